This is an optimization exercise on Yosys and OpenROAD, whose aim is small area, not a production implementation.
At most, simulation tests tie the RTL to the original design; equivalence was not proved.
Order is by start time. A run may have started before the one above it ended, and the first run may already hold edits.
The series may have gaps, and a smaller design here may also do less where the tests do not look.
Function not checked in runs 2, 3 and 5: the RTL went through the layout flow alone.
Power and IR drop assume default switching activity.

==> flow/design.v <==
module ari_unit #(parameter width =16,parameter MSB=32)  
(      input      [width-1:0] A,
       input      [width-1:0] B,
       input                  clk,
       input                  rest,
       input      [1:0]       alu_fun,
       input                  ari_EN,
       output reg [width-1:0] ari_out,  
       output reg             carry_out,
       output reg             ari_flag
       );
       reg  [width-1:0] ari_out_reg;  
 always @(posedge clk or negedge rest)  
       begin 
         if(!rest)
        ari_out <='b0;
      else
          ari_out <=ari_out_reg;
       end  
 always @(*)
      begin 
        carry_out=1'b0;
        ari_flag=1'b0;
        ari_out_reg='b0;
        if(ari_EN)
          begin
          case(alu_fun)    
          2'b00: begin
                 { carry_out,ari_out_reg}=A+B;
                  ari_flag=1'b1;
                  end 
          2'b01:begin
                {carry_out,ari_out_reg}=A-B;                  
                 ari_flag=1'b1;
                end                               
          2'b10:begin
                ari_out_reg=A*B;
                ari_flag=1'b1;
                end                                 
          2'b11:begin
                if(B=='b0)
                  ari_out_reg={width{1'b1}};  
                else
                  ari_out_reg=A/B;
                ari_flag=1'b1;
               end                   
          default: ari_out_reg='b0; 
          endcase
        end  
        else
            begin
            ari_out_reg='b0;
            end   
      end
  endmodule   
module cmp_unit #(parameter width =16)  
(      input      [width-1:0] A,
       input      [width-1:0] B,
       input                  clk,
       input                  rest,
       input      [1:0]       alu_fun,
       input                  cmp_EN,
       output reg [width-1:0] cmp_out,
       output reg             cmp_flag
       );
       reg [width-1:0]  cmp_out_reg; 
 always @(posedge clk or negedge rest)   
       begin 
         if(!rest)
        cmp_out <='b0;
      else
          cmp_out <=cmp_out_reg;
       end  
 always @(*)
      begin 
        cmp_flag=1'b0;
        cmp_out_reg=1'b0;
        if(cmp_EN)
          begin
              case(alu_fun)    
              2'b00: begin
                        cmp_out_reg='b0;
                        cmp_flag=1'b1;
                     end                                       
              2'b01:begin
                     if(A==B)
                       begin
                        cmp_out_reg='b1;
                        cmp_flag=1'b1;
                       end 
                      else
                        begin
                        cmp_out_reg='b0;
                        end
                    end
              2'b10:begin
                     if(A>B)
                       begin
                        cmp_out_reg='b10;
                        cmp_flag=1'b1;
                       end 
                      else
                        begin
                        cmp_out_reg='b0;
                        end
                    end
              2'b11:begin
                     if(A<B)
                       begin
                        cmp_out_reg='b11;
                        cmp_flag=1'b1;
                       end 
                      else
                        begin
                        cmp_out_reg='b0;
                        end
                    end
              default: cmp_out_reg='b0; 
              endcase
       end        
       else
          begin
          cmp_out_reg='b0;
          end 
      end
  endmodule   
module log_unit #(parameter width =16)  
(      input      [width-1:0] A,
       input      [width-1:0] B,
       input                  clk,
       input                  rest,
       input      [1:0]       alu_fun,
       input                  log_EN,
       output reg [width-1:0] log_out,
       output reg             log_flag
       );
       reg  [width-1:0] log_out_reg; 
 always @(posedge clk or negedge rest)   
       begin 
         if(!rest)
        log_out <=1'b0;
      else
          log_out <=log_out_reg;
       end  
 always @(*)
      begin 
        log_flag=1'b0;
        log_out_reg='b0;
        if(log_EN)
        begin  
             case(alu_fun)    
             2'b00: begin                    
                        log_out_reg=A&B;
                        log_flag=1'b1;
                    end                                     
            2'b01:begin     
                        log_out_reg=A|B;
                        log_flag=1'b1;
                   end     
            2'b10:begin                  
                        log_out_reg=~(A&B);
                        log_flag=1'b1;
                  end                    
           2'b11:begin           
                        log_out_reg=~(A|B);
                        log_flag=1'b1;
                 end                  
           default: log_out_reg='b0; 
          endcase  
        end
        else
            begin
            log_out_reg='b0;
            end
      end      
  endmodule   
module shift_unit #(parameter width =16)  
(      input      [width-1:0] A,
       input      [width-1:0] B,
       input                  clk,
       input                  rest,
       input      [1:0]       alu_fun,
       input                  shift_EN,
       output reg [(width*2)-1:0] shift_out,
       output reg             shift_flag
       );
       reg  [(width*2)-1:0]  shift_out_reg; 
 always @(posedge clk or negedge rest)   
       begin 
         if(!rest)
        shift_out <='b0;
      else
          shift_out <=shift_out_reg;
       end  
 always @(*)
      begin 
        shift_flag=1'b0;
        shift_out_reg='b0;
        if(shift_EN)
          begin
          case(alu_fun)    
              2'b00:begin              
                        shift_out_reg=A>>1;
                        shift_flag=1'b1;
                    end                                   
              2'b01:begin
                        shift_out_reg=A<<1;
                        shift_flag=1'b1;
                    end                 
              2'b10:begin
                        shift_out_reg=B>>1;
                        shift_flag=1'b1;
                    end 
              2'b11:begin   
                        shift_out_reg=B<<1;
                        shift_flag=1'b1;
                    end 
             default: shift_out_reg='b0; 
             endcase  
          end
          else
             begin
             shift_out_reg='b0;
             end
      end       
  endmodule   
module dec_unit   
(     
       input           [1:0]     alu_fun,
       output    reg             ari_EN,
       output    reg             log_EN,
       output    reg             cmp_EN,
       output    reg             shift_EN
       );
 always @(*)  
       begin 
       ari_EN=1'b0;
       log_EN=1'b0;
       cmp_EN=1'b0;
       shift_EN=1'b0;
       casex(alu_fun)
         2'b00:ari_EN=1'b1;
         2'b11:shift_EN=1'b1;
         2'b10:cmp_EN=1'b1;
         2'b01:log_EN=1'b1;
         default: begin
                   ari_EN=1'b0;
                   log_EN=1'b0;
                   cmp_EN=1'b0;
                   shift_EN=1'b0;
                  end
       endcase           
       end         
endmodule 
module ALU_TOP #(parameter wid =16,parameter MB=32)   
  (
   input  wire [wid-1:0] A,
   input  wire [wid-1:0] B,
   input  wire [3:0]     alu_fun,
   input  wire           clk,
   input  wire           rest,
   output wire  [wid-1:0]  ari_out,   
   output wire            carry_out,
   output wire            ari_flag,
   output wire  [wid-1:0] log_out,
   output wire            log_flag,
   output wire  [wid-1:0] cmp_out,
   output wire            cmp_flag,
   output wire  [wid-1:0] shift_out,
   output wire            shift_flag
   ); 
  wire  AR_EN,LO_EN,CM_EN,SH_EN; 
  wire [1:0]  ms,ls;
  assign ms=alu_fun[1:0];
  assign ls=alu_fun[3:2];
  ari_unit U_arithmatic (
  .A(A),
  .B(B),
  .clk(clk),
  .rest(rest),
  .alu_fun(ms),
  .ari_EN(AR_EN),
  .ari_out(ari_out),
  .carry_out(carry_out),
  .ari_flag(ari_flag)
  );
  cmp_unit U_compare (
  .A(A),
  .B(B),
  .clk(clk),
  .rest(rest),
  .alu_fun(ms),
  .cmp_EN(CM_EN),
  .cmp_out(cmp_out),
  .cmp_flag(cmp_flag)
  );
  log_unit U_logic (
  .A(A),
  .B(B),
  .clk(clk),
  .rest(rest),
  .alu_fun(ms),
  .log_EN(LO_EN),
  .log_out(log_out),
  .log_flag(log_flag)
  );
  shift_unit U_shift (
  .A(A),
  .B(B),
  .clk(clk),
  .rest(rest),
  .alu_fun(ms),
  .shift_EN(SH_EN),
  .shift_out(shift_out),
  .shift_flag(shift_flag)
  );
  dec_unit U_decoder (
  .alu_fun(ls),
  .cmp_EN(CM_EN),
  .ari_EN(AR_EN),
  .shift_EN(SH_EN),
  .log_EN(LO_EN)
  );
endmodule 
==> flow/run.sh <==
#!/bin/bash
# synth_recipe.tcl (not shown) runs the flow's synth.tcl, then flattens the netlist and writes it again
# the make line also repeats each setting of config.mk as NAME=value (left out here)
make -C /OpenROAD-flow-scripts/flow DESIGN_CONFIG=/design/flow/config.mk WORK_HOME=/design/flow/orfs CLKGATE_MAP_FILE= SYNTH_SCRIPT=/design/flow/synth_recipe.tcl finish
==> flow/config.mk <==
export PLATFORM = sky130hd
export DESIGN_NAME = ALU_TOP
export DESIGN_NICKNAME = ALU_TOP
export VERILOG_FILES = /design/flow/design.v
export SDC_FILE = /design/flow/constraint.sdc
export NUM_CORES = 4
export LEC_CHECK = 0
export CAP_MARGIN = 20
export CORE_MARGIN = 2
export CORE_UTILIZATION = 40
export SLEW_MARGIN = 20
==> flow/constraint.sdc <==
create_clock -name core_clock -period 35.0 [get_ports {clk}]
set_input_delay 7.0000 -clock core_clock [delete_from_list [all_inputs] [get_ports {clk}]]
set_output_delay 7.0000 -clock core_clock [all_outputs]
set_load 0.01 [all_outputs]
==> metrics.cfg, run 1 <==
[drt]
antenna_left=0
vias=15200
drc=0
totalWireLength_um=58100
drt_iter0_markers=1455
viasPerCell=6.12
wl_per_cell_um=23.4
first_pass_iters=5

[synthesis]
yosys_most_used_dff=dfrtp_1
yosys-top-cells-area=ha_1, fa_1, dfrtp_1, xnor2_1, nor2_1
synth_edf_count=0
syn_inst=1936
avgSynthCellArea_um2=7.74
synth_area_um2=15000
synth_largest_area_cell=ha_1
ys_warn_count=6
seq_area_frac_synth=0.0835
synth_cell_types=89
synthArstFlopShare=1.00
synth_top_area_frac=0.197
ys_seq_elements=50

[timing]
worst_pin_slew_ps=1000
tns_ps=0
min_period_ps=33610
maxSlewViolCount=0
post-route-period-util=0.960
setup_viol=0
holdWs_ps=6800
max_slew_margin=0.331
finalHoldViolCount=0
layout_setup_ws_ps=1390
timing.fmax_mhz=29.8

[cells_and_area]
fin_nets=2372
syn2layout_area_growth_pct=13.6
layout-drive-gt1-share=0.0952
instances_no_fill=2486
post-route-util=0.463

[worst_setup_path]
crit_path_end_kind=flip-flop
slowest_stage=or4_4
critPathTopFamily=compound AO/OA/AOI/OAI gates
max_stage_delay_ps=630
cp.arrival_ps=33810
crit_path_max_fanout=16
required_ps=35200
crit_path_frequent_cell=ha_1
path_buf_inv=6
path_depth=115
criticalPathCategory=input port to flip-flop
critPathLaunchType=input port

[clocking]
cts_hold_buf=0
clock_sinks=50
cts_root_buf=clkbuf_16
htreeDepth=2
clockBufferDepth=2
clk_pin_slew_ps=80
cts_tree=built
cts_buffers=5

[pwr]
pwr-share-comb=0.825
p_clk_frac=0.084
pwr-share-seq=0.091
p_per_area_nw_per_um2=40.9
swShare=0.513
p_int_w=0.000339
max-vdd-ir-drop_mv=0.0422
p_switching_w=0.000357
p_leak_nw=7.87

[global_routing]
grt.total_usage=0.295
top_usage_layer=met2
grt_use_met1=0.390
antenna_found_initial=0
grt_pass1_wl_um=87400
grt_max_degree=63
grt_pass1_vias=14700
met2_usage=0.496
grtUsageMet3=0.0355
grt-ovfl-total=0

[floorplanning]
rows=70
die_h_um=198
ios=107
start_util=0.407
die_area_um2=39000
core_area_um2=36800
die_x_um=198

[status]
status=finished clean

[place]
port_buffers=92
post-dp-hpwl_um=44100
dp.cells=2470
place.gp.congestion=1.00
post-place-ws_ps=-319

[run]
cap_violations=0

[hold_path]
hp-class=input port to asynchronous set/reset pin

cells in the final DEF, fill, tap and decap left out, drive strengths merged, types with 10 or more instances in the layout:
cell and count:
a211oi 23, a21o 42, a21oi 140, a31oi 21, and2 12, and3 11
buf 69, clkdlybuf4s50 89, conb 14, dfrtp 50, fa 82, ha 236
inv 169, mux2 19, mux2i 21, mux4 14, nand2 185, nand2b 21
nand3 34, nand4 10, nor2 199, nor2b 26, nor3 54, o211ai 23
o21a 34, o21ai 89, o21bai 10, o22ai 13, o31ai 17, or2 12
or3 20, xnor2 86, xor2 46
cell families after synthesis:
| logic type | share of synthesized area |
|---|---|
| xor+xnor | 0.0772 |
| compound gates | 0.220 |
| fa+ha+maj | 0.307 |
| simple gates | 0.190 |
| buf+inv | 0.0724 |
| mux | 0.0496 |
| flops | 0.0835 |
| other cells | 0.000250 |
per-layer routing:
layer  wire length (um)  up-vias
met5                  0        -
met4               2290        0
met3               4670      141
met2              26700      722
met1              24400     7410
li1                   -     6943
layout make-up:
type	instances	area (um^2)
antenna	1	2.50
timing repair buffer	158	1410
inverter	175	657
multi-input combinational	1626	12900
clock inverter	2	37.5
sequential	50	1250
tap	468	586
fill	3636	19800
clock buffer	6	129
final timing paths:
kind	from	end
max in group asynchronous	rest	U_logic.log_out[0]
max	B[9]	U_arithmatic.ari_out[0]
min	rest	U_shift.shift_out[2]
min in group core_clock	alu_fun[0]	U_compare.cmp_out[0]
cell usage after synthesis, types with 42 or more instances:
| cell type | n |
|---|---|
| fa_1 | 82 |
| nor3_1 | 51 |
| nor2_1 | 197 |
| nand2_1 | 185 |
| o21ai_0 | 82 |
| ha_1 | 236 |
| xnor2_1 | 86 |
| dfrtp_1 | 50 |
| a21o_1 | 42 |
| a21oi_1 | 139 |
| clkbuf_1 | 68 |
| inv_1 | 168 |
| xor2_1 | 46 |
timing repair:
| action | in CTS | in global routing |
|---|---|---|
| pin swaps | 0 | 8 |
| endpoints found under the setup margin | 1 | 2 |
| resized for setup | 3 | 53 |
| buffers inserted | 0 | 7 |
through the flow:
step	total power, W	cell area, um^2
finish	0.000697	17000
global route	0.000756	17000
CTS	0.000685	16700
detailed placement	0.000621	16500
global placement	0.000616	16500
floorplan	0.000472	15000
power by group through the flow:
stage	Combinational [W]	Sequential, W	Clock [W]
4_1_cts	0.000561	0.0000638	0.0000599
5_1_grt	0.000631	0.0000642	0.0000612
3_3_place_gp	0.000552	0.0000648	0
6_report	0.000574	0.0000637	0.0000584
2_1_floorplan	0.000404	0.0000675	0
3_5_place_dp	0.000556	0.0000649	0
==> run 2, diff against run 1 <==
==> flow/design.v (replaced) <==
module ALU_TOP (
  input  wire [15:0] A,
  input  wire [15:0] B,
  input  wire [3:0]  alu_fun,
  input  wire        clk,
  input  wire        rest,
  output wire [15:0] ari_out,
  output wire        carry_out,
  output wire        ari_flag,
  output wire [15:0] log_out,
  output wire        log_flag,
  output wire [15:0] cmp_out,
  output wire        cmp_flag,
  output wire [15:0] shift_out,
  output wire        shift_flag
);
  localparam P = 5;           
  localparam WP = 16 - P;     
  wire [1:0] u  = alu_fun[3:2];
  wire [1:0] op = alu_fun[1:0];
  assign ari_flag   = (u == 2'b00);
  assign log_flag   = (u == 2'b01);
  assign shift_flag = (u == 2'b11);
  wire cmp_en = (u == 2'b10);
  wire inv = op[0] | u[1];
  wire [16:0] csum = {1'b0, A} + {1'b0, B ^ {16{inv}}} + {16'b0, op[0]};
  wire cy = csum[16];
  wire eq = (A == B);
  assign carry_out = ari_flag & ~op[1] & (cy ^ op[0]);
  wire cmp_hit = (op == 2'b00) | ((op == 2'b01) & eq) |
                 ((op == 2'b10) & cy) | ((op == 2'b11) & ~cy);
  assign cmp_flag = cmp_en & cmp_hit;
  wire i_mul = (alu_fun == 4'b0010);
  wire i_div = (alu_fun == 4'b0011);
  wire [15:0] i_cy = i_mul ? 16'b0 : ~B;        
  wire [15:0] i_hz;           
  assign i_hz[0] = 1'b1;
  genvar j, k;
  generate
    for (j = 1; j < 16; j = j + 1) begin : g_ihz
      assign i_hz[j] = i_hz[j-1] & ~B[16-j];
    end
  endgenerate
  wire [15:0] i_q;
  wire [16*16-1:0] i_rem;     
  generate
    for (j = 15; j >= P; j = j - 1) begin : g_irow
      localparam W = 16 - j;
      wire [W-1:0] x, y, s;
      wire [W:0] cc;
      if (j == 15) begin : g_x
        assign x = A[15] & ~i_mul;
      end else begin : g_x
        assign x = {i_rem[(j+1)*16 +: W-1], A[j] & ~i_mul};
      end
      assign y = i_cy[W-1:0] | (B[W-1:0] & {W{A[j] & i_mul}});
      assign cc[0] = ~i_mul;
      for (k = 0; k < W; k = k + 1) begin : g_fa
        assign s[k] = x[k] ^ y[k] ^ cc[k];
        assign cc[k+1] = (x[k] & y[k]) | (cc[k] & (x[k] ^ y[k]));
      end
      assign i_q[j] = cc[W] & i_hz[j];
      wire sel = i_mul | (i_div & i_q[j]);
      assign i_rem[j*16 +: W] = sel ? s : x;
      if (j > 0) begin : g_pad
        assign i_rem[j*16+W +: j] = {j{1'b0}};
      end
    end
  endgenerate
  reg [WP-1:0] rr;            
  reg [WP-1:0] qr;            
  reg [P-1:0]  ar;            
  reg [15:0]   br;
  reg [3:0]    f;
  reg [1:0]    c;
  always @(posedge clk) begin
    rr <= i_rem[P*16 +: WP];
    qr <= i_q[15:P];
    ar <= A[P-1:0];
    br <= B;
  end
  always @(posedge clk or negedge rest) begin
    if (!rest) begin
      f <= 4'b1000;
      c <= 2'b00;
    end else begin
      f <= alu_fun;
      c <= {cmp_flag & op[1], cmp_flag & op[0]};
    end
  end
  assign cmp_out = {14'b0, c};
  wire [1:0] fu = f[3:2];
  wire [1:0] fo = f[1:0];
  wire ari_en = (fu == 2'b00);
  wire log_en = (fu == 2'b01);
  wire sh_en  = (fu == 2'b11);
  wire [15:0] a = {rr, ar};   
  reg [15:0] lg;
  always @(*) begin
    case (fo)
      2'b00: lg = a & br;
      2'b01: lg = a | br;
      2'b10: lg = ~(a & br);
      default: lg = ~(a | br);
    endcase
  end
  assign log_out = log_en ? lg : 16'b0;
  reg [15:0] sh;
  always @(*) begin
    case (fo)
      2'b00: sh = {1'b0, a[15:1]};
      2'b01: sh = {a[14:0], 1'b0};
      2'b10: sh = {1'b0, br[15:1]};
      default: sh = {br[14:0], 1'b0};
    endcase
  end
  assign shift_out = sh_en ? sh : 16'b0;
  wire mul  = (fo == 2'b10);
  wire div  = (fo == 2'b11);
  wire [15:0] cy_in = mul ? 16'b0 : (br ^ {16{fo != 2'b00}});
  wire [15:0] hz;
  assign hz[0] = 1'b1;
  generate
    for (j = 1; j < P; j = j + 1) begin : g_hz
      assign hz[j] = hz[j-1] & ~br[16-j];
    end
  endgenerate
  wire [15:0] q;
  wire [15:0] r0;
  wire [16*16-1:0] rem;
  assign rem[P*16 +: 16] = {{P{1'b0}}, rr};
  generate
    for (j = P - 1; j >= 0; j = j - 1) begin : g_row
      localparam W = 16 - j;
      wire [W-1:0] x, y, s;
      wire [W:0] cc;
      assign x = {rem[(j+1)*16 +: W-1], ar[j] & ~mul};
      assign y = cy_in[W-1:0] | (br[W-1:0] & {W{ar[j] & mul}});
      assign cc[0] = fo[0];
      for (k = 0; k < W; k = k + 1) begin : g_fa
        assign s[k] = x[k] ^ y[k] ^ cc[k];
        assign cc[k+1] = (x[k] & y[k]) | (cc[k] & (x[k] ^ y[k]));
      end
      assign q[j] = cc[W] & hz[j];
      if (j > 0) begin : g_r
        wire sel = mul | (div & q[j]);
        assign rem[j*16 +: 16] = {{j{1'b0}}, sel ? s : x};
      end else begin : g_r
        assign r0 = s;
        assign rem[15:0] = 16'b0;
      end
    end
  endgenerate
  assign q[15:P] = qr;
  assign ari_out = ari_en ? (div ? q : r0) : 16'b0;
endmodule
--- a/flow/config.mk
+++ b/flow/config.mk
@@ -5,6 +5,7 @@
 export SDC_FILE = /design/flow/constraint.sdc
 export NUM_CORES = 4
 export LEC_CHECK = 0
+export ABC_AREA = 1
 export CAP_MARGIN = 20
 export CORE_MARGIN = 2
 export CORE_UTILIZATION = 40
==> run 2 against run 1 <==
Against the previous run:
- power fell by 45%
- critical path type is now flip-flop to output pin
- critical endpoint is now ari_out[0]
- synthesized area decreased by 39%
- global-route usage down 1.0 points
- largest cell class unchanged
- still clean on timing, DRC and antenna
- combinational power fell by 53%
- clock-buffer cell count rose by 1
==> metrics.cfg, run 2 <==
[status]
status=finished clean

[worst_setup_path]
crit_path_max_fanout=4
crit_path_end_kind=output pin
slowest_stage=fa_2
max_stage_delay_ps=460
required_ps=28000
critPathLaunchType=flip-flop
cp.arrival_ps=27060
criticalPathCategory=flip-flop to output pin
crit_path_frequent_cell=fa_2

[synthesis]
synth_largest_area_cell=fa_1
synth_top_area_frac=0.296
ys_top_cells_by_count=nand2_1, inv_1, fa_1
synth_area_um2=9060
ys_seq_elements=49
yosys-top-cells-area=fa_1, dfxtp_1, nand2_1, inv_1, a21oi_1
synth_edf_count=0
synth.most_common_cell=nand2_1
syn_inst=1251
seq_area_frac_synth=0.112
ys_warn_count=1
yosys_most_used_dff=dfxtp_1
synthArstFlopShare=0.122
synth_cell_types=53
avgSynthCellArea_um2=7.25

[cells_and_area]
layout_common_cells=nand2_1, inv_1, buf_4
regArea_um2=1010
layout-drive-gt1-share=0.237
largest-register=br
final_common_cell=nand2_1
largest_register_ffs=16
multi_input_area_um2=7440
antenna_cells=0
instances_no_fill=1745
reg_top3=br x16, qr x11, rr x11
n_fill_cell=2282
syn2layout_area_growth_pct=30.8
post-route-util=0.529
fin_nets=1649

[place]
place.gp.congestion=0.950
post-dp-hpwl_um=27700
dp.cells=1730
port_buffers=92

[clocking]
cts_buffers=5
clock_sinks=49
htreeDepth=2
clk_pin_slew_ps=70
cts_hold_buf=0
clockBufferDepth=2
cts_tree=built
cts_root_buf=clkbuf_16

[hold_path]
hp-class=input port to asynchronous set/reset pin

[timing]
finalHoldViolCount=0
max_slew_margin=0.437
setup_viol=0
tns_ps=0
min_period_ps=34060
worst_pin_slew_ps=842
timing.fmax_mhz=29.4
post-route-period-util=0.973
maxSlewViolCount=0

[floorplanning]
die_area_um2=23900
die_h_um=155
start_util=0.404
rows=55
die_x_um=155
core_area_um2=22400
ios=107

[drt]
first_pass_iters=5
viasPerCell=5.36
antenna_left=0
wl_per_cell_um=19.3
drt_iter0_markers=757
vias=9354
drc=0
totalWireLength_um=33600

[global_routing]
grt_max_degree=43
grt-ovfl-total=0
antenna_found_initial=0
grt.total_usage=0.285
grt_pass1_wl_um=52500
grt_pass1_vias=9472

[run]
cap_violations=0

[pwr]
p_per_area_nw_per_um2=32.4
max-vdd-ir-drop_mv=0.0186
p_leak_nw=5.53
power_w=0.000385

run 2: cell count changes after synthesis, sizes merged, moves of 45 or more:
cell   change
dfrtp     -45
ha       -218
fa        +52
nor2      -76
xnor2     -71
run 2: worst paths after layout:
path                       start    endpoint  depth (start not counted)
worst max-delay path        f[1]  ari_out[0]                         99
worst min-delay path        rest        c[1]                          1
max in group asynchronous   rest        f[3]                          1
min in group core_clock     A[1]       ar[1]                          1
run 2: layer usage:
layer | routed length (um) | up-vias | global-route usage
li1 | - | 4410 | -
met1 | 13700 | 4468 | 0.365
met2 | 16600 | 397 | 0.503
met3 | 2100 | 79 | 0.0235
met4 | 1190 | 0 | 0.105
met5 | 0 | - | 0
run 2: logic make-up (layout without fill, tap and decap cells):
group	after synthesis	after routing	share of synthesized area
other cells	1	14	0.000414
mux	18	18	0.0199
buf+inv	268	464	0.118
xor+xnor	33	33	0.0319
fa+ha+maj	153	153	0.322
flops	49	49	0.112
compound gates	306	306	0.190
simple gates	423	423	0.206
run 2: layout make-up:
| cell class | count | area share |
|---|---|---|
| Sequential cell | 49 | 0.0854 |
| Clock buffer | 7 | 0.0120 |
| Timing Repair inverter | 1 | 0.000527 |
| Multi-Input combinational cell | 947 | 0.627 |
| Inverter | 205 | 0.0654 |
| Timing Repair Buffer | 250 | 0.179 |
| Tap cell | 285 | 0.0301 |
| Clock inverter | 1 | 0.000633 |
run 2: repair_timing:
action                     CTS  global route
setup endpoints to repair   17            17
pin swaps                    7            33
buffers inserted             1             4
gates resized for setup     36            96
cloned                       1             1
run 2: power breakdown:
group | switching [W] | internal [W]
logic | 0.000152 | 0.000119
registers | 0.00000564 | 0.0000599
clock network | 0.0000196 | 0.0000285
total | 0.000177 | 0.000207
run 2: stage by stage:
step | hold WS [ps] | setup WS, ps | instance area, um^2
after floorplan | 6700 | -5.89 | 9230
after global placement | 7260 | -690 | 11300
after detailed placement | 7260 | -1060 | 11300
after CTS | 6950 | 26.7 | 11600
after global routing | 6960 | -22.9 | 11900
final | 6940 | 936 | 11900
run 2: critical path, delay by kind of cell (launching register included):
family	cells	cell delay, ps
AO/OA/AOI/OAI	7	880
adder cells (fa/ha/maj)	66	22990
buffers and inverters	14	1220
flip-flops	1	400
AND/OR/NAND/NOR	12	1290
==> run 3, diff against run 2 <==
==> flow/flow/run.sh (new file) <==
#!/bin/bash
# Standard ORFS layout (standard.sh, unchanged synthesis), except that the
# port buffers use the smallest buffer cell instead of the one buffer_ports
# picks by default.
set -euo pipefail
bash standard.sh "BUFFER_PORTS_ARGS=-buffer_cell sky130_fd_sc_hd__buf_1" finish > standard_flow.log 2>&1
==> flow/standard.sh (new file) <==
#!/bin/bash
# synth_recipe.tcl (not shown) runs the flow's synth.tcl, then flattens the netlist and writes it again
# the make line also repeats each setting of config.mk as NAME=value (left out here)
make -C /OpenROAD-flow-scripts/flow DESIGN_CONFIG=/design/flow/config.mk WORK_HOME=/design/flow/orfs CLKGATE_MAP_FILE= SYNTH_SCRIPT=/design/flow/synth_recipe.tcl "${@:-finish}"
removed: flow/run.sh
==> run 3 against run 2 <==
Against the previous run:
- sequential power grew 0.6%
- synthesized area stayed put
- routed wire length fell by 4.7%
- non-clock buffer count fell by 22
- clock power increased by 14%
- global-route usage is 1.7 points lower
- core utilization fell by 3.5 points
- design area is 6.6% lower
- first-iteration DRC count grew 5.0%
==> metrics.cfg, run 3 <==
[floorplanning]
rows=55
start_util=0.404
die_x_um=155
ios=107
core_area_um2=22400
die_h_um=155
die_area_um2=23900

[cells_and_area]
antenna_cells=0
layout-drive-gt1-share=0.215
largest-register=br
syn2layout_area_growth_pct=22.3
fin_nets=1627
reg_top3=br x16, qr x11, rr x11
n_fill_cell=2291
final_common_cell=nand2_1
largest_register_ffs=16
layout_common_cells=nand2_1, inv_1, buf_4
finalInstanceArea_um2=11100

[synthesis]
yosys_most_used_dff=dfxtp_1
synth_largest_area_cell=fa_1
synth.most_common_cell=nand2_1
synth_edf_count=0
seq_area_frac_synth=0.112
syn_inst=1251
ys_seq_elements=49
synth_area_um2=9060
synth_top_area_frac=0.296
ys_top_cells_by_count=nand2_1, inv_1, fa_1
synthArstFlopShare=0.122
synth_cell_types=53
yosys-top-cells-area=fa_1, dfxtp_1, nand2_1, inv_1, a21oi_1
avgSynthCellArea_um2=7.25
ys_warn_count=1

[drt]
viasPerCell=5.31
drt_iter0_markers=795
wl_per_cell_um=18.6
vias=9156
drc=0
totalWireLength_um=32000
antenna_left=0
first_pass_iters=6

[pwr]
p_leak_nw=5.18
p_per_area_nw_per_um2=33.6
max-vdd-ir-drop_mv=0.0173

[clocking]
cts_buffers=5
cts_tree=built
clock_sinks=49
clk_pin_slew_ps=60
cts_hold_buf=0
clockBufferDepth=2
cts_root_buf=clkbuf_16
htreeDepth=2

[worst_setup_path]
slowest_stage=fa_1
critPathLaunchType=flip-flop
crit_path_max_fanout=5
criticalPathCategory=flip-flop to output pin
crit_path_end_kind=output pin
required_ps=28000
cp.arrival_ps=27130
crit_path_frequent_cell=fa_2
max_stage_delay_ps=480

[timing]
layout_setup_ws_ps=873
max_slew_margin=0.293
min_period_ps=34130
maxSlewViolCount=0
finalHoldViolCount=0
post-route-period-util=0.975
worst_pin_slew_ps=1060
holdWs_ps=6560
setup_viol=0
tns_ps=0
timing.fmax_mhz=29.3

[hold_path]
hp-class=input port to asynchronous set/reset pin

[run]
cap_violations=0

[status]
status=finished clean

[place]
placed_cell_area_um2=10600
post-place-ws_ps=-665
port_buffers=92
place.gp.congestion=0.977
post-dp-hpwl_um=26700

[global_routing]
grt_pass1_vias=9027
grt_max_degree=43
grt_pass1_wl_um=49500
antenna_found_initial=0
grt.total_usage=0.268
grt-ovfl-total=0

## run 3: changes by cell type in the layout (fill, tap and decap cells not counted), sizes merged
cell,change
bufinv,+1
dlymetal6s2s,-1
dlygate4sd2,-1
clkinv,-1
clkdlybuf4s50,-89
buf,+69
## run 3: final cells by class
class	instances	area, um^2	area share
Inverter	205	773	0.0698
Tap cell	285	357	0.0322
Timing Repair inverter	1	7.51	0.000677
Timing Repair Buffer	228	1390	0.125
Clock buffer	7	143	0.0129
Sequential cell	49	1010	0.0913
Multi-Input combinational cell	947	7370	0.665
Clock inverter	1	30.0	0.00271
## run 3: layer usage
| metal | part of all wire | global-route usage | up-vias |
|---|---|---|---|
| li1 | - | - | 4350 |
| met1 | 0.43 | 0.363 | 4368 |
| met2 | 0.48 | 0.456 | 368 |
| met3 | 0.058 | 0.0157 | 70 |
| met4 | 0.034 | 0.0935 | 0 |
| met5 | 0 | 0 | - |
## run 3: cell families (layout without fill, tap and decap cells)
family,count (synthesis),count (layout),share of synthesized area
compound gates,306,306,0.190
xor+xnor,33,33,0.0319
fa+ha+maj,153,153,0.322
buf+inv,268,442,0.118
flops,49,49,0.112
mux,18,18,0.0199
other cells,1,14,0.000414
simple gates,423,423,0.206
## run 3: worst paths after layout
check	start	end	slack (ps)	depth (start not counted)
max	f[0]	ari_out[15]	870	98
min	rest	c[1]	6560	1
max in group asynchronous	rest	f[3]	28160	1
min in group core_clock	A[2]	ar[2]	6910	1
## run 3: power by group
part           internal, W  total [W]  switching [W]
combinational     0.000105   0.000251       0.000147
clock            0.0000356  0.0000545      0.0000189
sequential       0.0000599  0.0000660     0.00000611
## run 3: worst max-delay path: cells and delay by family, from the launching register on
kind / cells / cell delay, ps
AO/OA/AOI/OAI: 6 / 940
adder cells (fa/ha/maj): 65 / 22970
buffers and inverters: 15 / 1310
flip-flops: 1 / 430
AND/OR/NAND/NOR: 12 / 1120
## run 3: timing repair
item,in CTS,in global routing
cloned,0,1
buffers inserted,4,4
gates resized for setup,23,76
setup endpoints to repair,15,16
pin swaps,4,21
hold endpoints to repair,0,0
## run 3: stage by stage
| step | std cells | utilization | total power [W] |
|---|---|---|---|
| 6_report | 1723 | 0.494 | 0.000372 |
| 3_3_place_gp | 1706 | 0.471 | 0.000302 |
| 4_1_cts | 1718 | 0.483 | 0.000365 |
| 3_5_place_dp | 1706 | 0.471 | 0.000306 |
| 2_1_floorplan | 1264 | - | 0.000230 |
| 5_1_grt | 1723 | 0.494 | 0.000412 |
==> run 4, diff against run 3 <==
==> flow/design.v (replaced) <==
module ALU_TOP (
  input  wire [15:0] A,
  input  wire [15:0] B,
  input  wire [3:0]  alu_fun,
  input  wire        clk,
  input  wire        rest,
  output wire [15:0] ari_out,
  output wire        carry_out,
  output wire        ari_flag,
  output wire [15:0] log_out,
  output wire        log_flag,
  output wire [15:0] cmp_out,
  output wire        cmp_flag,
  output wire [15:0] shift_out,
  output wire        shift_flag
);
  wire inv, i_mul, i_dv, i_v1, i_v0, i_nv1, i_nv0;
  wire [16:0] cc;
  wire [15:0] e;
  wire eq;
  dec_pre u_dec (.f(alu_fun), .inv(inv), .cin(cc[0]), .mul(i_mul), .dv(i_dv),
                 .v1(i_v1), .v0(i_v0), .nv1(i_nv1), .nv0(i_nv0),
                 .ari_flag(ari_flag), .log_flag(log_flag), .shift_flag(shift_flag));
  genvar k;
  generate
    for (k = 0; k < 16; k = k + 1) begin : g_cmp
      cmp_bit u_c (.a(A[k]), .b(B[k]), .inv(inv), .ci(cc[k]), .co(cc[k+1]), .e(e[k]));
    end
  endgenerate
  eq_tree u_eq (.e(e), .eq(eq));
  wire c_next1, c_next0;
  flag_out u_fl (.f(alu_fun), .cy(cc[16]), .eq(eq), .carry_out(carry_out), .cmp_flag(cmp_flag),
                 .c1(c_next1), .c0(c_next0));
  wire [15:0] i_nb;
  generate
    for (k = 0; k < 16; k = k + 1) begin : g_nb
      inv_c u_nb (.a(B[k]), .y(i_nb[k]));
    end
  endgenerate
  wire [15:0] i_hz;
  assign i_hz[0] = i_dv;
  nand_c u_i_hz1 (.a(i_hz[0]), .b(i_nb[15]), .y(i_hz[1]));
  nor_c u_i_hz2 (.a(i_hz[1]), .b(B[14]), .y(i_hz[2]));
  nand_c u_i_hz3 (.a(i_hz[2]), .b(i_nb[13]), .y(i_hz[3]));
  nor_c u_i_hz4 (.a(i_hz[3]), .b(B[12]), .y(i_hz[4]));
  nand_c u_i_hz5 (.a(i_hz[4]), .b(i_nb[11]), .y(i_hz[5]));
  nor_c u_i_hz6 (.a(i_hz[5]), .b(B[10]), .y(i_hz[6]));
  nand_c u_i_hz7 (.a(i_hz[6]), .b(i_nb[9]), .y(i_hz[7]));
  nor_c u_i_hz8 (.a(i_hz[7]), .b(B[8]), .y(i_hz[8]));
  nand_c u_i_hz9 (.a(i_hz[8]), .b(i_nb[7]), .y(i_hz[9]));
  nor_c u_i_hz10 (.a(i_hz[9]), .b(B[6]), .y(i_hz[10]));
  nand_c u_i_hz11 (.a(i_hz[10]), .b(i_nb[5]), .y(i_hz[11]));
  nor_c u_i_hz12 (.a(i_hz[11]), .b(B[4]), .y(i_hz[12]));
  nand_c u_i_hz13 (.a(i_hz[12]), .b(i_nb[3]), .y(i_hz[13]));
  nor_c u_i_hz14 (.a(i_hz[13]), .b(B[2]), .y(i_hz[14]));
  nand_c u_i_hz15 (.a(i_hz[14]), .b(i_nb[1]), .y(i_hz[15]));
  wire [0:0] i15_x, i15_s;
  wire [1:0] i15_c;
  mxi_c u_i15_x0 (.s(A[15]), .n1(i_nv1), .n0(i_nv0), .y(i15_x[0]));
  xor_c u_i15_s0 (.a(i15_x[0]), .b(B[0]), .y(i15_s[0]));
  wire i15_cn;
  nand_c u_i15_c1 (.a(i15_x[0]), .b(B[0]), .y(i15_cn));
  inv_c u_i15_c1i (.a(i15_cn), .y(i15_c[1]));
  wire i15_sel, i15_nsel;
  selg_01 u_i15_sg (.co(i15_c[1]), .hz(i_hz[15]), .mul(i_mul), .a(A[15]), .sel(i15_sel), .nsel(i15_nsel));
  wire [0:0] i15_out;
  mux_i u_i15_m0 (.s(i15_s[0]), .x(i15_x[0]), .sel(i15_sel), .nsel(i15_nsel), .o(i15_out[0]));
  wire [0:0] i14_rin = i15_out;
  wire [1:0] i14_x, i14_s;
  wire [2:0] i14_c;
  assign i14_x[1:1] = i14_rin;
  mxi_c u_i14_x0 (.s(A[14]), .n1(i_v1), .n0(i_v0), .y(i14_x[0]));
  xor_c u_i14_s0 (.a(i14_x[0]), .b(B[0]), .y(i14_s[0]));
  or_c u_i14_c1 (.a(i14_x[0]), .b(i_nb[0]), .y(i14_c[1]));
  fa_c u_i14_f1 (.x(i14_x[1]), .y(i_nb[1]), .ci(i14_c[1]), .s(i14_s[1]), .co(i14_c[2]));
  wire i14_sel, i14_nsel;
  selg_10 u_i14_sg (.co(i14_c[2]), .hz(i_hz[14]), .mul(i_mul), .a(A[14]), .sel(i14_sel), .nsel(i14_nsel));
  wire [1:0] i14_out;
  mux_i u_i14_m0 (.s(i14_s[0]), .x(i14_x[0]), .sel(i14_sel), .nsel(i14_nsel), .o(i14_out[0]));
  mux_i u_i14_m1 (.s(i14_s[1]), .x(i14_x[1]), .sel(i14_sel), .nsel(i14_nsel), .o(i14_out[1]));
  wire [1:0] i13_rin = i14_out;
  wire [2:0] i13_x, i13_s;
  wire [3:0] i13_c;
  assign i13_x[2:1] = i13_rin;
  mxi_c u_i13_x0 (.s(A[13]), .n1(i_nv1), .n0(i_nv0), .y(i13_x[0]));
  ha_c u_i13_h (.a(i13_x[0]), .b(B[0]), .s(i13_s[0]), .c(i13_c[1]));
  fa_c u_i13_f1 (.x(i13_x[1]), .y(B[1]), .ci(i13_c[1]), .s(i13_s[1]), .co(i13_c[2]));
  fa_c u_i13_f2 (.x(i13_x[2]), .y(B[2]), .ci(i13_c[2]), .s(i13_s[2]), .co(i13_c[3]));
  wire i13_sel, i13_nsel;
  selg_01 u_i13_sg (.co(i13_c[3]), .hz(i_hz[13]), .mul(i_mul), .a(A[13]), .sel(i13_sel), .nsel(i13_nsel));
  wire [2:0] i13_out;
  mux_i u_i13_m0 (.s(i13_s[0]), .x(i13_x[0]), .sel(i13_sel), .nsel(i13_nsel), .o(i13_out[0]));
  mux_i u_i13_m1 (.s(i13_s[1]), .x(i13_x[1]), .sel(i13_sel), .nsel(i13_nsel), .o(i13_out[1]));
  mux_i u_i13_m2 (.s(i13_s[2]), .x(i13_x[2]), .sel(i13_sel), .nsel(i13_nsel), .o(i13_out[2]));
  wire [2:0] i12_rin = i13_out;
  wire [3:0] i12_x, i12_s;
  wire [4:0] i12_c;
  assign i12_x[3:1] = i12_rin;
  mxi_c u_i12_x0 (.s(A[12]), .n1(i_v1), .n0(i_v0), .y(i12_x[0]));
  xor_c u_i12_s0 (.a(i12_x[0]), .b(B[0]), .y(i12_s[0]));
  or_c u_i12_c1 (.a(i12_x[0]), .b(i_nb[0]), .y(i12_c[1]));
  fa_c u_i12_f1 (.x(i12_x[1]), .y(i_nb[1]), .ci(i12_c[1]), .s(i12_s[1]), .co(i12_c[2]));
  fa_c u_i12_f2 (.x(i12_x[2]), .y(i_nb[2]), .ci(i12_c[2]), .s(i12_s[2]), .co(i12_c[3]));
  fa_c u_i12_f3 (.x(i12_x[3]), .y(i_nb[3]), .ci(i12_c[3]), .s(i12_s[3]), .co(i12_c[4]));
  wire i12_sel, i12_nsel;
  selg_10 u_i12_sg (.co(i12_c[4]), .hz(i_hz[12]), .mul(i_mul), .a(A[12]), .sel(i12_sel), .nsel(i12_nsel));
  wire [3:0] i12_out;
  mux_i u_i12_m0 (.s(i12_s[0]), .x(i12_x[0]), .sel(i12_sel), .nsel(i12_nsel), .o(i12_out[0]));
  mux_i u_i12_m1 (.s(i12_s[1]), .x(i12_x[1]), .sel(i12_sel), .nsel(i12_nsel), .o(i12_out[1]));
  mux_i u_i12_m2 (.s(i12_s[2]), .x(i12_x[2]), .sel(i12_sel), .nsel(i12_nsel), .o(i12_out[2]));
  mux_i u_i12_m3 (.s(i12_s[3]), .x(i12_x[3]), .sel(i12_sel), .nsel(i12_nsel), .o(i12_out[3]));
  wire [3:0] i11_rin = i12_out;
  wire [4:0] i11_x, i11_s;
  wire [5:0] i11_c;
  assign i11_x[4:1] = i11_rin;
  mxi_c u_i11_x0 (.s(A[11]), .n1(i_v1), .n0(i_v0), .y(i11_x[0]));
  xor_c u_i11_s0 (.a(i11_x[0]), .b(B[0]), .y(i11_s[0]));
  nor_c u_i11_c1 (.a(i11_x[0]), .b(i_nb[0]), .y(i11_c[1]));
  fa_c u_i11_f1 (.x(i11_x[1]), .y(B[1]), .ci(i11_c[1]), .s(i11_s[1]), .co(i11_c[2]));
  fa_c u_i11_f2 (.x(i11_x[2]), .y(B[2]), .ci(i11_c[2]), .s(i11_s[2]), .co(i11_c[3]));
  fa_c u_i11_f3 (.x(i11_x[3]), .y(B[3]), .ci(i11_c[3]), .s(i11_s[3]), .co(i11_c[4]));
  fa_c u_i11_f4 (.x(i11_x[4]), .y(B[4]), .ci(i11_c[4]), .s(i11_s[4]), .co(i11_c[5]));
  wire i11_sel, i11_nsel;
  selg_01 u_i11_sg (.co(i11_c[5]), .hz(i_hz[11]), .mul(i_mul), .a(A[11]), .sel(i11_sel), .nsel(i11_nsel));
  wire [4:0] i11_out;
  mux_i u_i11_m0 (.s(i11_s[0]), .x(i11_x[0]), .sel(i11_sel), .nsel(i11_nsel), .o(i11_out[0]));
  mux_i u_i11_m1 (.s(i11_s[1]), .x(i11_x[1]), .sel(i11_sel), .nsel(i11_nsel), .o(i11_out[1]));
  mux_i u_i11_m2 (.s(i11_s[2]), .x(i11_x[2]), .sel(i11_sel), .nsel(i11_nsel), .o(i11_out[2]));
  mux_i u_i11_m3 (.s(i11_s[3]), .x(i11_x[3]), .sel(i11_sel), .nsel(i11_nsel), .o(i11_out[3]));
  mux_i u_i11_m4 (.s(i11_s[4]), .x(i11_x[4]), .sel(i11_sel), .nsel(i11_nsel), .o(i11_out[4]));
  wire [4:0] i10_rin = i11_out;
  wire [5:0] i10_x, i10_s;
  wire [6:0] i10_c;
  assign i10_x[5:1] = i10_rin;
  mxi_c u_i10_x0 (.s(A[10]), .n1(i_nv1), .n0(i_nv0), .y(i10_x[0]));
  ha_c u_i10_h (.a(i10_x[0]), .b(B[0]), .s(i10_s[0]), .c(i10_c[1]));
  fa_c u_i10_f1 (.x(i10_x[1]), .y(B[1]), .ci(i10_c[1]), .s(i10_s[1]), .co(i10_c[2]));
  wire i10_ci2;
  inv_c u_i10_i2 (.a(i10_c[2]), .y(i10_ci2));
  fa_c u_i10_f2 (.x(i10_x[2]), .y(i_nb[2]), .ci(i10_ci2), .s(i10_s[2]), .co(i10_c[3]));
  fa_c u_i10_f3 (.x(i10_x[3]), .y(i_nb[3]), .ci(i10_c[3]), .s(i10_s[3]), .co(i10_c[4]));
  fa_c u_i10_f4 (.x(i10_x[4]), .y(i_nb[4]), .ci(i10_c[4]), .s(i10_s[4]), .co(i10_c[5]));
  fa_c u_i10_f5 (.x(i10_x[5]), .y(i_nb[5]), .ci(i10_c[5]), .s(i10_s[5]), .co(i10_c[6]));
  wire i10_sel, i10_nsel;
  selg_10 u_i10_sg (.co(i10_c[6]), .hz(i_hz[10]), .mul(i_mul), .a(A[10]), .sel(i10_sel), .nsel(i10_nsel));
  wire [5:0] i10_out;
  mux_i u_i10_m0 (.s(i10_s[0]), .x(i10_x[0]), .sel(i10_sel), .nsel(i10_nsel), .o(i10_out[0]));
  mux_i u_i10_m1 (.s(i10_s[1]), .x(i10_x[1]), .sel(i10_sel), .nsel(i10_nsel), .o(i10_out[1]));
  mux_i u_i10_m2 (.s(i10_s[2]), .x(i10_x[2]), .sel(i10_sel), .nsel(i10_nsel), .o(i10_out[2]));
  mux_i u_i10_m3 (.s(i10_s[3]), .x(i10_x[3]), .sel(i10_sel), .nsel(i10_nsel), .o(i10_out[3]));
  mux_i u_i10_m4 (.s(i10_s[4]), .x(i10_x[4]), .sel(i10_sel), .nsel(i10_nsel), .o(i10_out[4]));
  mux_i u_i10_m5 (.s(i10_s[5]), .x(i10_x[5]), .sel(i10_sel), .nsel(i10_nsel), .o(i10_out[5]));
  wire [5:0] i9_rin = i10_out;
  wire [6:0] i9_x, i9_s;
  wire [7:0] i9_c;
  assign i9_x[6:1] = i9_rin;
  mxi_c u_i9_x0 (.s(A[9]), .n1(i_v1), .n0(i_v0), .y(i9_x[0]));
  xor_c u_i9_s0 (.a(i9_x[0]), .b(B[0]), .y(i9_s[0]));
  or_c u_i9_c1 (.a(i9_x[0]), .b(i_nb[0]), .y(i9_c[1]));
  fa_c u_i9_f1 (.x(i9_x[1]), .y(i_nb[1]), .ci(i9_c[1]), .s(i9_s[1]), .co(i9_c[2]));
  fa_c u_i9_f2 (.x(i9_x[2]), .y(i_nb[2]), .ci(i9_c[2]), .s(i9_s[2]), .co(i9_c[3]));
  wire i9_ci3;
  inv_c u_i9_i3 (.a(i9_c[3]), .y(i9_ci3));
  fa_c u_i9_f3 (.x(i9_x[3]), .y(B[3]), .ci(i9_ci3), .s(i9_s[3]), .co(i9_c[4]));
  fa_c u_i9_f4 (.x(i9_x[4]), .y(B[4]), .ci(i9_c[4]), .s(i9_s[4]), .co(i9_c[5]));
  fa_c u_i9_f5 (.x(i9_x[5]), .y(B[5]), .ci(i9_c[5]), .s(i9_s[5]), .co(i9_c[6]));
  fa_c u_i9_f6 (.x(i9_x[6]), .y(B[6]), .ci(i9_c[6]), .s(i9_s[6]), .co(i9_c[7]));
  wire i9_sel, i9_nsel;
  selg_01 u_i9_sg (.co(i9_c[7]), .hz(i_hz[9]), .mul(i_mul), .a(A[9]), .sel(i9_sel), .nsel(i9_nsel));
  wire [6:0] i9_out;
  mux_i u_i9_m0 (.s(i9_s[0]), .x(i9_x[0]), .sel(i9_sel), .nsel(i9_nsel), .o(i9_out[0]));
  mux_i u_i9_m1 (.s(i9_s[1]), .x(i9_x[1]), .sel(i9_sel), .nsel(i9_nsel), .o(i9_out[1]));
  mux_i u_i9_m2 (.s(i9_s[2]), .x(i9_x[2]), .sel(i9_sel), .nsel(i9_nsel), .o(i9_out[2]));
  mux_i u_i9_m3 (.s(i9_s[3]), .x(i9_x[3]), .sel(i9_sel), .nsel(i9_nsel), .o(i9_out[3]));
  mux_i u_i9_m4 (.s(i9_s[4]), .x(i9_x[4]), .sel(i9_sel), .nsel(i9_nsel), .o(i9_out[4]));
  mux_i u_i9_m5 (.s(i9_s[5]), .x(i9_x[5]), .sel(i9_sel), .nsel(i9_nsel), .o(i9_out[5]));
  mux_i u_i9_m6 (.s(i9_s[6]), .x(i9_x[6]), .sel(i9_sel), .nsel(i9_nsel), .o(i9_out[6]));
  wire [6:0] i8_rin = i9_out;
  wire [7:0] i8_x, i8_s;
  wire [8:0] i8_c;
  assign i8_x[7:1] = i8_rin;
  mxi_c u_i8_x0 (.s(A[8]), .n1(i_nv1), .n0(i_nv0), .y(i8_x[0]));
  ha_c u_i8_h (.a(i8_x[0]), .b(B[0]), .s(i8_s[0]), .c(i8_c[1]));
  fa_c u_i8_f1 (.x(i8_x[1]), .y(B[1]), .ci(i8_c[1]), .s(i8_s[1]), .co(i8_c[2]));
  fa_c u_i8_f2 (.x(i8_x[2]), .y(B[2]), .ci(i8_c[2]), .s(i8_s[2]), .co(i8_c[3]));
  fa_c u_i8_f3 (.x(i8_x[3]), .y(B[3]), .ci(i8_c[3]), .s(i8_s[3]), .co(i8_c[4]));
  wire i8_ci4;
  inv_c u_i8_i4 (.a(i8_c[4]), .y(i8_ci4));
  fa_c u_i8_f4 (.x(i8_x[4]), .y(i_nb[4]), .ci(i8_ci4), .s(i8_s[4]), .co(i8_c[5]));
  fa_c u_i8_f5 (.x(i8_x[5]), .y(i_nb[5]), .ci(i8_c[5]), .s(i8_s[5]), .co(i8_c[6]));
  fa_c u_i8_f6 (.x(i8_x[6]), .y(i_nb[6]), .ci(i8_c[6]), .s(i8_s[6]), .co(i8_c[7]));
  fa_c u_i8_f7 (.x(i8_x[7]), .y(i_nb[7]), .ci(i8_c[7]), .s(i8_s[7]), .co(i8_c[8]));
  wire i8_sel, i8_nsel;
  selg_10 u_i8_sg (.co(i8_c[8]), .hz(i_hz[8]), .mul(i_mul), .a(A[8]), .sel(i8_sel), .nsel(i8_nsel));
  wire [7:0] i8_out;
  mux_i u_i8_m0 (.s(i8_s[0]), .x(i8_x[0]), .sel(i8_sel), .nsel(i8_nsel), .o(i8_out[0]));
  mux_i u_i8_m1 (.s(i8_s[1]), .x(i8_x[1]), .sel(i8_sel), .nsel(i8_nsel), .o(i8_out[1]));
  mux_i u_i8_m2 (.s(i8_s[2]), .x(i8_x[2]), .sel(i8_sel), .nsel(i8_nsel), .o(i8_out[2]));
  mux_i u_i8_m3 (.s(i8_s[3]), .x(i8_x[3]), .sel(i8_sel), .nsel(i8_nsel), .o(i8_out[3]));
  mux_i u_i8_m4 (.s(i8_s[4]), .x(i8_x[4]), .sel(i8_sel), .nsel(i8_nsel), .o(i8_out[4]));
  mux_i u_i8_m5 (.s(i8_s[5]), .x(i8_x[5]), .sel(i8_sel), .nsel(i8_nsel), .o(i8_out[5]));
  mux_i u_i8_m6 (.s(i8_s[6]), .x(i8_x[6]), .sel(i8_sel), .nsel(i8_nsel), .o(i8_out[6]));
  mux_i u_i8_m7 (.s(i8_s[7]), .x(i8_x[7]), .sel(i8_sel), .nsel(i8_nsel), .o(i8_out[7]));
  wire [7:0] i7_rin = i8_out;
  wire [8:0] i7_x, i7_s;
  wire [9:0] i7_c;
  assign i7_x[8:1] = i7_rin;
  mxi_c u_i7_x0 (.s(A[7]), .n1(i_v1), .n0(i_v0), .y(i7_x[0]));
  xor_c u_i7_s0 (.a(i7_x[0]), .b(B[0]), .y(i7_s[0]));
  or_c u_i7_c1 (.a(i7_x[0]), .b(i_nb[0]), .y(i7_c[1]));
  fa_c u_i7_f1 (.x(i7_x[1]), .y(i_nb[1]), .ci(i7_c[1]), .s(i7_s[1]), .co(i7_c[2]));
  fa_c u_i7_f2 (.x(i7_x[2]), .y(i_nb[2]), .ci(i7_c[2]), .s(i7_s[2]), .co(i7_c[3]));
  fa_c u_i7_f3 (.x(i7_x[3]), .y(i_nb[3]), .ci(i7_c[3]), .s(i7_s[3]), .co(i7_c[4]));
  fa_c u_i7_f4 (.x(i7_x[4]), .y(i_nb[4]), .ci(i7_c[4]), .s(i7_s[4]), .co(i7_c[5]));
  wire i7_ci5;
  inv_c u_i7_i5 (.a(i7_c[5]), .y(i7_ci5));
  fa_c u_i7_f5 (.x(i7_x[5]), .y(B[5]), .ci(i7_ci5), .s(i7_s[5]), .co(i7_c[6]));
  fa_c u_i7_f6 (.x(i7_x[6]), .y(B[6]), .ci(i7_c[6]), .s(i7_s[6]), .co(i7_c[7]));
  fa_c u_i7_f7 (.x(i7_x[7]), .y(B[7]), .ci(i7_c[7]), .s(i7_s[7]), .co(i7_c[8]));
  fa_c u_i7_f8 (.x(i7_x[8]), .y(B[8]), .ci(i7_c[8]), .s(i7_s[8]), .co(i7_c[9]));
  wire i7_sel, i7_nsel;
  selg_01 u_i7_sg (.co(i7_c[9]), .hz(i_hz[7]), .mul(i_mul), .a(A[7]), .sel(i7_sel), .nsel(i7_nsel));
  wire [8:0] i7_out;
  mux_i u_i7_m0 (.s(i7_s[0]), .x(i7_x[0]), .sel(i7_sel), .nsel(i7_nsel), .o(i7_out[0]));
  mux_i u_i7_m1 (.s(i7_s[1]), .x(i7_x[1]), .sel(i7_sel), .nsel(i7_nsel), .o(i7_out[1]));
  mux_i u_i7_m2 (.s(i7_s[2]), .x(i7_x[2]), .sel(i7_sel), .nsel(i7_nsel), .o(i7_out[2]));
  mux_i u_i7_m3 (.s(i7_s[3]), .x(i7_x[3]), .sel(i7_sel), .nsel(i7_nsel), .o(i7_out[3]));
  mux_i u_i7_m4 (.s(i7_s[4]), .x(i7_x[4]), .sel(i7_sel), .nsel(i7_nsel), .o(i7_out[4]));
  mux_i u_i7_m5 (.s(i7_s[5]), .x(i7_x[5]), .sel(i7_sel), .nsel(i7_nsel), .o(i7_out[5]));
  mux_i u_i7_m6 (.s(i7_s[6]), .x(i7_x[6]), .sel(i7_sel), .nsel(i7_nsel), .o(i7_out[6]));
  mux_i u_i7_m7 (.s(i7_s[7]), .x(i7_x[7]), .sel(i7_sel), .nsel(i7_nsel), .o(i7_out[7]));
  mux_i u_i7_m8 (.s(i7_s[8]), .x(i7_x[8]), .sel(i7_sel), .nsel(i7_nsel), .o(i7_out[8]));
  wire [8:0] i6_rin = i7_out;
  wire [9:0] i6_x, i6_s;
  wire [10:0] i6_c;
  assign i6_x[9:1] = i6_rin;
  mxi_c u_i6_x0 (.s(A[6]), .n1(i_nv1), .n0(i_nv0), .y(i6_x[0]));
  ha_c u_i6_h (.a(i6_x[0]), .b(B[0]), .s(i6_s[0]), .c(i6_c[1]));
  fa_c u_i6_f1 (.x(i6_x[1]), .y(B[1]), .ci(i6_c[1]), .s(i6_s[1]), .co(i6_c[2]));
  fa_c u_i6_f2 (.x(i6_x[2]), .y(B[2]), .ci(i6_c[2]), .s(i6_s[2]), .co(i6_c[3]));
  fa_c u_i6_f3 (.x(i6_x[3]), .y(B[3]), .ci(i6_c[3]), .s(i6_s[3]), .co(i6_c[4]));
  fa_c u_i6_f4 (.x(i6_x[4]), .y(B[4]), .ci(i6_c[4]), .s(i6_s[4]), .co(i6_c[5]));
  fa_c u_i6_f5 (.x(i6_x[5]), .y(B[5]), .ci(i6_c[5]), .s(i6_s[5]), .co(i6_c[6]));
  wire i6_ci6;
  inv_c u_i6_i6 (.a(i6_c[6]), .y(i6_ci6));
  fa_c u_i6_f6 (.x(i6_x[6]), .y(i_nb[6]), .ci(i6_ci6), .s(i6_s[6]), .co(i6_c[7]));
  fa_c u_i6_f7 (.x(i6_x[7]), .y(i_nb[7]), .ci(i6_c[7]), .s(i6_s[7]), .co(i6_c[8]));
  fa_c u_i6_f8 (.x(i6_x[8]), .y(i_nb[8]), .ci(i6_c[8]), .s(i6_s[8]), .co(i6_c[9]));
  fa_c u_i6_f9 (.x(i6_x[9]), .y(i_nb[9]), .ci(i6_c[9]), .s(i6_s[9]), .co(i6_c[10]));
  wire i6_sel, i6_nsel;
  selg_10 u_i6_sg (.co(i6_c[10]), .hz(i_hz[6]), .mul(i_mul), .a(A[6]), .sel(i6_sel), .nsel(i6_nsel));
  wire [9:0] i6_out;
  mux_i u_i6_m0 (.s(i6_s[0]), .x(i6_x[0]), .sel(i6_sel), .nsel(i6_nsel), .o(i6_out[0]));
  mux_i u_i6_m1 (.s(i6_s[1]), .x(i6_x[1]), .sel(i6_sel), .nsel(i6_nsel), .o(i6_out[1]));
  mux_i u_i6_m2 (.s(i6_s[2]), .x(i6_x[2]), .sel(i6_sel), .nsel(i6_nsel), .o(i6_out[2]));
  mux_i u_i6_m3 (.s(i6_s[3]), .x(i6_x[3]), .sel(i6_sel), .nsel(i6_nsel), .o(i6_out[3]));
  mux_i u_i6_m4 (.s(i6_s[4]), .x(i6_x[4]), .sel(i6_sel), .nsel(i6_nsel), .o(i6_out[4]));
  mux_i u_i6_m5 (.s(i6_s[5]), .x(i6_x[5]), .sel(i6_sel), .nsel(i6_nsel), .o(i6_out[5]));
  mux_i u_i6_m6 (.s(i6_s[6]), .x(i6_x[6]), .sel(i6_sel), .nsel(i6_nsel), .o(i6_out[6]));
  mux_i u_i6_m7 (.s(i6_s[7]), .x(i6_x[7]), .sel(i6_sel), .nsel(i6_nsel), .o(i6_out[7]));
  mux_i u_i6_m8 (.s(i6_s[8]), .x(i6_x[8]), .sel(i6_sel), .nsel(i6_nsel), .o(i6_out[8]));
  mux_i u_i6_m9 (.s(i6_s[9]), .x(i6_x[9]), .sel(i6_sel), .nsel(i6_nsel), .o(i6_out[9]));
  wire [9:0] i5_rin = i6_out;
  wire [10:0] i5_x, i5_s;
  wire [11:0] i5_c;
  assign i5_x[10:1] = i5_rin;
  mxi_c u_i5_x0 (.s(A[5]), .n1(i_nv1), .n0(i_nv0), .y(i5_x[0]));
  xor_c u_i5_s0 (.a(i5_x[0]), .b(B[0]), .y(i5_s[0]));
  nand_c u_i5_c1 (.a(i5_x[0]), .b(B[0]), .y(i5_c[1]));
  fa_c u_i5_f1 (.x(i5_x[1]), .y(i_nb[1]), .ci(i5_c[1]), .s(i5_s[1]), .co(i5_c[2]));
  fa_c u_i5_f2 (.x(i5_x[2]), .y(i_nb[2]), .ci(i5_c[2]), .s(i5_s[2]), .co(i5_c[3]));
  fa_c u_i5_f3 (.x(i5_x[3]), .y(i_nb[3]), .ci(i5_c[3]), .s(i5_s[3]), .co(i5_c[4]));
  fa_c u_i5_f4 (.x(i5_x[4]), .y(i_nb[4]), .ci(i5_c[4]), .s(i5_s[4]), .co(i5_c[5]));
  fa_c u_i5_f5 (.x(i5_x[5]), .y(i_nb[5]), .ci(i5_c[5]), .s(i5_s[5]), .co(i5_c[6]));
  fa_c u_i5_f6 (.x(i5_x[6]), .y(i_nb[6]), .ci(i5_c[6]), .s(i5_s[6]), .co(i5_c[7]));
  wire i5_ci7;
  inv_c u_i5_i7 (.a(i5_c[7]), .y(i5_ci7));
  fa_c u_i5_f7 (.x(i5_x[7]), .y(B[7]), .ci(i5_ci7), .s(i5_s[7]), .co(i5_c[8]));
  fa_c u_i5_f8 (.x(i5_x[8]), .y(B[8]), .ci(i5_c[8]), .s(i5_s[8]), .co(i5_c[9]));
  fa_c u_i5_f9 (.x(i5_x[9]), .y(B[9]), .ci(i5_c[9]), .s(i5_s[9]), .co(i5_c[10]));
  fa_c u_i5_f10 (.x(i5_x[10]), .y(B[10]), .ci(i5_c[10]), .s(i5_s[10]), .co(i5_c[11]));
  wire i5_sel, i5_nsel;
  selg_01 u_i5_sg (.co(i5_c[11]), .hz(i_hz[5]), .mul(i_mul), .a(A[5]), .sel(i5_sel), .nsel(i5_nsel));
  wire [10:0] i5_out;
  mux_i u_i5_m0 (.s(i5_s[0]), .x(i5_x[0]), .sel(i5_sel), .nsel(i5_nsel), .o(i5_out[0]));
  mux_i u_i5_m1 (.s(i5_s[1]), .x(i5_x[1]), .sel(i5_sel), .nsel(i5_nsel), .o(i5_out[1]));
  mux_i u_i5_m2 (.s(i5_s[2]), .x(i5_x[2]), .sel(i5_sel), .nsel(i5_nsel), .o(i5_out[2]));
  mux_i u_i5_m3 (.s(i5_s[3]), .x(i5_x[3]), .sel(i5_sel), .nsel(i5_nsel), .o(i5_out[3]));
  mux_i u_i5_m4 (.s(i5_s[4]), .x(i5_x[4]), .sel(i5_sel), .nsel(i5_nsel), .o(i5_out[4]));
  mux_i u_i5_m5 (.s(i5_s[5]), .x(i5_x[5]), .sel(i5_sel), .nsel(i5_nsel), .o(i5_out[5]));
  mux_i u_i5_m6 (.s(i5_s[6]), .x(i5_x[6]), .sel(i5_sel), .nsel(i5_nsel), .o(i5_out[6]));
  mux_i u_i5_m7 (.s(i5_s[7]), .x(i5_x[7]), .sel(i5_sel), .nsel(i5_nsel), .o(i5_out[7]));
  mux_i u_i5_m8 (.s(i5_s[8]), .x(i5_x[8]), .sel(i5_sel), .nsel(i5_nsel), .o(i5_out[8]));
  mux_i u_i5_m9 (.s(i5_s[9]), .x(i5_x[9]), .sel(i5_sel), .nsel(i5_nsel), .o(i5_out[9]));
  mux_i u_i5_m10 (.s(i5_s[10]), .x(i5_x[10]), .sel(i5_sel), .nsel(i5_nsel), .o(i5_out[10]));
  reg [10:0] rr;          
  reg [10:0] qr;          
  reg [4:0] ar;          
  reg [15:0] br;
  reg [3:0]  f;
  reg [1:0]  c;
  always @(posedge clk) begin
    rr <= i5_out;
    qr <= {i15_sel, i14_sel, i13_sel, i12_sel, i11_sel, i10_sel, i9_sel, i8_sel, i7_sel, i6_sel, i5_sel};
    ar <= A[4:0];
    br <= B;
  end
  always @(posedge clk or negedge rest) begin
    if (!rest) begin
      f <= 4'b1000;
      c <= 2'b00;
    end else begin
      f <= alu_fun;
      c <= {c_next1, c_next0};
    end
  end
  assign cmp_out = {14'b0, c};
  wire mul, dv, v1, v0, nv1, nv0, g0, ng0, e_q, e_t, e_f, l_np1, l_np0, l_op0, l_nop0;
  wire s_ar, s_al, s_br, s_bl, s_nar, s_nal;
  dec_post u_decp (.f(f), .a0(ar[0]), .mul(mul), .dv(dv), .v1(v1), .v0(v0), .nv1(nv1), .nv0(nv0),
                   .g0(g0), .ng0(ng0), .e_q(e_q), .e_t(e_t), .e_f(e_f),
                   .l_np1(l_np1), .l_np0(l_np0), .l_op0(l_op0), .l_nop0(l_nop0),
                   .s_ar(s_ar), .s_al(s_al), .s_br(s_br), .s_bl(s_bl), .s_nar(s_nar), .s_nal(s_nal));
  wire [15:0] nbr;
  generate
    for (k = 0; k < 16; k = k + 1) begin : g_nbr
      inv_c u_nbr (.a(br[k]), .y(nbr[k]));
    end
  endgenerate
  wire [15:0] hz;
  assign hz[0] = dv;
  nand_c u_hz1 (.a(hz[0]), .b(nbr[15]), .y(hz[1]));
  nor_c u_hz2 (.a(hz[1]), .b(br[14]), .y(hz[2]));
  nand_c u_hz3 (.a(hz[2]), .b(nbr[13]), .y(hz[3]));
  nor_c u_hz4 (.a(hz[3]), .b(br[12]), .y(hz[4]));
  assign hz[5] = 1'b0;
  assign hz[6] = 1'b0;
  assign hz[7] = 1'b0;
  assign hz[8] = 1'b0;
  assign hz[9] = 1'b0;
  assign hz[10] = 1'b0;
  assign hz[11] = 1'b0;
  assign hz[12] = 1'b0;
  assign hz[13] = 1'b0;
  assign hz[14] = 1'b0;
  assign hz[15] = 1'b0;
  wire [10:0] p4_rin = rr;
  wire p0_y0;
  nor_c u_p0_y0 (.a(nbr[0]), .b(ng0), .y(p0_y0));
  wire [11:0] p4_x, p4_s;
  wire [12:0] p4_c;
  assign p4_x[11:1] = p4_rin;
  mxi_c u_p4_x0 (.s(ar[4]), .n1(v1), .n0(v0), .y(p4_x[0]));
  xor_c u_p4_s0 (.a(p4_x[0]), .b(br[0]), .y(p4_s[0]));
  or_c u_p4_c1 (.a(p4_x[0]), .b(nbr[0]), .y(p4_c[1]));
  fa_c u_p4_f1 (.x(p4_x[1]), .y(nbr[1]), .ci(p4_c[1]), .s(p4_s[1]), .co(p4_c[2]));
  wire p4_ci2;
  inv_c u_p4_i2 (.a(p4_c[2]), .y(p4_ci2));
  fa_c u_p4_f2 (.x(p4_x[2]), .y(br[2]), .ci(p4_ci2), .s(p4_s[2]), .co(p4_c[3]));
  fa_c u_p4_f3 (.x(p4_x[3]), .y(br[3]), .ci(p4_c[3]), .s(p4_s[3]), .co(p4_c[4]));
  fa_c u_p4_f4 (.x(p4_x[4]), .y(br[4]), .ci(p4_c[4]), .s(p4_s[4]), .co(p4_c[5]));
  fa_c u_p4_f5 (.x(p4_x[5]), .y(br[5]), .ci(p4_c[5]), .s(p4_s[5]), .co(p4_c[6]));
  fa_c u_p4_f6 (.x(p4_x[6]), .y(br[6]), .ci(p4_c[6]), .s(p4_s[6]), .co(p4_c[7]));
  fa_c u_p4_f7 (.x(p4_x[7]), .y(br[7]), .ci(p4_c[7]), .s(p4_s[7]), .co(p4_c[8]));
  wire p4_ci8;
  inv_c u_p4_i8 (.a(p4_c[8]), .y(p4_ci8));
  fa_c u_p4_f8 (.x(p4_x[8]), .y(nbr[8]), .ci(p4_ci8), .s(p4_s[8]), .co(p4_c[9]));
  fa_c u_p4_f9 (.x(p4_x[9]), .y(nbr[9]), .ci(p4_c[9]), .s(p4_s[9]), .co(p4_c[10]));
  fa_c u_p4_f10 (.x(p4_x[10]), .y(nbr[10]), .ci(p4_c[10]), .s(p4_s[10]), .co(p4_c[11]));
  fa_c u_p4_f11 (.x(p4_x[11]), .y(nbr[11]), .ci(p4_c[11]), .s(p4_s[11]), .co(p4_c[12]));
  wire p4_sel, p4_nsel;
  selg_10 u_p4_sg (.co(p4_c[12]), .hz(hz[4]), .mul(mul), .a(ar[4]), .sel(p4_sel), .nsel(p4_nsel));
  wire [11:0] p4_out;
  mux_i u_p4_m0 (.s(p4_s[0]), .x(p4_x[0]), .sel(p4_sel), .nsel(p4_nsel), .o(p4_out[0]));
  mux_i u_p4_m1 (.s(p4_s[1]), .x(p4_x[1]), .sel(p4_sel), .nsel(p4_nsel), .o(p4_out[1]));
  mux_i u_p4_m2 (.s(p4_s[2]), .x(p4_x[2]), .sel(p4_sel), .nsel(p4_nsel), .o(p4_out[2]));
  mux_i u_p4_m3 (.s(p4_s[3]), .x(p4_x[3]), .sel(p4_sel), .nsel(p4_nsel), .o(p4_out[3]));
  mux_i u_p4_m4 (.s(p4_s[4]), .x(p4_x[4]), .sel(p4_sel), .nsel(p4_nsel), .o(p4_out[4]));
  mux_i u_p4_m5 (.s(p4_s[5]), .x(p4_x[5]), .sel(p4_sel), .nsel(p4_nsel), .o(p4_out[5]));
  mux_i u_p4_m6 (.s(p4_s[6]), .x(p4_x[6]), .sel(p4_sel), .nsel(p4_nsel), .o(p4_out[6]));
  mux_i u_p4_m7 (.s(p4_s[7]), .x(p4_x[7]), .sel(p4_sel), .nsel(p4_nsel), .o(p4_out[7]));
  mux_i u_p4_m8 (.s(p4_s[8]), .x(p4_x[8]), .sel(p4_sel), .nsel(p4_nsel), .o(p4_out[8]));
  mux_i u_p4_m9 (.s(p4_s[9]), .x(p4_x[9]), .sel(p4_sel), .nsel(p4_nsel), .o(p4_out[9]));
  mux_i u_p4_m10 (.s(p4_s[10]), .x(p4_x[10]), .sel(p4_sel), .nsel(p4_nsel), .o(p4_out[10]));
  mux_i u_p4_m11 (.s(p4_s[11]), .x(p4_x[11]), .sel(p4_sel), .nsel(p4_nsel), .o(p4_out[11]));
  wire [11:0] p3_rin = p4_out;
  wire [12:0] p3_x, p3_s;
  wire [13:0] p3_c;
  assign p3_x[12:1] = p3_rin;
  mxi_c u_p3_x0 (.s(ar[3]), .n1(nv1), .n0(nv0), .y(p3_x[0]));
  ha_c u_p3_h (.a(p3_x[0]), .b(br[0]), .s(p3_s[0]), .c(p3_c[1]));
  fa_c u_p3_f1 (.x(p3_x[1]), .y(br[1]), .ci(p3_c[1]), .s(p3_s[1]), .co(p3_c[2]));
  fa_c u_p3_f2 (.x(p3_x[2]), .y(br[2]), .ci(p3_c[2]), .s(p3_s[2]), .co(p3_c[3]));
  wire p3_ci3;
  inv_c u_p3_i3 (.a(p3_c[3]), .y(p3_ci3));
  fa_c u_p3_f3 (.x(p3_x[3]), .y(nbr[3]), .ci(p3_ci3), .s(p3_s[3]), .co(p3_c[4]));
  fa_c u_p3_f4 (.x(p3_x[4]), .y(nbr[4]), .ci(p3_c[4]), .s(p3_s[4]), .co(p3_c[5]));
  fa_c u_p3_f5 (.x(p3_x[5]), .y(nbr[5]), .ci(p3_c[5]), .s(p3_s[5]), .co(p3_c[6]));
  fa_c u_p3_f6 (.x(p3_x[6]), .y(nbr[6]), .ci(p3_c[6]), .s(p3_s[6]), .co(p3_c[7]));
  fa_c u_p3_f7 (.x(p3_x[7]), .y(nbr[7]), .ci(p3_c[7]), .s(p3_s[7]), .co(p3_c[8]));
  fa_c u_p3_f8 (.x(p3_x[8]), .y(nbr[8]), .ci(p3_c[8]), .s(p3_s[8]), .co(p3_c[9]));
  wire p3_ci9;
  inv_c u_p3_i9 (.a(p3_c[9]), .y(p3_ci9));
  fa_c u_p3_f9 (.x(p3_x[9]), .y(br[9]), .ci(p3_ci9), .s(p3_s[9]), .co(p3_c[10]));
  fa_c u_p3_f10 (.x(p3_x[10]), .y(br[10]), .ci(p3_c[10]), .s(p3_s[10]), .co(p3_c[11]));
  fa_c u_p3_f11 (.x(p3_x[11]), .y(br[11]), .ci(p3_c[11]), .s(p3_s[11]), .co(p3_c[12]));
  fa_c u_p3_f12 (.x(p3_x[12]), .y(br[12]), .ci(p3_c[12]), .s(p3_s[12]), .co(p3_c[13]));
  wire p3_sel, p3_nsel;
  selg_01 u_p3_sg (.co(p3_c[13]), .hz(hz[3]), .mul(mul), .a(ar[3]), .sel(p3_sel), .nsel(p3_nsel));
  wire [12:0] p3_out;
  mux_i u_p3_m0 (.s(p3_s[0]), .x(p3_x[0]), .sel(p3_sel), .nsel(p3_nsel), .o(p3_out[0]));
  mux_i u_p3_m1 (.s(p3_s[1]), .x(p3_x[1]), .sel(p3_sel), .nsel(p3_nsel), .o(p3_out[1]));
  mux_i u_p3_m2 (.s(p3_s[2]), .x(p3_x[2]), .sel(p3_sel), .nsel(p3_nsel), .o(p3_out[2]));
  mux_i u_p3_m3 (.s(p3_s[3]), .x(p3_x[3]), .sel(p3_sel), .nsel(p3_nsel), .o(p3_out[3]));
  mux_i u_p3_m4 (.s(p3_s[4]), .x(p3_x[4]), .sel(p3_sel), .nsel(p3_nsel), .o(p3_out[4]));
  mux_i u_p3_m5 (.s(p3_s[5]), .x(p3_x[5]), .sel(p3_sel), .nsel(p3_nsel), .o(p3_out[5]));
  mux_i u_p3_m6 (.s(p3_s[6]), .x(p3_x[6]), .sel(p3_sel), .nsel(p3_nsel), .o(p3_out[6]));
  mux_i u_p3_m7 (.s(p3_s[7]), .x(p3_x[7]), .sel(p3_sel), .nsel(p3_nsel), .o(p3_out[7]));
  mux_i u_p3_m8 (.s(p3_s[8]), .x(p3_x[8]), .sel(p3_sel), .nsel(p3_nsel), .o(p3_out[8]));
  mux_i u_p3_m9 (.s(p3_s[9]), .x(p3_x[9]), .sel(p3_sel), .nsel(p3_nsel), .o(p3_out[9]));
  mux_i u_p3_m10 (.s(p3_s[10]), .x(p3_x[10]), .sel(p3_sel), .nsel(p3_nsel), .o(p3_out[10]));
  mux_i u_p3_m11 (.s(p3_s[11]), .x(p3_x[11]), .sel(p3_sel), .nsel(p3_nsel), .o(p3_out[11]));
  mux_i u_p3_m12 (.s(p3_s[12]), .x(p3_x[12]), .sel(p3_sel), .nsel(p3_nsel), .o(p3_out[12]));
  wire [12:0] p2_rin = p3_out;
  wire [13:0] p2_x, p2_s;
  wire [14:0] p2_c;
  assign p2_x[13:1] = p2_rin;
  mxi_c u_p2_x0 (.s(ar[2]), .n1(nv1), .n0(nv0), .y(p2_x[0]));
  xor_c u_p2_s0 (.a(p2_x[0]), .b(br[0]), .y(p2_s[0]));
  nand_c u_p2_c1 (.a(p2_x[0]), .b(br[0]), .y(p2_c[1]));
  fa_c u_p2_f1 (.x(p2_x[1]), .y(nbr[1]), .ci(p2_c[1]), .s(p2_s[1]), .co(p2_c[2]));
  fa_c u_p2_f2 (.x(p2_x[2]), .y(nbr[2]), .ci(p2_c[2]), .s(p2_s[2]), .co(p2_c[3]));
  fa_c u_p2_f3 (.x(p2_x[3]), .y(nbr[3]), .ci(p2_c[3]), .s(p2_s[3]), .co(p2_c[4]));
  wire p2_ci4;
  inv_c u_p2_i4 (.a(p2_c[4]), .y(p2_ci4));
  fa_c u_p2_f4 (.x(p2_x[4]), .y(br[4]), .ci(p2_ci4), .s(p2_s[4]), .co(p2_c[5]));
  fa_c u_p2_f5 (.x(p2_x[5]), .y(br[5]), .ci(p2_c[5]), .s(p2_s[5]), .co(p2_c[6]));
  fa_c u_p2_f6 (.x(p2_x[6]), .y(br[6]), .ci(p2_c[6]), .s(p2_s[6]), .co(p2_c[7]));
  fa_c u_p2_f7 (.x(p2_x[7]), .y(br[7]), .ci(p2_c[7]), .s(p2_s[7]), .co(p2_c[8]));
  fa_c u_p2_f8 (.x(p2_x[8]), .y(br[8]), .ci(p2_c[8]), .s(p2_s[8]), .co(p2_c[9]));
  fa_c u_p2_f9 (.x(p2_x[9]), .y(br[9]), .ci(p2_c[9]), .s(p2_s[9]), .co(p2_c[10]));
  wire p2_ci10;
  inv_c u_p2_i10 (.a(p2_c[10]), .y(p2_ci10));
  fa_c u_p2_f10 (.x(p2_x[10]), .y(nbr[10]), .ci(p2_ci10), .s(p2_s[10]), .co(p2_c[11]));
  fa_c u_p2_f11 (.x(p2_x[11]), .y(nbr[11]), .ci(p2_c[11]), .s(p2_s[11]), .co(p2_c[12]));
  fa_c u_p2_f12 (.x(p2_x[12]), .y(nbr[12]), .ci(p2_c[12]), .s(p2_s[12]), .co(p2_c[13]));
  fa_c u_p2_f13 (.x(p2_x[13]), .y(nbr[13]), .ci(p2_c[13]), .s(p2_s[13]), .co(p2_c[14]));
  wire p2_sel, p2_nsel;
  selg_10 u_p2_sg (.co(p2_c[14]), .hz(hz[2]), .mul(mul), .a(ar[2]), .sel(p2_sel), .nsel(p2_nsel));
  wire [13:0] p2_out;
  mux_i u_p2_m0 (.s(p2_s[0]), .x(p2_x[0]), .sel(p2_sel), .nsel(p2_nsel), .o(p2_out[0]));
  mux_i u_p2_m1 (.s(p2_s[1]), .x(p2_x[1]), .sel(p2_sel), .nsel(p2_nsel), .o(p2_out[1]));
  mux_i u_p2_m2 (.s(p2_s[2]), .x(p2_x[2]), .sel(p2_sel), .nsel(p2_nsel), .o(p2_out[2]));
  mux_i u_p2_m3 (.s(p2_s[3]), .x(p2_x[3]), .sel(p2_sel), .nsel(p2_nsel), .o(p2_out[3]));
  mux_i u_p2_m4 (.s(p2_s[4]), .x(p2_x[4]), .sel(p2_sel), .nsel(p2_nsel), .o(p2_out[4]));
  mux_i u_p2_m5 (.s(p2_s[5]), .x(p2_x[5]), .sel(p2_sel), .nsel(p2_nsel), .o(p2_out[5]));
  mux_i u_p2_m6 (.s(p2_s[6]), .x(p2_x[6]), .sel(p2_sel), .nsel(p2_nsel), .o(p2_out[6]));
  mux_i u_p2_m7 (.s(p2_s[7]), .x(p2_x[7]), .sel(p2_sel), .nsel(p2_nsel), .o(p2_out[7]));
  mux_i u_p2_m8 (.s(p2_s[8]), .x(p2_x[8]), .sel(p2_sel), .nsel(p2_nsel), .o(p2_out[8]));
  mux_i u_p2_m9 (.s(p2_s[9]), .x(p2_x[9]), .sel(p2_sel), .nsel(p2_nsel), .o(p2_out[9]));
  mux_i u_p2_m10 (.s(p2_s[10]), .x(p2_x[10]), .sel(p2_sel), .nsel(p2_nsel), .o(p2_out[10]));
  mux_i u_p2_m11 (.s(p2_s[11]), .x(p2_x[11]), .sel(p2_sel), .nsel(p2_nsel), .o(p2_out[11]));
  mux_i u_p2_m12 (.s(p2_s[12]), .x(p2_x[12]), .sel(p2_sel), .nsel(p2_nsel), .o(p2_out[12]));
  mux_i u_p2_m13 (.s(p2_s[13]), .x(p2_x[13]), .sel(p2_sel), .nsel(p2_nsel), .o(p2_out[13]));
  wire [13:0] p1_rin = p2_out;
  wire [14:0] p1_x, p1_s;
  wire [15:0] p1_c;
  assign p1_x[14:1] = p1_rin;
  mxi_c u_p1_x0 (.s(ar[1]), .n1(v1), .n0(v0), .y(p1_x[0]));
  xor_c u_p1_s0 (.a(p1_x[0]), .b(br[0]), .y(p1_s[0]));
  or_c u_p1_c1 (.a(p1_x[0]), .b(nbr[0]), .y(p1_c[1]));
  fa_c u_p1_f1 (.x(p1_x[1]), .y(nbr[1]), .ci(p1_c[1]), .s(p1_s[1]), .co(p1_c[2]));
  wire p1_ci2;
  inv_c u_p1_i2 (.a(p1_c[2]), .y(p1_ci2));
  fa_c u_p1_f2 (.x(p1_x[2]), .y(br[2]), .ci(p1_ci2), .s(p1_s[2]), .co(p1_c[3]));
  fa_c u_p1_f3 (.x(p1_x[3]), .y(br[3]), .ci(p1_c[3]), .s(p1_s[3]), .co(p1_c[4]));
  fa_c u_p1_f4 (.x(p1_x[4]), .y(br[4]), .ci(p1_c[4]), .s(p1_s[4]), .co(p1_c[5]));
  wire p1_ci5;
  inv_c u_p1_i5 (.a(p1_c[5]), .y(p1_ci5));
  fa_c u_p1_f5 (.x(p1_x[5]), .y(nbr[5]), .ci(p1_ci5), .s(p1_s[5]), .co(p1_c[6]));
  fa_c u_p1_f6 (.x(p1_x[6]), .y(nbr[6]), .ci(p1_c[6]), .s(p1_s[6]), .co(p1_c[7]));
  fa_c u_p1_f7 (.x(p1_x[7]), .y(nbr[7]), .ci(p1_c[7]), .s(p1_s[7]), .co(p1_c[8]));
  fa_c u_p1_f8 (.x(p1_x[8]), .y(nbr[8]), .ci(p1_c[8]), .s(p1_s[8]), .co(p1_c[9]));
  fa_c u_p1_f9 (.x(p1_x[9]), .y(nbr[9]), .ci(p1_c[9]), .s(p1_s[9]), .co(p1_c[10]));
  fa_c u_p1_f10 (.x(p1_x[10]), .y(nbr[10]), .ci(p1_c[10]), .s(p1_s[10]), .co(p1_c[11]));
  wire p1_ci11;
  inv_c u_p1_i11 (.a(p1_c[11]), .y(p1_ci11));
  fa_c u_p1_f11 (.x(p1_x[11]), .y(br[11]), .ci(p1_ci11), .s(p1_s[11]), .co(p1_c[12]));
  fa_c u_p1_f12 (.x(p1_x[12]), .y(br[12]), .ci(p1_c[12]), .s(p1_s[12]), .co(p1_c[13]));
  fa_c u_p1_f13 (.x(p1_x[13]), .y(br[13]), .ci(p1_c[13]), .s(p1_s[13]), .co(p1_c[14]));
  fa_c u_p1_f14 (.x(p1_x[14]), .y(br[14]), .ci(p1_c[14]), .s(p1_s[14]), .co(p1_c[15]));
  wire p1_sel, p1_nsel;
  selg_01 u_p1_sg (.co(p1_c[15]), .hz(hz[1]), .mul(mul), .a(ar[1]), .sel(p1_sel), .nsel(p1_nsel));
  wire [14:0] p1_out;
  mux_i u_p1_m0 (.s(p1_s[0]), .x(p1_x[0]), .sel(p1_sel), .nsel(p1_nsel), .o(p1_out[0]));
  mux_i u_p1_m1 (.s(p1_s[1]), .x(p1_x[1]), .sel(p1_sel), .nsel(p1_nsel), .o(p1_out[1]));
  mux_i u_p1_m2 (.s(p1_s[2]), .x(p1_x[2]), .sel(p1_sel), .nsel(p1_nsel), .o(p1_out[2]));
  mux_i u_p1_m3 (.s(p1_s[3]), .x(p1_x[3]), .sel(p1_sel), .nsel(p1_nsel), .o(p1_out[3]));
  mux_i u_p1_m4 (.s(p1_s[4]), .x(p1_x[4]), .sel(p1_sel), .nsel(p1_nsel), .o(p1_out[4]));
  mux_i u_p1_m5 (.s(p1_s[5]), .x(p1_x[5]), .sel(p1_sel), .nsel(p1_nsel), .o(p1_out[5]));
  mux_i u_p1_m6 (.s(p1_s[6]), .x(p1_x[6]), .sel(p1_sel), .nsel(p1_nsel), .o(p1_out[6]));
  mux_i u_p1_m7 (.s(p1_s[7]), .x(p1_x[7]), .sel(p1_sel), .nsel(p1_nsel), .o(p1_out[7]));
  mux_i u_p1_m8 (.s(p1_s[8]), .x(p1_x[8]), .sel(p1_sel), .nsel(p1_nsel), .o(p1_out[8]));
  mux_i u_p1_m9 (.s(p1_s[9]), .x(p1_x[9]), .sel(p1_sel), .nsel(p1_nsel), .o(p1_out[9]));
  mux_i u_p1_m10 (.s(p1_s[10]), .x(p1_x[10]), .sel(p1_sel), .nsel(p1_nsel), .o(p1_out[10]));
  mux_i u_p1_m11 (.s(p1_s[11]), .x(p1_x[11]), .sel(p1_sel), .nsel(p1_nsel), .o(p1_out[11]));
  mux_i u_p1_m12 (.s(p1_s[12]), .x(p1_x[12]), .sel(p1_sel), .nsel(p1_nsel), .o(p1_out[12]));
  mux_i u_p1_m13 (.s(p1_s[13]), .x(p1_x[13]), .sel(p1_sel), .nsel(p1_nsel), .o(p1_out[13]));
  mux_i u_p1_m14 (.s(p1_s[14]), .x(p1_x[14]), .sel(p1_sel), .nsel(p1_nsel), .o(p1_out[14]));
  wire [14:0] p0_rin = p1_out;
  wire [15:0] p0_x, p0_s;
  wire [16:0] p0_c;
  assign p0_x[15:1] = p0_rin;
  mxi_c u_p0_x0 (.s(ar[0]), .n1(nv1), .n0(nv0), .y(p0_x[0]));
  ha_c u_p0_h (.a(p0_x[0]), .b(p0_y0), .s(p0_s[0]), .c(p0_c[1]));
  wire p0_y1;
  nor_c u_p0_y1 (.a(nbr[1]), .b(ng0), .y(p0_y1));
  fa_c u_p0_f1 (.x(p0_x[1]), .y(p0_y1), .ci(p0_c[1]), .s(p0_s[1]), .co(p0_c[2]));
  wire p0_y2;
  nor_c u_p0_y2 (.a(nbr[2]), .b(ng0), .y(p0_y2));
  fa_c u_p0_f2 (.x(p0_x[2]), .y(p0_y2), .ci(p0_c[2]), .s(p0_s[2]), .co(p0_c[3]));
  wire p0_ci3;
  inv_c u_p0_i3 (.a(p0_c[3]), .y(p0_ci3));
  wire p0_y3;
  nand_c u_p0_y3 (.a(br[3]), .b(g0), .y(p0_y3));
  fa_c u_p0_f3 (.x(p0_x[3]), .y(p0_y3), .ci(p0_ci3), .s(p0_s[3]), .co(p0_c[4]));
  wire p0_y4;
  nand_c u_p0_y4 (.a(br[4]), .b(g0), .y(p0_y4));
  fa_c u_p0_f4 (.x(p0_x[4]), .y(p0_y4), .ci(p0_c[4]), .s(p0_s[4]), .co(p0_c[5]));
  wire p0_y5;
  nand_c u_p0_y5 (.a(br[5]), .b(g0), .y(p0_y5));
  fa_c u_p0_f5 (.x(p0_x[5]), .y(p0_y5), .ci(p0_c[5]), .s(p0_s[5]), .co(p0_c[6]));
  wire p0_ci6;
  inv_c u_p0_i6 (.a(p0_c[6]), .y(p0_ci6));
  wire p0_y6;
  nor_c u_p0_y6 (.a(nbr[6]), .b(ng0), .y(p0_y6));
  fa_c u_p0_f6 (.x(p0_x[6]), .y(p0_y6), .ci(p0_ci6), .s(p0_s[6]), .co(p0_c[7]));
  wire p0_y7;
  nor_c u_p0_y7 (.a(nbr[7]), .b(ng0), .y(p0_y7));
  fa_c u_p0_f7 (.x(p0_x[7]), .y(p0_y7), .ci(p0_c[7]), .s(p0_s[7]), .co(p0_c[8]));
  wire p0_y8;
  nor_c u_p0_y8 (.a(nbr[8]), .b(ng0), .y(p0_y8));
  fa_c u_p0_f8 (.x(p0_x[8]), .y(p0_y8), .ci(p0_c[8]), .s(p0_s[8]), .co(p0_c[9]));
  wire p0_y9;
  nor_c u_p0_y9 (.a(nbr[9]), .b(ng0), .y(p0_y9));
  fa_c u_p0_f9 (.x(p0_x[9]), .y(p0_y9), .ci(p0_c[9]), .s(p0_s[9]), .co(p0_c[10]));
  wire p0_y10;
  nor_c u_p0_y10 (.a(nbr[10]), .b(ng0), .y(p0_y10));
  fa_c u_p0_f10 (.x(p0_x[10]), .y(p0_y10), .ci(p0_c[10]), .s(p0_s[10]), .co(p0_c[11]));
  wire p0_y11;
  nor_c u_p0_y11 (.a(nbr[11]), .b(ng0), .y(p0_y11));
  fa_c u_p0_f11 (.x(p0_x[11]), .y(p0_y11), .ci(p0_c[11]), .s(p0_s[11]), .co(p0_c[12]));
  wire p0_ci12;
  inv_c u_p0_i12 (.a(p0_c[12]), .y(p0_ci12));
  wire p0_y12;
  nand_c u_p0_y12 (.a(br[12]), .b(g0), .y(p0_y12));
  fa_c u_p0_f12 (.x(p0_x[12]), .y(p0_y12), .ci(p0_ci12), .s(p0_s[12]), .co(p0_c[13]));
  wire p0_y13;
  nand_c u_p0_y13 (.a(br[13]), .b(g0), .y(p0_y13));
  fa_c u_p0_f13 (.x(p0_x[13]), .y(p0_y13), .ci(p0_c[13]), .s(p0_s[13]), .co(p0_c[14]));
  wire p0_y14;
  nand_c u_p0_y14 (.a(br[14]), .b(g0), .y(p0_y14));
  fa_c u_p0_f14 (.x(p0_x[14]), .y(p0_y14), .ci(p0_c[14]), .s(p0_s[14]), .co(p0_c[15]));
  wire p0_y15;
  nand_c u_p0_y15 (.a(br[15]), .b(g0), .y(p0_y15));
  fa_c u_p0_f15 (.x(p0_x[15]), .y(p0_y15), .ci(p0_c[15]), .s(p0_s[15]), .co(p0_c[16]));
  wire p0_ok;
  okg_10 u_p0_ok (.co(p0_c[16]), .hz(hz[0]), .ok(p0_ok));
  wire [15:0] a_p = {rr, ar};
  wire [15:0] q = {qr, p4_sel, p3_sel, p2_sel, p1_sel, p0_ok};
  aout u_ao0 (.q(q[0]), .s(p0_s[0]), .eq(e_q), .ea(e_t), .eb(e_f), .o(ari_out[0]));
  aout u_ao1 (.q(q[1]), .s(p0_s[1]), .eq(e_q), .ea(e_t), .eb(e_f), .o(ari_out[1]));
  aout u_ao2 (.q(q[2]), .s(p0_s[2]), .eq(e_q), .ea(e_t), .eb(e_f), .o(ari_out[2]));
  aout u_ao3 (.q(q[3]), .s(p0_s[3]), .eq(e_q), .ea(e_f), .eb(e_t), .o(ari_out[3]));
  aout u_ao4 (.q(q[4]), .s(p0_s[4]), .eq(e_q), .ea(e_f), .eb(e_t), .o(ari_out[4]));
  aout u_ao5 (.q(q[5]), .s(p0_s[5]), .eq(e_q), .ea(e_f), .eb(e_t), .o(ari_out[5]));
  aout u_ao6 (.q(q[6]), .s(p0_s[6]), .eq(e_q), .ea(e_t), .eb(e_f), .o(ari_out[6]));
  aout u_ao7 (.q(q[7]), .s(p0_s[7]), .eq(e_q), .ea(e_t), .eb(e_f), .o(ari_out[7]));
  aout u_ao8 (.q(q[8]), .s(p0_s[8]), .eq(e_q), .ea(e_t), .eb(e_f), .o(ari_out[8]));
  aout u_ao9 (.q(q[9]), .s(p0_s[9]), .eq(e_q), .ea(e_t), .eb(e_f), .o(ari_out[9]));
  aout u_ao10 (.q(q[10]), .s(p0_s[10]), .eq(e_q), .ea(e_t), .eb(e_f), .o(ari_out[10]));
  aout u_ao11 (.q(q[11]), .s(p0_s[11]), .eq(e_q), .ea(e_t), .eb(e_f), .o(ari_out[11]));
  aout u_ao12 (.q(q[12]), .s(p0_s[12]), .eq(e_q), .ea(e_f), .eb(e_t), .o(ari_out[12]));
  aout u_ao13 (.q(q[13]), .s(p0_s[13]), .eq(e_q), .ea(e_f), .eb(e_t), .o(ari_out[13]));
  aout u_ao14 (.q(q[14]), .s(p0_s[14]), .eq(e_q), .ea(e_f), .eb(e_t), .o(ari_out[14]));
  aout u_ao15 (.q(q[15]), .s(p0_s[15]), .eq(e_q), .ea(e_f), .eb(e_t), .o(ari_out[15]));
  logb u_lg0 (.a(a_p[0]), .b(br[0]), .c(l_op0), .np1(l_np1), .np0(l_np0), .o(log_out[0]));
  logb u_lg1 (.a(a_p[1]), .b(br[1]), .c(l_op0), .np1(l_np1), .np0(l_np0), .o(log_out[1]));
  logb u_lg2 (.a(a_p[2]), .b(br[2]), .c(l_op0), .np1(l_np1), .np0(l_np0), .o(log_out[2]));
  logb u_lg3 (.a(a_p[3]), .b(br[3]), .c(l_op0), .np1(l_np1), .np0(l_np0), .o(log_out[3]));
  logb u_lg4 (.a(a_p[4]), .b(br[4]), .c(l_op0), .np1(l_np1), .np0(l_np0), .o(log_out[4]));
  logb u_lg5 (.a(a_p[5]), .b(nbr[5]), .c(l_nop0), .np1(l_np0), .np0(l_np1), .o(log_out[5]));
  logb u_lg6 (.a(a_p[6]), .b(br[6]), .c(l_op0), .np1(l_np1), .np0(l_np0), .o(log_out[6]));
  logb u_lg7 (.a(a_p[7]), .b(br[7]), .c(l_op0), .np1(l_np1), .np0(l_np0), .o(log_out[7]));
  logb u_lg8 (.a(a_p[8]), .b(br[8]), .c(l_op0), .np1(l_np1), .np0(l_np0), .o(log_out[8]));
  logb u_lg9 (.a(a_p[9]), .b(br[9]), .c(l_op0), .np1(l_np1), .np0(l_np0), .o(log_out[9]));
  logb u_lg10 (.a(a_p[10]), .b(br[10]), .c(l_op0), .np1(l_np1), .np0(l_np0), .o(log_out[10]));
  logb u_lg11 (.a(a_p[11]), .b(br[11]), .c(l_op0), .np1(l_np1), .np0(l_np0), .o(log_out[11]));
  logb u_lg12 (.a(a_p[12]), .b(nbr[12]), .c(l_nop0), .np1(l_np0), .np0(l_np1), .o(log_out[12]));
  logb u_lg13 (.a(a_p[13]), .b(nbr[13]), .c(l_nop0), .np1(l_np0), .np0(l_np1), .o(log_out[13]));
  logb u_lg14 (.a(a_p[14]), .b(nbr[14]), .c(l_nop0), .np1(l_np0), .np0(l_np1), .o(log_out[14]));
  logb u_lg15 (.a(a_p[15]), .b(nbr[15]), .c(l_nop0), .np1(l_np0), .np0(l_np1), .o(log_out[15]));
  shb_tx u_sh0 (.a1(a_p[1]), .er(s_ar), .b1(br[1]), .ebr(s_br), .o(shift_out[0]));
  shb_tt u_sh1 (.a1(a_p[2]), .er(s_ar), .b1(br[2]), .ebr(s_br), .a0(a_p[0]), .el(s_al), .b0(br[0]), .ebl(s_bl), .o(shift_out[1]));
  shb_tt u_sh2 (.a1(a_p[3]), .er(s_ar), .b1(br[3]), .ebr(s_br), .a0(a_p[1]), .el(s_al), .b0(br[1]), .ebl(s_bl), .o(shift_out[2]));
  shb_tt u_sh3 (.a1(a_p[4]), .er(s_ar), .b1(br[4]), .ebr(s_br), .a0(a_p[2]), .el(s_al), .b0(br[2]), .ebl(s_bl), .o(shift_out[3]));
  shb_nt u_sh4 (.a1(a_p[5]), .er(s_nar), .b1(br[5]), .ebr(s_br), .a0(a_p[3]), .el(s_al), .b0(br[3]), .ebl(s_bl), .o(shift_out[4]));
  shb_tt u_sh5 (.a1(a_p[6]), .er(s_ar), .b1(br[6]), .ebr(s_br), .a0(a_p[4]), .el(s_al), .b0(br[4]), .ebl(s_bl), .o(shift_out[5]));
  shb_tn u_sh6 (.a1(a_p[7]), .er(s_ar), .b1(br[7]), .ebr(s_br), .a0(a_p[5]), .el(s_nal), .b0(br[5]), .ebl(s_bl), .o(shift_out[6]));
  shb_tt u_sh7 (.a1(a_p[8]), .er(s_ar), .b1(br[8]), .ebr(s_br), .a0(a_p[6]), .el(s_al), .b0(br[6]), .ebl(s_bl), .o(shift_out[7]));
  shb_tt u_sh8 (.a1(a_p[9]), .er(s_ar), .b1(br[9]), .ebr(s_br), .a0(a_p[7]), .el(s_al), .b0(br[7]), .ebl(s_bl), .o(shift_out[8]));
  shb_tt u_sh9 (.a1(a_p[10]), .er(s_ar), .b1(br[10]), .ebr(s_br), .a0(a_p[8]), .el(s_al), .b0(br[8]), .ebl(s_bl), .o(shift_out[9]));
  shb_tt u_sh10 (.a1(a_p[11]), .er(s_ar), .b1(br[11]), .ebr(s_br), .a0(a_p[9]), .el(s_al), .b0(br[9]), .ebl(s_bl), .o(shift_out[10]));
  shb_nt u_sh11 (.a1(a_p[12]), .er(s_nar), .b1(br[12]), .ebr(s_br), .a0(a_p[10]), .el(s_al), .b0(br[10]), .ebl(s_bl), .o(shift_out[11]));
  shb_nt u_sh12 (.a1(a_p[13]), .er(s_nar), .b1(br[13]), .ebr(s_br), .a0(a_p[11]), .el(s_al), .b0(br[11]), .ebl(s_bl), .o(shift_out[12]));
  shb_nn u_sh13 (.a1(a_p[14]), .er(s_nar), .b1(br[14]), .ebr(s_br), .a0(a_p[12]), .el(s_nal), .b0(br[12]), .ebl(s_bl), .o(shift_out[13]));
  shb_nn u_sh14 (.a1(a_p[15]), .er(s_nar), .b1(br[15]), .ebr(s_br), .a0(a_p[13]), .el(s_nal), .b0(br[13]), .ebl(s_bl), .o(shift_out[14]));
  shb_xn u_sh15 (.a0(a_p[14]), .el(s_nal), .b0(br[14]), .ebl(s_bl), .o(shift_out[15]));
endmodule
module aout (input q, input s, input eq, input ea, input eb, output o);
  assign o = (q & eq) | (s & ea) | (~s & eb);
endmodule
module cmp_bit (input a, input b, input inv, input ci, output co, output e);
  wire y = b ^ inv;
  assign co = (a & y) | (ci & (a | y));
  assign e = ~(a ^ b);
endmodule
module dec_post (input [3:0] f, input a0, output mul, output dv, output v1, output v0, output nv1, output nv0, output g0, output ng0, output e_q, output e_t, output e_f, output l_np1, output l_np0, output l_op0, output l_nop0, output s_ar, output s_al, output s_br, output s_bl, output s_nar, output s_nal);
  wire ari_en = (f[3:2] == 2'b00);
  wire log_en = (f[3:2] == 2'b01);
  wire sh_en  = (f[3:2] == 2'b11);
  wire sub = (f == 4'b0001);
  assign mul = (f == 4'b0010);
  assign dv  = (f == 4'b0011);
  wire inj = sub | dv;
  assign v1 = ~mul & ~inj;
  assign v0 = ~mul & inj;
  assign nv1 = ~v1;
  assign nv0 = ~v0;
  assign g0 = a0 | ~mul;        
  assign ng0 = ~g0;
  assign e_q = ari_en & dv;             
  assign e_t = ari_en & ~dv & ~sub;     
  assign e_f = ari_en & sub;            
  assign l_np1 = ~(log_en & ~f[1]);    
  assign l_np0 = ~(log_en & f[1]);     
  assign l_op0 = f[0];
  assign l_nop0 = ~f[0];
  assign s_ar = sh_en & (f[1:0] == 2'b00);    
  assign s_al = sh_en & (f[1:0] == 2'b01);    
  assign s_br = sh_en & (f[1:0] == 2'b10);    
  assign s_bl = sh_en & (f[1:0] == 2'b11);    
  assign s_nar = ~s_ar;
  assign s_nal = ~s_al;
endmodule
module dec_pre (input [3:0] f, output inv, output cin, output mul, output dv, output v1, output v0, output nv1, output nv0, output ari_flag, output log_flag, output shift_flag);
  assign ari_flag   = (f[3:2] == 2'b00);
  assign log_flag   = (f[3:2] == 2'b01);
  assign shift_flag = (f[3:2] == 2'b11);
  assign inv = f[0] | f[3];
  assign cin = f[0];
  assign mul = (f == 4'b0010);
  assign dv  = (f == 4'b0011);
  wire inj = (f == 4'b0001) | dv;
  assign v1 = ~mul & ~inj;
  assign v0 = ~mul & inj;
  assign nv1 = ~v1;
  assign nv0 = ~v0;
endmodule
module eq_tree (input [15:0] e, output eq);
  assign eq = &e;
endmodule
module fa_c (input x, input y, input ci, output s, output co);
  assign s  = x ^ y ^ ci;
  assign co = (x & y) | (ci & (x ^ y));
endmodule
module flag_out (input [3:0] f, input cy, input eq, output carry_out, output cmp_flag, output c1, output c0);
  wire [1:0] op = f[1:0];
  assign carry_out = (f[3:2] == 2'b00) & ~op[1] & (cy ^ op[0]);
  assign cmp_flag = (f[3:2] == 2'b10) & ((op == 2'b00) | ((op == 2'b01) & eq) |
                                         ((op == 2'b10) & cy) | ((op == 2'b11) & ~cy));
  assign c1 = cmp_flag & op[1];
  assign c0 = cmp_flag & op[0];
endmodule
module ha_c (input a, input b, output s, output c);
  assign s = a ^ b;
  assign c = a & b;
endmodule
module inv_c (input a, output y);
  assign y = ~a;
endmodule
module logb (input a, input b, input c, input np1, input np0, output o);
  assign o = ~(((a & b) | (c & (a | b))) ? np1 : np0);
endmodule
module mux_i (input s, input x, input sel, input nsel, output o);
  assign o = ~((s | nsel) & (x | sel));
endmodule
module mxi_c (input s, input n1, input n0, output y);
  assign y = ~(s ? n1 : n0);
endmodule
module nand_c (input a, input b, output y);
  assign y = ~(a & b);
endmodule
module nor_c (input a, input b, output y);
  assign y = ~(a | b);
endmodule
module okg_10 (input co, input hz, output ok);
  assign ok = co & hz;
endmodule
module or_c (input a, input b, output y);
  assign y = a | b;
endmodule
module selg_01 (input co, input hz, input mul, input a, output sel, output nsel);
  wire t = (mul & a) | (~co & ~hz);
  assign sel = t;
  assign nsel = ~t;
endmodule
module selg_10 (input co, input hz, input mul, input a, output sel, output nsel);
  wire t = (mul & a) | (co & hz);
  assign sel = t;
  assign nsel = ~t;
endmodule
module shb_nn (input a1, input b1, input er, input ebr, input a0, input b0, input el, input ebl, output o);
  assign o = (~a1 & ~er) | (b1 & ebr) | (~a0 & ~el) | (b0 & ebl);
endmodule
module shb_nt (input a1, input b1, input er, input ebr, input a0, input b0, input el, input ebl, output o);
  assign o = (~a1 & ~er) | (b1 & ebr) | (a0 & el) | (b0 & ebl);
endmodule
module shb_tn (input a1, input b1, input er, input ebr, input a0, input b0, input el, input ebl, output o);
  assign o = (a1 & er) | (b1 & ebr) | (~a0 & ~el) | (b0 & ebl);
endmodule
module shb_tt (input a1, input b1, input er, input ebr, input a0, input b0, input el, input ebl, output o);
  assign o = (a1 & er) | (b1 & ebr) | (a0 & el) | (b0 & ebl);
endmodule
module shb_tx (input a1, input b1, input er, input ebr, output o);
  assign o = (a1 & er) | (b1 & ebr);
endmodule
module shb_xn (input a0, input b0, input el, input ebl, output o);
  assign o = (~a0 & ~el) | (b0 & ebl);
endmodule
module xor_c (input a, input b, output y);
  assign y = a ^ b;
endmodule
--- a/flow/config.mk
+++ b/flow/config.mk
@@ -5,8 +5,8 @@
 export SDC_FILE = /design/flow/constraint.sdc
 export NUM_CORES = 4
 export LEC_CHECK = 0
-export ABC_AREA = 1
 export CAP_MARGIN = 20
 export CORE_MARGIN = 2
 export CORE_UTILIZATION = 40
 export SLEW_MARGIN = 20
+export SYNTH_HIERARCHICAL = 1
==> run 4 against run 3 <==
Against the previous run:
- flip-flop and latch count unchanged
- design area down 30%
- synthesized area down 23%
- power down 34%
- non-clock buffer count down 124
- hold slack worse by 3.1 ps
- sequential share of layout area up 3.8 points
- sequential power up 4.5%
- critical path type is now input port to flip-flop
- critical endpoint is now rr[10]
- highest routed layer unchanged
==> metrics.cfg, run 4 <==
[status]
status=finished clean

[global_routing]
grt-ovfl-total=0
grt_pass1_vias=5939
grt_max_degree=23
grt_pass1_wl_um=32700
antenna_found_initial=0
grt.total_usage=0.231

[floorplanning]
start_util=0.406
die_x_um=136
rows=48
ios=107
die_h_um=136
die_area_um2=18500
core_area_um2=17200

[cells_and_area]
layout_common_cells=fa_1, o22ai_1, buf_1
final_common_cell=fa_1
syn2layout_area_growth_pct=12.1
layout-drive-gt1-share=0.105
largest-register=br
antenna_cells=0
fin_nets=941
instances_no_fill=1003
largest_register_ffs=16
reg_top3=br x16, qr x11, rr x11

[worst_setup_path]
crit_path_end_kind=flip-flop
required_ps=35130
path_buf_inv=8
criticalPathCategory=input port to flip-flop
crit_path_max_fanout=11
slowest_stage=fa_1
crit_path_frequent_cell=fa_1
critPathTopFamily=adder cells
startpoint=alu_fun[3]
max_stage_delay_ps=440
cp.arrival_ps=33550
critPathLaunchType=input port

[timing]
holdWs_ps=6560
rsz0062_at_grt=no
max_slew_margin=0.309
min_period_ps=33410
timing.fmax_mhz=29.9
worst_pin_slew_ps=1030
setup_viol=0
tns_ps=0
post-route-period-util=0.955
finalHoldViolCount=0
layout_setup_ws_ps=1590
maxSlewViolCount=0

[synthesis]
seq_area_frac_synth=0.145
synth_cell_types=48
ys_warn_count=7
yosys-top-cells-area=fa_1, dfxtp_1, o22ai_1, maj3_2, mux2i_1
avgSynthCellArea_um2=10.4
synth_largest_area_cell=fa_1
synth_edf_count=0
yosys_most_used_dff=dfxtp_1
syn_inst=672
synth_area_um2=6970
ys_top_cells_by_count=fa_1, o22ai_1, inv_1
ys_seq_elements=49
synthArstFlopShare=0.122
synth_top_area_frac=0.345

[clocking]
clock_sinks=49
cts_buffers=5
cts_hold_buf=0
clk_pin_slew_ps=70
htreeDepth=2
cts_root_buf=clkbuf_16
clockBufferDepth=2
cts_tree=built

[place]
post-dp-hpwl_um=17000
place.gp.congestion=0.951
dp.cells=993
port_buffers=92
post-place-ws_ps=788

[pwr]
p_per_area_nw_per_um2=31.5
p_leak_nw=2.95
max-vdd-ir-drop_mv=0.0192

[drt]
drt_iter0_markers=356
antenna_left=0
totalWireLength_um=20500
wl_per_cell_um=20.4
vias=5839
drc=0
first_pass_iters=5
viasPerCell=5.82

[hold_path]
hp-class=input port to asynchronous set/reset pin

[run]
cap_violations=0

==> run 4: cell count changes in the layout (fill, tap and decap cells not counted), sizes merged, moves of 15 or more <==
cell / before / now
a21oi: 135 / 1
a221o: 0 / 16
a22oi: 0 / 27
buf: 228 / 102
inv: 203 / 51
maj3: 1 / 32
nand2: 218 / 38
nand3: 40 / 1
nor2: 123 / 31
nor2b: 0 / 16
o21ai: 117 / 2
o221ai: 15 / 0
o22ai: 0 / 120
==> run 4: power by group <==
| group | switching, W | leakage (nW) | internal (W) |
|---|---|---|---|
| logic | 0.0000745 | 2.45 | 0.0000554 |
| clock network | 0.0000204 | 0.0712 | 0.0000266 |
| registers | 0.00000923 | 0.432 | 0.0000598 |
==> run 4: metal layers <==
layer  routed length, um  GRT usage
met5                   0          0
met4                 625     0.0752
met3                 988     0.0160
met2               10300      0.400
met1                8580      0.310
==> run 4: worst max path at each step <==
| stage | endpoint | slack [ps] | cells after the start |
|---|---|---|---|
| floorplan | rr[0] | 2720 | 84 |
| global placement | rr[10] | 1100 | 99 |
| detailed placement | rr[10] | 790 | 100 |
| CTS | rr[10] | 1020 | 100 |
| global route | rr[10] | 30 | 102 |
| finish | rr[10] | 1590 | 102 |
==> run 4: what timing repair did <==
action                     in CTS  in global routing
hold endpoints to repair        0                  0
gates resized for setup         0                 12
setup endpoints to repair       0                 12
setup buffers                   0                  2
==> run 4: per-module statistics from Yosys (local to each module, per instance), excerpt <==
module / cells / times used / cell area [um^2]
selg_10: 2 / 7 / 16.3
mux_i: 1 / 120 / 6.26
inv_c: 1 / 48 / 3.75
flag_out: 10 / 1 / 75.1
shb_xn: 1 / 1 / 15.0
dec_pre: 11 / 1 / 78.8
mxi_c: 1 / 16 / 10.0
nor_c: 1 / 19 / 3.75
cmp_bit: 3 / 16 / 28.8
selg_01: 2 / 8 / 23.8
shb_nt: 3 / 3 / 18.8
nand_c: 1 / 20 / 3.75
dec_post: 30 / 1 / 155
okg_10: 1 / 1 / 6.26
eq_tree: 5 / 1 / 37.5
==> run 4: cell families (layout without fill, tap and decap cells) <==
group | after synthesis | in the layout | synth area share
XOR/XNOR | 43 | 43 | 0.0540
AND/OR/NAND/NOR | 119 | 119 | 0.0857
multiplexers | 32 | 32 | 0.0460
other | 1 | 14 | 0.000538
adder cells (fa/ha/maj) | 158 | 158 | 0.407
flip-flops | 49 | 49 | 0.145
buffers and inverters | 69 | 162 | 0.0476
AO/OA/AOI/OAI | 201 | 201 | 0.214
==> run 4: layout make-up <==
cell class | instances | area [um^2]
Clock buffer | 6 | 129
Clock inverter | 2 | 13.8
Fill cell | 1708 | 9370
Inverter | 50 | 188
Multi-Input combinational cell | 567 | 5750
Sequential cell | 49 | 1010
Tap cell | 225 | 282
Timing Repair Buffer | 104 | 438
==> run 4: metrics by stage <==
stage          utilization  instance area (um^2)  power (W)
2_1_floorplan            -                  7020   0.000164
3_3_place_gp         0.441                  7580   0.000194
3_5_place_dp         0.441                  7580   0.000199
4_1_cts              0.450                  7720   0.000246
5_1_grt              0.455                  7810   0.000269
6_report             0.455                  7810   0.000246
==> run 5, diff against run 4 <==
--- a/flow/design.v
+++ b/flow/design.v
@@ -62,7 +62,9 @@
   nand_c u_i15_c1 (.a(i15_x[0]), .b(B[0]), .y(i15_cn));
   inv_c u_i15_c1i (.a(i15_cn), .y(i15_c[1]));
   wire i15_sel, i15_nsel;
-  selg_01 u_i15_sg (.co(i15_c[1]), .hz(i_hz[15]), .mul(i_mul), .a(A[15]), .sel(i15_sel), .nsel(i15_nsel));
+  wire i15_nma;
+  nand_c u_i15_nma (.a(i_mul), .b(A[15]), .y(i15_nma));
+  selg_n u_i15_sg (.co(i15_c[1]), .hz(i_hz[15]), .nma(i15_nma), .sel(i15_sel), .nsel(i15_nsel));
   wire [0:0] i15_out;
   mux_i u_i15_m0 (.s(i15_s[0]), .x(i15_x[0]), .sel(i15_sel), .nsel(i15_nsel), .o(i15_out[0]));
   wire [0:0] i14_rin = i15_out;
@@ -87,7 +89,9 @@
   fa_c u_i13_f1 (.x(i13_x[1]), .y(B[1]), .ci(i13_c[1]), .s(i13_s[1]), .co(i13_c[2]));
   fa_c u_i13_f2 (.x(i13_x[2]), .y(B[2]), .ci(i13_c[2]), .s(i13_s[2]), .co(i13_c[3]));
   wire i13_sel, i13_nsel;
-  selg_01 u_i13_sg (.co(i13_c[3]), .hz(i_hz[13]), .mul(i_mul), .a(A[13]), .sel(i13_sel), .nsel(i13_nsel));
+  wire i13_nma;
+  nand_c u_i13_nma (.a(i_mul), .b(A[13]), .y(i13_nma));
+  selg_n u_i13_sg (.co(i13_c[3]), .hz(i_hz[13]), .nma(i13_nma), .sel(i13_sel), .nsel(i13_nsel));
   wire [2:0] i13_out;
   mux_i u_i13_m0 (.s(i13_s[0]), .x(i13_x[0]), .sel(i13_sel), .nsel(i13_nsel), .o(i13_out[0]));
   mux_i u_i13_m1 (.s(i13_s[1]), .x(i13_x[1]), .sel(i13_sel), .nsel(i13_nsel), .o(i13_out[1]));
@@ -121,7 +125,9 @@
   fa_c u_i11_f3 (.x(i11_x[3]), .y(B[3]), .ci(i11_c[3]), .s(i11_s[3]), .co(i11_c[4]));
   fa_c u_i11_f4 (.x(i11_x[4]), .y(B[4]), .ci(i11_c[4]), .s(i11_s[4]), .co(i11_c[5]));
   wire i11_sel, i11_nsel;
-  selg_01 u_i11_sg (.co(i11_c[5]), .hz(i_hz[11]), .mul(i_mul), .a(A[11]), .sel(i11_sel), .nsel(i11_nsel));
+  wire i11_nma;
+  nand_c u_i11_nma (.a(i_mul), .b(A[11]), .y(i11_nma));
+  selg_n u_i11_sg (.co(i11_c[5]), .hz(i_hz[11]), .nma(i11_nma), .sel(i11_sel), .nsel(i11_nsel));
   wire [4:0] i11_out;
   mux_i u_i11_m0 (.s(i11_s[0]), .x(i11_x[0]), .sel(i11_sel), .nsel(i11_nsel), .o(i11_out[0]));
   mux_i u_i11_m1 (.s(i11_s[1]), .x(i11_x[1]), .sel(i11_sel), .nsel(i11_nsel), .o(i11_out[1]));
@@ -166,7 +172,9 @@
   fa_c u_i9_f5 (.x(i9_x[5]), .y(B[5]), .ci(i9_c[5]), .s(i9_s[5]), .co(i9_c[6]));
   fa_c u_i9_f6 (.x(i9_x[6]), .y(B[6]), .ci(i9_c[6]), .s(i9_s[6]), .co(i9_c[7]));
   wire i9_sel, i9_nsel;
-  selg_01 u_i9_sg (.co(i9_c[7]), .hz(i_hz[9]), .mul(i_mul), .a(A[9]), .sel(i9_sel), .nsel(i9_nsel));
+  wire i9_nma;
+  nand_c u_i9_nma (.a(i_mul), .b(A[9]), .y(i9_nma));
+  selg_n u_i9_sg (.co(i9_c[7]), .hz(i_hz[9]), .nma(i9_nma), .sel(i9_sel), .nsel(i9_nsel));
   wire [6:0] i9_out;
   mux_i u_i9_m0 (.s(i9_s[0]), .x(i9_x[0]), .sel(i9_sel), .nsel(i9_nsel), .o(i9_out[0]));
   mux_i u_i9_m1 (.s(i9_s[1]), .x(i9_x[1]), .sel(i9_sel), .nsel(i9_nsel), .o(i9_out[1]));
@@ -219,7 +227,9 @@
   fa_c u_i7_f7 (.x(i7_x[7]), .y(B[7]), .ci(i7_c[7]), .s(i7_s[7]), .co(i7_c[8]));
   fa_c u_i7_f8 (.x(i7_x[8]), .y(B[8]), .ci(i7_c[8]), .s(i7_s[8]), .co(i7_c[9]));
   wire i7_sel, i7_nsel;
-  selg_01 u_i7_sg (.co(i7_c[9]), .hz(i_hz[7]), .mul(i_mul), .a(A[7]), .sel(i7_sel), .nsel(i7_nsel));
+  wire i7_nma;
+  nand_c u_i7_nma (.a(i_mul), .b(A[7]), .y(i7_nma));
+  selg_n u_i7_sg (.co(i7_c[9]), .hz(i_hz[7]), .nma(i7_nma), .sel(i7_sel), .nsel(i7_nsel));
   wire [8:0] i7_out;
   mux_i u_i7_m0 (.s(i7_s[0]), .x(i7_x[0]), .sel(i7_sel), .nsel(i7_nsel), .o(i7_out[0]));
   mux_i u_i7_m1 (.s(i7_s[1]), .x(i7_x[1]), .sel(i7_sel), .nsel(i7_nsel), .o(i7_out[1]));
@@ -280,7 +290,9 @@
   fa_c u_i5_f9 (.x(i5_x[9]), .y(B[9]), .ci(i5_c[9]), .s(i5_s[9]), .co(i5_c[10]));
   fa_c u_i5_f10 (.x(i5_x[10]), .y(B[10]), .ci(i5_c[10]), .s(i5_s[10]), .co(i5_c[11]));
   wire i5_sel, i5_nsel;
-  selg_01 u_i5_sg (.co(i5_c[11]), .hz(i_hz[5]), .mul(i_mul), .a(A[5]), .sel(i5_sel), .nsel(i5_nsel));
+  wire i5_nma;
+  nand_c u_i5_nma (.a(i_mul), .b(A[5]), .y(i5_nma));
+  selg_n u_i5_sg (.co(i5_c[11]), .hz(i_hz[5]), .nma(i5_nma), .sel(i5_sel), .nsel(i5_nsel));
   wire [10:0] i5_out;
   mux_i u_i5_m0 (.s(i5_s[0]), .x(i5_x[0]), .sel(i5_sel), .nsel(i5_nsel), .o(i5_out[0]));
   mux_i u_i5_m1 (.s(i5_s[1]), .x(i5_x[1]), .sel(i5_sel), .nsel(i5_nsel), .o(i5_out[1]));
@@ -406,7 +418,9 @@
   fa_c u_p3_f11 (.x(p3_x[11]), .y(br[11]), .ci(p3_c[11]), .s(p3_s[11]), .co(p3_c[12]));
   fa_c u_p3_f12 (.x(p3_x[12]), .y(br[12]), .ci(p3_c[12]), .s(p3_s[12]), .co(p3_c[13]));
   wire p3_sel, p3_nsel;
-  selg_01 u_p3_sg (.co(p3_c[13]), .hz(hz[3]), .mul(mul), .a(ar[3]), .sel(p3_sel), .nsel(p3_nsel));
+  wire p3_nma;
+  nand_c u_p3_nma (.a(mul), .b(ar[3]), .y(p3_nma));
+  selg_n u_p3_sg (.co(p3_c[13]), .hz(hz[3]), .nma(p3_nma), .sel(p3_sel), .nsel(p3_nsel));
   wire [12:0] p3_out;
   mux_i u_p3_m0 (.s(p3_s[0]), .x(p3_x[0]), .sel(p3_sel), .nsel(p3_nsel), .o(p3_out[0]));
   mux_i u_p3_m1 (.s(p3_s[1]), .x(p3_x[1]), .sel(p3_sel), .nsel(p3_nsel), .o(p3_out[1]));
@@ -490,7 +504,9 @@
   fa_c u_p1_f13 (.x(p1_x[13]), .y(br[13]), .ci(p1_c[13]), .s(p1_s[13]), .co(p1_c[14]));
   fa_c u_p1_f14 (.x(p1_x[14]), .y(br[14]), .ci(p1_c[14]), .s(p1_s[14]), .co(p1_c[15]));
   wire p1_sel, p1_nsel;
-  selg_01 u_p1_sg (.co(p1_c[15]), .hz(hz[1]), .mul(mul), .a(ar[1]), .sel(p1_sel), .nsel(p1_nsel));
+  wire p1_nma;
+  nand_c u_p1_nma (.a(mul), .b(ar[1]), .y(p1_nma));
+  selg_n u_p1_sg (.co(p1_c[15]), .hz(hz[1]), .nma(p1_nma), .sel(p1_sel), .nsel(p1_nsel));
   wire [14:0] p1_out;
   mux_i u_p1_m0 (.s(p1_s[0]), .x(p1_x[0]), .sel(p1_sel), .nsel(p1_nsel), .o(p1_out[0]));
   mux_i u_p1_m1 (.s(p1_s[1]), .x(p1_x[1]), .sel(p1_sel), .nsel(p1_nsel), .o(p1_out[1]));
@@ -710,13 +726,13 @@
 module or_c (input a, input b, output y);
   assign y = a | b;
 endmodule
-module selg_01 (input co, input hz, input mul, input a, output sel, output nsel);
-  wire t = (mul & a) | (~co & ~hz);
+module selg_10 (input co, input hz, input mul, input a, output sel, output nsel);
+  wire t = (mul & a) | (co & hz);
   assign sel = t;
   assign nsel = ~t;
 endmodule
-module selg_10 (input co, input hz, input mul, input a, output sel, output nsel);
-  wire t = (mul & a) | (co & hz);
+module selg_n (input co, input hz, input nma, output sel, output nsel);
+  wire t = ~nma | (~co & ~hz);
   assign sel = t;
   assign nsel = ~t;
 endmodule
==> flow/flow/run.sh (replaced) <==
#!/bin/bash
# Standard ORFS layout (standard.sh, with its unchanged synthesis), except:
#  - port buffers use the smallest buffer cell, not the one buffer_ports picks;
#  - the clock tree uses clkbuf_8 cells and no dummy loads (the tree stays
#    balanced by CTS as usual).
set -euo pipefail
bash standard.sh \
  "BUFFER_PORTS_ARGS=-buffer_cell sky130_fd_sc_hd__buf_1" \
  "CTS_ARGS=-sink_clustering_enable -repair_clock_nets -dont_use_dummy_load -buf_list sky130_fd_sc_hd__clkbuf_8" \
  finish > standard_flow.log 2>&1
==> run 5 against run 4 <==
Against the previous run:
- die area shrank 0.84%
- combinational power hardly changed
- first-iteration DRC count increased by 26%
- largest cell class unchanged
- via count increased by 1.0%
- critical path depth fell by 1
- global-route usage grew 0.30 points
- still clean
- highest routed layer unchanged
- largest power group unchanged
- maximum frequency down 0.18%
==> metrics.cfg, run 5 <==
[status]
status=finished clean

[pwr]
p_clk_frac=0.130
p_per_area_nw_per_um2=29.6
swShare=0.440
p_leak_nw=2.93
p_switching_w=0.0000999
p_int_w=0.000127
pwr-share-comb=0.571
max-vdd-ir-drop_mv=0.0141
pwr-share-seq=0.300

[timing]
maxSlewViolCount=0
min_period_ps=33470
post-route-period-util=0.956
tns_ps=0
setup_viol=0
worst_pin_slew_ps=1030
holdWs_ps=6550
timing.fmax_mhz=29.9
max_slew_margin=0.308
finalHoldViolCount=0

[synthesis]
synth_largest_area_cell=fa_1
ys_seq_elements=49
synth_cell_types=47
avgSynthCellArea_um2=10.2
ys_top_cells_by_count=fa_1, o22ai_1, inv_1
synth_top_area_frac=0.348
ys_warn_count=7
synth_edf_count=0
seq_area_frac_synth=0.147
yosys_most_used_dff=dfxtp_1
synth_area_um2=6910
yosys-top-cells-area=fa_1, dfxtp_1, o22ai_1, maj3_2, mux2i_1
syn_inst=680
synthArstFlopShare=0.122

[global_routing]
grt_pass1_vias=5705
grtUsageMet3=0.0172
top_usage_layer=met2
met2_usage=0.385
grt_use_met1=0.341
antenna_found_initial=0
grt.total_usage=0.234
grt-ovfl-total=0
grt_max_degree=21
grt_pass1_wl_um=32700

[worst_setup_path]
criticalPathCategory=input port to flip-flop
max_stage_delay_ps=450
crit_path_frequent_cell=fa_1
crit_end=rr[4]
path_depth=101
slowest_stage=fa_1
required_ps=35140
crit_path_max_fanout=11
critPathTopFamily=adder cells
crit_path_end_kind=flip-flop
critPathLaunchType=input port
startpoint=alu_fun[3]
cp.arrival_ps=33610
path_buf_inv=7

[cells_and_area]
layout_common_cells=fa_1, o22ai_1, buf_1
final_common_cell=fa_1
layout-drive-gt1-share=0.0964
reg_top3=br x16, qr x11, rr x11
largest_register_ffs=16
fin_nets=954
syn2layout_area_growth_pct=11.2
antenna_cells=0
largest-register=br

[drt]
wl_per_cell_um=20.5
drt_iter0_markers=449
drc=0
vias=5900
viasPerCell=5.82
totalWireLength_um=20800
antenna_left=0
first_pass_iters=5

[clocking]
htreeDepth=2
cts_hold_buf=0
clock_sinks=49
clk_pin_slew_ps=90
cts_buffers=5
clockBufferDepth=2
cts_tree=built
cts_root_buf=clkbuf_8

[floorplanning]
ios=107
core_area_um2=17100
die_area_um2=18300
die_x_um=135
start_util=0.404
rows=48
die_h_um=135

[hold_path]
hp-class=input port to asynchronous set/reset pin

[place]
post-dp-hpwl_um=16700
port_buffers=92
place.gp.congestion=0.889

[run]
cap_violations=0

==> run 5: worst min-delay path by stage <==
stage          from  endpoint
6_report       rest      f[2]
3_5_place_dp   rest      c[1]
2_1_floorplan  rest      c[0]
3_3_place_gp   rest      f[2]
4_1_cts        rest      f[2]
5_1_grt        rest      f[2]
==> run 5: per-module statistics from Yosys, one instance, submodules excluded, a selection <==
module    area [um^2]  cells  times used  flip-flops and latches
cmp_bit          28.8      3          16                       0
mxi_c            10.0      1          16                       0
fa_c             20.0      1         120                       0
logb             21.3      2          16                       0
shb_tt           18.8      3           8                       0
flag_out         75.1     10           1                       0
shb_nn           20.0      3           2                       0
inv_c            3.75      1          48                       0
selg_10          16.3      2           7                       0
dec_pre          78.8     11           1                       0
shb_tx           8.76      1           1                       0
mux_i            6.26      1         120                       0
ha_c             12.5      1           6                       0
nand_c           3.75      1          28                       0
==> run 5: logic make-up after synthesis <==
group / Yosys count / share of synthesized area
adder cells (fa/ha/maj): 158 / 0.411
other: 1 / 0.000543
flip-flops: 49 / 0.147
buffers and inverters: 69 / 0.0480
AO/OA/AOI/OAI: 201 / 0.202
XOR/XNOR: 43 / 0.0545
multiplexers: 32 / 0.0464
AND/OR/NAND/NOR: 127 / 0.0907
==> run 5: area by class of cell <==
cell class	instances	area, um^2
clock buffers	5	68.8
fillers	1753	9430
inverters	50	188
multi-input cells	575	5660
flip-flops and latches	49	1010
well taps	225	282
repair buffers	109	472
==> run 5: repair_timing <==
item                       4_1_cts  5_1_grt
resized for setup                0       10
setup endpoints to repair        0       12
buffers inserted                 0        3
==> run 5: metrics by stage <==
stage	worst slack, ps	instance area (um^2)	total power (W)	cells	utilization
3_5_place_dp	887	7540	0.000197	1004	0.441
5_1_grt	-65.3	7680	0.000251	1013	0.449
3_3_place_gp	1280	7540	0.000194	1003	0.440
6_report	1530	7680	0.000227	1013	0.449
2_1_floorplan	3430	6960	0.000162	693	-
4_1_cts	1180	7610	0.000227	1009	0.445
==> run 5: power groups by stage <==
| stage | logic [W] | registers (W) | clock network (W) |
|---|---|---|---|
| 2_1_floorplan | 0.0000962 | 0.0000660 | 0 |
| 3_3_place_gp | 0.000125 | 0.0000693 | 0 |
| 3_5_place_dp | 0.000128 | 0.0000693 | 0 |
| 4_1_cts | 0.000129 | 0.0000680 | 0.0000301 |
| 5_1_grt | 0.000150 | 0.0000689 | 0.0000327 |
| 6_report | 0.000130 | 0.0000681 | 0.0000295 |
==> run 5: metal layers <==
| metal | wire length [um] | up-vias |
|---|---|---|
| li1 | - | 2694 |
| met1 | 9240 | 2986 |
| met2 | 10200 | 198 |
| met3 | 1050 | 22 |
| met4 | 324 | 0 |
| met5 | 0 | - |
==> run 6, diff against run 5 <==
--- a/flow/design.v
+++ b/flow/design.v
@@ -327,10 +327,10 @@
     end
   end
   assign cmp_out = {14'b0, c};
-  wire mul, dv, v1, v0, nv1, nv0, g0, ng0, e_q, e_t, e_f, l_np1, l_np0, l_op0, l_nop0;
+  wire mul, dv, v1, v0, nv1, nv0, g0, ng0, e_q, e_t, e_f, e_nt, e_nf, l_np1, l_np0, l_op0, l_nop0;
   wire s_ar, s_al, s_br, s_bl, s_nar, s_nal;
   dec_post u_decp (.f(f), .a0(ar[0]), .mul(mul), .dv(dv), .v1(v1), .v0(v0), .nv1(nv1), .nv0(nv0),
-                   .g0(g0), .ng0(ng0), .e_q(e_q), .e_t(e_t), .e_f(e_f),
+                   .g0(g0), .ng0(ng0), .e_q(e_q), .e_t(e_t), .e_f(e_f), .e_nt(e_nt), .e_nf(e_nf),
                    .l_np1(l_np1), .l_np0(l_np0), .l_op0(l_op0), .l_nop0(l_nop0),
                    .s_ar(s_ar), .s_al(s_al), .s_br(s_br), .s_bl(s_bl), .s_nar(s_nar), .s_nal(s_nal));
   wire [15:0] nbr;
@@ -584,22 +584,22 @@
   okg_10 u_p0_ok (.co(p0_c[16]), .hz(hz[0]), .ok(p0_ok));
   wire [15:0] a_p = {rr, ar};
   wire [15:0] q = {qr, p4_sel, p3_sel, p2_sel, p1_sel, p0_ok};
-  aout u_ao0 (.q(q[0]), .s(p0_s[0]), .eq(e_q), .ea(e_t), .eb(e_f), .o(ari_out[0]));
-  aout u_ao1 (.q(q[1]), .s(p0_s[1]), .eq(e_q), .ea(e_t), .eb(e_f), .o(ari_out[1]));
-  aout u_ao2 (.q(q[2]), .s(p0_s[2]), .eq(e_q), .ea(e_t), .eb(e_f), .o(ari_out[2]));
-  aout u_ao3 (.q(q[3]), .s(p0_s[3]), .eq(e_q), .ea(e_f), .eb(e_t), .o(ari_out[3]));
-  aout u_ao4 (.q(q[4]), .s(p0_s[4]), .eq(e_q), .ea(e_f), .eb(e_t), .o(ari_out[4]));
-  aout u_ao5 (.q(q[5]), .s(p0_s[5]), .eq(e_q), .ea(e_f), .eb(e_t), .o(ari_out[5]));
-  aout u_ao6 (.q(q[6]), .s(p0_s[6]), .eq(e_q), .ea(e_t), .eb(e_f), .o(ari_out[6]));
-  aout u_ao7 (.q(q[7]), .s(p0_s[7]), .eq(e_q), .ea(e_t), .eb(e_f), .o(ari_out[7]));
-  aout u_ao8 (.q(q[8]), .s(p0_s[8]), .eq(e_q), .ea(e_t), .eb(e_f), .o(ari_out[8]));
-  aout u_ao9 (.q(q[9]), .s(p0_s[9]), .eq(e_q), .ea(e_t), .eb(e_f), .o(ari_out[9]));
-  aout u_ao10 (.q(q[10]), .s(p0_s[10]), .eq(e_q), .ea(e_t), .eb(e_f), .o(ari_out[10]));
-  aout u_ao11 (.q(q[11]), .s(p0_s[11]), .eq(e_q), .ea(e_t), .eb(e_f), .o(ari_out[11]));
-  aout u_ao12 (.q(q[12]), .s(p0_s[12]), .eq(e_q), .ea(e_f), .eb(e_t), .o(ari_out[12]));
-  aout u_ao13 (.q(q[13]), .s(p0_s[13]), .eq(e_q), .ea(e_f), .eb(e_t), .o(ari_out[13]));
-  aout u_ao14 (.q(q[14]), .s(p0_s[14]), .eq(e_q), .ea(e_f), .eb(e_t), .o(ari_out[14]));
-  aout u_ao15 (.q(q[15]), .s(p0_s[15]), .eq(e_q), .ea(e_f), .eb(e_t), .o(ari_out[15]));
+  aout u_ao0 (.q(q[0]), .s(p0_s[0]), .eq(e_q), .ea(e_t), .neb(e_nf), .o(ari_out[0]));
+  aout u_ao1 (.q(q[1]), .s(p0_s[1]), .eq(e_q), .ea(e_t), .neb(e_nf), .o(ari_out[1]));
+  aout u_ao2 (.q(q[2]), .s(p0_s[2]), .eq(e_q), .ea(e_t), .neb(e_nf), .o(ari_out[2]));
+  aout u_ao3 (.q(q[3]), .s(p0_s[3]), .eq(e_q), .ea(e_f), .neb(e_nt), .o(ari_out[3]));
+  aout u_ao4 (.q(q[4]), .s(p0_s[4]), .eq(e_q), .ea(e_f), .neb(e_nt), .o(ari_out[4]));
+  aout u_ao5 (.q(q[5]), .s(p0_s[5]), .eq(e_q), .ea(e_f), .neb(e_nt), .o(ari_out[5]));
+  aout u_ao6 (.q(q[6]), .s(p0_s[6]), .eq(e_q), .ea(e_t), .neb(e_nf), .o(ari_out[6]));
+  aout u_ao7 (.q(q[7]), .s(p0_s[7]), .eq(e_q), .ea(e_t), .neb(e_nf), .o(ari_out[7]));
+  aout u_ao8 (.q(q[8]), .s(p0_s[8]), .eq(e_q), .ea(e_t), .neb(e_nf), .o(ari_out[8]));
+  aout u_ao9 (.q(q[9]), .s(p0_s[9]), .eq(e_q), .ea(e_t), .neb(e_nf), .o(ari_out[9]));
+  aout u_ao10 (.q(q[10]), .s(p0_s[10]), .eq(e_q), .ea(e_t), .neb(e_nf), .o(ari_out[10]));
+  aout u_ao11 (.q(q[11]), .s(p0_s[11]), .eq(e_q), .ea(e_t), .neb(e_nf), .o(ari_out[11]));
+  aout u_ao12 (.q(q[12]), .s(p0_s[12]), .eq(e_q), .ea(e_f), .neb(e_nt), .o(ari_out[12]));
+  aout u_ao13 (.q(q[13]), .s(p0_s[13]), .eq(e_q), .ea(e_f), .neb(e_nt), .o(ari_out[13]));
+  aout u_ao14 (.q(q[14]), .s(p0_s[14]), .eq(e_q), .ea(e_f), .neb(e_nt), .o(ari_out[14]));
+  aout u_ao15 (.q(q[15]), .s(p0_s[15]), .eq(e_q), .ea(e_f), .neb(e_nt), .o(ari_out[15]));
   logb u_lg0 (.a(a_p[0]), .b(br[0]), .c(l_op0), .np1(l_np1), .np0(l_np0), .o(log_out[0]));
   logb u_lg1 (.a(a_p[1]), .b(br[1]), .c(l_op0), .np1(l_np1), .np0(l_np0), .o(log_out[1]));
   logb u_lg2 (.a(a_p[2]), .b(br[2]), .c(l_op0), .np1(l_np1), .np0(l_np0), .o(log_out[2]));
@@ -633,15 +633,15 @@
   shb_nn u_sh14 (.a1(a_p[15]), .er(s_nar), .b1(br[15]), .ebr(s_br), .a0(a_p[13]), .el(s_nal), .b0(br[13]), .ebl(s_bl), .o(shift_out[14]));
   shb_xn u_sh15 (.a0(a_p[14]), .el(s_nal), .b0(br[14]), .ebl(s_bl), .o(shift_out[15]));
 endmodule
-module aout (input q, input s, input eq, input ea, input eb, output o);
-  assign o = (q & eq) | (s & ea) | (~s & eb);
+module aout (input q, input s, input eq, input ea, input neb, output o);
+  assign o = (q & eq) | (s & ea) | ~(s | neb);
 endmodule
 module cmp_bit (input a, input b, input inv, input ci, output co, output e);
   wire y = b ^ inv;
   assign co = (a & y) | (ci & (a | y));
   assign e = ~(a ^ b);
 endmodule
-module dec_post (input [3:0] f, input a0, output mul, output dv, output v1, output v0, output nv1, output nv0, output g0, output ng0, output e_q, output e_t, output e_f, output l_np1, output l_np0, output l_op0, output l_nop0, output s_ar, output s_al, output s_br, output s_bl, output s_nar, output s_nal);
+module dec_post (input [3:0] f, input a0, output mul, output dv, output v1, output v0, output nv1, output nv0, output g0, output ng0, output e_q, output e_t, output e_f, output e_nt, output e_nf, output l_np1, output l_np0, output l_op0, output l_nop0, output s_ar, output s_al, output s_br, output s_bl, output s_nar, output s_nal);
   wire ari_en = (f[3:2] == 2'b00);
   wire log_en = (f[3:2] == 2'b01);
   wire sh_en  = (f[3:2] == 2'b11);
@@ -658,6 +658,8 @@
   assign e_q = ari_en & dv;             
   assign e_t = ari_en & ~dv & ~sub;     
   assign e_f = ari_en & sub;            
+  assign e_nt = ~e_t;
+  assign e_nf = ~e_f;
   assign l_np1 = ~(log_en & ~f[1]);    
   assign l_np0 = ~(log_en & f[1]);     
   assign l_op0 = f[0];
==> run 6 against run 5 <==
Against the previous run:
- still clean on timing, DRC and antenna
- sequential power rose by 0.9%
- maximum frequency about the same
- global-route usage about the same
- via count grew 0.37%
- design area up 0.23%
- clock power fell by 4%
- die area is essentially flat
- power hardly changed
- clock-buffer cell count is the same
- non-clock buffer count rose by 1
- critical path type unchanged
- critical endpoint is now rr[9]
- highest routed layer unchanged
==> metrics.cfg, run 6 <==
[status]
status=finished clean

[synthesis]
yosys_most_used_dff=dfxtp_1
synth_edf_count=0
ys_warn_count=7
ys_seq_elements=49
yosys-top-cells-area=fa_1, dfxtp_1, o22ai_1, maj3_2, mux2i_1
synthArstFlopShare=0.122
syn_inst=681
avgSynthCellArea_um2=10.2
ys_top_cells_by_count=fa_1, o22ai_1, inv_1
seq_area_frac_synth=0.146
synth_largest_area_cell=fa_1
synth_cell_types=46
synth_top_area_frac=0.347
synth_area_um2=6910

[cells_and_area]
largest_register_ffs=16
fin_nets=955
layout-drive-gt1-share=0.103
largest-register=br
antenna_cells=0
layout_common_cells=fa_1, o22ai_1, buf_1
instances_no_fill=1014
syn2layout_area_growth_pct=11.4
final_common_cell=fa_1
reg_top3=br x16, qr x11, rr x11

[drt]
antenna_left=0
totalWireLength_um=20800
vias=5922
wl_per_cell_um=20.6
viasPerCell=5.84
first_pass_iters=5
drt_iter0_markers=354
drc=0

[timing]
finalHoldViolCount=0
worst_pin_slew_ps=1060
layout_setup_ws_ps=1510
post-route-period-util=0.957
tns_ps=0
min_period_ps=33490
timing.fmax_mhz=29.9
rsz0062_at_grt=no
maxSlewViolCount=0
max_slew_margin=0.291
setup_viol=0

[global_routing]
grt.total_usage=0.235
top_usage_layer=met2
grtUsageMet3=0.0116
antenna_found_initial=0
grt_use_met1=0.337
grt_pass1_wl_um=33000
met2_usage=0.387
grt_pass1_vias=5815
grt_max_degree=22
grt-ovfl-total=0

[worst_setup_path]
path_buf_inv=6
cp.arrival_ps=33630
max_stage_delay_ps=460
crit_path_frequent_cell=fa_1
startpoint=alu_fun[3]
criticalPathCategory=input port to flip-flop
slowest_stage=fa_1
required_ps=35140
critPathTopFamily=adder cells
crit_path_end_kind=flip-flop
critPathLaunchType=input port
crit_path_max_fanout=11

[hold_path]
hp-class=input port to asynchronous set/reset pin

[clocking]
clockBufferDepth=2
cts_tree=built
htreeDepth=2
cts_hold_buf=0
clk_pin_slew_ps=80
clock_sinks=49
cts_root_buf=clkbuf_8
cts_buffers=5

[floorplanning]
die_area_um2=18400
core_area_um2=17100
die_h_um=135
rows=48
start_util=0.404
ios=107
die_x_um=135

[run]
cap_violations=0

[place]
port_buffers=92
post-place-ws_ps=587
dp.cells=1004
post-dp-hpwl_um=16800
place.gp.congestion=0.860

[pwr]
max-vdd-ir-drop_mv=0.0144
p_per_area_nw_per_um2=29.5
p_leak_nw=2.94

-- run 6: cell count changes in the layout (fill, tap and decap cells not counted), moves of 2 or more --
cell,before,now
o22ai_2,1,3
buf_4,16,18
o22ai_1,119,117
nand3_1,1,3
nor2_1,28,38
inv_1,50,53
nand2_1,46,44
nor2b_1,16,0
-- run 6: through the flow --
step	total power (W)	hold WS (ps)	instance area, um^2	utilization
CTS	0.000226	6550	7600	0.444
detailed placement	0.000198	6870	7540	0.440
finish	0.000227	6540	7700	0.450
global route	0.000250	6560	7700	0.450
global placement	0.000195	6880	7540	0.440
floorplan	0.000163	6700	6960	-
-- run 6: repair_timing --
action	4_1_cts	5_1_grt
buffers inserted	0	5
gates resized for setup	0	13
endpoints found under the setup margin	0	12
-- run 6: area by class of cell --
type	instances	area (um^2)
clock buffers	5	68.8
fillers	1709	9420
inverters	53	199
multi-input cells	572	5660
flip-flops and latches	49	1010
well taps	225	282
repair buffers	110	482
-- run 6: Yosys stat by module (local to each module, per instance), a selection --
module    flops+latches  cells inside
ALU_TOP              49            64
eq_tree               0             5
selg_n                0             2
flag_out              0            10
mux_i                 0             1
shb_nt                0             3
dec_pre               0            11
shb_tx                0             1
shb_tn                0             3
okg_10                0             1
ha_c                  0             1
selg_10               0             2
cmp_bit               0             3
nand_c                0             1
nor_c                 0             1
shb_tt                0             3
-- run 6: report_power, final --
group	total, W	switching [W]	internal (W)
clock	0.0000283	0.0000154	0.0000129
sequential	0.0000687	0.00000899	0.0000597
combinational	0.000130	0.0000751	0.0000549
total	0.000227	0.0000995	0.000128
-- run 6: metal layers --
metal	part of all wire	wire length, um
met3	0.048	997
met5	0	0
met2	0.48	10100
met1	0.44	9240
met4	0.025	514
-- run 6: cell families (layout without fill, tap and decap cells) --
logic type	Yosys count	in the layout	synth area share
AOI/OAI and AO/OA	201	201	0.202
and+or+nand+nor	124	124	0.0879
buffers and inverters	73	168	0.0516
muxes	32	32	0.0463
xor gates and xnor gates	43	43	0.0545
adders and majority gates	158	158	0.410
DFF	49	49	0.146
other	1	14	0.000542
-- run 6: worst max-delay path by stage --
stage                        to  slack [ps]  cells after the start
after floorplan           rr[0]        3430                    100
after global placement    rr[9]         910                    100
after detailed placement  rr[9]         590                    100
after CTS                 rr[9]         830                    100
after global routing      rr[8]         0.3                    101
final                     rr[9]        1510                     99
==> run 7, diff against run 6 <==
--- a/flow/config.mk
+++ b/flow/config.mk
@@ -7,6 +7,6 @@
 export LEC_CHECK = 0
 export CAP_MARGIN = 20
 export CORE_MARGIN = 2
-export CORE_UTILIZATION = 40
+export CORE_UTILIZATION = 60
 export SLEW_MARGIN = 20
 export SYNTH_HIERARCHICAL = 1
==> run 7 against run 6 <==
Against the previous run:
- still clean
- critical path depth grew 2
- sequential power fell by 0.6%
- power increased by 1.1%
- via count up 0.25%
- largest cell class unchanged
==> metrics.cfg, run 7 <==
[clocking]
clockBufferDepth=2
cts_tree=built
cts_buffers=5
clk_pin_slew_ps=70
htreeDepth=2
cts_root_buf=clkbuf_8
clock_sinks=49

[synthesis]
synth_area_um2=6910
ys_warn_count=7
synth_largest_area_cell=fa_1
ys_top_cells_by_count=fa_1, o22ai_1, inv_1
synth_edf_count=0
ys_seq_elements=49
avgSynthCellArea_um2=10.2
syn_inst=681
seq_area_frac_synth=0.146
synth_cell_types=46
yosys_most_used_dff=dfxtp_1
synthArstFlopShare=0.122
yosys-top-cells-area=fa_1, dfxtp_1, o22ai_1, maj3_2, mux2i_1
synth_top_area_frac=0.347

[hold_path]
hp-class=input port to asynchronous set/reset pin

[global_routing]
grt.total_usage=0.324
grt_max_degree=22
grt-ovfl-total=0
antenna_found_initial=0
grt_pass1_vias=6075
grt_pass1_wl_um=31700

[floorplanning]
ios=107
die_area_um2=12400
start_util=0.611
die_h_um=111
die_x_um=111
rows=39
core_area_um2=11300

[pwr]
max-vdd-ir-drop_mv=0.0149
power_w=0.000229
p_leak_nw=2.92
p_per_area_nw_per_um2=30.4

[drt]
drc=0
antenna_left=0
viasPerCell=6.40
drt_iter0_markers=525
wl_per_cell_um=21.7
first_pass_iters=5
totalWireLength_um=20100
vias=5937

[cells_and_area]
largest_register_ffs=16
instances_no_fill=927
layout_common_cells=fa_1, o22ai_1, buf_1
reg_top3=br x16, qr x11, rr x11
final_common_cell=fa_1
largest-register=br
fin_nets=950
layout-drive-gt1-share=0.0957
n_fill_cell=943
syn2layout_area_growth_pct=9.27
antenna_cells=0

[place]
port_buffers=92
post-dp-hpwl_um=16300
place.gp.congestion=0.909
post-place-ws_ps=563
dp.cells=920

[run]
cap_violations=0

[timing]
layout_setup_ws_ps=1260
setup_viol=0
max_slew_margin=0.214
timing.fmax_mhz=29.6
maxSlewViolCount=0
finalHoldViolCount=0
holdWs_ps=6560
tns_ps=0
worst_pin_slew_ps=1170
min_period_ps=33740
post-route-period-util=0.964

[status]
status=finished clean

[worst_setup_path]
slowest_stage=fa_1
max_stage_delay_ps=460
required_ps=35140
path_buf_inv=7
crit_path_frequent_cell=fa_1
crit_path_max_fanout=11
path_depth=101
criticalPathCategory=input port to flip-flop
crit_path_end_kind=flip-flop
critPathTopFamily=adder cells
cp.arrival_ps=33880
critPathLaunchType=input port

==> run 7: logic make-up after synthesis <==
kind of cell,count (synthesis),synth area share
simple gates,124,0.0879
fa+ha+maj,158,0.410
flops,49,0.146
mux,32,0.0463
other cells,1,0.000542
buf+inv,73,0.0516
xor+xnor,43,0.0545
compound gates,201,0.202
==> run 7: metal layers <==
layer | vias up | GRT usage | part of all wire
met4 | 0 | 0.125 | 0.032
li1 | 2675 | - | -
met5 | - | 0 | 0
met2 | 291 | 0.563 | 0.51
met3 | 45 | 0.0299 | 0.064
met1 | 2926 | 0.424 | 0.40
==> run 7: layout make-up <==
class	count	area (um^2)	area share
Inverter	53	199	0.0263
Timing Repair Buffer	105	444	0.0588
Clock buffer	5	68.8	0.00911
Multi-Input combinational cell	572	5650	0.748
Sequential cell	49	1010	0.134
Tap cell	143	179	0.0237
==> run 7: worst paths after layout <==
| check | start | end | slack [ps] |
|---|---|---|---|
| min | rest | c[1] | 6560 |
| min in group core_clock | A[3] | ar[3] | 6890 |
| max | alu_fun[3] | rr[9] | 1260 |
| max in group asynchronous | rest | f[3] | 28160 |
==> run 7: report_power, final <==
part | internal, W | leakage, nW | total [W] | switching, W
combinational | 0.0000557 | 2.45 | 0.000132 | 0.0000767
clock | 0.0000129 | 0.0359 | 0.0000287 | 0.0000158
sequential | 0.0000597 | 0.432 | 0.0000683 | 0.00000860
total | 0.000128 | 2.92 | 0.000229 | 0.000101
==> run 7: metrics by stage <==
step / instance area [um^2] / util
2_1_floorplan: 6960 / -
3_3_place_gp: 7420 / 0.655
3_5_place_dp: 7420 / 0.655
4_1_cts: 7490 / 0.661
5_1_grt: 7550 / 0.667
6_report: 7550 / 0.667
==> run 7: timing repair <==
action,4_1_cts,5_1_grt
hold buffers,0,0
gates resized for setup,0,13
buffers inserted,0,2
endpoints found under the setup margin,0,12
==> run 7: modules after synthesis, one instance, submodules excluded, a selection <==
module | copies in the design | cells inside | flops+latches
flag_out | 1 | 10 | 0
aout | 16 | 2 | 0
xor_c | 10 | 1 | 0
dec_pre | 1 | 11 | 0
selg_10 | 7 | 2 | 0
nor_c | 19 | 1 | 0
==> run 8, diff against run 7 <==
--- a/flow/config.mk
+++ b/flow/config.mk
@@ -7,6 +7,6 @@
 export LEC_CHECK = 0
 export CAP_MARGIN = 20
 export CORE_MARGIN = 2
-export CORE_UTILIZATION = 60
+export CORE_UTILIZATION = 75
 export SLEW_MARGIN = 20
 export SYNTH_HIERARCHICAL = 1
==> run 8 against run 7 <==
Against the previous run:
- still clean
- power rose by 2.2%
- clock-buffer cell count did not move
- maximum frequency barely moved
- via count rose by 6.4%
- global-route usage rose by 8.8 points
- critical path type unchanged
- largest power group unchanged
==> metrics.cfg, run 8 <==
[status]
status=finished clean

[timing]
max_slew_margin=0.224
layout_setup_ws_ps=1260
min_period_ps=33740
worst_pin_slew_ps=1160
post-route-period-util=0.964
timing.fmax_mhz=29.6
maxSlewViolCount=0
tns_ps=0
finalHoldViolCount=0
setup_viol=0

[clocking]
clockBufferDepth=2
cts_tree=built
clk_pin_slew_ps=90
htreeDepth=2
cts_root_buf=clkbuf_8
cts_buffers=5
clock_sinks=49

[global_routing]
grt_pass1_wl_um=31800
grt.total_usage=0.412
grt-ovfl-total=0
grt_pass1_vias=6214
antenna_found_initial=0
grt_max_degree=22

[worst_setup_path]
crit_path_max_fanout=11
path_depth=101
critPathLaunchType=input port
max_stage_delay_ps=470
required_ps=35140
crit_path_end_kind=flip-flop
path_buf_inv=7
cp.arrival_ps=33870
crit_path_frequent_cell=fa_1
critPathTopFamily=adder cells
criticalPathCategory=input port to flip-flop
slowest_stage=fa_1

[synthesis]
seq_area_frac_synth=0.146
synth_top_area_frac=0.347
synth_cell_types=46
avgSynthCellArea_um2=10.2
ys_seq_elements=49
ys_warn_count=7
synth_edf_count=0
syn_inst=681
yosys-top-cells-area=fa_1, dfxtp_1, o22ai_1, maj3_2, mux2i_1
synth_largest_area_cell=fa_1
yosys_most_used_dff=dfxtp_1
ys_top_cells_by_count=fa_1, o22ai_1, inv_1
synth_area_um2=6910
synthArstFlopShare=0.122

[run]
cap_violations=0

[floorplanning]
core_area_um2=9110
die_x_um=100
rows=35
die_area_um2=10000
die_h_um=100
start_util=0.759
ios=107

[cells_and_area]
largest-register=br
syn2layout_area_growth_pct=8.96
largest_register_ffs=16
n_fill_cell=560
fin_nets=952
layout-drive-gt1-share=0.101
reg_top3=br x16, qr x11, rr x11
multi_input_area_um2=5660
antenna_cells=0
layout_common_cells=fa_1, o22ai_1, buf_1
regArea_um2=1010
final_common_cell=fa_1

[pwr]
max-vdd-ir-drop_mv=0.0179
p_leak_nw=2.93
p_per_area_nw_per_um2=31.1

[hold_path]
hp-class=input port to asynchronous set/reset pin

[drt]
drt_iter0_markers=437
wl_per_cell_um=22.5
first_pass_iters=5
vias=6314
antenna_left=0
totalWireLength_um=20200
drc=0
viasPerCell=7.04

[place]
port_buffers=92
place.gp.congestion=0.966
post-dp-hpwl_um=16000
post-place-ws_ps=777

==> run 8: logic make-up (layout without fill, tap and decap cells) <==
logic type	count (synthesis)	in the layout	synth area share
multiplexers	32	32	0.0463
flip-flops	49	49	0.146
other	1	14	0.000542
AND/OR/NAND/NOR	124	124	0.0879
AO/OA/AOI/OAI	201	201	0.202
XOR/XNOR	43	43	0.0545
buffers and inverters	73	165	0.0516
adder cells (fa/ha/maj)	158	158	0.410
==> run 8: per-layer routing <==
layer | share of wire | global-route usage | wire length [um] | up-vias
li1 | - | - | - | 2693
met1 | 0.36 | 0.521 | 7190 | 3101
met2 | 0.50 | 0.699 | 10100 | 414
met3 | 0.088 | 0.0557 | 1770 | 106
met4 | 0.057 | 0.207 | 1150 | 0
met5 | 0 | 0 | 0 | -
==> run 8: power breakdown <==
group / leakage [nW] / internal [W] / switching, W
Combinational: 2.46 / 0.0000570 / 0.0000791
Sequential: 0.432 / 0.0000598 / 0.00000835
Clock: 0.0359 / 0.0000129 / 0.0000174
Total: 2.93 / 0.000130 / 0.000105
==> run 8: final timing paths <==
kind | start | endpoint | slack (ps)
min | rest | c[0] | 6540
max in group asynchronous | rest | f[3] | 28180
max | alu_fun[3] | rr[10] | 1260
min in group core_clock | A[3] | ar[3] | 6870
==> run 8: Yosys stat by module, one instance, submodules excluded, a selection <==
module / cells / copies in the design
flag_out: 10 / 1
cmp_bit: 3 / 16
fa_c: 1 / 120
shb_tn: 3 / 1
selg_10: 2 / 7
ha_c: 1 / 6
inv_c: 1 / 48
==> run 8: timing repair <==
action / in CTS / in global routing
hold endpoints to repair: 0 / 0
hold buffers: 0 / 0
setup buffers: 0 / 3
gates resized for setup: 0 / 15
setup endpoints to repair: 0 / 12
==> run 8: final cells by class <==
cell class / count / area share
inverter: 53 / 0.0264
timing repair buffer: 107 / 0.0610
tap: 111 / 0.0184
clock buffer: 5 / 0.00913
multi-input combinational: 572 / 0.751
sequential: 49 / 0.134
==> run 8: metrics by stage <==
| step | total power, W | hold WS, ps | instance area [um^2] | utilization | instances |
|---|---|---|---|---|---|
| 5_1_grt | 0.000251 | 6560 | 7530 | 0.827 | 897 |
| 2_1_floorplan | 0.000163 | 6700 | 6960 | - | 694 |
| 4_1_cts | 0.000229 | 6540 | 7450 | 0.818 | 894 |
| 6_report | 0.000235 | 6540 | 7530 | 0.827 | 897 |
| 3_5_place_dp | 0.000199 | 6870 | 7390 | 0.811 | 889 |
| 3_3_place_gp | 0.000190 | 6860 | 7390 | 0.811 | 889 |
==> run 9, diff against run 8 <==
--- a/flow/flow/run.sh
+++ b/flow/flow/run.sh
@@ -6,5 +6,5 @@
 set -euo pipefail
 bash standard.sh \
   "BUFFER_PORTS_ARGS=-buffer_cell sky130_fd_sc_hd__buf_1" \
-  "CTS_ARGS=-sink_clustering_enable -repair_clock_nets -dont_use_dummy_load -buf_list sky130_fd_sc_hd__clkbuf_8" \
+  "CTS_ARGS=-sink_clustering_enable -repair_clock_nets -dont_use_dummy_load -sink_clustering_size 25 -buf_list sky130_fd_sc_hd__clkbuf_8" \
   finish > standard_flow.log 2>&1
--- a/flow/config.mk
+++ b/flow/config.mk
@@ -7,6 +7,6 @@
 export LEC_CHECK = 0
 export CAP_MARGIN = 20
 export CORE_MARGIN = 2
-export CORE_UTILIZATION = 75
+export CORE_UTILIZATION = 60
 export SLEW_MARGIN = 20
 export SYNTH_HIERARCHICAL = 1
==> run 9 against run 8 <==
Against the previous run:
- synthesized cell count unchanged
- final cell count grew 3.3%
- setup slack worse by 6.9 ps
- synthesized area unchanged
- global-route usage decreased by 8.8 points
- sequential share of layout area about the same
- first-iteration DRC count up 20%
- core utilization is 16 points lower
- combinational power down 3%
- critical path depth did not move
- clock power is 6% lower
- highest routed layer unchanged
==> metrics.cfg, run 9 <==
[cells_and_area]
largest-register=br
post-route-util=0.667
finalInstanceArea_um2=7550
layout_common_cells=fa_1, o22ai_1, buf_1
antenna_cells=0
syn2layout_area_growth_pct=9.27
final_common_cell=fa_1
layout-drive-gt1-share=0.0957
reg_top3=br x16, qr x11, rr x11
fin_nets=950
largest_register_ffs=16
n_fill_cell=943

[pwr]
p_per_area_nw_per_um2=30.4
swShare=0.441
max-vdd-ir-drop_mv=0.0149
p_int_w=0.000128
p_switching_w=0.000101
power_w=0.000229
pwr-share-seq=0.298
p_leak_nw=2.92
pwr-share-comb=0.577
p_clk_frac=0.125

[clocking]
cts_buffers=5
clockBufferDepth=2
cts_hold_buf=0
htreeDepth=2
cts_root_buf=clkbuf_8
clock_sinks=49
cts_tree=built
clk_pin_slew_ps=70

[synthesis]
synth_compound_area_frac=0.202
synth_xor_area_frac=0.0545
synth_edf_count=0
yosys_most_used_dff=dfxtp_1
yosys-top-cells-area=fa_1, dfxtp_1, o22ai_1, maj3_2, mux2i_1
syn_inst=681
synth_area_um2=6910
seq_area_frac_synth=0.146
ys_top_cells_by_count=fa_1, o22ai_1, inv_1
ys_seq_elements=49
synth_cell_types=46
muxShareOfSynthArea=0.0463
synthArstFlopShare=0.122
synth_top_area_frac=0.347
synth_largest_area_cell=fa_1
ys_warn_count=7
synth_top_family_by_area=adder cells
synthAdderAreaFrac=0.410
avgSynthCellArea_um2=10.2
synth-simple-area-share=0.0879

[timing]
post-route-period-util=0.964
min_period_ps=33740
worst_pin_slew_ps=1170
max_slew_margin=0.214
setup_viol=0
maxSlewViolCount=0
holdWs_ps=6560
layout_setup_ws_ps=1260
finalHoldViolCount=0
timing.fmax_mhz=29.6

[worst_setup_path]
critPathLaunchType=input port
required_ps=35140
crit_path_end_kind=flip-flop
slowest_stage=fa_1
max_stage_delay_ps=460
path_buf_inv=7
critPathTopFamily=adder cells
crit_path_max_fanout=11
criticalPathCategory=input port to flip-flop
crit_path_frequent_cell=fa_1
cp.arrival_ps=33880

[run]
cap_violations=0

[global_routing]
grt_pass1_vias=6075
grt-ovfl-total=0
grt.total_usage=0.324
grt_pass1_wl_um=31700
antenna_found_initial=0
grt_max_degree=22

[floorplanning]
start_util=0.611
die_h_um=111
rows=39
ios=107
die_x_um=111
die_area_um2=12400
core_area_um2=11300

[drt]
antenna_left=0
drc=0
drt_iter0_markers=525
wl_per_cell_um=21.7
totalWireLength_um=20100
vias=5937
viasPerCell=6.40
first_pass_iters=5

[place]
post-place-ws_ps=563
placed_cell_area_um2=7420
post-dp-hpwl_um=16300
port_buffers=92
place.gp.congestion=0.909

[hold_path]
hp-class=input port to asynchronous set/reset pin

[status]
status=finished clean

-- run 9: cell types whose count changed in the layout (fill, tap and decap cells not counted), sizes merged --
cell	previous run	this run
buf	106	104
-- run 9: metal layers --
metal	vias to the layer above	share of wire	track usage
met3	45	0.064	0.0299
met2	291	0.51	0.563
li1	2675	-	-
met5	-	0	0
met1	2926	0.40	0.424
met4	0	0.032	0.125
-- run 9: cell type report --
class / count / area (um^2) / share of cell area
Multi-Input combinational cell: 572 / 5650 / 0.748
Sequential cell: 49 / 1010 / 0.134
Timing Repair Buffer: 105 / 444 / 0.0588
Clock buffer: 5 / 68.8 / 0.00911
Inverter: 53 / 199 / 0.0263
Tap cell: 143 / 179 / 0.0237
-- run 9: cell families (layout without fill, tap and decap cells) --
group	after synthesis	after routing
buffers and inverters	73	163
adder cells (fa/ha/maj)	158	158
flip-flops	49	49
XOR/XNOR	43	43
AND/OR/NAND/NOR	124	124
other	1	14
multiplexers	32	32
AO/OA/AOI/OAI	201	201
-- run 9: per-stage QoR --
stage | TNS (ps) | cells
final | 0 | 927
after global routing | -178 | 927
after CTS | 0 | 925
after detailed placement | 0 | 920
after global placement | 0 | 920
after floorplan | 0 | 694
-- run 9: what timing repair did --
action | in CTS | in global routing
setup endpoints to repair | 0 | 12
resized for setup | 0 | 13
setup buffers | 0 | 2
-- run 9: path summary, 6_finish.rpt --
check	slack, ps	cells past startpoint	to	start
max in group asynchronous	28160	1	f[3]	rest
min in group core_clock	6890	1	ar[3]	A[3]
min	6560	1	c[1]	rest
max	1260	101	rr[9]	alu_fun[3]
-- run 9: modules after synthesis (local to each module, per instance), a selection --
module,cell area [um^2],flops+latches,times used
shb_tt,18.8,0,8
or_c,6.26,0,6
mux_i,6.26,0,120
shb_tx,8.76,0,1
eq_tree,37.5,0,1
selg_10,16.3,0,7
aout,13.8,0,16
xor_c,8.76,0,10
-- run 9: power groups by stage --
stage           Clock, W  Combinational (W)  Sequential [W]
6_report       0.0000287           0.000132       0.0000683
4_1_cts        0.0000296           0.000130       0.0000682
5_1_grt        0.0000309           0.000149       0.0000692
2_1_floorplan          0          0.0000967       0.0000659
3_5_place_dp           0           0.000129       0.0000695
3_3_place_gp           0           0.000123       0.0000694
==> run 10, diff against run 9 <==
--- a/flow/flow/run.sh
+++ b/flow/flow/run.sh
@@ -6,5 +6,5 @@
 set -euo pipefail
 bash standard.sh \
   "BUFFER_PORTS_ARGS=-buffer_cell sky130_fd_sc_hd__buf_1" \
-  "CTS_ARGS=-sink_clustering_enable -repair_clock_nets -dont_use_dummy_load -sink_clustering_size 25 -buf_list sky130_fd_sc_hd__clkbuf_8" \
+  "CTS_ARGS=-sink_clustering_enable -repair_clock_nets -dont_use_dummy_load -buf_list sky130_fd_sc_hd__clkbuf_8" \
   finish > standard_flow.log 2>&1
--- a/flow/config.mk
+++ b/flow/config.mk
@@ -5,8 +5,8 @@
 export SDC_FILE = /design/flow/constraint.sdc
 export NUM_CORES = 4
 export LEC_CHECK = 0
-export CAP_MARGIN = 20
+export CAP_MARGIN = 5
 export CORE_MARGIN = 2
 export CORE_UTILIZATION = 60
-export SLEW_MARGIN = 20
+export SLEW_MARGIN = 5
 export SYNTH_HIERARCHICAL = 1
==> run 10 against run 9 <==
Against the previous run:
- core utilization unchanged
- via count is the same
- critical path type unchanged
- final cell count is the same
- still clean
- design area unchanged
- highest routed layer unchanged
==> metrics.cfg, run 10 <==
[place]
port_buffers=92
place.gp.congestion=0.909
post-dp-hpwl_um=16300
dp.cells=920
post-place-ws_ps=563

[clocking]
clockBufferDepth=2
cts_root_buf=clkbuf_8
cts_hold_buf=0
cts_tree=built
clk_pin_slew_ps=70
htreeDepth=2
clock_sinks=49
cts_buffers=5

[synthesis]
ys_top_cells_by_count=fa_1, o22ai_1, inv_1
ys_warn_count=7
synth_largest_area_cell=fa_1
syn_inst=681
synth_area_um2=6910
synth_top_area_frac=0.347
yosys_most_used_dff=dfxtp_1
ys_seq_elements=49
synth_edf_count=0
synthArstFlopShare=0.122
avgSynthCellArea_um2=10.2
seq_area_frac_synth=0.146
yosys-top-cells-area=fa_1, dfxtp_1, o22ai_1, maj3_2, mux2i_1
synth_cell_types=46

[cells_and_area]
n_fill_cell=943
syn2layout_area_growth_pct=9.27
reg_top3=br x16, qr x11, rr x11
multi_input_area_um2=5650
largest_register_ffs=16
layout_common_cells=fa_1, o22ai_1, buf_1
instances_no_fill=927
final_common_cell=fa_1
antenna_cells=0
regArea_um2=1010
layout-drive-gt1-share=0.0957
largest-register=br
fin_nets=950

[worst_setup_path]
criticalPathCategory=input port to flip-flop
crit_path_frequent_cell=fa_1
crit_path_end_kind=flip-flop
critPathLaunchType=input port
crit_path_max_fanout=11
cp.arrival_ps=33880
slowest_stage=fa_1
required_ps=35140
max_stage_delay_ps=460

[floorplanning]
rows=39
start_util=0.611
die_x_um=111
ios=107
core_area_um2=11300
die_h_um=111
die_area_um2=12400

[drt]
totalWireLength_um=20100
drc=0
drt_iter0_markers=525
first_pass_iters=5
vias=5937
viasPerCell=6.40
wl_per_cell_um=21.7
antenna_left=0

[timing]
min_period_ps=33740
layout_setup_ws_ps=1260
worst_pin_slew_ps=1170
maxSlewViolCount=0
max_slew_margin=0.214
timing.fmax_mhz=29.6
setup_viol=0
finalHoldViolCount=0
post-route-period-util=0.964

[status]
status=finished clean

[global_routing]
grt.total_usage=0.324
antenna_found_initial=0
grt_pass1_wl_um=31700
grt_pass1_vias=6075
grt_max_degree=22
grt-ovfl-total=0

[pwr]
p_switching_w=0.000101
pwr-share-seq=0.298
p_leak_nw=2.92
power_w=0.000229
pwr-share-comb=0.577
p_int_w=0.000128
swShare=0.441
p_clk_frac=0.125
p_per_area_nw_per_um2=30.4
max-vdd-ir-drop_mv=0.0149

[hold_path]
hp-class=input port to asynchronous set/reset pin

[run]
cap_violations=0

## run 10: repair_timing
action,4_1_cts,5_1_grt
setup buffers,0,2
resized for setup,0,13
hold endpoints to repair,0,0
endpoints found under the setup margin,0,12
## run 10: kinds of logic (layout without fill, tap and decap cells)
group / after synthesis / after routing / share of synthesized area
AO/OA/AOI/OAI: 201 / 201 / 0.202
other: 1 / 14 / 0.000542
adder cells (fa/ha/maj): 158 / 158 / 0.410
flip-flops: 49 / 49 / 0.146
AND/OR/NAND/NOR: 124 / 124 / 0.0879
XOR/XNOR: 43 / 43 / 0.0545
buffers and inverters: 73 / 163 / 0.0516
multiplexers: 32 / 32 / 0.0463
## run 10: critical path: cells and delay by family
| kind | cells | cell delay (ps) |
|---|---|---|
| adders and majority gates | 55 | 18610 |
| buffers and inverters | 7 | 570 |
| and+or+nand+nor | 17 | 2530 |
| AOI/OAI and AO/OA | 22 | 5130 |
## run 10: layer usage
layer / track usage / share of wire / vias up
met2: 0.563 / 0.51 / 291
met5: 0 / 0 / -
met4: 0.125 / 0.032 / 0
li1: - / - / 2675
met1: 0.424 / 0.40 / 2926
met3: 0.0299 / 0.064 / 45
## run 10: final cells by class
class / instances / share of cell area
multi-input combinational: 572 / 0.748
sequential: 49 / 0.134
timing repair buffer: 105 / 0.0588
inverter: 53 / 0.0263
tap: 143 / 0.0237
clock buffer: 5 / 0.00911
## run 10: worst max path at each step
stage / start / to / depth (start not counted)
2_1_floorplan: alu_fun[3] / rr[0] / 100
3_3_place_gp: alu_fun[0] / rr[10] / 100
3_5_place_dp: alu_fun[0] / rr[5] / 100
4_1_cts: alu_fun[0] / rr[9] / 100
5_1_grt: alu_fun[3] / rr[9] / 101
6_report: alu_fun[3] / rr[9] / 101
## run 10: stage by stage
step                      cell area [um^2]  hold WS [ps]  utilization  setup TNS [ps]
after floorplan                       6960          6700            -               0
after global placement                7420          6860        0.655               0
after detailed placement              7420          6880        0.655               0
after CTS                             7490          6560        0.661               0
after global routing                  7550          6570        0.667            -178
final                                 7550          6560        0.667               0
## run 10: modules after synthesis (local to each module, per instance), a selection
module / area, um^2 / flip-flops and latches
shb_nt: 18.8 / 0
cmp_bit: 28.8 / 0
selg_10: 16.3 / 0
shb_xn: 15.0 / 0
aout: 13.8 / 0
mxi_c: 10.0 / 0
ha_c: 12.5 / 0
## run 10: power by group through the flow
stage / Clock, W / Combinational, W / Sequential, W
after floorplan: 0 / 0.0000967 / 0.0000659
after CTS: 0.0000296 / 0.000130 / 0.0000682
after global placement: 0 / 0.000123 / 0.0000694
after global routing: 0.0000309 / 0.000149 / 0.0000692
final: 0.0000287 / 0.000132 / 0.0000683
after detailed placement: 0 / 0.000129 / 0.0000695
==> run 11, diff against run 10 <==
--- a/flow/config.mk
+++ b/flow/config.mk
@@ -5,8 +5,9 @@
 export SDC_FILE = /design/flow/constraint.sdc
 export NUM_CORES = 4
 export LEC_CHECK = 0
-export CAP_MARGIN = 5
+export CAP_MARGIN = 20
 export CORE_MARGIN = 2
 export CORE_UTILIZATION = 60
-export SLEW_MARGIN = 5
+export GPL_TIMING_DRIVEN = 0
+export SLEW_MARGIN = 20
 export SYNTH_HIERARCHICAL = 1
==> run 11 against run 10 <==
Against the previous run:
- largest power group unchanged
- combinational power about the same
- maximum frequency up 0.89%
- setup slack better by 300 ps
- via count up 3.6%
- final cell count up 1.6%
- design area up 2.2%
- sequential power down 1%
- critical path type unchanged
- sequential share of layout area down 0.29 points
- synthesized cell count unchanged
- clock power down 3%
==> metrics.cfg, run 11 <==
[status]
status=finished clean

[clocking]
htreeDepth=2
cts_tree=built
clockBufferDepth=2
clock_sinks=49
cts_root_buf=clkbuf_8
cts_hold_buf=0
cts_buffers=5
clk_pin_slew_ps=80

[global_routing]
grt.total_usage=0.322
grt_pass1_vias=6182
grt_pass1_wl_um=31700
grt-ovfl-total=0
antenna_found_initial=0
grt_max_degree=18

[floorplanning]
ios=107
start_util=0.611
rows=39
die_area_um2=12400
die_h_um=111
die_x_um=111
core_area_um2=11300

[hold_path]
hp-class=input port to asynchronous set/reset pin

[synthesis]
synth_largest_area_cell=fa_1
synth_cell_types=46
synth_area_um2=6910
avgSynthCellArea_um2=10.2
synth_top_area_frac=0.347
synthArstFlopShare=0.122
ys_warn_count=7
seq_area_frac_synth=0.146
ys_top_cells_by_count=fa_1, o22ai_1, inv_1
ys_seq_elements=49
synth_edf_count=0
yosys-top-cells-area=fa_1, dfxtp_1, o22ai_1, maj3_2, mux2i_1
syn_inst=681
yosys_most_used_dff=dfxtp_1

[cells_and_area]
finalInstanceArea_um2=7720
reg_top3=br x16, qr x11, rr x11
regArea_um2=1010
final_common_cell=fa_1
n_fill_cell=973
largest-register=br
multi_input_area_um2=5710
layout_common_cells=fa_1, o22ai_1, buf_1
fin_nets=965
antenna_cells=0
syn2layout_area_growth_pct=11.7
largest_register_ffs=16
layout-drive-gt1-share=0.129
instances_no_fill=942

[worst_setup_path]
cp.arrival_ps=33580
slowest_stage=fa_1
crit_path_frequent_cell=fa_1
critPathLaunchType=input port
path_buf_inv=7
criticalPathCategory=input port to flip-flop
crit_path_max_fanout=11
crit_path_end_kind=flip-flop
required_ps=35140
max_stage_delay_ps=460
critPathTopFamily=adder cells

[drt]
antenna_left=0
viasPerCell=6.53
drt_iter0_markers=613
drc=0
vias=6149
totalWireLength_um=19900
first_pass_iters=5
wl_per_cell_um=21.1

[run]
cap_violations=0

[timing]
worst_pin_slew_ps=1130
holdWs_ps=6550
post-route-period-util=0.956
max_slew_margin=0.246
maxSlewViolCount=0
setup_viol=0
min_period_ps=33440
finalHoldViolCount=0
timing.fmax_mhz=29.9

[place]
place.gp.congestion=0.897
port_buffers=92
dp.cells=932
placed_cell_area_um2=7520
post-dp-hpwl_um=16400

[pwr]
max-vdd-ir-drop_mv=0.0169
p_leak_nw=3.01
p_per_area_nw_per_um2=29.8

-- run 11: kinds of logic after synthesis --
logic type               count (synthesis)  share of synthesized area
AO/OA/AOI/OAI                          201                      0.202
buffers and inverters                   73                     0.0516
flip-flops                              49                      0.146
XOR/XNOR                                43                     0.0545
multiplexers                            32                     0.0463
AND/OR/NAND/NOR                        124                     0.0879
other                                    1                   0.000542
adder cells (fa/ha/maj)                158                      0.410
-- run 11: cell type report --
class                           count  area share
Inverter                           53      0.0258
Tap cell                          143      0.0232
Sequential cell                    49       0.131
Buffer                             20      0.0204
Clock buffer                        5     0.00891
Multi-Input combinational cell    572       0.739
Timing Repair Buffer              100      0.0517
-- run 11: path summary, 6_finish.rpt --
| check | slack (ps) | endpoint | from | cells past startpoint |
|---|---|---|---|---|
| max | 1560 | rr[5] | alu_fun[3] | 101 |
| min | 6550 | f[2] | rest | 1 |
| max in group asynchronous | 28180 | f[3] | rest | 1 |
| min in group core_clock | 6900 | ar[1] | A[1] | 1 |
-- run 11: power breakdown --
part	internal [W]	total (W)	switching (W)	leakage (nW)
combinational	0.0000572	0.000135	0.0000779	2.54
clock	0.0000129	0.0000277	0.0000148	0.0359
sequential	0.0000598	0.0000676	0.00000786	0.432
total	0.000130	0.000230	0.000101	3.01
-- run 11: per-module statistics from Yosys (local to each module, per instance), a selection --
module	flops+latches	cells	area, um^2
ALU_TOP	49	64	1120
aout	0	2	13.8
fa_c	0	1	20.0
inv_c	0	1	3.75
okg_10	0	1	6.26
or_c	0	1	6.26
shb_nn	0	3	20.0
shb_tn	0	3	18.8
shb_xn	0	1	15.0
xor_c	0	1	8.76
-- run 11: routing by layer --
layer | part of all wire | track usage | vias to the layer above
met5 | 0 | 0 | -
met4 | 0.033 | 0.113 | 0
met3 | 0.067 | 0.0218 | 63
met2 | 0.51 | 0.566 | 264
met1 | 0.39 | 0.426 | 3107
li1 | - | - | 2715
-- run 11: stage by stage --
stage	total power (W)	setup WS, ps	setup TNS (ps)	util
floorplan	0.000163	3430	0	-
global placement	0.000192	619	0	0.661
detailed placement	0.000200	402	0	0.665
CTS	0.000227	676	0	0.671
global route	0.000250	-50.8	-426	0.682
finish	0.000230	1560	0	0.682
-- run 11: repair_timing --
action                     in CTS  in global routing
setup endpoints to repair       0                 12
setup buffers                   0                  4
resized for setup               0                 21

==> separate check: timing with driven ports <==
In the flow no input, the clock included, has a driving cell. The finished layouts below were timed again as built, in two steps. Step 1 (the two cells are an assumption about what drives the block):
set clk [get_ports {clk}]
set_driving_cell -lib_cell sky130_fd_sc_hd__clkbuf_16 $clk
set_driving_cell -lib_cell sky130_fd_sc_hd__buf_2 [delete_from_list [all_inputs] $clk]
Step 2 times the ports against the registers' clock, not the clock port: input delays grow and output delays shrink by t, the midpoint of the rising clock arrivals with the driver on. Three values: ideal, step 1, step 2; two values: the first two.
run	t, ns	setup WS [ns]	worst data-port slew with drivers (ns)
run 1	0.352	1.387 / 1.404 / 1.052	0.06
run 2	0.320	0.936 / 0.897 / 1.188	0.06
run 3	0.318	0.873 / 0.840 / 1.157	0.05
run 4	0.324	1.588 / 1.606 / 1.283	0.03
run 5	0.319	1.526 / 1.538 / 1.219	0.03
run 6	0.317	1.505 / 1.512 / 1.195	0.04
run 7	0.319	1.257 / 1.268 / 0.949	0.05
run 8	0.329	1.264 / 1.274 / 0.945	0.05
run 9	0.319	1.257 / 1.268 / 0.949	0.05
run 10	0.319	1.257 / 1.268 / 0.949	0.05
run 11	0.307	1.556 / 1.563 / 1.255	0.04
After both steps setup and hold are still met in every run listed. For run 1, which loses most, drivers alone change the setup slack by +0.017 ns; drivers and shift together by -0.335 ns.
